What follows belongs to an exercise in optimizing a design on an open flow for small area; a production flow would make more cautious choices. Where RTL was checked, it was by simulation tests only, not by an equivalence proof against the original. Order is by start time. A run may have started before the one above it ended, and the first run may already hold edits. The series may have gaps, and a smaller design here may also do less where the tests do not look. For runs 3 to 7, only the layout was checked, not whether the RTL still works. Power is estimated from default activity; no workload was simulated.

**flow/config.mk**
```make
export PLATFORM = sky130hd
export DESIGN_NAME = sobel_processor
export DESIGN_NICKNAME = sobel_processor
export VERILOG_FILES = /design/flow/design.v
export SDC_FILE = /design/flow/constraint.sdc
export NUM_CORES = 4
export LEC_CHECK = 0
export CAP_MARGIN = 20
export CORE_MARGIN = 2
export CORE_UTILIZATION = 40
export PLACE_DENSITY = 0.6
export SLEW_MARGIN = 20
```
**flow/constraint.sdc**
```tcl
create_clock -name core_clock -period 13.0 [get_ports {clk}]
set_input_delay 2.6000 -clock core_clock [delete_from_list [all_inputs] [get_ports {clk}]]
set_output_delay 2.6000 -clock core_clock [all_outputs]
set_load 0.01 [all_outputs]
```
**flow/design.v**
```verilog
module bram #(
    parameter ADDR_WIDTH = 10,
    parameter DATA_WIDTH = 8
)(
    output reg  [DATA_WIDTH-1:0] dout,
    input  wire                   clk,
    input  wire                   cea,
    input  wire                   reseta,
    input  wire [ADDR_WIDTH-1:0]  ada,
    input  wire [DATA_WIDTH-1:0]  din,
    input  wire                   ceb,
    input  wire                   resetb,
    input  wire                   oce,
    input  wire [ADDR_WIDTH-1:0]  adb
);
    localparam integer DEPTH = 1 << ADDR_WIDTH;
    (* ram_style = "block", syn_ramstyle = "block_ram" *)
    reg [DATA_WIDTH-1:0] mem [0:DEPTH-1];
    reg [DATA_WIDTH-1:0] dout_reg;
    always @(posedge clk) begin
        if (!reseta && cea) begin
            mem[ada] <= din;
        end
    end
    always @(posedge clk) begin
        if (resetb) begin
            dout_reg <= {DATA_WIDTH{1'b0}};
            dout     <= {DATA_WIDTH{1'b0}};
        end else begin
            if (ceb) begin
                dout_reg <= mem[adb];
            end
            if (oce) begin
                dout <= dout_reg;
            end
        end
    end
endmodule
module line_buffer #(
    parameter IMG_WIDTH   = 640,
    parameter PIXEL_WIDTH = 8,
    parameter ADDR_WIDTH  = 10
)(
    input  wire                     clk,
    input  wire                     rst_n,
    input  wire                     pixel_valid,
    input  wire [PIXEL_WIDTH-1:0]   pixel_in,
    output wire                     window_valid,
    output wire [PIXEL_WIDTH*9-1:0] window_out
);
    reg [ADDR_WIDTH-1:0] col_addr;
    reg [ADDR_WIDTH-1:0] row_count;
    reg pixel_valid_d1, pixel_valid_d2;
    reg [ADDR_WIDTH-1:0] col_addr_d1, col_addr_d2;
    reg [ADDR_WIDTH-1:0] row_count_d1, row_count_d2;
    reg [PIXEL_WIDTH-1:0] pixel_in_d1, pixel_in_d2;
    wire [PIXEL_WIDTH-1:0] line0_q, line1_q, line2_q;
    reg [PIXEL_WIDTH-1:0] top_row  [0:2];   
    reg [PIXEL_WIDTH-1:0] mid_row  [0:2];   
    reg [PIXEL_WIDTH-1:0] bot_row  [0:2];   
    reg prefill_active;
    reg [ADDR_WIDTH+1:0] fill_count;
    localparam FLUSH_THRESHOLD = (IMG_WIDTH * 2) + 1;
    localparam [PIXEL_WIDTH-1:0] ZERO_PIXEL = {PIXEL_WIDTH{1'b0}};
    reg window_valid_reg;
    integer i;
    always @(posedge clk or negedge rst_n) begin
        if (!rst_n) begin
            col_addr <= {ADDR_WIDTH{1'b0}};
        end else if (pixel_valid) begin
            col_addr <= (col_addr == IMG_WIDTH - 1) ? {ADDR_WIDTH{1'b0}} : col_addr + 1'b1;
        end
    end
    always @(posedge clk or negedge rst_n) begin
        if (!rst_n) begin
            row_count <= {ADDR_WIDTH{1'b0}};
        end else if (pixel_valid && (col_addr == IMG_WIDTH - 1)) begin
            if (row_count != {ADDR_WIDTH{1'b1}}) begin
                row_count <= row_count + 1'b1;
            end
        end
    end
    always @(posedge clk or negedge rst_n) begin
        if (!rst_n) begin
            prefill_active <= 1'b1;
            fill_count <= {(ADDR_WIDTH+2){1'b0}};
        end else if (prefill_active && pixel_valid) begin
            if (fill_count >= FLUSH_THRESHOLD - 1) begin
                prefill_active <= 1'b0;
            end else begin
                fill_count <= fill_count + 1'b1;
            end
        end
    end
    always @(posedge clk or negedge rst_n) begin
        if (!rst_n) begin
            pixel_valid_d1 <= 1'b0;
            col_addr_d1    <= {ADDR_WIDTH{1'b0}};
            row_count_d1   <= {ADDR_WIDTH{1'b0}};
            pixel_in_d1    <= {PIXEL_WIDTH{1'b0}};
        end else begin
            pixel_valid_d1 <= pixel_valid;
            if (pixel_valid) begin
                col_addr_d1  <= col_addr;
                row_count_d1 <= row_count;
                pixel_in_d1  <= pixel_in;
            end
        end
    end
    always @(posedge clk or negedge rst_n) begin
        if (!rst_n) begin
            pixel_valid_d2 <= 1'b0;
            col_addr_d2    <= {ADDR_WIDTH{1'b0}};
            row_count_d2   <= {ADDR_WIDTH{1'b0}};
            pixel_in_d2    <= {PIXEL_WIDTH{1'b0}};
        end else begin
            pixel_valid_d2 <= pixel_valid_d1;
            if (pixel_valid_d1) begin
                col_addr_d2  <= col_addr_d1;
                row_count_d2 <= row_count_d1;
                pixel_in_d2  <= pixel_in_d1;
            end
        end
    end
    always @(posedge clk or negedge rst_n) begin
        if (!rst_n) begin
            for (i = 0; i < 3; i = i + 1) begin
                top_row[i] <= ZERO_PIXEL;
                mid_row[i] <= ZERO_PIXEL;
                bot_row[i] <= ZERO_PIXEL;
            end
        end else if (pixel_valid_d2) begin
            if (prefill_active) begin
                for (i = 0; i < 3; i = i + 1) begin
                    top_row[i] <= ZERO_PIXEL;
                    mid_row[i] <= ZERO_PIXEL;
                    bot_row[i] <= ZERO_PIXEL;
                end
            end else begin
                top_row[0] <= top_row[1];
                top_row[1] <= top_row[2];
                top_row[2] <= line2_q;       
                mid_row[0] <= mid_row[1];
                mid_row[1] <= mid_row[2];
                mid_row[2] <= line1_q;       
                bot_row[0] <= bot_row[1];
                bot_row[1] <= bot_row[2];
                bot_row[2] <= pixel_in_d2;   
            end
        end
    end
    always @(posedge clk or negedge rst_n) begin
        if (!rst_n) begin
            window_valid_reg <= 1'b0;
        end else begin
            window_valid_reg <= pixel_valid_d2 && 
                                (row_count_d2 >= 3) && 
                                (col_addr_d2 >= 2) && 
                                !prefill_active;
        end
    end
    assign window_valid = window_valid_reg;
    assign window_out[7:0]   = top_row[0];
    assign window_out[15:8]  = top_row[1];
    assign window_out[23:16] = top_row[2];
    assign window_out[31:24] = mid_row[0];
    assign window_out[39:32] = mid_row[1];
    assign window_out[47:40] = mid_row[2];
    assign window_out[55:48] = bot_row[0];
    assign window_out[63:56] = bot_row[1];
    assign window_out[71:64] = bot_row[2];
    bram #(.ADDR_WIDTH(ADDR_WIDTH), .DATA_WIDTH(PIXEL_WIDTH)) line0 (
        .dout   (line0_q),
        .clk    (clk),
        .cea    (pixel_valid),       
        .reseta (~rst_n),
        .ceb    (1'b1),              
        .resetb (~rst_n),
        .oce    (1'b1),              
        .ada    (col_addr),          
        .din    (pixel_in),          
        .adb    (col_addr)           
    );
    wire [PIXEL_WIDTH-1:0] line1_din = (prefill_active && (row_count_d1 == 0)) 
                                       ? ZERO_PIXEL : line0_q;
    bram #(.ADDR_WIDTH(ADDR_WIDTH), .DATA_WIDTH(PIXEL_WIDTH)) line1 (
        .dout   (line1_q),
        .clk    (clk),
        .cea    (pixel_valid_d1),
        .reseta (~rst_n),
        .ceb    (1'b1),
        .resetb (~rst_n),
        .oce    (1'b1),
        .ada    (col_addr_d1),
        .din    (line1_din),
        .adb    (col_addr_d1)
    );
    wire [PIXEL_WIDTH-1:0] line2_din = (prefill_active && (row_count_d2 <= 1)) 
                                       ? ZERO_PIXEL : line1_q;
    bram #(.ADDR_WIDTH(ADDR_WIDTH), .DATA_WIDTH(PIXEL_WIDTH)) line2 (
        .dout   (line2_q),
        .clk    (clk),
        .cea    (pixel_valid_d2),
        .reseta (~rst_n),
        .ceb    (1'b1),
        .resetb (~rst_n),
        .oce    (1'b1),
        .ada    (col_addr_d2),
        .din    (line2_din),
        .adb    (col_addr_d2)
    );
endmodule
module rgb_to_gray (
    input  wire        clk,
    input  wire        rst_n,
    input  wire        pixel_valid,
    input  wire [15:0] rgb565_in,      
    output reg         gray_valid,
    output reg  [7:0]  gray_out
);
    wire [7:0] red   = {rgb565_in[15:11], rgb565_in[15:13]};   
    wire [7:0] green = {rgb565_in[10:5], rgb565_in[10:9]};    
    wire [7:0] blue  = {rgb565_in[4:0], rgb565_in[4:2]};      
    wire [9:0] simple_avg = red + green + blue;
    wire [7:0] gray_simple = simple_avg[9:2];   
    wire [15:0] red_weighted   = red * 77;     
    wire [15:0] green_weighted = green * 151;  
    wire [15:0] blue_weighted  = blue * 28;    
    wire [17:0] weighted_sum   = red_weighted + green_weighted + blue_weighted;
    wire [7:0]  gray_weighted  = weighted_sum[15:8];   
    parameter USE_WEIGHTED = 1;   
    wire [7:0] gray_result = USE_WEIGHTED ? gray_weighted : gray_simple;
    always @(posedge clk or negedge rst_n) begin
        if (!rst_n) begin
            gray_valid <= 1'b0;
            gray_out <= 8'd0;
        end else begin
            gray_valid <= pixel_valid;
            gray_out <= gray_result;
        end
    end
endmodule
module gaussian_blur #(
    parameter PIXEL_WIDTH = 8
)(
    input  wire clk,
    input  wire rst_n,
    input  wire window_valid,
    input  wire [PIXEL_WIDTH*9-1:0] window_flat,
    output reg blur_valid,
    output reg [PIXEL_WIDTH*9-1:0] window_blurred
);
    wire [PIXEL_WIDTH-1:0] p00 = window_flat[PIXEL_WIDTH*0 +: PIXEL_WIDTH];
    wire [PIXEL_WIDTH-1:0] p01 = window_flat[PIXEL_WIDTH*1 +: PIXEL_WIDTH];
    wire [PIXEL_WIDTH-1:0] p02 = window_flat[PIXEL_WIDTH*2 +: PIXEL_WIDTH];
    wire [PIXEL_WIDTH-1:0] p10 = window_flat[PIXEL_WIDTH*3 +: PIXEL_WIDTH];
    wire [PIXEL_WIDTH-1:0] p11 = window_flat[PIXEL_WIDTH*4 +: PIXEL_WIDTH];
    wire [PIXEL_WIDTH-1:0] p12 = window_flat[PIXEL_WIDTH*5 +: PIXEL_WIDTH];
    wire [PIXEL_WIDTH-1:0] p20 = window_flat[PIXEL_WIDTH*6 +: PIXEL_WIDTH];
    wire [PIXEL_WIDTH-1:0] p21 = window_flat[PIXEL_WIDTH*7 +: PIXEL_WIDTH];
    wire [PIXEL_WIDTH-1:0] p22 = window_flat[PIXEL_WIDTH*8 +: PIXEL_WIDTH];
    wire [PIXEL_WIDTH+3:0] sum = 
        p00 + (p01 << 1) + p02 +
        (p10 << 1) + (p11 << 2) + (p12 << 1) +
        p20 + (p21 << 1) + p22;
    wire [PIXEL_WIDTH-1:0] center_blurred = sum[PIXEL_WIDTH+3:4];  
    wire [PIXEL_WIDTH-1:0] b00 = p00;
    wire [PIXEL_WIDTH-1:0] b01 = p01;
    wire [PIXEL_WIDTH-1:0] b02 = p02;
    wire [PIXEL_WIDTH-1:0] b10 = p10;
    wire [PIXEL_WIDTH-1:0] b11 = center_blurred;  
    wire [PIXEL_WIDTH-1:0] b12 = p12;
    wire [PIXEL_WIDTH-1:0] b20 = p20;
    wire [PIXEL_WIDTH-1:0] b21 = p21;
    wire [PIXEL_WIDTH-1:0] b22 = p22;
    always @(posedge clk or negedge rst_n) begin
        if (!rst_n) begin
            blur_valid <= 1'b0;
            window_blurred <= {(PIXEL_WIDTH*9){1'b0}};
        end else begin
            blur_valid <= window_valid;
            if (window_valid) begin
                window_blurred <= {b22, b21, b20, b12, b11, b10, b02, b01, b00};
            end
        end
    end
endmodule
module bilateral_filter #(
    parameter PIXEL_WIDTH = 8,
    parameter SIGMA_SPATIAL = 2,     
    parameter SIGMA_RANGE = 20       
)(
    input  wire clk,
    input  wire rst_n,
    input  wire window_valid,
    input  wire [PIXEL_WIDTH*9-1:0] window_flat,
    output reg filter_valid,
    output reg [PIXEL_WIDTH*9-1:0] window_filtered
);
    wire [PIXEL_WIDTH-1:0] p00 = window_flat[PIXEL_WIDTH*0 +: PIXEL_WIDTH];
    wire [PIXEL_WIDTH-1:0] p01 = window_flat[PIXEL_WIDTH*1 +: PIXEL_WIDTH];
    wire [PIXEL_WIDTH-1:0] p02 = window_flat[PIXEL_WIDTH*2 +: PIXEL_WIDTH];
    wire [PIXEL_WIDTH-1:0] p10 = window_flat[PIXEL_WIDTH*3 +: PIXEL_WIDTH];
    wire [PIXEL_WIDTH-1:0] p11 = window_flat[PIXEL_WIDTH*4 +: PIXEL_WIDTH];  
    wire [PIXEL_WIDTH-1:0] p12 = window_flat[PIXEL_WIDTH*5 +: PIXEL_WIDTH];
    wire [PIXEL_WIDTH-1:0] p20 = window_flat[PIXEL_WIDTH*6 +: PIXEL_WIDTH];
    wire [PIXEL_WIDTH-1:0] p21 = window_flat[PIXEL_WIDTH*7 +: PIXEL_WIDTH];
    wire [PIXEL_WIDTH-1:0] p22 = window_flat[PIXEL_WIDTH*8 +: PIXEL_WIDTH];
    wire signed [PIXEL_WIDTH:0] diff00 = p11 - p00;
    wire signed [PIXEL_WIDTH:0] diff01 = p11 - p01;
    wire signed [PIXEL_WIDTH:0] diff02 = p11 - p02;
    wire signed [PIXEL_WIDTH:0] diff10 = p11 - p10;
    wire signed [PIXEL_WIDTH:0] diff12 = p11 - p12;
    wire signed [PIXEL_WIDTH:0] diff20 = p11 - p20;
    wire signed [PIXEL_WIDTH:0] diff21 = p11 - p21;
    wire signed [PIXEL_WIDTH:0] diff22 = p11 - p22;
    wire [PIXEL_WIDTH-1:0] abs_diff00 = (diff00[PIXEL_WIDTH]) ? -diff00 : diff00;
    wire [PIXEL_WIDTH-1:0] abs_diff01 = (diff01[PIXEL_WIDTH]) ? -diff01 : diff01;
    wire [PIXEL_WIDTH-1:0] abs_diff02 = (diff02[PIXEL_WIDTH]) ? -diff02 : diff02;
    wire [PIXEL_WIDTH-1:0] abs_diff10 = (diff10[PIXEL_WIDTH]) ? -diff10 : diff10;
    wire [PIXEL_WIDTH-1:0] abs_diff12 = (diff12[PIXEL_WIDTH]) ? -diff12 : diff12;
    wire [PIXEL_WIDTH-1:0] abs_diff20 = (diff20[PIXEL_WIDTH]) ? -diff20 : diff20;
    wire [PIXEL_WIDTH-1:0] abs_diff21 = (diff21[PIXEL_WIDTH]) ? -diff21 : diff21;
    wire [PIXEL_WIDTH-1:0] abs_diff22 = (diff22[PIXEL_WIDTH]) ? -diff22 : diff22;
    wire [2:0] w00 = (abs_diff00 < SIGMA_RANGE) ? 3'd1 : 3'd0;
    wire [2:0] w01 = (abs_diff01 < SIGMA_RANGE) ? 3'd2 : 3'd0;
    wire [2:0] w02 = (abs_diff02 < SIGMA_RANGE) ? 3'd1 : 3'd0;
    wire [2:0] w10 = (abs_diff10 < SIGMA_RANGE) ? 3'd2 : 3'd0;
    wire [2:0] w11 = 3'd4;  
    wire [2:0] w12 = (abs_diff12 < SIGMA_RANGE) ? 3'd2 : 3'd0;
    wire [2:0] w20 = (abs_diff20 < SIGMA_RANGE) ? 3'd1 : 3'd0;
    wire [2:0] w21 = (abs_diff21 < SIGMA_RANGE) ? 3'd2 : 3'd0;
    wire [2:0] w22 = (abs_diff22 < SIGMA_RANGE) ? 3'd1 : 3'd0;
    wire [PIXEL_WIDTH+7:0] weighted_sum = 
        (p00 * w00) + (p01 * w01) + (p02 * w02) +
        (p10 * w10) + (p11 * w11) + (p12 * w12) +
        (p20 * w20) + (p21 * w21) + (p22 * w22);
    wire [4:0] weight_sum = w00 + w01 + w02 + w10 + w11 + w12 + w20 + w21 + w22;
    wire [PIXEL_WIDTH-1:0] center_filtered = 
        (weight_sum > 0) ? (weighted_sum / weight_sum) : p11;
    wire [PIXEL_WIDTH-1:0] f00 = p00;
    wire [PIXEL_WIDTH-1:0] f01 = p01;
    wire [PIXEL_WIDTH-1:0] f02 = p02;
    wire [PIXEL_WIDTH-1:0] f10 = p10;
    wire [PIXEL_WIDTH-1:0] f11 = center_filtered;
    wire [PIXEL_WIDTH-1:0] f12 = p12;
    wire [PIXEL_WIDTH-1:0] f20 = p20;
    wire [PIXEL_WIDTH-1:0] f21 = p21;
    wire [PIXEL_WIDTH-1:0] f22 = p22;
    always @(posedge clk or negedge rst_n) begin
        if (!rst_n) begin
            filter_valid <= 1'b0;
            window_filtered <= {(PIXEL_WIDTH*9){1'b0}};
        end else begin
            filter_valid <= window_valid;
            if (window_valid) begin
                window_filtered <= {f22, f21, f20, f12, f11, f10, f02, f01, f00};
            end
        end
    end
endmodule
module sobel_kernel #(
    parameter PIXEL_WIDTH = 8,
    parameter SOBEL_WIDTH = 11
)(
    input  wire clk,
    input  wire rst_n,
    input  wire window_valid,
    input  wire [PIXEL_WIDTH*9-1:0] window_flat,
    output reg sobel_valid,
    output reg signed [SOBEL_WIDTH-1:0] gx_out,
    output reg signed [SOBEL_WIDTH-1:0] gy_out
);
    wire [PIXEL_WIDTH-1:0] p0 = window_flat[7:0];
    wire [PIXEL_WIDTH-1:0] p1 = window_flat[15:8];
    wire [PIXEL_WIDTH-1:0] p2 = window_flat[23:16];
    wire [PIXEL_WIDTH-1:0] p3 = window_flat[31:24];
    wire [PIXEL_WIDTH-1:0] p4 = window_flat[39:32];
    wire [PIXEL_WIDTH-1:0] p5 = window_flat[47:40];
    wire [PIXEL_WIDTH-1:0] p6 = window_flat[55:48];
    wire [PIXEL_WIDTH-1:0] p7 = window_flat[63:56];
    wire [PIXEL_WIDTH-1:0] p8 = window_flat[71:64];
    wire signed [PIXEL_WIDTH:0] ps0 = {1'b0, p0};
    wire signed [PIXEL_WIDTH:0] ps1 = {1'b0, p1};
    wire signed [PIXEL_WIDTH:0] ps2 = {1'b0, p2};
    wire signed [PIXEL_WIDTH:0] ps3 = {1'b0, p3};
    wire signed [PIXEL_WIDTH:0] ps4 = {1'b0, p4};
    wire signed [PIXEL_WIDTH:0] ps5 = {1'b0, p5};
    wire signed [PIXEL_WIDTH:0] ps6 = {1'b0, p6};
    wire signed [PIXEL_WIDTH:0] ps7 = {1'b0, p7};
    wire signed [PIXEL_WIDTH:0] ps8 = {1'b0, p8};
    wire signed [SOBEL_WIDTH-1:0] gx_result =
        -ps0 + ps2 - (ps3 <<< 1) + (ps5 <<< 1) - ps6 + ps8;
    wire signed [SOBEL_WIDTH-1:0] gy_result =
        -ps0 - (ps1 <<< 1) - ps2 + ps6 + (ps7 <<< 1) + ps8;
    wire [SOBEL_WIDTH-1:0] gx_abs_dbg = gx_result[SOBEL_WIDTH-1] ? (~gx_result + 1'b1) : gx_result;
    wire [SOBEL_WIDTH-1:0] gy_abs_dbg = gy_result[SOBEL_WIDTH-1] ? (~gy_result + 1'b1) : gy_result;
    wire [SOBEL_WIDTH:0] mag_sum_dbg = {1'b0, gx_abs_dbg} + {1'b0, gy_abs_dbg};
    wire mag_overflow_dbg = |mag_sum_dbg[SOBEL_WIDTH:PIXEL_WIDTH];
    wire [PIXEL_WIDTH-1:0] mag_sat_dbg = mag_overflow_dbg ? {PIXEL_WIDTH{1'b1}} : mag_sum_dbg[PIXEL_WIDTH-1:0];
    always @(posedge clk or negedge rst_n) begin
        if (!rst_n) begin
            sobel_valid <= 1'b0;
            gx_out <= 0;
            gy_out <= 0;
        end else begin
            sobel_valid <= window_valid;
            gx_out <= gx_result;
            gy_out <= gy_result;
        end
    end
endmodule
module edge_mag #(
    parameter SOBEL_WIDTH = 11,
    parameter OUTPUT_WIDTH = 8
)(
    input  wire clk,
    input  wire rst_n,
    input  wire sobel_valid,
    input  wire signed [SOBEL_WIDTH-1:0] gx_in,
    input  wire signed [SOBEL_WIDTH-1:0] gy_in,
    output reg edge_valid,
    output reg [OUTPUT_WIDTH-1:0] edge_magnitude
);
    wire [SOBEL_WIDTH-1:0] gx_abs = gx_in[SOBEL_WIDTH-1] ? (~gx_in + 1'b1) : gx_in;
    wire [SOBEL_WIDTH-1:0] gy_abs = gy_in[SOBEL_WIDTH-1] ? (~gy_in + 1'b1) : gy_in;
    wire [SOBEL_WIDTH:0] magnitude_sum = {1'b0, gx_abs} + {1'b0, gy_abs};
    wire [SOBEL_WIDTH:0] magnitude_scaled = magnitude_sum >> 1;
    wire [OUTPUT_WIDTH-1:0] magnitude_pre = magnitude_scaled[OUTPUT_WIDTH-1:0];
    wire [OUTPUT_WIDTH-1:0] max_value = {OUTPUT_WIDTH{1'b1}};
    wire [OUTPUT_WIDTH-1:0] magnitude_sat = (magnitude_scaled > max_value) ? max_value : magnitude_pre;
    always @(posedge clk or negedge rst_n) begin
        if (!rst_n) begin
            edge_valid <= 1'b0;
            edge_magnitude <= {OUTPUT_WIDTH{1'b0}};
        end else begin
            edge_valid <= sobel_valid;
            if (sobel_valid) begin
                edge_magnitude <= magnitude_sat;
            end else begin
                edge_magnitude <= {OUTPUT_WIDTH{1'b0}};
            end
        end
    end
endmodule
module image_binarization #(
    parameter PIXEL_WIDTH       = 8,
    parameter DEFAULT_THRESHOLD = 8'd100,
    parameter HIGH_THRESHOLD    = 8'd150,    
    parameter LOW_THRESHOLD     = 8'd50,     
    parameter ADAPTIVE_MODE     = 0          
)(
    input  wire                     clk,
    input  wire                     rst_n,
    input  wire [PIXEL_WIDTH-1:0]   edge_magnitude,
    input  wire                     edge_valid,
    input  wire [PIXEL_WIDTH-1:0]   threshold,           
    input  wire [1:0]               threshold_mode,      
    output reg                      binary_pixel,
    output reg                      binary_valid,
    output reg                      strong_edge,         
    output reg                      weak_edge            
);
    wire fixed_threshold_result;
    assign fixed_threshold_result = (edge_magnitude > threshold);
    wire is_strong_edge;
    wire is_weak_edge;
    wire is_suppressed;
    assign is_strong_edge = (edge_magnitude >= HIGH_THRESHOLD);
    assign is_weak_edge   = (edge_magnitude >= LOW_THRESHOLD) && 
                            (edge_magnitude < HIGH_THRESHOLD);
    assign is_suppressed  = (edge_magnitude < LOW_THRESHOLD);
    reg [PIXEL_WIDTH+7:0] magnitude_sum;     
    reg [7:0]             pixel_count;
    reg [PIXEL_WIDTH-1:0] local_mean;
    wire [PIXEL_WIDTH-1:0] adaptive_threshold;
    always @(posedge clk or negedge rst_n) begin
        if (!rst_n) begin
            magnitude_sum <= 0;
            pixel_count <= 0;
            local_mean <= 8'd100;    
        end else if (edge_valid) begin
            if (pixel_count == 8'd255) begin
                magnitude_sum <= edge_magnitude;
                pixel_count <= 1;
                local_mean <= magnitude_sum[PIXEL_WIDTH+7:8];   
            end else begin
                magnitude_sum <= magnitude_sum + edge_magnitude;
                pixel_count <= pixel_count + 1;
            end
        end
    end
    assign adaptive_threshold = local_mean + 8'd20;
    wire adaptive_result = (edge_magnitude > adaptive_threshold);
    reg binary_result;
    always @(*) begin
        case (threshold_mode)
            2'b00:   binary_result = fixed_threshold_result;       
            2'b01:   binary_result = adaptive_result;              
            2'b10:   binary_result = is_strong_edge | is_weak_edge;  
            default: binary_result = fixed_threshold_result;
        endcase
    end
    always @(posedge clk or negedge rst_n) begin
        if (!rst_n) begin
            binary_pixel <= 1'b0;
            binary_valid <= 1'b0;
            strong_edge  <= 1'b0;
            weak_edge    <= 1'b0;
        end else begin
            binary_valid <= edge_valid;
            if (edge_valid) begin
                binary_pixel <= binary_result;
                strong_edge  <= is_strong_edge;
                weak_edge    <= is_weak_edge;
            end
        end
    end
endmodule
module noise_rejection_filter (
    input  wire clk,
    input  wire rst_n,
    input  wire pixel_valid,
    input  wire pixel_in,
    output reg pixel_out,
    output reg pixel_out_valid
);
    reg [2:0] row_current;
    reg prev_out;
    reg prev_prev_out;
    wire has_horizontal;
    wire has_vertical;
    wire keep_pixel;
    assign has_horizontal = row_current[0] | row_current[2];   
    assign has_vertical = prev_out | prev_prev_out;             
    assign keep_pixel = row_current[1] && (has_horizontal || has_vertical);
    always @(posedge clk or negedge rst_n) begin
        if (!rst_n) begin
            row_current <= 3'b0;
            prev_out <= 1'b0;
            prev_prev_out <= 1'b0;
            pixel_out <= 1'b0;
            pixel_out_valid <= 1'b0;
        end else if (pixel_valid) begin
            row_current <= {row_current[1:0], pixel_in};
            prev_prev_out <= prev_out;
            prev_out <= keep_pixel;
            pixel_out <= keep_pixel;
            pixel_out_valid <= pixel_valid;
        end
    end
endmodule
module sobel_processor #(
    parameter IMG_WIDTH = 64,
    parameter IMG_HEIGHT = 480,
    parameter PIXEL_WIDTH = 8,
    parameter USE_BILATERAL = 1               
)(
    input  wire clk,
    input  wire rst_n,
    input  wire href,
    input  wire vsync,
    input  wire [15:0] pixel_in,
    input  wire sobel_enable,
    input  wire [7:0] edge_threshold,         
    input  wire [1:0] threshold_mode,         
    output wire pixel_valid,
    output wire [15:0] pixel_out,
    output wire binary_pixel,                 
    output wire binary_valid,                 
    output wire strong_edge,                  
    output wire weak_edge                     
);
    wire [PIXEL_WIDTH-1:0] gray_pixel;
    wire gray_valid;
    wire [PIXEL_WIDTH*9-1:0] window_flat;
    wire window_valid;
    wire [PIXEL_WIDTH*9-1:0] window_blurred;
    wire blur_valid;
    wire signed [10:0] gx, gy;
    wire sobel_valid;
    wire [PIXEL_WIDTH-1:0] edge_magnitude;
    wire edge_valid;
    rgb_to_gray #(.USE_WEIGHTED(1)) u_rgb2gray (
        .clk(clk), .rst_n(rst_n), .pixel_valid(href),
        .rgb565_in(pixel_in), .gray_out(gray_pixel), .gray_valid(gray_valid)
    );
    localparam LB_ADDR_WIDTH = $clog2(IMG_WIDTH);
    line_buffer #(.IMG_WIDTH(IMG_WIDTH), .ADDR_WIDTH(LB_ADDR_WIDTH)) u_linebuf (
        .clk(clk), .rst_n(rst_n), .pixel_valid(gray_valid),
        .pixel_in(gray_pixel), .window_valid(window_valid), .window_out(window_flat)
    );
    gaussian_blur #(.PIXEL_WIDTH(PIXEL_WIDTH)) u_gaussian (
        .clk(clk), .rst_n(rst_n), .window_valid(window_valid),
        .window_flat(window_flat), .blur_valid(blur_valid), .window_blurred(window_blurred)
    );
    wire [PIXEL_WIDTH*9-1:0] window_bilateral;
    wire bilateral_valid;
    bilateral_filter #(
        .PIXEL_WIDTH(PIXEL_WIDTH),
        .SIGMA_RANGE(28)   
    ) u_bilateral (
        .clk(clk), .rst_n(rst_n), .window_valid(window_valid),
        .window_flat(window_flat), .filter_valid(bilateral_valid), .window_filtered(window_bilateral)
    );
    wire [PIXEL_WIDTH*9-1:0] window_filtered = USE_BILATERAL ? window_bilateral : window_blurred;
    wire filter_valid = USE_BILATERAL ? bilateral_valid : blur_valid;
    sobel_kernel u_sobel (
        .clk(clk), .rst_n(rst_n), .window_valid(filter_valid),
        .window_flat(window_filtered), .sobel_valid(sobel_valid), .gx_out(gx), .gy_out(gy)
    );
    edge_mag u_magnitude (
        .clk(clk), .rst_n(rst_n), .sobel_valid(sobel_valid),
        .gx_in(gx), .gy_in(gy), .edge_valid(edge_valid), .edge_magnitude(edge_magnitude)
    );
    reg signed [10:0] gx_prev, gy_prev;
    reg edge_valid_d;
    reg [PIXEL_WIDTH-1:0] edge_magnitude_d;
    reg [PIXEL_WIDTH-1:0] magnitude_prev;
    always @(posedge clk or negedge rst_n) begin
        if (!rst_n)
            edge_valid_d <= 1'b0;
        else
            edge_valid_d <= edge_valid;
    end
    always @(posedge clk) begin
        if (edge_valid) begin
            gx_prev <= gx;
            gy_prev <= gy;
            edge_magnitude_d <= edge_magnitude;
            magnitude_prev <= edge_magnitude;
        end
    end
    wire signed [21:0] dot_product = (gx * gx_prev) + (gy * gy_prev);
    wire signed [21:0] mag_product = (gx * gx) + (gy * gy) + 1;
    wire gradient_consistent = (dot_product > (mag_product >>> 1));  
    wire [PIXEL_WIDTH-1:0] mag_diff = (edge_magnitude_d > magnitude_prev) ? 
                                      (edge_magnitude_d - magnitude_prev) : 
                                      (magnitude_prev - edge_magnitude_d);
    wire magnitude_stable = (mag_diff < 8'd40);  
    wire magnitude_strong = (edge_magnitude_d > 8'd65);  
    wire edge_is_valid = gradient_consistent && magnitude_stable && magnitude_strong && edge_valid_d;
    wire [PIXEL_WIDTH-1:0] filtered_magnitude = edge_is_valid ? edge_magnitude_d : 8'd0;
    wire filtered_valid = edge_valid_d;
    wire binary_pixel_raw;
    wire binary_valid_raw;
    image_binarization #(
        .PIXEL_WIDTH(8),
        .DEFAULT_THRESHOLD(8'd100),
        .HIGH_THRESHOLD(8'd95),          
        .LOW_THRESHOLD(8'd55)            
    ) u_binarization (
        .clk            (clk),
        .rst_n          (rst_n),
        .edge_magnitude (filtered_magnitude),   
        .edge_valid     (filtered_valid),       
        .threshold      (edge_threshold),
        .threshold_mode (threshold_mode),
        .binary_pixel   (binary_pixel_raw),     
        .binary_valid   (binary_valid_raw),
        .strong_edge    (strong_edge),
        .weak_edge      (weak_edge)
    );
    noise_rejection_filter u_noise_filter (
        .clk              (clk),
        .rst_n            (rst_n),
        .pixel_valid      (binary_valid_raw),
        .pixel_in         (binary_pixel_raw),
        .pixel_out        (binary_pixel),
        .pixel_out_valid  (binary_valid)
    );
    wire [15:0] sobel_rgb565 = {edge_magnitude[7:3], edge_magnitude[7:2], edge_magnitude[7:3]};
    assign pixel_valid = sobel_enable ? edge_valid : href;
    assign pixel_out = sobel_enable ? sobel_rgb565 : pixel_in;
endmodule
```
**flow/run.sh**
```bash
#!/bin/bash
# synth_recipe.tcl (not shown) runs the flow's synth.tcl, then flattens the netlist and writes it again
# the make line also repeats each setting of config.mk as NAME=value (left out here)
make -C /OpenROAD-flow-scripts/flow DESIGN_CONFIG=/design/flow/config.mk WORK_HOME=/design/flow/orfs CLKGATE_MAP_FILE= SYNTH_SCRIPT=/design/flow/synth_recipe.tcl finish
```
==> results.yml, run 1 <==
status:
  status: "complete, no violations"
final_layout:
  n_fill_cell: 21000
  fin_cells: 10300
  reg_top3: "u_linebuf.line0.mem: 512 flops, u_linebuf.line1.mem: 512 flops, u_linebuf.line2.mem: 512 flops"
  post-route-cell-area_sq_um: 105000
  drive_gt1_share_pct: 7.70
  layout.nets: 7982
  area_growth_pct: 10.9
sta:
  finalClockSkew_ns: 0.0403
  setup-tns-final_ns: 0
  worstMarginPinSlew_ns: 1.16
  setup_violations: 0
  period_share_pct: 93.2
  fmax_mhz: 82.5
  hold_viol: 0
  drv_slew: 0
  fin_crit_ns: 12.12
  relSlewSlack_pct: 21.7
  grt_setup_unrepaired: "false"
pwr:
  p_leak_nw: 39.9
  power_density_nw_per_um2: 158
  irDropWorstVdd_mv: 0.235
routing:
  vias: 56000
  wl_per_cell_um: 22.3
  drc_errors: 0
  dr.pass1.iters: 7
  viasPerCell: 5.45
  drtIter0Drc: 5239
  antenna_left: 0
  wl_um: 229000
clocking:
  post_cts_buffers: 0
  cts_sinks: 1899
  clk_latency_ns: 0.84
  cts_resized: 0
  cts_hold_buf: 0
  clk_pin_slew_worst_paths_ns: 0.06
  cts_tree: "done"
  cts-htree-levels: 4
  clock_path_buffers: 3
  cts_root_buffer: "clkbuf_16"
  cts_made_buffers: 183
place:
  dp_hpwl_um: 145000
  place.gp.congestion: 0.839
  placed_area_sq_um: 99000
  portBuffers: 50
  post-place-cells: 9942
setup_path:
  crit_path_max_incr_delay_ns: 0.79
  criticalPathCategory: "register to register"
  cp_num_buf_inv: 3
  crit_arrival_ns: 12.82
  path_common_cell: "fa_1"
  cpMaxStageDelayCell: "dfrtp_1"
  critPathLaunchType: "register"
  critPathMaxFanout: 13
  endpoint_kind: "register"
  critPathRequiredTime_ns: 13.70
  crit_family: "adder cells"
synth:
  synth_warnings: 13
  syn_area_sq_um: 94900
  avgSynthCellArea_sq_um: 13.6
  seq_area_frac_synth_pct: 58.1
  synth_nets: 7989
  ys_types: 79
  synth_edf_count: 1566
  ys.flop_type: "edfxtp_1"
  syn_inst: 6984
  ys_top_cells_by_area: "edfxtp_1 50%, fa_1 13%, dfrtp_1 7.4%"
  synthArstFlopShare_pct: 15.0
  yosys.area.top_type: "edfxtp_1"
  ys_ff_latch: 1899
  synth_top_area_share_pct: 49.6
floorplanning:
  rows: 178
  die_area_sq_um: 241000
  ios: 52
  core-area_sq_um: 236000
  start_util_pct: 40.3
  dieHeight_um: 491
  die_w_um: 491
global_route:
  grt_overflow: 0
  grtUsageTotal_pct: 19.0
  antenna_found_initial: 3
  grt_max_degree: 98
  grt_pass1_vias: 57900
  grt_first_pass_wirelength_um: 352000
hold_path:
  hold_path.class: "register to register"
run:
  drv_cap: 0
area by class of cell:
type	count	area [sq um]	area share, %
diodes	2	5.00	0.00476
clock buffers	221	4860	4.62
clock inverters	119	1350	1.28
inverters	943	3540	3.36
multi-input cells	3797	35100	33.3
flip-flops and latches	1899	55200	52.4
well taps	3150	3940	3.75
repair buffers	153	1290	1.23
cells in the final DEF (no fill, tap or decap), drive strengths merged, types with 12 or more instances in the layout:
cell           netlist  final
edfxtp            1566   1566
inv                939    948
fa                 618    618
a22oi              497    497
nand2              362    362
ha                 356    356
nor2               329    329
dfrtp              281    281
clkbuf             276    221
o21ai              180    180
and2               159    159
a31oi              150    150
a22o               138    138
a221oi             137    137
xnor2              131    131
a21oi              109    109
buf                 68    104
clkinv               4     88
mux2                79     79
nand3b              72     72
clkdlybuf4s50        0     49
dfxtp               48     48
nand4               47     47
nor2b               37     37
xor2                37     37
a41oi               34     34
o21a                34     34
nor4                34     34
nor3                33     33
nand3               32     32
bufinv               0     21
a21o                21     21
and3                20     20
or3                 18     18
nand2b              15     15
o21bai              13     13
or2                 13     13
o31ai               12     12
logic make-up after synthesis:
logic type	synth area share, %
flops	58.1
buf+inv	5.12
fa+ha+maj	17.7
mux	0.958
simple gates	6.21
other cells	0.00395
compound gates	10.3
xor+xnor	1.55
synth_stat cells (15+ instances only):
master,count
and2_1,159
xnor2_1,131
nand3_1,32
nor2_1,328
nor2b_1,37
nor4_1,34
edfxtp_1,1566
nand2_1,362
nand3b_1,72
ha_1,356
a22o_1,138
nand4_1,46
dfrtp_1,281
buf_1,65
and3_1,19
a31oi_1,149
or3_1,17
dfxtp_1,48
clkbuf_1,276
o21a_1,33
xor2_1,37
o21ai_0,177
a221oi_1,137
fa_1,618
a21oi_1,109
a22oi_1,497
a21o_1,20
mux2_2,79
a41oi_1,34
nand2b_1,15
nor3_1,32
inv_1,939
worst reg2reg max path, delay by kind of cell, from the launching register on:
| family | cells | cell delay [ns] |
|---|---|---|
| compound gates | 8 | 2.05 |
| xor+xnor | 2 | 0.49 |
| simple gates | 11 | 3.24 |
| buf+inv | 3 | 0.54 |
| flops | 1 | 0.79 |
| fa+ha+maj | 10 | 4.95 |
routing by layer:
layer / vias to the layer above / track usage, % / part of all wire (%)
met5: - / 0 / 0.0057
met4: 2 / 5.80 / 2.9
met3: 356 / 3.02 / 6.8
met2: 1934 / 30.5 / 47
met1: 28800 / 26.5 / 43
li1: 24900 / - / -
power breakdown:
part,leakage [nW],internal (mW),switching [mW]
registers,18.4,7.20,0.368
clock network,3.04,3.11,2.37
logic,18.4,1.20,2.41
worst paths after layout:
kind / to / cells after the start / slack (ns) / from
worst max-delay path: u_binarization.magnitude_sum[9] / 34 / 0.88 / u_sobel.gy_out[9]
worst min-delay path: u_sobel.sobel_valid / 0 / 0.35 / u_bilateral.filter_valid
worst max register to register: u_binarization.magnitude_sum[9] / 34 / 0.88 / u_sobel.gy_out[9]
worst min register to register: u_sobel.sobel_valid / 0 / 0.35 / u_bilateral.filter_valid
max in group asynchronous: u_bilateral.window_filtered[7] / 3 / 9.09 / rst_n
min in group asynchronous: u_rgb2gray.gray_out[0] / 1 / 1.72 / rst_n
stage by stage:
step	util, %	setup slack (ns)	hold WS [ns]	power [mW]
global route	44.6	0.165	0.369	17.4
global placement	42.0	0.873	0.333	11.2
CTS	44.6	0.827	0.348	16.7
floorplan	-	2.60	0.331	9.84
finish	44.6	0.880	0.346	16.7
detailed placement	42.0	0.843	0.335	11.3
==> run 2, diff against run 1 <==
==> flow/design.v (replaced) <==
module sobel_processor #(
    parameter IMG_WIDTH = 64,
    parameter IMG_HEIGHT = 480,
    parameter PIXEL_WIDTH = 8,
    parameter USE_BILATERAL = 1
)(
    input  wire clk,
    input  wire rst_n,
    input  wire href,
    input  wire vsync,
    input  wire [15:0] pixel_in,
    input  wire sobel_enable,
    input  wire [7:0] edge_threshold,
    input  wire [1:0] threshold_mode,
    output wire pixel_valid,
    output wire [15:0] pixel_out,
    output wire binary_pixel,
    output wire binary_valid,
    output wire strong_edge,
    output wire weak_edge
);
    wire [7:0] red   = {pixel_in[15:11], pixel_in[15:13]};
    wire [7:0] green = {pixel_in[10:5],  pixel_in[10:9]};
    wire [7:0] blue  = {pixel_in[4:0],   pixel_in[4:2]};
    wire [17:0] wsum = red * 77 + green * 151 + blue * 28;
    wire [7:0] gray  = wsum[15:8];
    localparam N = 199;
    reg [8*N-1:0] dl;
    always @(posedge clk) begin
        if (href)
            dl <= {dl[8*N-9:0], gray};
    end
    wire [7:0] d [0:N-1];
    genvar gj;
    generate
        for (gj = 0; gj < N; gj = gj + 1) begin : g_taps
            assign d[gj] = dl[8*gj+7 -: 8];
        end
    endgenerate
    reg [5:0] cl;
    reg [2:0] rc;
    reg       a1;
    always @(posedge clk or negedge rst_n) begin
        if (!rst_n) begin
            cl <= 6'd63;
            rc <= 3'd7;
            a1 <= 1'b0;
        end else begin
            a1 <= href;
            if (href) begin
                cl <= cl + 1'b1;
                if (cl == 6'd63 && rc != 3'd3)
                    rc <= rc + 1'b1;
            end
        end
    end
    wire va = a1 && (rc == 3'd3) && (cl >= 6'd2);
    wire c2 = (cl == 6'd2);
    wire c3 = (cl == 6'd3);
    wire c4 = (cl == 6'd4);
    wire c5 = (cl == 6'd5);
    wire lo = (cl < 6'd4);
    wire [7:0] p8 = d[0];
    wire [7:0] p7 = d[1];
    wire [7:0] p6 = d[2];
    wire [7:0] p5 = d[130];
    wire [7:0] p3 = c2 ? d[68]  : c3 ? d[131] : d[132];
    wire [7:0] p2 = c2 ? d[132] : c3 ? d[195] : d[196];
    wire [7:0] p1 = lo ? d[133] : c4 ? d[196] : d[197];
    wire [7:0] p0 = c2 ? d[133] : lo ? d[134] : c4 ? d[134] : c5 ? d[197] : d[198];
    wire signed [10:0] e0 = {3'b0, p0};
    wire signed [10:0] e1 = {2'b0, p1, 1'b0};
    wire signed [10:0] e2 = {3'b0, p2};
    wire signed [10:0] e3 = {2'b0, p3, 1'b0};
    wire signed [10:0] e5 = {2'b0, p5, 1'b0};
    wire signed [10:0] e6 = {3'b0, p6};
    wire signed [10:0] e7 = {2'b0, p7, 1'b0};
    wire signed [10:0] e8 = {3'b0, p8};
    wire signed [10:0] gxc = e2 + e5 + e8 - e0 - e3 - e6;
    wire signed [10:0] gyc = e6 + e7 + e8 - e0 - e1 - e2;
    reg signed [10:0] gxa, gya;
    always @(posedge clk) begin
        gxa <= gxc;
        gya <= gyc;
    end
    wire [10:0] gx_abs = gxa[10] ? -gxa : gxa;
    wire [10:0] gy_abs = gya[10] ? -gya : gya;
    wire [11:0] msum   = {1'b0, gx_abs} + {1'b0, gy_abs};
    wire [7:0]  mag    = (msum[11:1] > 11'd255) ? 8'd255 : msum[8:1];
    wire signed [12:0] gxa2 = {gxa[10], gxa, 1'b0};
    wire signed [12:0] gya2 = {gya[10], gya, 1'b0};
    wire signed [12:0] ux = gxa2 - gxc;
    wire signed [12:0] uy = gya2 - gyc;
    wire signed [24:0] cdot = gxc * ux + gyc * uy;
    wire cons = (cdot >= 25'sd2);
    reg vb, v3, v4, v5, v6, ev, evd;
    always @(posedge clk or negedge rst_n) begin
        if (!rst_n) begin
            vb <= 1'b0; v3 <= 1'b0; v4 <= 1'b0; v5 <= 1'b0; v6 <= 1'b0;
            ev <= 1'b0; evd <= 1'b0;
        end else begin
            vb <= va; v3 <= vb; v4 <= v3; v5 <= v4; v6 <= v5;
            ev <= v6; evd <= ev;
        end
    end
    reg [7:0] m3, m4, m5, m6, emd;
    reg f4, f5, f6, f7, f8;
    always @(posedge clk) begin
        m3 <= mag;
        m4 <= m3; m5 <= m4; m6 <= m5;
        f4 <= cons && (m3 > 8'd65);
        f5 <= f4; f6 <= f5; f7 <= f6; f8 <= f7;
    end
    reg [7:0] em;
    always @(posedge clk or negedge rst_n) begin
        if (!rst_n)
            em <= 8'd0;
        else
            em <= v6 ? m6 : 8'd0;
    end
    always @(posedge clk)
        emd <= em;
    wire [7:0] fm = f8 ? emd : 8'd0;
    reg [15:0] msum_acc;
    reg [7:0]  pcount;
    reg [7:0]  local_mean;
    always @(posedge clk or negedge rst_n) begin
        if (!rst_n) begin
            msum_acc   <= 16'd0;
            pcount     <= 8'd0;
            local_mean <= 8'd100;
        end else if (evd) begin
            if (pcount == 8'd255) begin
                msum_acc   <= fm;
                pcount     <= 8'd1;
                local_mean <= msum_acc[15:8];
            end else begin
                msum_acc <= msum_acc + fm;
                pcount   <= pcount + 1'b1;
            end
        end
    end
    wire [7:0] adaptive_threshold = local_mean + 8'd20;
    wire is_strong = (fm >= 8'd95);
    wire is_weak   = (fm >= 8'd55) && (fm < 8'd95);
    reg  bres;
    always @(*) begin
        case (threshold_mode)
            2'b01:   bres = (fm > adaptive_threshold);
            2'b10:   bres = (fm >= 8'd55);
            default: bres = (fm > edge_threshold);
        endcase
    end
    reg bp_raw, bv_raw, se_r, we_r;
    always @(posedge clk or negedge rst_n) begin
        if (!rst_n) begin
            bp_raw <= 1'b0; bv_raw <= 1'b0; se_r <= 1'b0; we_r <= 1'b0;
        end else begin
            bv_raw <= evd;
            if (evd) begin
                bp_raw <= bres;
                se_r   <= is_strong;
                we_r   <= is_weak;
            end
        end
    end
    assign strong_edge = se_r;
    assign weak_edge   = we_r;
    reg [2:0] row_cur;
    reg prev_prev_out, nr_out, nr_valid;
    wire keep = row_cur[1] && (row_cur[0] | row_cur[2] | nr_out | prev_prev_out);
    always @(posedge clk or negedge rst_n) begin
        if (!rst_n) begin
            row_cur <= 3'b0; prev_prev_out <= 1'b0; nr_out <= 1'b0; nr_valid <= 1'b0;
        end else if (bv_raw) begin
            row_cur       <= {row_cur[1:0], bp_raw};
            prev_prev_out <= nr_out;
            nr_out        <= keep;
            nr_valid      <= 1'b1;
        end
    end
    assign binary_pixel = nr_out;
    assign binary_valid = nr_valid;
    assign pixel_valid = sobel_enable ? ev : href;
    assign pixel_out   = sobel_enable ? {em[7:3], em[7:2], em[7:3]} : pixel_in;
endmodule
==> run 2 against run 1 <==
Compared with the run above:
- still clean on timing, DRC and antenna
- cell count decreased by 31%
- global-route usage decreased by 5.9 points
- utilization rose by 1.5 points
- fmax is 2.3% lower
- non-clock buffer count is 105 higher
- synthesized cell count decreased by 40%
- sequential cell count decreased by 173
- setup slack got worse by 0.29 ns
- cell area decreased by 22%
- wire length down 49%
- die area fell by 24%
- critical path type unchanged
- largest cell class unchanged
==> results.yml, run 2 <==
routing:
  drtIter0Drc: 2186
  vias: 32900
  drc_errors: 0
  viasPerCell: 4.66
  dr.pass1.iters: 5
  wl_um: 117000
  wl_per_cell_um: 16.6
  antenna_left: 0
clocking:
  clk_pin_slew_worst_paths_ns: 0.07
  clock_path_buffers: 3
  cts_tree: "done"
  cts_made_buffers: 162
  cts-htree-levels: 4
  cts_root_buffer: "clkbuf_16"
  clk_latency_ns: 0.76
  cts_sinks: 1726
floorplanning:
  die_w_um: 428
  rows: 155
  start_util_pct: 40.3
  dieHeight_um: 428
  die_area_sq_um: 183000
  ios: 52
  core-area_sq_um: 178000
global_route:
  antenna_found_initial: 1
  grt_overflow: 0
  grt_first_pass_wirelength_um: 190000
  grtUsageTotal_pct: 13.1
  grt_max_degree: 184
  grt_pass1_vias: 34000
sta:
  fmax_mhz: 80.6
  finalClockSkew_ns: 0.0456
  relSlewSlack_pct: 32.0
  worstMarginPinSlew_ns: 1.02
  drv_slew: 0
  fin_crit_ns: 12.41
  setup_violations: 0
  period_share_pct: 95.4
  hold_viol: 0
final_layout:
  final_common_cell: "edfxtp_1"
  reg_top3: "dl: 1592 flops, msum_acc: 16 flops"
  layout_common_cells: "1592 x edfxtp_1, 599 x inv_1, 438 x fa_1"
  layout.nets: 5308
  post-route-cell-area_sq_um: 82400
  n_fill_cell: 15200
  area_growth_pct: 14.6
  seq_area_sq_um: 50800
  regMostFlops: "dl"
  drive_gt1_share_pct: 11.5
  multi_input_area_sq_um: 18900
  fin_cells: 7069
  utilization_pct: 46.2
  largest_reg_flops: 1592
setup_path:
  criticalPathCategory: "register to register"
  r2r_slack_ns: 0.59
  cpMaxStageDelayCell: "fa_1"
  critPathRequiredTime_ns: 13.61
  critPathMaxFanout: 14
  critPathLaunchType: "register"
  path_common_cell: "fa_1"
  crit_arrival_ns: 13.01
  endpoint_kind: "register"
  crit_path_max_incr_delay_ns: 0.59
synth:
  synth_nets: 4947
  synth_warnings: 1
  yosys.cell_count.top_type: "edfxtp_1"
  yosys.area.top_type: "edfxtp_1"
  seq_area_frac_synth_pct: 70.7
  ys_top_cells_by_area: "edfxtp_1 66%, fa_1 12%, ha_1 4.5%"
  synthArstFlopShare_pct: 3.88
  ys_types: 83
  syn_inst: 4217
  synth_edf_count: 1592
  ys_top_cells_by_count: "1592 x edfxtp_1, 601 x inv_1, 442 x fa_1, 257 x ha_1, 248 x nand2_1"
  synth_top_area_share_pct: 66.5
  avgSynthCellArea_sq_um: 17.0
  ys.flop_type: "edfxtp_1"
  syn_area_sq_um: 71900
  ys_ff_latch: 1726
run:
  drv_cap: 0
status:
  status: "complete, no violations"
place:
  post-place-cells: 6755
  dp_hpwl_um: 78200
  placed_area_sq_um: 76600
  place.gp.congestion: 0.845
  portBuffers: 50
hold_path:
  hold_path.class: "register to register"
run 2: cell count changes after synthesis, moves of 114 or more:
| cell | change |
|---|---|
| a22o_1 | -136 |
| a221oi_1 | -137 |
| a31oi_1 | -144 |
| inv_1 | -338 |
| fa_1 | -176 |
| nor2_1 | -175 |
| a22oi_1 | -496 |
| nand2_1 | -114 |
| dfrtp_1 | -226 |
| clkbuf_1 | -222 |
run 2: worst max-delay path, delay by kind of cell (launching register included):
kind            cells  cell delay, ns
compound gates      9            2.04
flops               1            0.41
buf+inv            11            1.19
xor+xnor            1            0.17
fa+ha+maj          14            6.56
simple gates       10            1.86
run 2: layout make-up:
| type | count | share of cell area, % |
|---|---|---|
| timing repair buffer | 258 | 2.61 |
| inverter | 611 | 2.78 |
| antenna | 2 | 0.00607 |
| multi-input combinational | 1819 | 22.9 |
| clock inverter | 87 | 1.11 |
| sequential | 1726 | 61.7 |
| clock buffer | 211 | 5.30 |
| tap | 2355 | 3.58 |
run 2: repair_timing:
item / 4_1_cts / 5_1_grt
hold buffers: 0 / 0
endpoints found under the hold margin: 0 / 0
buffers inserted: 0 / 13
pin swaps: 0 / 24
endpoints found under the setup margin: 1 / 1
gates resized for setup: 3 / 75
run 2: stage by stage:
step / setup TNS (ns) / setup WS, ns / hold slack [ns]
final: 0 / 0.593 / 0.325
after global routing: -0.00713 / -0.00713 / 0.334
after CTS: 0 / 0.00642 / 0.327
after detailed placement: -0.0451 / -0.0451 / 0.312
after global placement: -0.319 / -0.319 / 0.311
after floorplan: 0 / 0.0130 / 0.310
run 2: per-layer routing:
| metal | share of wire (%) | routed length [um] | global-route usage (%) |
|---|---|---|---|
| met1 | 49 | 57800 | 19.9 |
| met2 | 44 | 52000 | 19.4 |
| met3 | 3.7 | 4340 | 2.05 |
| met4 | 2.5 | 2960 | 4.03 |
| met5 | 0 | 0 | 0 |
run 2: final timing paths:
check / startpoint / endpoint / cells after the start
max in group asynchronous: rst_n / msum_acc[7] / 2
worst max-delay path: cl[5] / f4 / 45
worst min-delay path: m5[2] / m6[2] / 0
min in group asynchronous: rst_n / bp_raw / 2
worst min register to register: m5[2] / m6[2] / 0
worst max register to register: cl[5] / f4 / 45
run 2: cells by family (layout without fill, tap and decap cells):
family	after synthesis	after routing	synth area share, %
flops	1726	1726	70.7
fa+ha+maj	700	700	16.8
buf+inv	672	1167	3.54
simple gates	657	657	4.26
compound gates	311	311	2.74
xor+xnor	104	104	1.28
mux	47	47	0.667
other cells	0	2	0
Power of run 2 is left out: the tool's default activity adds up to more than one toggle a clock period on the data nets, which glitch-free logic cannot reach.
==> run 3, diff against run 2 <==
--- a/flow/design.v
+++ b/flow/design.v
@@ -91,8 +91,43 @@
     wire signed [12:0] gya2 = {gya[10], gya, 1'b0};
     wire signed [12:0] ux = gxa2 - gxc;
     wire signed [12:0] uy = gya2 - gyc;
-    wire signed [24:0] cdot = gxc * ux + gyc * uy;
-    wire cons = (cdot >= 25'sd2);
+    wire [11:0] bxe = {gxc[10], gxc};
+    wire [11:0] bye = {gyc[10], gyc};
+    wire [13:0] mxe = {ux[12], ux};
+    wire [13:0] mye = {uy[12], uy};
+    reg  [24:0] cacc;
+    reg  [2:0]  bg;
+    reg  [13:0] bpp;
+    reg         bneg;
+    integer bi;
+    always @(*) begin
+        cacc = 25'd0 - 25'd2;
+        for (bi = 0; bi < 6; bi = bi + 1) begin
+            bg = {bxe[2*bi+1], bxe[2*bi], (bi == 0) ? 1'b0 : bxe[2*bi-1]};
+            case (bg)
+                3'b001, 3'b010: bpp = mxe;
+                3'b011:         bpp = {mxe[12:0], 1'b0};
+                3'b100:         bpp = ~{mxe[12:0], 1'b0};
+                3'b101, 3'b110: bpp = ~mxe;
+                default:        bpp = 14'd0;
+            endcase
+            bneg = bg[2] & ~(bg[1] & bg[0]);
+            cacc = cacc + ({11'd0, ~bpp[13], bpp[12:0]} << (2*bi)) - (25'd1 << (13+2*bi))
+                        + ({24'd0, bneg} << (2*bi));
+            bg = {bye[2*bi+1], bye[2*bi], (bi == 0) ? 1'b0 : bye[2*bi-1]};
+            case (bg)
+                3'b001, 3'b010: bpp = mye;
+                3'b011:         bpp = {mye[12:0], 1'b0};
+                3'b100:         bpp = ~{mye[12:0], 1'b0};
+                3'b101, 3'b110: bpp = ~mye;
+                default:        bpp = 14'd0;
+            endcase
+            bneg = bg[2] & ~(bg[1] & bg[0]);
+            cacc = cacc + ({11'd0, ~bpp[13], bpp[12:0]} << (2*bi)) - (25'd1 << (13+2*bi))
+                        + ({24'd0, bneg} << (2*bi));
+        end
+    end
+    wire cons = ~cacc[24];
     reg vb, v3, v4, v5, v6, ev, evd;
     always @(posedge clk or negedge rst_n) begin
         if (!rst_n) begin
--- a/flow/config.mk
+++ b/flow/config.mk
@@ -8,5 +8,6 @@
 export CAP_MARGIN = 20
 export CORE_MARGIN = 2
 export CORE_UTILIZATION = 40
+export CTS_BUF_LIST = sky130_fd_sc_hd__clkbuf_4
 export PLACE_DENSITY = 0.6
 export SLEW_MARGIN = 20
==> run 3 against run 2 <==
Compared with the run above:
- utilization is 0.66 points lower
- synthesized cell count is 6.1% lower
- clock skew is 0.036 ns higher
- die area is 4.0% lower
- worst hold slack worse by 0.0091 ns
- register-to-register slack better by 0.19 ns
- area after synthesis is 4.1% lower
- sequential share of layout area is 3.4 points higher
- largest cell class unchanged
==> results.yml, run 3 <==
setup_path:
  critPathRequiredTime_ns: 14.11
  cpMaxStageDelayCell: "fa_1"
  critPathLaunchType: "register"
  endpoint_kind: "register"
  crit_path_max_incr_delay_ns: 0.52
  criticalPathCategory: "register to register"
  path_common_cell: "fa_1"
  crit_arrival_ns: 13.33
  critPathMaxFanout: 19
synth:
  synth-adder-area-share_pct: 12.3
  yosys.area.top_type: "edfxtp_1"
  synth_edf_count: 1592
  ys_ff_latch: 1726
  ys_types: 78
  synthArstFlopShare_pct: 3.88
  synth_top_area_share_pct: 69.3
  ys_top_cells_by_area: "edfxtp_1 69%, fa_1 7.5%, ha_1 4.6%"
  seq_area_frac_synth_pct: 73.7
  avgSynthCellArea_sq_um: 17.4
  synth_warnings: 1
  syn_inst: 3959
  ys_top_cells_by_count: "1592 x edfxtp_1, 374 x inv_1, 258 x fa_1, 251 x ha_1, 177 x xnor2_1"
  yosys.cell_count.top_type: "edfxtp_1"
  yosys.area_share.simple_pct: 3.25
  syn_area_sq_um: 69000
  synth_top_family_by_area: "adder cells"
  synth_nets: 4499
  muxShareOfSynthArea_pct: 1.18
  ys.flop_type: "edfxtp_1"
  synth_compound_area_share_pct: 4.23
  synthXorXnorAreaFrac_pct: 2.71
floorplanning:
  ios: 52
  die_area_sq_um: 176000
  dieHeight_um: 419
  start_util_pct: 40.2
  rows: 152
  die_w_um: 419
  core-area_sq_um: 172000
final_layout:
  largest_reg_flops: 1592
  layout.nets: 4983
  area_growth_pct: 13.2
  regMostFlops: "dl"
  layout_common_cells: "1592 x edfxtp_1, 616 x clkbuf_4, 374 x inv_1"
  drive_gt1_share_pct: 17.4
  n_fill_cell: 15100
  reg_top3: "dl: 1592 flops, msum_acc: 16 flops"
  final_common_cell: "edfxtp_1"
clocking:
  post_cts_buffers: 0
  cts_made_buffers: 422
  cts_sinks: 1726
  cts_tree: "done"
  cts-htree-levels: 5
  cts_resized: 0
  clk_pin_slew_worst_paths_ns: 0.08
  clock_path_buffers: 4
  cts_root_buffer: "clkbuf_4"
  clk_latency_ns: 1.25
  cts_hold_buf: 0
routing:
  drtIter0Drc: 2447
  vias: 32900
  antenna_left: 0
  wl_um: 119000
  viasPerCell: 4.65
  drc_errors: 0
  dr.pass1.iters: 6
  wl_per_cell_um: 16.9
sta:
  grt_setup_unrepaired: "false"
  fmax_mhz: 81.8
  fin_crit_ns: 12.22
  setup_violations: 0
  drv_slew: 0
  worstMarginPinSlew_ns: 1.11
  finalClockSkew_ns: 0.0811
  setup-tns-final_ns: 0
  period_share_pct: 94.0
  relSlewSlack_pct: 25.9
  hold_viol: 0
place:
  dp_hpwl_um: 75700
  place.gp.congestion: 0.871
  portBuffers: 50
global_route:
  grt_max_degree: 210
  grt_first_pass_wirelength_um: 187000
  antenna_found_initial: 7
  grt_overflow: 0
  grtUsageTotal_pct: 13.8
  grt_pass1_vias: 33300
hold_path:
  hold_path.class: "register to register"
status:
  status: "complete, no violations"
run:
  drv_cap: 0
## run 3: metrics by stage
| step | cells | hold slack, ns | instance area (sq um) | utilization [%] | setup slack, ns |
|---|---|---|---|---|---|
| 6_report | 7063 | 0.316 | 78100 | 45.5 | 0.780 |
| 2_1_floorplan | 3959 | 0.310 | 69000 | - | 1.10 |
| 5_1_grt | 7061 | 0.321 | 78100 | 45.5 | 0.0168 |
| 3_3_place_gp | 6328 | 0.310 | 72800 | 42.5 | 0.283 |
| 3_5_place_dp | 6328 | 0.312 | 72800 | 42.5 | 0.347 |
| 4_1_cts | 7051 | 0.309 | 78000 | 45.5 | 0.230 |
## run 3: layout make-up
cell class	instances	area, sq um	area share (%)
sequential	1726	50800	65.1
multi-input combinational	1754	16300	20.9
clock buffer	615	4620	5.91
tap	2310	2890	3.70
inverter	381	1430	1.83
timing repair buffer	158	1390	1.78
clock inverter	108	554	0.710
antenna	11	27.5	0.0353
## run 3: critical path, delay by kind of cell (launching register included)
kind / cells / cell delay, ns
adder cells (fa/ha/maj): 15 / 6.25
AND/OR/NAND/NOR: 9 / 1.49
XOR/XNOR: 5 / 0.93
buffers and inverters: 8 / 1.39
flip-flops: 1 / 0.40
AO/OA/AOI/OAI: 8 / 1.66
## run 3: path summary, 6_finish.rpt
kind	from	endpoint	slack, ns	depth (start not counted)
worst max-delay path	cl[5]	f4	0.78	45
worst min-delay path	m3[4]	m4[4]	0.32	0
worst max register to register	cl[5]	f4	0.78	45
worst min register to register	m3[4]	m4[4]	0.32	0
max in group asynchronous	rst_n	msum_acc[13]	10.84	2
min in group asynchronous	rst_n	we_r	1.56	2
## run 3: per-layer routing
layer	GRT usage (%)	vias up	part of all wire [%]
met5	0	-	0.013
met3	3.75	207	5.1
li1	-	15600	-
met4	5.76	2	3.0
met2	19.5	758	44
met1	19.9	16300	48
## run 3: cells by family (layout without fill, tap and decap cells)
group | after synthesis | in the layout
flops | 1726 | 1726
fa+ha+maj | 523 | 523
simple gates | 500 | 500
buf+inv | 479 | 1262
compound gates | 446 | 446
xor+xnor | 206 | 206
mux | 79 | 79
other cells | 0 | 11
Power of run 3 is left out for the same reason.
==> run 4, diff against run 3 <==
--- a/flow/config.mk
+++ b/flow/config.mk
@@ -7,7 +7,8 @@
 export LEC_CHECK = 0
 export CAP_MARGIN = 20
 export CORE_MARGIN = 2
-export CORE_UTILIZATION = 40
-export CTS_BUF_LIST = sky130_fd_sc_hd__clkbuf_4
-export PLACE_DENSITY = 0.6
+export CORE_UTILIZATION = 60
+export CTS_BUF_LIST = sky130_fd_sc_hd__clkbuf_8
+export CTS_CLUSTER_SIZE = 30
+export PLACE_DENSITY = 0.75
 export SLEW_MARGIN = 20
==> run 4 against run 3 <==
Compared with the run above:
- non-clock buffer count up 1
- fmax down 1.8%
- critical path type unchanged
- synthesized cell count unchanged
- largest cell class unchanged
- utilization up 22 points
==> results.yml, run 4 <==
floorplanning:
  rows: 124
  dieHeight_um: 343
  core-area_sq_um: 114000
  die_area_sq_um: 118000
  die_w_um: 343
  ios: 52
  start_util_pct: 60.4
final_layout:
  final_common_cell: "edfxtp_1"
  layout.nets: 4837
  regMostFlops: "dl"
  n_fill_cell: 7324
  area_growth_pct: 11.2
  drive_gt1_share_pct: 11.5
  multi_input_area_sq_um: 16300
  utilization_pct: 67.2
  reg_top3: "dl: 1592 flops, msum_acc: 16 flops"
  seq_area_sq_um: 50800
  largest_reg_flops: 1592
  layout_common_cells: "1592 x edfxtp_1, 450 x inv_1, 281 x clkbuf_8"
sta:
  hold_viol: 0
  setup_violations: 0
  whs_ns: 0.284
  finalClockSkew_ns: 0.0948
  drv_slew: 0
  fmax_mhz: 80.4
  period_share_pct: 95.7
  worstMarginPinSlew_ns: 1.10
  setup-tns-final_ns: 0
  relSlewSlack_pct: 26.9
  fin_crit_ns: 12.44
  grt_setup_unrepaired: "false"
  fin_ws_ns: 0.555
setup_path:
  endpoint_kind: "register"
  timing.rr.end: "f4"
  crit_path_max_incr_delay_ns: 0.64
  r2r-start: "cl[2]"
  reg2reg_depth: 46
  cpMaxStageDelayCell: "dfstp_2"
  path_common_cell: "fa_1"
  critPathRequiredTime_ns: 13.76
  critPathMaxFanout: 11
  critPathLaunchType: "register"
  r2r_slack_ns: 0.56
  criticalPathCategory: "register to register"
  crit_arrival_ns: 13.20
clocking:
  cts_sinks: 1726
  cts_hold_buf: 0
  cts-htree-levels: 5
  cts_root_buffer: "clkbuf_8"
  clock_path_buffers: 4
  clk_latency_ns: 0.91
  cts_made_buffers: 275
  cts_tree: "done"
  clk_pin_slew_worst_paths_ns: 0.06
hold_path:
  whs_endpoint: "v4"
  hold_path_startpoint: "v3"
  hold_path.class: "register to register"
  hold_depth: 0
synth:
  synth_warnings: 1
  avgSynthCellArea_sq_um: 17.4
  synth_edf_count: 1592
  ys.flop_type: "edfxtp_1"
  yosys.area.top_type: "edfxtp_1"
  ys_ff_latch: 1726
  ys_top_cells_by_area: "edfxtp_1 69%, fa_1 7.5%, ha_1 4.6%"
  ys_types: 78
  synth_top_area_share_pct: 69.3
  synth_nets: 4499
  synthArstFlopShare_pct: 3.88
  ys_top_cells_by_count: "1592 x edfxtp_1, 374 x inv_1, 258 x fa_1, 251 x ha_1, 177 x xnor2_1"
  seq_area_frac_synth_pct: 73.7
  yosys.cell_count.top_type: "edfxtp_1"
  syn_area_sq_um: 69000
  syn_inst: 3959
routing:
  dr.pass1.iters: 6
  wl_um: 121000
  drc_errors: 0
  vias: 32200
  drtIter0Drc: 2597
  viasPerCell: 5.38
  wl_per_cell_um: 20.3
  antenna_left: 0
global_route:
  antenna_found_initial: 7
  grtUsageTotal_pct: 21.2
  grt_max_degree: 215
  grt_overflow: 0
  grt_pass1_vias: 32600
  grt_first_pass_wirelength_um: 188000
run:
  drv_cap: 0
place:
  portBuffers: 50
  dp_slack_ns: 0.340
  place.gp.congestion: 0.948
  dp_hpwl_um: 77800
status:
  status: "complete, no violations"
-- run 4: area by class of cell --
type	instances	area share, %
diodes	2	0.00653
clock buffers	281	5.04
clock inverters	171	1.22
inverters	381	1.86
multi-input cells	1754	21.3
flip-flops and latches	1726	66.3
well taps	1512	2.47
repair buffers	159	1.80
-- run 4: critical path: cells and delay by family (launching register included) --
family / cells / cell delay, ns
AND/OR/NAND/NOR: 9 / 1.44
XOR/XNOR: 5 / 1.04
multiplexers: 1 / 0.24
AO/OA/AOI/OAI: 6 / 1.04
adder cells (fa/ha/maj): 15 / 6.36
buffers and inverters: 10 / 1.49
flip-flops: 1 / 0.64
-- run 4: routing by layer --
| layer | track usage, % | wire length (um) | up-vias |
|---|---|---|---|
| met4 | 6.72 | 2740 | 0 |
| li1 | - | - | 15000 |
| met2 | 32.7 | 57400 | 803 |
| met1 | 31.5 | 55700 | 16200 |
| met3 | 3.51 | 5430 | 193 |
| met5 | 0 | 0 | - |
-- run 4: kinds of logic after synthesis --
kind of cell / after synthesis / share of synthesized area, %
flops: 1726 / 73.7
fa+ha+maj: 523 / 12.3
simple gates: 500 / 3.25
buf+inv: 479 / 2.65
compound gates: 446 / 4.23
xor+xnor: 206 / 2.71
mux: 79 / 1.18
-- run 4: timing repair --
action	CTS	global route
endpoints found under the setup margin	0	1
buffers inserted	0	1
gates resized for setup	0	8
-- run 4: metrics by stage --
stage	std cells	instance area, sq um
2_1_floorplan	3959	69000
3_3_place_gp	5530	71800
6_report	5986	76700
5_1_grt	5985	76700
3_5_place_dp	5530	71800
4_1_cts	5982	76600
-- run 4: how the worst max path moves through the flow --
stage	startpoint	end	slack, ns	cells after the start
final	cl[2]	f4	0.56	46
after global routing	cl[2]	f4	0.003	46
after CTS	cl[5]	f4	0.23	46
after detailed placement	cl[5]	f4	0.34	46
after global placement	cl[5]	f4	0.42	43
after floorplan	cl[2]	f4	1.10	47
Power of run 4 is left out for the same reason.
==> run 5, diff against run 4 <==
--- a/flow/design.v
+++ b/flow/design.v
@@ -19,24 +19,18 @@
     output wire strong_edge,
     output wire weak_edge
 );
-    wire [7:0] red   = {pixel_in[15:11], pixel_in[15:13]};
-    wire [7:0] green = {pixel_in[10:5],  pixel_in[10:9]};
-    wire [7:0] blue  = {pixel_in[4:0],   pixel_in[4:2]};
-    wire [17:0] wsum = red * 77 + green * 151 + blue * 28;
+    wire [17:0] red   = {pixel_in[15:11], pixel_in[15:13]};
+    wire [17:0] green = {pixel_in[10:5],  pixel_in[10:9]};
+    wire [17:0] blue  = {pixel_in[4:0],   pixel_in[4:2]};
+    wire [17:0] wsum  = (red << 6) + (red << 3) + (red << 2) + red
+                      + (green << 7) + (green << 4) + (green << 3) - green
+                      + (blue << 5) - (blue << 2);
     wire [7:0] gray  = wsum[15:8];
-    localparam N = 199;
-    reg [8*N-1:0] dl;
-    always @(posedge clk) begin
-        if (href)
-            dl <= {dl[8*N-9:0], gray};
-    end
-    wire [7:0] d [0:N-1];
-    genvar gj;
-    generate
-        for (gj = 0; gj < N; gj = gj + 1) begin : g_taps
-            assign d[gj] = dl[8*gj+7 -: 8];
-        end
-    endgenerate
+    localparam NB = 129;
+    localparam NC = 61;
+    reg [23:0]     la;
+    reg [8*NB-1:0] lb;
+    reg [8*NC-1:0] lc;
     reg [5:0] cl;
     reg [2:0] rc;
     reg       a1;
@@ -54,54 +48,76 @@
             end
         end
     end
+    wire en_b = (cl != 6'd1);
+    wire en_c = (cl == 6'd63) || (cl == 6'd0) || (cl > 6'd4);
+    always @(posedge clk) begin
+        if (href) begin
+            la <= {la[15:0], gray};
+            if (en_b) begin
+                lb <= {lb[8*NB-9:0], la[23:16]};
+                if (en_c)
+                    lc <= {lc[8*NC-9:0], lb[8*NB-1 -: 8]};
+            end
+        end
+    end
+    wire [7:0] a_ [0:2];
+    wire [7:0] b_ [0:NB-1];
+    wire [7:0] c_ [0:NC-1];
+    genvar gj;
+    generate
+        for (gj = 0; gj < 3; gj = gj + 1) begin : g_ta
+            assign a_[gj] = la[8*gj+7 -: 8];
+        end
+        for (gj = 0; gj < NB; gj = gj + 1) begin : g_tb
+            assign b_[gj] = lb[8*gj+7 -: 8];
+        end
+        for (gj = 0; gj < NC; gj = gj + 1) begin : g_tc
+            assign c_[gj] = lc[8*gj+7 -: 8];
+        end
+    endgenerate
     wire va = a1 && (rc == 3'd3) && (cl >= 6'd2);
     wire c2 = (cl == 6'd2);
     wire c3 = (cl == 6'd3);
     wire c4 = (cl == 6'd4);
     wire c5 = (cl == 6'd5);
-    wire lo = (cl < 6'd4);
-    wire [7:0] p8 = d[0];
-    wire [7:0] p7 = d[1];
-    wire [7:0] p6 = d[2];
-    wire [7:0] p5 = d[130];
-    wire [7:0] p3 = c2 ? d[68]  : c3 ? d[131] : d[132];
-    wire [7:0] p2 = c2 ? d[132] : c3 ? d[195] : d[196];
-    wire [7:0] p1 = lo ? d[133] : c4 ? d[196] : d[197];
-    wire [7:0] p0 = c2 ? d[133] : lo ? d[134] : c4 ? d[134] : c5 ? d[197] : d[198];
-    wire signed [10:0] e0 = {3'b0, p0};
-    wire signed [10:0] e1 = {2'b0, p1, 1'b0};
-    wire signed [10:0] e2 = {3'b0, p2};
-    wire signed [10:0] e3 = {2'b0, p3, 1'b0};
-    wire signed [10:0] e5 = {2'b0, p5, 1'b0};
-    wire signed [10:0] e6 = {3'b0, p6};
-    wire signed [10:0] e7 = {2'b0, p7, 1'b0};
-    wire signed [10:0] e8 = {3'b0, p8};
-    wire signed [10:0] gxc = e2 + e5 + e8 - e0 - e3 - e6;
-    wire signed [10:0] gyc = e6 + e7 + e8 - e0 - e1 - e2;
-    reg signed [10:0] gxa, gya;
+    wire [7:0] p8 = a_[0];
+    wire [7:0] p7 = a_[1];
+    wire [7:0] p6 = a_[2];
+    wire [7:0] p5 = b_[125];
+    wire [7:0] p3 = c2 ? b_[63]  : c3 ? b_[126] : b_[127];
+    wire [7:0] p2 = c2 ? b_[126] : (c3 | c4) ? c_[59] : c_[58];
+    wire [7:0] p1 = (c2 | c3) ? b_[127] : c_[59];
+    wire [7:0] p0 = c2 ? b_[127] : (c3 | c4) ? b_[128] : c5 ? c_[59] : c_[60];
+    wire signed [9:0] x0 = {1'b0, p5} - {1'b0, p3};
+    wire signed [9:0] x1 = {1'b0, p7} - {1'b0, p1};
+    wire signed [9:0] x2 = {1'b0, p8} - {1'b0, p0};
+    wire signed [9:0] x3 = {1'b0, p2} - {1'b0, p6};
+    wire signed [10:0] sc = x2 + x0 + x1;
+    wire signed [10:0] tc = x3 + x0 - x1;
+    reg signed [10:0] sa, ta;
     always @(posedge clk) begin
-        gxa <= gxc;
-        gya <= gyc;
-    end
-    wire [10:0] gx_abs = gxa[10] ? -gxa : gxa;
-    wire [10:0] gy_abs = gya[10] ? -gya : gya;
-    wire [11:0] msum   = {1'b0, gx_abs} + {1'b0, gy_abs};
-    wire [7:0]  mag    = (msum[11:1] > 11'd255) ? 8'd255 : msum[8:1];
-    wire signed [12:0] gxa2 = {gxa[10], gxa, 1'b0};
-    wire signed [12:0] gya2 = {gya[10], gya, 1'b0};
-    wire signed [12:0] ux = gxa2 - gxc;
-    wire signed [12:0] uy = gya2 - gyc;
-    wire [11:0] bxe = {gxc[10], gxc};
-    wire [11:0] bye = {gyc[10], gyc};
+        sa <= sc;
+        ta <= tc;
+    end
+    wire [9:0] s_abs = sa[10] ? -sa : sa;
+    wire [9:0] t_abs = ta[10] ? -ta : ta;
+    wire [9:0] mx    = (s_abs > t_abs) ? s_abs : t_abs;
+    wire [7:0] mag   = (mx[9:8] != 2'b00) ? 8'd255 : mx[7:0];
+    wire signed [12:0] sa2 = {sa[10], sa, 1'b0};
+    wire signed [12:0] ta2 = {ta[10], ta, 1'b0};
+    wire signed [12:0] ux = sa2 - sc;
+    wire signed [12:0] uy = ta2 - tc;
+    wire [11:0] bxe = {sc[10], sc};
+    wire [11:0] bye = {tc[10], tc};
     wire [13:0] mxe = {ux[12], ux};
     wire [13:0] mye = {uy[12], uy};
-    reg  [24:0] cacc;
+    reg  [22:0] cacc;
     reg  [2:0]  bg;
     reg  [13:0] bpp;
     reg         bneg;
     integer bi;
     always @(*) begin
-        cacc = 25'd0 - 25'd2;
+        cacc = 23'd0 - 23'd1;
         for (bi = 0; bi < 6; bi = bi + 1) begin
             bg = {bxe[2*bi+1], bxe[2*bi], (bi == 0) ? 1'b0 : bxe[2*bi-1]};
             case (bg)
@@ -112,8 +128,8 @@
                 default:        bpp = 14'd0;
             endcase
             bneg = bg[2] & ~(bg[1] & bg[0]);
-            cacc = cacc + ({11'd0, ~bpp[13], bpp[12:0]} << (2*bi)) - (25'd1 << (13+2*bi))
-                        + ({24'd0, bneg} << (2*bi));
+            cacc = cacc + ({9'd0, ~bpp[13], bpp[12:0]} << (2*bi)) - (23'd1 << (13+2*bi))
+                        + ({22'd0, bneg} << (2*bi));
             bg = {bye[2*bi+1], bye[2*bi], (bi == 0) ? 1'b0 : bye[2*bi-1]};
             case (bg)
                 3'b001, 3'b010: bpp = mye;
@@ -123,11 +139,11 @@
                 default:        bpp = 14'd0;
             endcase
             bneg = bg[2] & ~(bg[1] & bg[0]);
-            cacc = cacc + ({11'd0, ~bpp[13], bpp[12:0]} << (2*bi)) - (25'd1 << (13+2*bi))
-                        + ({24'd0, bneg} << (2*bi));
-        end
-    end
-    wire cons = ~cacc[24];
+            cacc = cacc + ({9'd0, ~bpp[13], bpp[12:0]} << (2*bi)) - (23'd1 << (13+2*bi))
+                        + ({22'd0, bneg} << (2*bi));
+        end
+    end
+    wire cons = ~cacc[22];
     reg vb, v3, v4, v5, v6, ev, evd;
     always @(posedge clk or negedge rst_n) begin
         if (!rst_n) begin
--- a/flow/config.mk
+++ b/flow/config.mk
@@ -8,7 +8,8 @@
 export CAP_MARGIN = 20
 export CORE_MARGIN = 2
 export CORE_UTILIZATION = 60
-export CTS_BUF_LIST = sky130_fd_sc_hd__clkbuf_8
+export CTS_BUF_LIST = sky130_fd_sc_hd__clkbuf_16
+export CTS_CLUSTER_DIAMETER = 100
 export CTS_CLUSTER_SIZE = 30
 export PLACE_DENSITY = 0.75
 export SLEW_MARGIN = 20
==> run 5 against run 4 <==
Compared with the run above:
- count of clock-buffer cells in the layout decreased by 212
- cell area decreased by 5.4%
- first-iteration DRC count increased by 3.3%
- clock skew decreased by 0.046 ns
- cell count decreased by 6.4%
- synthesized cell count decreased by 2.1%
- non-clock buffer count increased by 88
- sequential cell count decreased by 48
==> results.yml, run 5 <==
status:
  status: "complete, no violations"
clocking:
  cts_hold_buf: 0
  cts_tree: "done"
  cts-htree-levels: 3
  clock_path_buffers: 3
  cts_root_buffer: "clkbuf_16"
  cts_sinks: 1678
  clk_latency_ns: 0.69
  clk_pin_slew_worst_paths_ns: 0.12
  cts_made_buffers: 67
sta:
  fmax_mhz: 80.3
  fin_ws_ns: 0.551
  period_share_pct: 95.8
  relSlewSlack_pct: 28.8
  worstMarginPinSlew_ns: 1.06
  fin_crit_ns: 12.45
  finalClockSkew_ns: 0.0491
  drv_slew: 0
  grt_setup_unrepaired: "false"
  hold_viol: 0
  setup_violations: 0
final_layout:
  regMostFlops: "lb"
  layout.nets: 4575
  area_growth_pct: 8.73
  layout_common_cells: "1544 x edfxtp_1, 320 x inv_1, 246 x ha_1"
  final_common_cell: "edfxtp_1"
  largest_reg_flops: 1032
  drive_gt1_share_pct: 9.46
  reg_top3: "lb: 1032 flops, lc: 488 flops, la: 24 flops"
setup_path:
  endpoint_kind: "register"
  criticalPathCategory: "register to register"
  critPathRequiredTime_ns: 13.57
  crit_path_max_incr_delay_ns: 0.61
  critPathMaxFanout: 5
  cpMaxStageDelayCell: "dfstp_2"
  cp_num_buf_inv: 9
  path_common_cell: "fa_1"
  crit_family: "adder cells"
  critPathLaunchType: "register"
  crit_arrival_ns: 13.02
synth:
  synth_edf_count: 1544
  yosys.cell_count.top_type: "edfxtp_1"
  ys_top_cells_by_area: "edfxtp_1 70%, fa_1 5.9%, ha_1 4.7%"
  ys_types: 83
  syn_area_sq_um: 66700
  ys.flop_type: "edfxtp_1"
  yosys.area_share.simple_pct: 3.85
  synth_compound_area_share_pct: 4.76
  synth_top_area_share_pct: 69.5
  synth_nets: 4356
  seq_area_frac_synth_pct: 74.1
  synthArstFlopShare_pct: 3.99
  synth-adder-area-share_pct: 10.7
  ys_ff_latch: 1678
  synth_warnings: 1
  synth_top_family_by_area: "adder cells"
  synthXorXnorAreaFrac_pct: 3.05
  ys_top_cells_by_count: "1544 x edfxtp_1, 314 x inv_1, 251 x ha_1, 197 x fa_1, 173 x xnor2_1"
  avgSynthCellArea_sq_um: 17.2
  yosys.area.top_type: "edfxtp_1"
  syn_inst: 3877
  muxShareOfSynthArea_pct: 1.16
global_route:
  grt_first_pass_wirelength_um: 179000
  grt_max_degree: 222
  antenna_found_initial: 2
  grt_pass1_vias: 30800
  grt_overflow: 0
  grtUsageTotal_pct: 20.9
floorplanning:
  die_w_um: 337
  ios: 52
  dieHeight_um: 337
  core-area_sq_um: 111000
  start_util_pct: 60.3
  die_area_sq_um: 114000
  rows: 122
routing:
  dr.pass1.iters: 7
  drc_errors: 0
  antenna_left: 0
  wl_per_cell_um: 20.8
  drtIter0Drc: 2682
  wl_um: 116000
  vias: 31000
  viasPerCell: 5.54
hold_path:
  hold_path.class: "register to register"
run:
  drv_cap: 0
place:
  portBuffers: 50
  dp_slack_ns: -0.0560
  place.gp.congestion: 0.904
  dp_hpwl_um: 75300
==> run 5: cell types whose count changed in the layout (fill, tap and decap cells not counted), sizes merged, moves of 11 or more <==
cell	before	now
clkinv	78	7
fa	258	197
buf	110	198
nand3	33	45
inv	461	330
a21o	29	40
edfxtp	1592	1544
clkbuf	282	69
o22ai	12	23
xor2	23	38
==> run 5: what timing repair did <==
item | in CTS | in global routing
resized for setup | 4 | 54
pin swaps | 0 | 16
endpoints found under the setup margin | 1 | 1
setup buffers | 0 | 9
==> run 5: area by class of cell <==
type,instances,area [sq um]
antenna,1,2.50
clock buffer,69,1730
clock inverter,16,166
fill,7526,38000
inverter,321,1200
multi-input combinational,1781,16000
sequential,1678,49400
tap,1488,1860
timing repair buffer,247,2150
==> run 5: worst paths after layout <==
path | start | end | slack, ns | cells after the start
worst min register to register | m5[4] | m6[4] | 0.29 | 0
max in group asynchronous | rst_n | prev_prev_out | 10.33 | 2
worst min-delay path | m5[4] | m6[4] | 0.29 | 0
min in group asynchronous | rst_n | se_r | 2.11 | 2
worst max register to register | cl[0] | f4 | 0.55 | 50
worst max-delay path | cl[0] | f4 | 0.55 | 50
==> run 5: cell families (layout without fill, tap and decap cells) <==
family,count (synthesis),in the layout
DFF,1678,1678
and+or+nand+nor,548,548
AOI/OAI and AO/OA,488,488
adders and majority gates,452,452
buffers and inverters,418,653
xor gates and xnor gates,218,218
muxes,75,75
other,0,1
==> run 5: through the flow <==
stage	utilization, %	instances	setup TNS, ns	hold slack [ns]	area, sq um
6_report	65.6	5601	0	0.295	72500
5_1_grt	65.6	5600	0	0.302	72500
2_1_floorplan	-	3877	-	0.310	66700
3_3_place_gp	63.4	5501	0	0.311	70100
4_1_cts	65.2	5586	0	0.292	72000
3_5_place_dp	63.4	5501	-0.0560	0.312	70100
==> run 5: metal layers <==
metal | vias to the layer above | share of wire (%) | track usage, %
met4 | 0 | 3.0 | 6.73
met1 | 15700 | 45 | 31.0
met2 | 667 | 47 | 32.8
met3 | 162 | 4.3 | 2.72
met5 | - | 0 | 0
li1 | 14500 | - | -
Power of run 5 is left out for the same reason.
==> run 6, diff against run 5 <==
--- a/flow/config.mk
+++ b/flow/config.mk
@@ -8,8 +8,8 @@
 export CAP_MARGIN = 20
 export CORE_MARGIN = 2
 export CORE_UTILIZATION = 60
-export CTS_BUF_LIST = sky130_fd_sc_hd__clkbuf_16
-export CTS_CLUSTER_DIAMETER = 100
-export CTS_CLUSTER_SIZE = 30
+export CTS_BUF_LIST = sky130_fd_sc_hd__clkbuf_8 sky130_fd_sc_hd__clkbuf_16
+export CTS_CLUSTER_DIAMETER = 90
+export CTS_CLUSTER_SIZE = 18
 export PLACE_DENSITY = 0.75
 export SLEW_MARGIN = 20
==> run 6 against run 5 <==
Compared with the run above:
- still clean
- clock skew is 0.026 ns higher
- area after synthesis stayed put
- critical path depth stayed put
- via count is 1.2% higher
- worst hold slack better by 0.025 ns
- cell count is 0.75% higher
- critical path type unchanged
- cell area is 1.2% higher
==> results.yml, run 6 <==
global_route:
  antenna_found_initial: 2
  grtUsageTotal_pct: 21.8
  grt_overflow: 0
  grt_max_degree: 222
  grt_first_pass_wirelength_um: 186000
  grt_pass1_vias: 31700
routing:
  dr.pass1.iters: 6
  wl_um: 121000
  drc_errors: 0
  antenna_left: 0
  vias: 31400
  viasPerCell: 5.57
  wl_per_cell_um: 21.5
  drtIter0Drc: 2746
final_layout:
  largest_reg_flops: 1032
  area_growth_pct: 10.1
  post-route-cell-area_sq_um: 73400
  fin_cells: 5643
  regMostFlops: "lb"
  drive_gt1_share_pct: 10.2
  reg_top3: "lb: 1032 flops, lc: 488 flops, la: 24 flops"
  final_common_cell: "edfxtp_1"
  layout_common_cells: "1544 x edfxtp_1, 328 x inv_1, 245 x ha_1"
  layout.nets: 4608
  n_fill_cell: 7392
sta:
  relSlewSlack_pct: 26.2
  fmax_mhz: 80.1
  hold_viol: 0
  worstMarginPinSlew_ns: 1.11
  setup_violations: 0
  drv_slew: 0
  period_share_pct: 96.0
  fin_crit_ns: 12.49
  finalClockSkew_ns: 0.0749
synth:
  synth_top_area_share_pct: 69.5
  seq_area_frac_synth_pct: 74.1
  yosys.area.top_type: "edfxtp_1"
  syn_area_sq_um: 66700
  synthArstFlopShare_pct: 3.99
  ys_types: 83
  yosys.cell_count.top_type: "edfxtp_1"
  synth_edf_count: 1544
  syn_inst: 3877
  synth_nets: 4356
  ys_top_cells_by_count: "1544 x edfxtp_1, 314 x inv_1, 251 x ha_1, 197 x fa_1, 173 x xnor2_1"
  ys_ff_latch: 1678
  avgSynthCellArea_sq_um: 17.2
  synth_warnings: 1
  ys_top_cells_by_area: "edfxtp_1 70%, fa_1 5.9%, ha_1 4.7%"
  ys.flop_type: "edfxtp_1"
floorplanning:
  rows: 122
  core-area_sq_um: 111000
  dieHeight_um: 337
  ios: 52
  die_w_um: 337
  start_util_pct: 60.3
  die_area_sq_um: 114000
place:
  post-place-cells: 5501
  portBuffers: 50
  placed_area_sq_um: 70100
  place.gp.congestion: 0.904
  dp_hpwl_um: 75300
setup_path:
  r2r_slack_ns: 0.51
  critPathMaxFanout: 5
  timing.rr.end: "f4"
  cpMaxStageDelayCell: "dfstp_2"
  crit_path_max_incr_delay_ns: 0.60
  criticalPathCategory: "register to register"
  critPathLaunchType: "register"
  r2r-start: "cl[0]"
  crit_arrival_ns: 13.03
  path_common_cell: "fa_1"
  cp-endpoint: "f4"
  reg2reg_depth: 50
  setup.worst_path.start: "cl[0]"
  critPathRequiredTime_ns: 13.54
  endpoint_kind: "register"
clocking:
  clock_path_buffers: 3
  cts_root_buffer: "clkbuf_16"
  clk_pin_slew_worst_paths_ns: 0.08
  cts_sinks: 1678
  cts_tree: "done"
  cts_hold_buf: 0
  cts-htree-levels: 3
  clk_latency_ns: 0.73
  cts_made_buffers: 104
run:
  drv_cap: 0
hold_path:
  hold_path.class: "register to register"
status:
  status: "complete, no violations"
-- run 6: repair_timing --
action | 4_1_cts | 5_1_grt
resized for setup | 5 | 50
pin swaps | 0 | 19
setup buffers | 0 | 7
setup endpoints to repair | 1 | 1
-- run 6: logic make-up (layout without fill, tap and decap cells) --
| kind of cell | Yosys count | after routing | share of synthesized area, % |
|---|---|---|---|
| flip-flops | 1678 | 1678 | 74.1 |
| AND/OR/NAND/NOR | 548 | 548 | 3.85 |
| AO/OA/AOI/OAI | 488 | 488 | 4.76 |
| adder cells (fa/ha/maj) | 452 | 452 | 10.7 |
| buffers and inverters | 418 | 694 | 2.42 |
| XOR/XNOR | 218 | 218 | 3.05 |
| multiplexers | 75 | 75 | 1.16 |
| other | 0 | 2 | 0 |
-- run 6: metrics by stage --
step	hold WS [ns]	util [%]	setup WS (ns)	setup TNS, ns
after CTS	0.301	66.1	0.0110	0
after floorplan	0.310	-	-44.26	-
final	0.320	66.4	0.515	0
after global placement	0.311	63.4	0.172	0
after detailed placement	0.312	63.4	-0.0560	-0.0560
after global routing	0.312	66.4	-0.0547	-0.0547
-- run 6: how the worst min path moves through the flow --
stage          slack, ns     to   from  depth (start not counted)
4_1_cts             0.30  m4[3]  m3[3]                          0
3_3_place_gp        0.31  m5[6]  m4[6]                          0
3_5_place_dp        0.31     f6     f5                          0
2_1_floorplan       0.31     f5     f4                          0
5_1_grt             0.31  m4[3]  m3[3]                          0
6_report            0.32  m4[3]  m3[3]                          0
-- run 6: critical path: cells and delay by family, from the launching register on --
| family | cells | cell delay (ns) |
|---|---|---|
| flip-flops | 1 | 0.60 |
| AND/OR/NAND/NOR | 8 | 1.62 |
| buffers and inverters | 9 | 0.89 |
| XOR/XNOR | 5 | 0.91 |
| multiplexers | 3 | 0.73 |
| AO/OA/AOI/OAI | 12 | 2.36 |
| adder cells (fa/ha/maj) | 13 | 5.15 |
-- run 6: area by class of cell --
class                      instances  area (sq um)  share of cell area [%]
sequential                      1678         49400                    67.3
tap                             1488          1860                    2.54
multi-input combinational       1781         16000                    21.8
inverter                         321          1200                    1.64
clock inverter                    25           239                   0.326
antenna                            2          5.00                 0.00682
clock buffer                     105          2620                    3.56
timing repair buffer             243          2100                    2.86
-- run 6: routing by layer --
layer / share of wire [%] / global-route usage [%] / up-vias / wire length (um)
met5: 0 / 0 / - / 0
met4: 3.5 / 7.52 / 0 / 4260
met3: 4.3 / 2.84 / 211 / 5180
met2: 48 / 34.9 / 740 / 58100
met1: 44 / 31.4 / 15800 / 53700
li1: - / - / 14600 / -
Power of run 6 is left out for the same reason.
==> run 7, diff against run 6 <==
--- a/flow/config.mk
+++ b/flow/config.mk
@@ -8,8 +8,9 @@
 export CAP_MARGIN = 20
 export CORE_MARGIN = 2
 export CORE_UTILIZATION = 60
-export CTS_BUF_LIST = sky130_fd_sc_hd__clkbuf_8 sky130_fd_sc_hd__clkbuf_16
-export CTS_CLUSTER_DIAMETER = 90
-export CTS_CLUSTER_SIZE = 18
+export CTS_BUF_LIST = sky130_fd_sc_hd__clkbuf_16
+export CTS_CLUSTER_DIAMETER = 100
+export CTS_CLUSTER_SIZE = 30
+export GPL_TIMING_DRIVEN = 0
 export PLACE_DENSITY = 0.75
 export SLEW_MARGIN = 20
==> run 7 against run 6 <==
Compared with the run above:
- setup slack got worse by 0.16 ns
- utilization rose by 0.81 points
- sequential share of layout area decreased by 0.81 points
- area after synthesis is the same
- cell area rose by 1.2%
- critical path type unchanged
- die area is the same
- global-route usage increased by 1.1 points
- fmax down 1.3%
- clock skew is 0.023 ns lower
- register-to-register slack worse by 0.16 ns
- via count increased by 1.0%
==> results.yml, run 7 <==
hold_path:
  hold_path.class: "register to register"
synth:
  ys_top_cells_by_area: "edfxtp_1 70%, fa_1 5.9%, ha_1 4.7%"
  ys_types: 83
  synth_edf_count: 1544
  synth_warnings: 1
  avgSynthCellArea_sq_um: 17.2
  synth_nets: 4356
  synth_top_area_share_pct: 69.5
  seq_area_frac_synth_pct: 74.1
  syn_inst: 3877
  yosys.cell_count.top_type: "edfxtp_1"
  yosys.area.top_type: "edfxtp_1"
  ys_ff_latch: 1678
  synthArstFlopShare_pct: 3.99
  ys_top_cells_by_count: "1544 x edfxtp_1, 314 x inv_1, 251 x ha_1, 197 x fa_1, 173 x xnor2_1"
  syn_area_sq_um: 66700
  ys.flop_type: "edfxtp_1"
routing:
  drc_errors: 0
  vias: 31700
  wl_per_cell_um: 22.7
  wl_um: 128000
  drtIter0Drc: 2933
  dr.pass1.iters: 5
  antenna_left: 0
  viasPerCell: 5.64
sta:
  period_share_pct: 97.3
  setup_violations: 0
  finalClockSkew_ns: 0.0516
  drv_slew: 0
  whs_ns: 0.306
  worstMarginPinSlew_ns: 1.08
  hold_viol: 0
  fmax_mhz: 79.1
  fin_ws_ns: 0.351
  fin_crit_ns: 12.65
  relSlewSlack_pct: 27.6
clocking:
  cts_made_buffers: 68
  cts_hold_buf: 0
  clk_pin_slew_worst_paths_ns: 0.11
  clock_path_buffers: 3
  clk_latency_ns: 0.69
  cts-htree-levels: 3
  cts_sinks: 1678
  cts_root_buffer: "clkbuf_16"
  cts_tree: "done"
setup_path:
  crit_arrival_ns: 13.23
  cpMaxStageDelayCell: "fa_1"
  cp-endpoint: "f4"
  crit_path_max_incr_delay_ns: 0.56
  r2r-start: "cl[5]"
  setup.worst_path.start: "cl[5]"
  critPathRequiredTime_ns: 13.58
  critPathLaunchType: "register"
  reg2reg_depth: 55
  endpoint_kind: "register"
  timing.rr.end: "f4"
  criticalPathCategory: "register to register"
  critPathMaxFanout: 10
  r2r_slack_ns: 0.35
status:
  status: "complete, no violations"
floorplanning:
  start_util_pct: 60.3
  dieHeight_um: 337
  rows: 122
  ios: 52
  die_w_um: 337
  core-area_sq_um: 111000
  die_area_sq_um: 114000
run:
  drv_cap: 0
global_route:
  grt_max_degree: 36
  grt_overflow: 0
  grt_pass1_vias: 31700
  grt_first_pass_wirelength_um: 194000
  antenna_found_initial: 5
  grtUsageTotal_pct: 22.9
final_layout:
  largest_reg_flops: 1032
  layout_common_cells: "1544 x edfxtp_1, 328 x inv_1, 239 x ha_1"
  regMostFlops: "lb"
  reg_top3: "lb: 1032 flops, lc: 488 flops, la: 24 flops"
  fin_cells: 5630
  layout.nets: 4595
  area_growth_pct: 11.4
  drive_gt1_share_pct: 10.0
  n_fill_cell: 7293
  diodes: 0
  final_common_cell: "edfxtp_1"
place:
  post-place-cells: 5491
  dp_hpwl_um: 85600
  dp_slack_ns: -3.09
  portBuffers: 50
  place.gp.congestion: 0.939
run 7: cell counts after synthesis:
Identical to the previous run, type by type.
run 7: cells by family after synthesis:
logic type      Yosys count  synth area share (%)
flops                  1678                  74.1
simple gates            548                  3.85
compound gates          488                  4.76
fa+ha+maj               452                  10.7
buf+inv                 418                  2.42
xor+xnor                218                  3.05
mux                      75                  1.16
run 7: per-layer routing:
layer | vias up | global-route usage, % | part of all wire (%)
li1 | 14600 | - | -
met1 | 16200 | 33.3 | 45
met2 | 761 | 36.9 | 48
met3 | 159 | 2.82 | 4.2
met4 | 2 | 6.72 | 3.1
met5 | - | 0 | 0.010
run 7: worst min path at each step:
stage / from / end / slack (ns) / cells after the start
2_1_floorplan: f4 / f5 / 0.31 / 0
3_3_place_gp: m5[2] / m6[2] / 0.31 / 0
3_5_place_dp: f7 / f8 / 0.31 / 0
4_1_cts: m4[2] / m5[2] / 0.30 / 0
5_1_grt: m3[0] / m4[0] / 0.32 / 0
6_report: m3[0] / m4[0] / 0.31 / 0
run 7: repair_timing:
action                                  CTS  global route
pin swaps                                18            44
resized for setup                        88            94
buffers inserted                         20            28
endpoints found under the setup margin    1             1
run 7: stage by stage:
| step | util (%) | setup TNS, ns | instance area, sq um |
|---|---|---|---|
| 6_report | 67.2 | 0 | 74300 |
| 5_1_grt | 67.2 | -0.0997 | 74300 |
| 4_1_cts | 66.7 | 0 | 73700 |
| 3_5_place_dp | 64.4 | -3.09 | 71100 |
| 3_3_place_gp | 62.5 | - | 69100 |
| 2_1_floorplan | - | - | 66700 |
run 7: area by class of cell:
class	count	area, sq um	share of cell area (%)
plain buffers	92	495	0.667
clock buffers	70	1750	2.36
clock inverters	26	224	0.301
inverters	321	1210	1.62
multi-input cells	1781	16500	22.2
flip-flops and latches	1678	49400	66.5
well taps	1488	1860	2.51
repair buffers	174	2890	3.89
run 7: worst max-delay path: cells and delay by family (launching register included):
family	cells	cell delay (ns)
muxes	1	0.25
xor gates and xnor gates	5	0.81
DFF	1	0.42
and+or+nand+nor	16	3.20
adders and majority gates	14	5.04
buffers and inverters	11	1.18
AOI/OAI and AO/OA	8	1.61
Power of run 7 is left out for the same reason.
==> run 8, diff against run 7 <==
--- a/flow/design.v
+++ b/flow/design.v
@@ -94,21 +94,23 @@
     wire signed [9:0] x3 = {1'b0, p2} - {1'b0, p6};
     wire signed [10:0] sc = x2 + x0 + x1;
     wire signed [10:0] tc = x3 + x0 - x1;
-    reg signed [10:0] sa, ta;
+    reg signed [10:0] sa, ta, sb, tb;
     always @(posedge clk) begin
         sa <= sc;
         ta <= tc;
+        sb <= sa;
+        tb <= ta;
     end
     wire [9:0] s_abs = sa[10] ? -sa : sa;
     wire [9:0] t_abs = ta[10] ? -ta : ta;
     wire [9:0] mx    = (s_abs > t_abs) ? s_abs : t_abs;
     wire [7:0] mag   = (mx[9:8] != 2'b00) ? 8'd255 : mx[7:0];
-    wire signed [12:0] sa2 = {sa[10], sa, 1'b0};
-    wire signed [12:0] ta2 = {ta[10], ta, 1'b0};
-    wire signed [12:0] ux = sa2 - sc;
-    wire signed [12:0] uy = ta2 - tc;
-    wire [11:0] bxe = {sc[10], sc};
-    wire [11:0] bye = {tc[10], tc};
+    wire signed [12:0] sb2 = {sb[10], sb, 1'b0};
+    wire signed [12:0] tb2 = {tb[10], tb, 1'b0};
+    wire signed [12:0] ux = sb2 - sa;
+    wire signed [12:0] uy = tb2 - ta;
+    wire [11:0] bxe = {sa[10], sa};
+    wire [11:0] bye = {ta[10], ta};
     wire [13:0] mxe = {ux[12], ux};
     wire [13:0] mye = {uy[12], uy};
     reg  [22:0] cacc;
@@ -155,12 +157,12 @@
         end
     end
     reg [7:0] m3, m4, m5, m6, emd;
-    reg f4, f5, f6, f7, f8;
+    reg f5, f6, f7, f8;
     always @(posedge clk) begin
         m3 <= mag;
         m4 <= m3; m5 <= m4; m6 <= m5;
-        f4 <= cons && (m3 > 8'd65);
-        f5 <= f4; f6 <= f5; f7 <= f6; f8 <= f7;
+        f5 <= cons && (m4 > 8'd65);
+        f6 <= f5; f7 <= f6; f8 <= f7;
     end
     reg [7:0] em;
     always @(posedge clk or negedge rst_n) begin
--- a/flow/config.mk
+++ b/flow/config.mk
@@ -7,10 +7,9 @@
 export LEC_CHECK = 0
 export CAP_MARGIN = 20
 export CORE_MARGIN = 2
-export CORE_UTILIZATION = 60
+export CORE_UTILIZATION = 70
 export CTS_BUF_LIST = sky130_fd_sc_hd__clkbuf_16
 export CTS_CLUSTER_DIAMETER = 100
 export CTS_CLUSTER_SIZE = 30
-export GPL_TIMING_DRIVEN = 0
-export PLACE_DENSITY = 0.75
+export PLACE_DENSITY = 0.85
 export SLEW_MARGIN = 20
==> run 8 against run 7 <==
Compared with the run above:
- synthesized cell count shrank 1.1%
- global-route usage grew 3.2 points
- utilization grew 7.5 points
- sequential share of layout area grew 3.9 points
- count of clock-buffer cells in the layout shrank 2
- worst hold slack gained 0.027 ns
- setup slack gained 3.1 ns
- clock skew shrank 0.0089 ns
- area after synthesis is essentially flat
- sequential cell count grew 21
- first-iteration DRC count grew 22%
- critical endpoint is now f5
==> results.yml, run 8 <==
hold_path:
  hold_path_startpoint: "m5[4]"
  hold_depth: 0
  hold_path.class: "register to register"
  whs_endpoint: "m6[4]"
synth:
  avgSynthCellArea_sq_um: 17.4
  syn_inst: 3836
  ys_ff_latch: 1699
  synth_warnings: 1
  synth_top_area_share_pct: 69.5
  syn_area_sq_um: 66700
  synth_nets: 4315
  yosys.cell_count.top_type: "edfxtp_1"
  ys.flop_type: "edfxtp_1"
  synthArstFlopShare_pct: 3.94
  yosys.area.top_type: "edfxtp_1"
  seq_area_frac_synth_pct: 74.7
  ys_types: 72
  ys_top_cells_by_count: "1544 x edfxtp_1, 325 x inv_1, 243 x ha_1, 205 x fa_1, 179 x nor2_1"
  synth_edf_count: 1544
  ys_top_cells_by_area: "edfxtp_1 70%, fa_1 6.2%, ha_1 4.6%"
setup_path:
  crit_arrival_ns: 10.06
  reg2reg_depth: 24
  timing.rr.end: "f5"
  critPathRequiredTime_ns: 13.55
  r2r_slack_ns: 3.50
  critPathLaunchType: "register"
  r2r-start: "sa[5]"
  endpoint_kind: "register"
  critPathMaxFanout: 16
  criticalPathCategory: "register to register"
sta:
  relSlewSlack_pct: 19.4
  whs_ns: 0.333
  hold_viol: 0
  grt_setup_unrepaired: "false"
  finalClockSkew_ns: 0.0427
  fin_crit_ns: 9.50
  setup_violations: 0
  fmax_mhz: 105
  worstMarginPinSlew_ns: 1.21
  setup-tns-final_ns: 0
  drv_slew: 0
  period_share_pct: 73.1
clocking:
  cts-htree-levels: 3
  post_cts_buffers: 0
  clk_latency_ns: 0.67
  cts_sinks: 1699
  cts_hold_buf: 0
  cts_made_buffers: 67
  cts_tree: "done"
  cts_root_buffer: "clkbuf_16"
  cts_resized: 0
  clock_path_buffers: 3
  clk_pin_slew_worst_paths_ns: 0.11
final_layout:
  final_common_cell: "edfxtp_1"
  area_growth_pct: 6.12
  reg_top3: "lb: 1032 flops, lc: 488 flops, la: 24 flops"
  largest_reg_flops: 1032
  fin_cells: 5182
  regMostFlops: "lb"
  drive_gt1_share_pct: 4.88
  layout_common_cells: "1544 x edfxtp_1, 337 x inv_1, 243 x ha_1"
  layout.nets: 4376
routing:
  vias: 31300
  dr.pass1.iters: 8
  wl_um: 126000
  wl_per_cell_um: 24.3
  viasPerCell: 6.04
  drtIter0Drc: 3566
  drc_errors: 0
  antenna_left: 0
place:
  post-place-cells: 5089
  dp_hpwl_um: 77500
  portBuffers: 50
  place.gp.congestion: 0.939
floorplanning:
  die_w_um: 313
  start_util_pct: 70.4
  rows: 113
  die_area_sq_um: 97800
  core-area_sq_um: 94700
  ios: 52
  dieHeight_um: 313
global_route:
  grt_first_pass_wirelength_um: 190000
  globalRouteMet1Util_pct: 37.3
  grt_util_met2_pct: 43.0
  busiest_layer: "met2"
  antenna_found_initial: 4
  grt_overflow: 0
  met3_usage_pct: 3.73
  grt_pass1_vias: 31500
  grt_max_degree: 225
  grtUsageTotal_pct: 26.1
run:
  drv_cap: 0
status:
  status: "complete, no violations"
run 8: kinds of logic (layout without fill, tap and decap cells):
| logic type | count (synthesis) | in the layout | share of synthesized area, % |
|---|---|---|---|
| multiplexers | 61 | 61 | 0.944 |
| buffers and inverters | 435 | 515 | 2.48 |
| AND/OR/NAND/NOR | 480 | 480 | 3.25 |
| AO/OA/AOI/OAI | 487 | 487 | 4.85 |
| flip-flops | 1699 | 1699 | 74.7 |
| other | 0 | 1 | 0 |
| XOR/XNOR | 226 | 226 | 3.07 |
| adder cells (fa/ha/maj) | 448 | 448 | 10.7 |
run 8: worst max-delay path by stage:
stage	start	depth (start not counted)	slack, ns	to
2_1_floorplan	href	3	-44.26	lc[0]
3_3_place_gp	sa[5]	24	3.77	f5
3_5_place_dp	ta[3]	27	3.73	f5
4_1_cts	ta[3]	27	3.73	f5
5_1_grt	ta[3]	27	3.09	f5
6_report	sa[5]	24	3.50	f5
run 8: per-layer routing:
metal  up-vias  routed length (um)
met2      1247               62400
met3       258                7890
met5         -                  13
li1      14000                   -
met1     15800               51800
met4         2                4110
run 8: stage by stage:
step                setup WS (ns)  util, %  cell area [sq um]
floorplan                  -44.26        -              66700
global placement             3.77     72.6              68800
detailed placement           3.73     72.6              68800
CTS                          3.73     74.6              70700
global route                 3.09     74.7              70800
finish                       3.50     74.7              70800
run 8: area by class of cell:
class                           instances  area, sq um
Timing Repair Buffer                   96          950
Antenna cell                            1         2.50
Multi-Input combinational cell       1702        15300
Sequential cell                      1699        49800
Clock buffer                           68         1700
Clock inverter                         20          158
Inverter                              331         1240
Fill cell                            5300        23900
Tap cell                             1265         1580
run 8: critical path, stage by stage, from the launching register on:
cell	delay (ns)
dfxtp_1	0.85
inv_1	0.58
ha_1	0.50
o21ai_0	0.18
nand2b_1	0.08
a31o_2	0.27
xor2_2	0.92
xnor2_1	0.20
nor2_1	0.07
a211oi_1	0.43
fa_1	0.53
fa_1	0.49
inv_1	0.05
fa_1	0.50
fa_1	0.52
fa_1	0.50
ha_1	0.35
ha_1	0.30
o21ai_0	0.08
a21oi_1	0.42
o2111ai_1	0.24
a21oi_1	0.37
xnor3_1	0.46
xnor2_1	0.40
nor2_1	0.07
Power of run 8 is left out for the same reason.
==> run 9, diff against run 8 <==
--- a/flow/config.mk
+++ b/flow/config.mk
@@ -7,9 +7,9 @@
 export LEC_CHECK = 0
 export CAP_MARGIN = 20
 export CORE_MARGIN = 2
-export CORE_UTILIZATION = 70
+export CORE_UTILIZATION = 60
 export CTS_BUF_LIST = sky130_fd_sc_hd__clkbuf_16
 export CTS_CLUSTER_DIAMETER = 100
 export CTS_CLUSTER_SIZE = 30
-export PLACE_DENSITY = 0.85
+export PLACE_DENSITY = 0.75
 export SLEW_MARGIN = 20
==> run 9 against run 8 <==
Compared with the run above:
- critical path depth grew 3
- still clean
- count of clock-buffer cells in the layout unchanged
- wire length fell by 15%
- cell area up 0.44%
- die area up 16%
- critical endpoint unchanged
==> results.yml, run 9 <==
synth:
  yosys.cell_count.top_type: "edfxtp_1"
  seq_area_frac_synth_pct: 74.7
  synth_edf_count: 1544
  yosys.area.top_type: "edfxtp_1"
  synth_top_area_share_pct: 69.5
  syn_inst: 3836
  ys_types: 72
  ys.flop_type: "edfxtp_1"
  syn_area_sq_um: 66700
  ys_top_cells_by_count: "1544 x edfxtp_1, 325 x inv_1, 243 x ha_1, 205 x fa_1, 179 x nor2_1"
  synth_warnings: 1
  synth_nets: 4315
  ys_ff_latch: 1699
  ys_top_cells_by_area: "edfxtp_1 70%, fa_1 6.2%, ha_1 4.6%"
  avgSynthCellArea_sq_um: 17.4
  synthArstFlopShare_pct: 3.94
final_layout:
  final_common_cell: "edfxtp_1"
  multi_input_area_sq_um: 15400
  utilization_pct: 64.3
  area_growth_pct: 6.59
  regMostFlops: "lb"
  reg_top3: "lb: 1032 flops, lc: 488 flops, la: 24 flops"
  diodes: 0
  largest_reg_flops: 1032
  seq_area_sq_um: 49800
  drive_gt1_share_pct: 4.89
  layout.nets: 4373
  layout_common_cells: "1544 x edfxtp_1, 330 x inv_1, 243 x ha_1"
  n_fill_cell: 7581
floorplanning:
  core-area_sq_um: 111000
  die_area_sq_um: 114000
  dieHeight_um: 337
  die_w_um: 337
  rows: 122
  start_util_pct: 60.4
  ios: 52
place:
  portBuffers: 50
  place.gp.congestion: 0.930
  dp_hpwl_um: 67400
routing:
  drtIter0Drc: 2374
  viasPerCell: 5.50
  antenna_left: 0
  dr.pass1.iters: 5
  wl_um: 107000
  vias: 29700
  drc_errors: 0
  wl_per_cell_um: 19.8
global_route:
  antenna_found_initial: 2
  grtUsageTotal_pct: 19.1
  grt_first_pass_wirelength_um: 166000
  grt_pass1_vias: 29500
  grt_max_degree: 219
  grt_overflow: 0
clocking:
  cts_hold_buf: 0
  cts_tree: "done"
  cts_root_buffer: "clkbuf_16"
  clk_pin_slew_worst_paths_ns: 0.11
  cts_made_buffers: 67
  cts-htree-levels: 3
  post_cts_buffers: 0
  clk_latency_ns: 0.67
  clock_path_buffers: 3
  cts_sinks: 1699
  cts_resized: 0
sta:
  fmax_mhz: 108
  hold_viol: 0
  relSlewSlack_pct: 26.5
  drv_slew: 0
  finalClockSkew_ns: 0.0230
  period_share_pct: 71.2
  fin_crit_ns: 9.25
  setup_violations: 0
  setup-tns-final_ns: 0
  worstMarginPinSlew_ns: 1.10
  grt_setup_unrepaired: "false"
setup_path:
  critPathMaxFanout: 17
  crit_arrival_ns: 9.81
  critPathRequiredTime_ns: 13.56
  critPathLaunchType: "register"
  criticalPathCategory: "register to register"
  endpoint_kind: "register"
hold_path:
  hold_path.class: "register to register"
run:
  drv_cap: 0
status:
  status: "complete, no violations"
run 9: cell counts after synthesis:
Identical to the previous run, type by type.
run 9: critical path, stage by stage, from the launching register on:
cell,delay [ns]
dfxtp_1,0.86
inv_2,0.32
ha_1,0.43
o21a_1,0.15
o31a_1,0.21
o21a_1,0.13
nor2_1,0.05
xnor2_2,0.83
xnor2_1,0.12
a221oi_1,0.38
fa_1,0.47
inv_1,0.08
fa_1,0.44
fa_1,0.56
inv_1,0.06
fa_1,0.53
inv_1,0.05
fa_1,0.47
ha_1,0.31
ha_1,0.30
nand3_1,0.07
or3_1,0.35
a21oi_1,0.44
o2111ai_1,0.21
a21oi_1,0.46
xnor3_1,0.50
xnor2_1,0.28
nor2_1,0.06
run 9: path summary, 6_finish.rpt:
check | start | end | slack, ns | cells past startpoint
setup / recovery | sa[3] | f5 | 3.75 | 27
hold / removal | m3[1] | m4[1] | 0.33 | 0
setup reg to reg | sa[3] | f5 | 3.75 | 27
hold reg to reg | m3[1] | m4[1] | 0.33 | 0
max in group asynchronous | rst_n | local_mean[1] | 10.29 | 2
min in group asynchronous | rst_n | nr_valid | 2.13 | 2
run 9: metrics by stage:
step	hold WS [ns]	setup WS, ns	instance area (sq um)	instances
after CTS	0.334	3.79	71000	5392
after global placement	0.310	3.88	69100	5308
after detailed placement	0.312	3.84	69100	5309
after global routing	0.341	3.34	71100	5396
final	0.332	3.75	71100	5396
after floorplan	0.310	-44.26	66700	3836
run 9: metal layers:
| layer | global-route usage (%) | vias to the layer above | part of all wire, % |
|---|---|---|---|
| li1 | - | 14000 | - |
| met1 | 29.0 | 14900 | 47 |
| met2 | 29.4 | 616 | 46 |
| met3 | 2.91 | 137 | 4.7 |
| met4 | 5.31 | 2 | 2.3 |
| met5 | 0 | - | 0.010 |
run 9: area by class of cell:
class	instances	share of cell area [%]
clock inverters	15	0.245
inverters	331	1.75
flip-flops and latches	1699	70.1
repair buffers	93	1.31
well taps	1488	2.62
multi-input cells	1702	21.6
clock buffers	68	2.39
run 9: cells by family (layout without fill, tap and decap cells):
group | Yosys count | count (layout) | synth area share [%]
AO/OA/AOI/OAI | 487 | 487 | 4.85
XOR/XNOR | 226 | 226 | 3.07
adder cells (fa/ha/maj) | 448 | 448 | 10.7
buffers and inverters | 435 | 507 | 2.48
flip-flops | 1699 | 1699 | 74.7
multiplexers | 61 | 61 | 0.944
AND/OR/NAND/NOR | 480 | 480 | 3.25
Power of run 9 is left out for the same reason.
==> run 10, diff against run 9 <==
--- a/flow/design.v
+++ b/flow/design.v
@@ -107,19 +107,21 @@
     wire [7:0] mag   = (mx[9:8] != 2'b00) ? 8'd255 : mx[7:0];
     wire signed [12:0] sb2 = {sb[10], sb, 1'b0};
     wire signed [12:0] tb2 = {tb[10], tb, 1'b0};
-    wire signed [12:0] ux = sb2 - sa;
-    wire signed [12:0] uy = tb2 - ta;
+    wire signed [12:0] ux = sa - sb2;
+    wire signed [12:0] uy = ta - tb2;
     wire [11:0] bxe = {sa[10], sa};
     wire [11:0] bye = {ta[10], ta};
     wire [13:0] mxe = {ux[12], ux};
     wire [13:0] mye = {uy[12], uy};
-    reg  [22:0] cacc;
+    reg  [13:0] rx [0:5];
+    reg  [13:0] ry [0:5];
+    reg  [11:0] nvx, nvy;
     reg  [2:0]  bg;
     reg  [13:0] bpp;
-    reg         bneg;
     integer bi;
     always @(*) begin
-        cacc = 23'd0 - 23'd1;
+        nvx = 12'd0;
+        nvy = 12'd0;
         for (bi = 0; bi < 6; bi = bi + 1) begin
             bg = {bxe[2*bi+1], bxe[2*bi], (bi == 0) ? 1'b0 : bxe[2*bi-1]};
             case (bg)
@@ -129,9 +131,8 @@
                 3'b101, 3'b110: bpp = ~mxe;
                 default:        bpp = 14'd0;
             endcase
-            bneg = bg[2] & ~(bg[1] & bg[0]);
-            cacc = cacc + ({9'd0, ~bpp[13], bpp[12:0]} << (2*bi)) - (23'd1 << (13+2*bi))
-                        + ({22'd0, bneg} << (2*bi));
+            nvx[2*bi] = bg[2] & ~(bg[1] & bg[0]);
+            rx[bi] = {~bpp[13], bpp[12:0]};
             bg = {bye[2*bi+1], bye[2*bi], (bi == 0) ? 1'b0 : bye[2*bi-1]};
             case (bg)
                 3'b001, 3'b010: bpp = mye;
@@ -140,12 +141,19 @@
                 3'b101, 3'b110: bpp = ~mye;
                 default:        bpp = 14'd0;
             endcase
-            bneg = bg[2] & ~(bg[1] & bg[0]);
-            cacc = cacc + ({9'd0, ~bpp[13], bpp[12:0]} << (2*bi)) - (23'd1 << (13+2*bi))
-                        + ({22'd0, bneg} << (2*bi));
-        end
-    end
-    wire cons = ~cacc[22];
+            nvy[2*bi] = bg[2] & ~(bg[1] & bg[0]);
+            ry[bi] = {~bpp[13], bpp[12:0]};
+        end
+    end
+    localparam [22:0] SEXT = 23'b10101011 << 14;
+    wire [22:0] qs = SEXT + {11'd0, nvx} + {11'd0, nvy}
+                   + {9'd0, rx[0]}        + {9'd0, ry[0]}
+                   + {7'd0, rx[1], 2'd0}  + {7'd0, ry[1], 2'd0}
+                   + {5'd0, rx[2], 4'd0}  + {5'd0, ry[2], 4'd0}
+                   + {3'd0, rx[3], 6'd0}  + {3'd0, ry[3], 6'd0}
+                   + {1'd0, rx[4], 8'd0}  + {1'd0, ry[4], 8'd0}
+                   + {rx[5][12:0], 10'd0} + {ry[5][12:0], 10'd0};
+    wire cons = qs[22];
     reg vb, v3, v4, v5, v6, ev, evd;
     always @(posedge clk or negedge rst_n) begin
         if (!rst_n) begin
==> run 10 against run 9 <==
Compared with the run above:
- still clean
- via count hardly changed
- cell count increased by 0.44%
- wire length decreased by 1.4%
- clock skew is 0.018 ns higher
- non-clock buffer count is 1 lower
- sequential share of layout area is 0.25 points lower
- worst hold slack better by 0.0026 ns
- critical path type unchanged
- largest cell class unchanged
- highest routed layer is now met4
==> results.yml, run 10 <==
final_layout:
  area_growth_pct: 6.62
  drive_gt1_share_pct: 5.29
  fin_cells: 5420
  diodes: 0
  layout_common_cells: "1544 x edfxtp_1, 341 x inv_1, 234 x ha_1"
  reg_top3: "lb: 1032 flops, lc: 488 flops, la: 24 flops"
  n_fill_cell: 7510
  layout.nets: 4384
  regMostFlops: "lb"
  final_common_cell: "edfxtp_1"
  largest_reg_flops: 1032
sta:
  fin_crit_ns: 9.17
  setup_violations: 0
  period_share_pct: 70.5
  drv_slew: 0
  hold_viol: 0
  finalClockSkew_ns: 0.0412
  worstMarginPinSlew_ns: 1.13
  relSlewSlack_pct: 24.4
  grt_setup_unrepaired: "false"
  whs_ns: 0.335
  setup-tns-final_ns: 0
  fmax_mhz: 109
synth:
  syn_area_sq_um: 66900
  yosys.area.top_type: "edfxtp_1"
  seq_area_frac_synth_pct: 74.4
  synth_top_area_share_pct: 69.3
  yosys.cell_count.top_type: "edfxtp_1"
  ys_ff_latch: 1699
  synth_nets: 4323
  synthArstFlopShare_pct: 3.94
  ys.flop_type: "edfxtp_1"
  ys_types: 89
  synth_edf_count: 1544
  ys_top_cells_by_area: "edfxtp_1 69%, fa_1 6.1%, ha_1 4.4%"
  syn_inst: 3853
  avgSynthCellArea_sq_um: 17.4
  synth_warnings: 3
  ys_top_cells_by_count: "1544 x edfxtp_1, 337 x inv_1, 234 x ha_1, 205 x fa_1, 171 x nand2_1"
global_route:
  grt_overflow: 0
  grt_max_degree: 231
  grt_first_pass_wirelength_um: 165000
  grtUsageTotal_pct: 18.9
  antenna_found_initial: 0
  grt_pass1_vias: 28900
setup_path:
  critPathLaunchType: "register"
  critPathMaxFanout: 12
  critPathRequiredTime_ns: 13.62
  criticalPathCategory: "register to register"
  crit_arrival_ns: 9.78
  endpoint_kind: "register"
place:
  post-place-cells: 5329
  place.gp.congestion: 0.916
  portBuffers: 50
  dp_hpwl_um: 66600
status:
  status: "complete, no violations"
clocking:
  cts_resized: 0
  cts_tree: "done"
  cts_root_buffer: "clkbuf_16"
  clk_pin_slew_worst_paths_ns: 0.11
  post_cts_buffers: 0
  clock_path_buffers: 3
  clk_latency_ns: 0.70
  cts-htree-levels: 3
  cts_sinks: 1699
  cts_hold_buf: 0
  cts_made_buffers: 70
floorplanning:
  dieHeight_um: 338
  rows: 122
  start_util_pct: 60.5
  die_area_sq_um: 114000
  die_w_um: 338
  ios: 52
  core-area_sq_um: 111000
routing:
  viasPerCell: 5.48
  wl_per_cell_um: 19.4
  drc_errors: 0
  wl_um: 105000
  antenna_left: 0
  vias: 29700
  drtIter0Drc: 2628
  dr.pass1.iters: 6
hold_path:
  hold_path.class: "register to register"
run:
  drv_cap: 0
-- run 10: layout make-up --
cell class | count | area [sq um] | share of cell area (%)
clock buffer | 70 | 1750 | 2.45
clock inverter | 20 | 344 | 0.482
inverter | 339 | 1270 | 1.78
multi-input combinational | 1712 | 15400 | 21.6
sequential | 1699 | 49800 | 69.8
tap | 1488 | 1860 | 2.61
timing repair buffer | 92 | 885 | 1.24
-- run 10: per-layer routing --
| metal | wire length, um | vias to the layer above | track usage, % |
|---|---|---|---|
| met2 | 47100 | 529 | 28.2 |
| met5 | 0 | - | 0 |
| met1 | 50900 | 15000 | 29.7 |
| li1 | - | 14000 | - |
| met4 | 2950 | 0 | 5.45 |
| met3 | 4290 | 149 | 2.43 |
-- run 10: cell families after synthesis --
family          after synthesis  synth area share, %
compound gates              482                 4.86
xor+xnor                    214                 2.88
fa+ha+maj                   439                 10.5
buf+inv                     442                 2.60
flops                      1699                 74.4
mux                          84                 1.29
simple gates                493                 3.43
-- run 10: stage by stage --
| stage | setup WS (ns) | area (sq um) | util [%] |
|---|---|---|---|
| 2_1_floorplan | -44.26 | 66900 | - |
| 3_3_place_gp | 3.98 | 69200 | 62.6 |
| 3_5_place_dp | 3.94 | 69200 | 62.6 |
| 4_1_cts | 3.85 | 71300 | 64.4 |
| 5_1_grt | 3.50 | 71400 | 64.5 |
| 6_report | 3.83 | 71400 | 64.5 |
-- run 10: final timing paths --
path                             from         to  slack (ns)  depth (start not counted)
worst max-delay path            sa[1]         f5        3.83                         27
worst max register to register  sa[1]         f5        3.83                         27
worst min register to register  m4[0]      m5[0]        0.33                          0
max in group asynchronous       rst_n  pcount[7]       10.31                          2
min in group asynchronous       rst_n       we_r        2.09                          2
worst min-delay path            m4[0]      m5[0]        0.33                          0
-- run 10: critical path, cell delays in order (launching register included) --
cell,delay (ns)
dfxtp_1,0.57
inv_1,0.39
ha_1,0.26
inv_1,0.06
fa_1,0.44
a21o_1,0.22
a21oi_2,0.20
o21bai_1,0.15
a2111oi_4,0.42
nor2_1,0.13
xnor2_2,0.78
mux2i_1,0.27
a21oi_1,0.11
fa_1,0.57
fa_1,0.53
fa_1,0.52
fa_1,0.53
fa_1,0.50
ha_1,0.31
ha_1,0.31
nand4_1,0.09
nor4_1,0.06
a211oi_1,0.42
o22ai_1,0.22
a211o_1,0.32
xnor2_1,0.15
xnor2_1,0.32
mux2i_1,0.21
Power of run 10 is left out for the same reason.
==> run 11, diff against run 10 <==
==> flow/flow/run.sh (new file) <==
#!/bin/bash
set -e
export BUFFER_PORTS_ARGS="-buffer_cell sky130_fd_sc_hd__buf_1"
bash standard.sh > standard.log 2>&1
==> flow/standard.sh (new file) <==
#!/bin/bash
# synth_recipe.tcl (not shown) runs the flow's synth.tcl, then flattens the netlist and writes it again
# the make line also repeats each setting of config.mk as NAME=value (left out here)
make -C /OpenROAD-flow-scripts/flow DESIGN_CONFIG=/design/flow/config.mk WORK_HOME=/design/flow/orfs CLKGATE_MAP_FILE= SYNTH_SCRIPT=/design/flow/synth_recipe.tcl "${@:-finish}"
removed: flow/run.sh
==> run 11 against run 10 <==
Compared with the run above:
- still clean on timing, DRC and antenna
- non-clock buffer count increased by 3
- area after synthesis unchanged
- die area unchanged
- sequential share of layout area increased by 0.38 points
- critical path type unchanged
- largest cell class unchanged
==> results.yml, run 11 <==
status:
  status: "complete, no violations"
setup_path:
  endpoint_kind: "register"
  r2r_slack_ns: 4.06
  path_common_cell: "fa_1"
  critPathRequiredTime_ns: 13.60
  critPathMaxFanout: 12
  critPathLaunchType: "register"
  crit_family: "adder cells"
  r2r-start: "sa[1]"
  criticalPathCategory: "register to register"
  cpMaxStageDelayCell: "xnor2_2"
  timing.rr.end: "f5"
  reg2reg_depth: 29
  crit_arrival_ns: 9.55
  crit_path_max_incr_delay_ns: 0.72
  cp_num_buf_inv: 5
routing:
  drc_errors: 0
  dr.pass1.iters: 5
  wl_per_cell_um: 19.6
  drtIter0Drc: 2702
  viasPerCell: 5.51
  wl_um: 106000
  vias: 29900
  antenna_left: 0
sta:
  relSlewSlack_pct: 29.3
  finalClockSkew_ns: 0.0402
  fin_crit_ns: 8.94
  period_share_pct: 68.8
  fmax_mhz: 112
  worstMarginPinSlew_ns: 1.05
  drv_slew: 0
  grt_setup_unrepaired: "false"
  setup_violations: 0
  setup-tns-final_ns: 0
  hold_viol: 0
final_layout:
  reg_top3: "lb: 1032 flops, lc: 488 flops, la: 24 flops"
  regMostFlops: "lb"
  layout_common_cells: "1544 x edfxtp_1, 348 x inv_1, 234 x ha_1"
  multi_input_area_sq_um: 15400
  drive_gt1_share_pct: 5.28
  layout.nets: 4385
  area_growth_pct: 6.04
  n_fill_cell: 7549
  seq_area_sq_um: 49800
  largest_reg_flops: 1032
  final_common_cell: "edfxtp_1"
synth:
  yosys.area.top_type: "edfxtp_1"
  synth_edf_count: 1544
  syn_area_sq_um: 66900
  ys.flop_type: "edfxtp_1"
  ys_top_cells_by_count: "1544 x edfxtp_1, 337 x inv_1, 234 x ha_1, 205 x fa_1, 171 x nand2_1"
  syn_inst: 3853
  seq_area_frac_synth_pct: 74.4
  synthArstFlopShare_pct: 3.94
  ys_types: 89
  synth_top_area_share_pct: 69.3
  synth_nets: 4323
  yosys.cell_count.top_type: "edfxtp_1"
  ys_ff_latch: 1699
  synth_warnings: 3
  avgSynthCellArea_sq_um: 17.4
  ys_top_cells_by_area: "edfxtp_1 69%, fa_1 6.1%, ha_1 4.4%"
clocking:
  post_cts_buffers: 0
  cts_hold_buf: 0
  clock_path_buffers: 3
  cts-htree-levels: 3
  clk_pin_slew_worst_paths_ns: 0.10
  cts_made_buffers: 68
  cts_resized: 0
  clk_latency_ns: 0.68
  cts_root_buffer: "clkbuf_16"
  cts_sinks: 1699
  cts_tree: "done"
global_route:
  grtUsageTotal_pct: 19.1
  busiest_layer: "met1"
  met3_usage_pct: 2.47
  grt_pass1_vias: 29100
  grt_first_pass_wirelength_um: 167000
  grt_max_degree: 209
  grt_overflow: 0
  grt_util_met2_pct: 29.1
  antenna_found_initial: 3
  globalRouteMet1Util_pct: 29.5
floorplanning:
  ios: 52
  dieHeight_um: 338
  die_area_sq_um: 114000
  core-area_sq_um: 111000
  start_util_pct: 60.5
  die_w_um: 338
  rows: 122
place:
  place.gp.congestion: 0.912
  dp_hpwl_um: 66600
  portBuffers: 50
hold_path:
  hold_path.class: "register to register"
  hold_depth: 0
  hold_path_startpoint: "m5[2]"
  whs_endpoint: "m6[2]"
run:
  drv_cap: 0
run 11: cell counts after synthesis:
No cell type changed its count.
run 11: worst max-delay path by stage:
stage	from	to	slack [ns]	cells past startpoint
after floorplan	href	lc[0]	-44.26	3
after global placement	sa[1]	f5	4.21	29
after detailed placement	sa[1]	f5	4.15	29
after CTS	sa[1]	f5	4.06	29
after global routing	sa[1]	f5	3.74	29
final	sa[1]	f5	4.06	29
run 11: cells by family (layout without fill, tap and decap cells):
group	after synthesis	after routing	synth area share (%)
AOI/OAI and AO/OA	482	482	4.86
xor gates and xnor gates	214	214	2.88
adders and majority gates	439	439	10.5
buffers and inverters	442	526	2.60
DFF	1699	1699	74.4
muxes	84	84	1.29
other	0	2	0
and+or+nand+nor	493	493	3.43
run 11: per-layer routing:
metal | share of wire [%] | routed length (um) | up-vias
li1 | - | - | 14000
met1 | 47 | 50200 | 15100
met2 | 46 | 49100 | 634
met3 | 4.5 | 4770 | 138
met4 | 2.3 | 2400 | 0
met5 | 0 | 0 | -
run 11: cell type report:
type,instances,area share [%]
Clock inverter,22,0.372
Antenna cell,2,0.00705
Timing Repair Buffer,95,0.807
Multi-Input combinational cell,1712,21.7
Inverter,339,1.79
Tap cell,1488,2.62
Sequential cell,1699,70.2
Clock buffer,70,2.47
run 11: stage by stage:
stage	hold WS [ns]	cell area, sq um	setup WS (ns)	cells	util [%]
after CTS	0.328	71000	4.06	5425	64.1
after global placement	0.314	68900	4.21	5333	62.3
after detailed placement	0.312	68900	4.15	5333	62.3
final	0.327	71000	4.06	5427	64.1
after floorplan	0.310	66900	-44.26	3853	-
after global routing	0.334	71000	3.74	5425	64.1
run 11: worst register-to-register path: cells and delay by family (launching register included):
family,cells,cell delay (ns)
AND/OR/NAND/NOR,3,0.93
buffers and inverters,5,0.63
adder cells (fa/ha/maj),9,3.78
flip-flops,1,0.31
AO/OA/AOI/OAI,7,1.76
XOR/XNOR,4,1.24
multiplexers,1,0.21
Power of run 11 is left out for the same reason.
==> run 12, diff against run 11 <==
--- a/flow/design.v
+++ b/flow/design.v
@@ -101,8 +101,8 @@
         sb <= sa;
         tb <= ta;
     end
-    wire [9:0] s_abs = sa[10] ? -sa : sa;
-    wire [9:0] t_abs = ta[10] ? -ta : ta;
+    wire [9:0] s_abs = sb[10] ? -sb : sb;
+    wire [9:0] t_abs = tb[10] ? -tb : tb;
     wire [9:0] mx    = (s_abs > t_abs) ? s_abs : t_abs;
     wire [7:0] mag   = (mx[9:8] != 2'b00) ? 8'd255 : mx[7:0];
     wire signed [12:0] sb2 = {sb[10], sb, 1'b0};
@@ -164,11 +164,11 @@
             ev <= v6; evd <= ev;
         end
     end
-    reg [7:0] m3, m4, m5, m6, emd;
+    reg [7:0] m4, m5, m6, emd;
     reg f5, f6, f7, f8;
     always @(posedge clk) begin
-        m3 <= mag;
-        m4 <= m3; m5 <= m4; m6 <= m5;
+        m4 <= mag;
+        m5 <= m4; m6 <= m5;
         f5 <= cons && (m4 > 8'd65);
         f6 <= f5; f7 <= f6; f8 <= f7;
     end
==> run 12 against run 11 <==
Compared with the run above:
- synthesized cell count shrank 0.83%
- clock skew increased by 0.00068 ns
- register-to-register slack lost 0.31 ns
- count of clock-buffer cells in the layout is 1 higher
- area after synthesis fell by 1.0%
- cell area fell by 0.80%
- via count down 0.66%
- critical path type unchanged
- utilization up 0.37 points
- first-iteration DRC count grew 6.6%
- non-clock buffer count is 9 lower
==> results.yml, run 12 <==
routing:
  wl_per_cell_um: 20.2
  dr.pass1.iters: 5
  viasPerCell: 5.53
  drtIter0Drc: 2880
  wl_um: 108000
  drc_errors: 0
  vias: 29700
  antenna_left: 0
place:
  portBuffers: 50
  place.gp.congestion: 0.892
  dp_hpwl_um: 66900
  dp_slack_ns: 3.83
synth:
  syn_area_sq_um: 66300
  synth_warnings: 3
  synth_top_area_share_pct: 70.0
  avgSynthCellArea_sq_um: 17.3
  syn_inst: 3821
  seq_area_frac_synth_pct: 74.9
  ys.flop_type: "edfxtp_1"
  yosys.cell_count.top_type: "edfxtp_1"
  ys_top_cells_by_area: "edfxtp_1 70%, fa_1 6.2%, ha_1 4.4%"
  synth_edf_count: 1544
  ys_types: 63
  ys_ff_latch: 1691
  ys_top_cells_by_count: "1544 x edfxtp_1, 325 x inv_1, 232 x ha_1, 205 x fa_1, 173 x nand2_1"
  synth_nets: 4289
  synthArstFlopShare_pct: 3.96
  yosys.area.top_type: "edfxtp_1"
sta:
  grt_setup_unrepaired: "false"
  drv_slew: 0
  setup-tns-final_ns: 0
  setup_violations: 0
  fin_crit_ns: 9.25
  period_share_pct: 71.2
  finalClockSkew_ns: 0.0409
  hold_viol: 0
  fmax_mhz: 108
  worstMarginPinSlew_ns: 1.17
  fin_ws_ns: 3.75
  relSlewSlack_pct: 22.0
  whs_ns: 0.335
final_layout:
  n_fill_cell: 7321
  final_common_cell: "edfxtp_1"
  regMostFlops: "lb"
  layout.nets: 4338
  drive_gt1_share_pct: 4.87
  diodes: 0
  seq_area_sq_um: 49700
  area_growth_pct: 6.26
  largest_reg_flops: 1032
  reg_top3: "lb: 1032 flops, lc: 488 flops, la: 24 flops"
  multi_input_area_sq_um: 15100
  layout_common_cells: "1544 x edfxtp_1, 342 x inv_1, 232 x ha_1"
clocking:
  cts_hold_buf: 0
  clk_latency_ns: 0.67
  cts-htree-levels: 3
  cts_resized: 0
  cts_made_buffers: 69
  post_cts_buffers: 0
  clk_pin_slew_worst_paths_ns: 0.11
  clock_path_buffers: 3
  cts_tree: "done"
  cts_root_buffer: "clkbuf_16"
  cts_sinks: 1691
global_route:
  grt_max_degree: 219
  grt_first_pass_wirelength_um: 168000
  antenna_found_initial: 3
  grt_pass1_vias: 29100
  grtUsageTotal_pct: 19.7
  grt_overflow: 0
floorplanning:
  dieHeight_um: 336
  ios: 52
  die_area_sq_um: 113000
  core-area_sq_um: 109000
  rows: 121
  start_util_pct: 60.7
  die_w_um: 336
setup_path:
  critPathMaxFanout: 16
  endpoint_kind: "register"
  critPathRequiredTime_ns: 13.60
  crit_path_max_incr_delay_ns: 0.83
  cpMaxStageDelayCell: "xor2_2"
  critPathLaunchType: "register"
  criticalPathCategory: "register to register"
  path_common_cell: "fa_1"
  crit_arrival_ns: 9.85
status:
  status: "complete, no violations"
hold_path:
  hold_path.class: "register to register"
run:
  drv_cap: 0
-- run 12: changes by cell type in the layout (fill, tap and decap cells not counted), moves of 12 or more --
cell and delta:
a221o_1 +12, nor2_1 +18, mux2i_1 -23, a21oi_1 +19, a21o_1 -15, buf_4 -13, xor2_1 +13, xnor2_1 -12
mux2_2 +12
-- run 12: cell type report --
cell class | instances | share of cell area (%)
Multi-Input combinational cell | 1695 | 21.4
Clock buffer | 71 | 2.52
Inverter | 327 | 1.74
Sequential cell | 1691 | 70.5
Clock inverter | 30 | 0.414
Timing Repair Buffer | 86 | 0.777
Tap cell | 1476 | 2.62
-- run 12: metal layers --
| metal | share of wire, % | track usage, % | routed length (um) | vias up |
|---|---|---|---|---|
| met4 | 2.6 | 5.51 | 2790 | 0 |
| met2 | 46 | 30.4 | 50300 | 667 |
| met3 | 4.6 | 2.92 | 4950 | 131 |
| met1 | 46 | 29.6 | 50400 | 15000 |
| met5 | 0 | 0 | 0 | - |
| li1 | - | - | - | 13900 |
-- run 12: cell families (layout without fill, tap and decap cells) --
kind of cell	Yosys count	after routing	synth area share, %
xor gates and xnor gates	216	216	2.87
buffers and inverters	435	514	2.49
and+or+nand+nor	497	497	3.37
adders and majority gates	437	437	10.6
AOI/OAI and AO/OA	472	472	4.59
DFF	1691	1691	74.9
muxes	73	73	1.16
-- run 12: worst paths after layout --
kind / startpoint / endpoint / slack [ns] / cells after the start
worst min register to register: m5[7] / m6[7] / 0.34 / 0
max in group asynchronous: rst_n / vb / 10.26 / 2
worst max-delay path: ta[1] / f5 / 3.75 / 26
worst max register to register: ta[1] / f5 / 3.75 / 26
min in group asynchronous: rst_n / local_mean[3] / 2.12 / 2
worst min-delay path: m5[7] / m6[7] / 0.34 / 0
-- run 12: critical path: cells and delay by family, from the launching register on --
kind	cells	cell delay (ns)
multiplexers	2	0.48
AND/OR/NAND/NOR	4	0.50
buffers and inverters	2	0.28
XOR/XNOR	2	1.29
AO/OA/AOI/OAI	7	2.33
flip-flops	1	0.44
adder cells (fa/ha/maj)	9	3.82
-- run 12: through the flow --
| step | area (sq um) | instances | util [%] |
|---|---|---|---|
| after global placement | 68300 | 5273 | 62.6 |
| after CTS | 70300 | 5374 | 64.4 |
| after detailed placement | 68300 | 5273 | 62.6 |
| after floorplan | 66300 | 3821 | - |
| after global routing | 70400 | 5376 | 64.5 |
| final | 70400 | 5376 | 64.5 |
Power of run 12 is left out for the same reason.
==> run 13, diff against run 12 <==
--- a/flow/design.v
+++ b/flow/design.v
@@ -19,18 +19,193 @@
     output wire strong_edge,
     output wire weak_edge
 );
-    wire [17:0] red   = {pixel_in[15:11], pixel_in[15:13]};
-    wire [17:0] green = {pixel_in[10:5],  pixel_in[10:9]};
-    wire [17:0] blue  = {pixel_in[4:0],   pixel_in[4:2]};
-    wire [17:0] wsum  = (red << 6) + (red << 3) + (red << 2) + red
-                      + (green << 7) + (green << 4) + (green << 3) - green
-                      + (blue << 5) - (blue << 2);
-    wire [7:0] gray  = wsum[15:8];
+    wire gr_1 = pixel_in[14] ^ pixel_in[12];
+    wire gr_2 = pixel_in[14] & pixel_in[12];
+    wire gr_3 = pixel_in[15] ^ pixel_in[13];
+    wire gr_4 = pixel_in[15] & pixel_in[13];
+    wire gr_5 = pixel_in[11] ^ pixel_in[14];
+    wire gr_6 = pixel_in[11] & pixel_in[14];
+    wire gr_7 = pixel_in[14] ^ pixel_in[15];
+    wire gr_8 = pixel_in[14] & pixel_in[15];
+    wire gr_9 = pixel_in[15] ^ pixel_in[11] ^ pixel_in[13];
+    wire gr_10 = (pixel_in[15] & pixel_in[11]) | (pixel_in[15] & pixel_in[13]) | (pixel_in[11] & pixel_in[13]);
+    wire gr_11 = pixel_in[10] ^ pixel_in[5];
+    wire gr_12 = pixel_in[10] & pixel_in[5];
+    wire gr_13 = pixel_in[13] ^ pixel_in[11] ^ pixel_in[12];
+    wire gr_14 = (pixel_in[13] & pixel_in[11]) | (pixel_in[13] & pixel_in[12]) | (pixel_in[11] & pixel_in[12]);
+    wire gr_15 = pixel_in[14] ^ pixel_in[5] ^ pixel_in[6];
+    wire gr_16 = (pixel_in[14] & pixel_in[5]) | (pixel_in[14] & pixel_in[6]) | (pixel_in[5] & pixel_in[6]);
+    wire gr_17 = ~pixel_in[9] ^ pixel_in[3];
+    wire gr_18 = ~pixel_in[9] & pixel_in[3];
+    wire gr_19 = pixel_in[13] ^ pixel_in[15] ^ pixel_in[9];
+    wire gr_20 = (pixel_in[13] & pixel_in[15]) | (pixel_in[13] & pixel_in[9]) | (pixel_in[15] & pixel_in[9]);
+    wire gr_21 = pixel_in[6] ^ pixel_in[7] ^ ~pixel_in[10];
+    wire gr_22 = (pixel_in[6] & pixel_in[7]) | (pixel_in[6] & ~pixel_in[10]) | (pixel_in[7] & ~pixel_in[10]);
+    wire gr_23 = pixel_in[4] ^ ~pixel_in[2] ^ gr_1;
+    wire gr_24 = (pixel_in[4] & ~pixel_in[2]) | (pixel_in[4] & gr_1) | (~pixel_in[2] & gr_1);
+    wire gr_25 = pixel_in[14] ^ pixel_in[10] ^ pixel_in[7];
+    wire gr_26 = (pixel_in[14] & pixel_in[10]) | (pixel_in[14] & pixel_in[7]) | (pixel_in[10] & pixel_in[7]);
+    wire gr_27 = pixel_in[8] ^ pixel_in[0] ^ ~pixel_in[3];
+    wire gr_28 = (pixel_in[8] & pixel_in[0]) | (pixel_in[8] & ~pixel_in[3]) | (pixel_in[0] & ~pixel_in[3]);
+    wire gr_29 = 1'b1 ^ gr_3 ^ gr_2;
+    wire gr_30 = (1'b1 & gr_3) | (1'b1 & gr_2) | (gr_3 & gr_2);
+    wire gr_31 = pixel_in[15] ^ pixel_in[5] ^ pixel_in[8];
+    wire gr_32 = (pixel_in[15] & pixel_in[5]) | (pixel_in[15] & pixel_in[8]) | (pixel_in[5] & pixel_in[8]);
+    wire gr_33 = pixel_in[9] ^ pixel_in[1] ^ ~pixel_in[4];
+    wire gr_34 = (pixel_in[9] & pixel_in[1]) | (pixel_in[9] & ~pixel_in[4]) | (pixel_in[1] & ~pixel_in[4]);
+    wire gr_35 = 1'b1 ^ gr_5 ^ gr_4;
+    wire gr_36 = (1'b1 & gr_5) | (1'b1 & gr_4) | (gr_5 & gr_4);
+    wire gr_37 = pixel_in[12] ^ pixel_in[15] ^ pixel_in[6];
+    wire gr_38 = (pixel_in[12] & pixel_in[15]) | (pixel_in[12] & pixel_in[6]) | (pixel_in[15] & pixel_in[6]);
+    wire gr_39 = pixel_in[9] ^ pixel_in[10] ^ pixel_in[2];
+    wire gr_40 = (pixel_in[9] & pixel_in[10]) | (pixel_in[9] & pixel_in[2]) | (pixel_in[10] & pixel_in[2]);
+    wire gr_41 = pixel_in[13] ^ pixel_in[7];
+    wire gr_42 = pixel_in[13] & pixel_in[7];
+    wire gr_43 = pixel_in[13] ^ pixel_in[15];
+    wire gr_44 = pixel_in[13] & pixel_in[15];
+    wire gr_45 = pixel_in[13] ^ pixel_in[14] ^ pixel_in[11];
+    wire gr_46 = (pixel_in[13] & pixel_in[14]) | (pixel_in[13] & pixel_in[11]) | (pixel_in[14] & pixel_in[11]);
+    wire gr_47 = pixel_in[9] ^ ~pixel_in[6];
+    wire gr_48 = pixel_in[9] & ~pixel_in[6];
+    wire gr_49 = pixel_in[12] ^ pixel_in[9] ^ pixel_in[10];
+    wire gr_50 = (pixel_in[12] & pixel_in[9]) | (pixel_in[12] & pixel_in[10]) | (pixel_in[9] & pixel_in[10]);
+    wire gr_51 = ~pixel_in[7] ^ ~pixel_in[4] ^ gr_7;
+    wire gr_52 = (~pixel_in[7] & ~pixel_in[4]) | (~pixel_in[7] & gr_7) | (~pixel_in[4] & gr_7);
+    wire gr_53 = ~pixel_in[8] ^ pixel_in[2] ^ ~pixel_in[0];
+    wire gr_54 = (~pixel_in[8] & pixel_in[2]) | (~pixel_in[8] & ~pixel_in[0]) | (pixel_in[2] & ~pixel_in[0]);
+    wire gr_55 = gr_9 ^ gr_11 ^ gr_8;
+    wire gr_56 = (gr_9 & gr_11) | (gr_9 & gr_8) | (gr_11 & gr_8);
+    wire gr_57 = ~pixel_in[1] ^ gr_13 ^ gr_15;
+    wire gr_58 = (~pixel_in[1] & gr_13) | (~pixel_in[1] & gr_15) | (gr_13 & gr_15);
+    wire gr_59 = gr_17 ^ gr_10 ^ gr_12;
+    wire gr_60 = (gr_17 & gr_10) | (gr_17 & gr_12) | (gr_10 & gr_12);
+    wire gr_61 = gr_19 ^ gr_21 ^ gr_23;
+    wire gr_62 = (gr_19 & gr_21) | (gr_19 & gr_23) | (gr_21 & gr_23);
+    wire gr_63 = gr_14 ^ gr_16 ^ gr_18;
+    wire gr_64 = (gr_14 & gr_16) | (gr_14 & gr_18) | (gr_16 & gr_18);
+    wire gr_65 = gr_25 ^ gr_27 ^ gr_29;
+    wire gr_66 = (gr_25 & gr_27) | (gr_25 & gr_29) | (gr_27 & gr_29);
+    wire gr_67 = gr_20 ^ gr_22 ^ gr_24;
+    wire gr_68 = (gr_20 & gr_22) | (gr_20 & gr_24) | (gr_22 & gr_24);
+    wire gr_69 = gr_31 ^ gr_33 ^ gr_35;
+    wire gr_70 = (gr_31 & gr_33) | (gr_31 & gr_35) | (gr_33 & gr_35);
+    wire gr_71 = gr_26 ^ gr_28 ^ gr_30;
+    wire gr_72 = (gr_26 & gr_28) | (gr_26 & gr_30) | (gr_28 & gr_30);
+    wire gr_73 = gr_6 ^ gr_37 ^ gr_39;
+    wire gr_74 = (gr_6 & gr_37) | (gr_6 & gr_39) | (gr_37 & gr_39);
+    wire gr_75 = gr_32 ^ gr_34 ^ gr_36;
+    wire gr_76 = (gr_32 & gr_34) | (gr_32 & gr_36) | (gr_34 & gr_36);
+    wire gr_77 = pixel_in[10] ^ pixel_in[3] ^ 1'b1;
+    wire gr_78 = (pixel_in[10] & pixel_in[3]) | (pixel_in[10] & 1'b1) | (pixel_in[3] & 1'b1);
+    wire gr_79 = gr_41 ^ gr_38 ^ gr_40;
+    wire gr_80 = (gr_41 & gr_38) | (gr_41 & gr_40) | (gr_38 & gr_40);
+    wire gr_81 = pixel_in[14] ^ pixel_in[8] ^ pixel_in[4];
+    wire gr_82 = (pixel_in[14] & pixel_in[8]) | (pixel_in[14] & pixel_in[4]) | (pixel_in[8] & pixel_in[4]);
+    wire gr_83 = 1'b1 ^ gr_42;
+    wire gr_84 = 1'b1 & gr_42;
+    wire gr_85 = pixel_in[15] ^ pixel_in[9];
+    wire gr_86 = pixel_in[15] & pixel_in[9];
+    wire gr_87 = ~pixel_in[5] ^ ~pixel_in[2];
+    wire gr_88 = ~pixel_in[5] & ~pixel_in[2];
+    wire gr_89 = ~pixel_in[3] ^ gr_45 ^ gr_47;
+    wire gr_90 = (~pixel_in[3] & gr_45) | (~pixel_in[3] & gr_47) | (gr_45 & gr_47);
+    wire gr_91 = gr_49 ^ gr_51 ^ gr_46;
+    wire gr_92 = (gr_49 & gr_51) | (gr_49 & gr_46) | (gr_51 & gr_46);
+    wire gr_93 = gr_53 ^ gr_55 ^ gr_50;
+    wire gr_94 = (gr_53 & gr_55) | (gr_53 & gr_50) | (gr_55 & gr_50);
+    wire gr_95 = gr_57 ^ gr_59 ^ gr_54;
+    wire gr_96 = (gr_57 & gr_59) | (gr_57 & gr_54) | (gr_59 & gr_54);
+    wire gr_97 = gr_61 ^ gr_63 ^ gr_58;
+    wire gr_98 = (gr_61 & gr_63) | (gr_61 & gr_58) | (gr_63 & gr_58);
+    wire gr_99 = gr_65 ^ gr_67 ^ gr_62;
+    wire gr_100 = (gr_65 & gr_67) | (gr_65 & gr_62) | (gr_67 & gr_62);
+    wire gr_101 = gr_69 ^ gr_71 ^ gr_66;
+    wire gr_102 = (gr_69 & gr_71) | (gr_69 & gr_66) | (gr_71 & gr_66);
+    wire gr_103 = gr_73 ^ gr_75 ^ gr_70;
+    wire gr_104 = (gr_73 & gr_75) | (gr_73 & gr_70) | (gr_75 & gr_70);
+    wire gr_105 = gr_77 ^ gr_79 ^ gr_74;
+    wire gr_106 = (gr_77 & gr_79) | (gr_77 & gr_74) | (gr_79 & gr_74);
+    wire gr_107 = gr_81 ^ gr_83 ^ gr_78;
+    wire gr_108 = (gr_81 & gr_83) | (gr_81 & gr_78) | (gr_83 & gr_78);
+    wire gr_109 = 1'b1 ^ gr_85 ^ gr_82;
+    wire gr_110 = (1'b1 & gr_85) | (1'b1 & gr_82) | (gr_85 & gr_82);
+    wire gr_111 = pixel_in[10] ^ 1'b1;
+    wire gr_112 = pixel_in[10] & 1'b1;
+    wire gr_113 = pixel_in[13] ^ ~pixel_in[9];
+    wire gr_114 = pixel_in[13] & ~pixel_in[9];
+    wire gr_115 = pixel_in[14] ^ ~pixel_in[10];
+    wire gr_116 = pixel_in[14] & ~pixel_in[10];
+    wire gr_117 = 1'b1 ^ gr_43 ^ gr_87;
+    wire gr_118 = (1'b1 & gr_43) | (1'b1 & gr_87) | (gr_43 & gr_87);
+    wire gr_119 = gr_44 ^ gr_89 ^ gr_88;
+    wire gr_120 = (gr_44 & gr_89) | (gr_44 & gr_88) | (gr_89 & gr_88);
+    wire gr_121 = gr_48 ^ gr_91 ^ gr_90;
+    wire gr_122 = (gr_48 & gr_91) | (gr_48 & gr_90) | (gr_91 & gr_90);
+    wire gr_123 = gr_52 ^ gr_93 ^ gr_92;
+    wire gr_124 = (gr_52 & gr_93) | (gr_52 & gr_92) | (gr_93 & gr_92);
+    wire gr_125 = gr_56 ^ gr_95 ^ gr_94;
+    wire gr_126 = (gr_56 & gr_95) | (gr_56 & gr_94) | (gr_95 & gr_94);
+    wire gr_127 = gr_60 ^ gr_97 ^ gr_96;
+    wire gr_128 = (gr_60 & gr_97) | (gr_60 & gr_96) | (gr_97 & gr_96);
+    wire gr_129 = gr_64 ^ gr_99 ^ gr_98;
+    wire gr_130 = (gr_64 & gr_99) | (gr_64 & gr_98) | (gr_99 & gr_98);
+    wire gr_131 = gr_68 ^ gr_101 ^ gr_100;
+    wire gr_132 = (gr_68 & gr_101) | (gr_68 & gr_100) | (gr_101 & gr_100);
+    wire gr_133 = gr_72 ^ gr_103 ^ gr_102;
+    wire gr_134 = (gr_72 & gr_103) | (gr_72 & gr_102) | (gr_103 & gr_102);
+    wire gr_135 = gr_76 ^ gr_105 ^ gr_104;
+    wire gr_136 = (gr_76 & gr_105) | (gr_76 & gr_104) | (gr_105 & gr_104);
+    wire gr_137 = gr_80 ^ gr_107 ^ gr_106;
+    wire gr_138 = (gr_80 & gr_107) | (gr_80 & gr_106) | (gr_107 & gr_106);
+    wire gr_139 = gr_84 ^ gr_109 ^ gr_108;
+    wire gr_140 = (gr_84 & gr_109) | (gr_84 & gr_108) | (gr_109 & gr_108);
+    wire gr_141 = gr_86 ^ gr_111 ^ gr_110;
+    wire gr_142 = (gr_86 & gr_111) | (gr_86 & gr_110) | (gr_111 & gr_110);
+    wire gr_143 = 1'b1 ^ gr_112;
+    wire gr_144 = 1'b1 & gr_112;
+    wire gr_145 = 1'b1 ^ gr_113;
+    wire gr_146 = 1'b1 & gr_113;
+    wire gr_147 = gr_115 ^ gr_114 ^ gr_146;
+    wire gr_148 = (gr_115 & gr_114) | (gr_115 & gr_146) | (gr_114 & gr_146);
+    wire gr_149 = gr_117 ^ gr_116 ^ gr_148;
+    wire gr_150 = (gr_117 & gr_116) | (gr_117 & gr_148) | (gr_116 & gr_148);
+    wire gr_151 = gr_119 ^ gr_118 ^ gr_150;
+    wire gr_152 = (gr_119 & gr_118) | (gr_119 & gr_150) | (gr_118 & gr_150);
+    wire gr_153 = gr_121 ^ gr_120 ^ gr_152;
+    wire gr_154 = (gr_121 & gr_120) | (gr_121 & gr_152) | (gr_120 & gr_152);
+    wire gr_155 = gr_123 ^ gr_122 ^ gr_154;
+    wire gr_156 = (gr_123 & gr_122) | (gr_123 & gr_154) | (gr_122 & gr_154);
+    wire gr_157 = gr_125 ^ gr_124 ^ gr_156;
+    wire gr_158 = (gr_125 & gr_124) | (gr_125 & gr_156) | (gr_124 & gr_156);
+    wire gr_159 = gr_127 ^ gr_126 ^ gr_158;
+    wire gr_160 = (gr_127 & gr_126) | (gr_127 & gr_158) | (gr_126 & gr_158);
+    wire gr_161 = gr_129 ^ gr_128 ^ gr_160;
+    wire gr_162 = (gr_129 & gr_128) | (gr_129 & gr_160) | (gr_128 & gr_160);
+    wire gr_163 = gr_131 ^ gr_130 ^ gr_162;
+    wire gr_164 = (gr_131 & gr_130) | (gr_131 & gr_162) | (gr_130 & gr_162);
+    wire gr_165 = gr_133 ^ gr_132 ^ gr_164;
+    wire gr_166 = (gr_133 & gr_132) | (gr_133 & gr_164) | (gr_132 & gr_164);
+    wire gr_167 = gr_135 ^ gr_134 ^ gr_166;
+    wire gr_168 = (gr_135 & gr_134) | (gr_135 & gr_166) | (gr_134 & gr_166);
+    wire gr_169 = gr_137 ^ gr_136 ^ gr_168;
+    wire gr_170 = (gr_137 & gr_136) | (gr_137 & gr_168) | (gr_136 & gr_168);
+    wire gr_171 = gr_139 ^ gr_138 ^ gr_170;
+    wire gr_172 = (gr_139 & gr_138) | (gr_139 & gr_170) | (gr_138 & gr_170);
+    wire gr_173 = gr_141 ^ gr_140 ^ gr_172;
+    wire gr_174 = (gr_141 & gr_140) | (gr_141 & gr_172) | (gr_140 & gr_172);
+    wire gr_175 = gr_143 ^ gr_142 ^ gr_174;
+    wire gr_176 = (gr_143 & gr_142) | (gr_143 & gr_174) | (gr_142 & gr_174);
+    wire [7:0] gray = {gr_175, gr_173, gr_171, gr_169, gr_167, gr_165, gr_163, gr_161};
     localparam NB = 129;
     localparam NC = 61;
     reg [23:0]     la;
     reg [8*NB-1:0] lb;
     reg [8*NC-1:0] lc;
+    wire [5:0] cl_inc;
+    wire [2:0] rc_inc;
+    wire [1:0] inc_co;
+    rca #(6) u_clinc (.a(cl), .b(6'd0), .ci(1'b1), .s(cl_inc), .co(inc_co[0]));
+    rca #(3) u_rcinc (.a(rc), .b(3'd0), .ci(1'b1), .s(rc_inc), .co(inc_co[1]));
     reg [5:0] cl;
     reg [2:0] rc;
     reg       a1;
@@ -42,14 +217,14 @@
         end else begin
             a1 <= href;
             if (href) begin
-                cl <= cl + 1'b1;
+                cl <= cl_inc;
                 if (cl == 6'd63 && rc != 3'd3)
-                    rc <= rc + 1'b1;
+                    rc <= rc_inc;
             end
         end
     end
     wire en_b = (cl != 6'd1);
-    wire en_c = (cl == 6'd63) || (cl == 6'd0) || (cl > 6'd4);
+    wire en_c = (cl == 6'd63) || (cl == 6'd0) || (|cl[5:3]) || (cl[2] & (cl[1] | cl[0]));
     always @(posedge clk) begin
         if (href) begin
             la <= {la[15:0], gray};
@@ -75,7 +250,7 @@
             assign c_[gj] = lc[8*gj+7 -: 8];
         end
     endgenerate
-    wire va = a1 && (rc == 3'd3) && (cl >= 6'd2);
+    wire va = a1 && (rc == 3'd3) && (|cl[5:1]);
     wire c2 = (cl == 6'd2);
     wire c3 = (cl == 6'd3);
     wire c4 = (cl == 6'd4);
@@ -88,12 +263,24 @@
     wire [7:0] p2 = c2 ? b_[126] : (c3 | c4) ? c_[59] : c_[58];
     wire [7:0] p1 = (c2 | c3) ? b_[127] : c_[59];
     wire [7:0] p0 = c2 ? b_[127] : (c3 | c4) ? b_[128] : c5 ? c_[59] : c_[60];
-    wire signed [9:0] x0 = {1'b0, p5} - {1'b0, p3};
-    wire signed [9:0] x1 = {1'b0, p7} - {1'b0, p1};
-    wire signed [9:0] x2 = {1'b0, p8} - {1'b0, p0};
-    wire signed [9:0] x3 = {1'b0, p2} - {1'b0, p6};
-    wire signed [10:0] sc = x2 + x0 + x1;
-    wire signed [10:0] tc = x3 + x0 - x1;
+    wire [8:0] x0, x1, x2, x3;
+    wire [3:0] xco;
+    rca #(9) u_x0 (.a({1'b0, p5}), .b(~{1'b0, p3}), .ci(1'b1), .s(x0), .co(xco[0]));
+    rca #(9) u_x1 (.a({1'b0, p7}), .b(~{1'b0, p1}), .ci(1'b1), .s(x1), .co(xco[1]));
+    rca #(9) u_x2 (.a({1'b0, p8}), .b(~{1'b0, p0}), .ci(1'b1), .s(x2), .co(xco[2]));
+    rca #(9) u_x3 (.a({1'b0, p2}), .b(~{1'b0, p6}), .ci(1'b1), .s(x3), .co(xco[3]));
+    wire [10:0] e0 = {{2{x0[8]}}, x0};
+    wire [10:0] e1 = {{2{x1[8]}}, x1};
+    wire [10:0] e2 = {{2{x2[8]}}, x2};
+    wire [10:0] e3 = {{2{x3[8]}}, x3};
+    wire [10:0] scs, scc, tcs, tcc, sc_u, tc_u;
+    wire [1:0] sco;
+    csa #(11) u_scsa (.x(e2), .y(e0), .z(e1), .s(scs), .c(scc));
+    rca #(11) u_sc (.a(scs), .b(scc), .ci(1'b0), .s(sc_u), .co(sco[0]));
+    csa #(11) u_tcsa (.x(e3), .y(e0), .z(~e1), .s(tcs), .c(tcc));
+    rca #(11) u_tc (.a(tcs), .b(tcc), .ci(1'b1), .s(tc_u), .co(sco[1]));
+    wire signed [10:0] sc = sc_u;
+    wire signed [10:0] tc = tc_u;
     reg signed [10:0] sa, ta, sb, tb;
     always @(posedge clk) begin
         sa <= sc;
@@ -101,14 +288,20 @@
         sb <= sa;
         tb <= ta;
     end
-    wire [9:0] s_abs = sb[10] ? -sb : sb;
-    wire [9:0] t_abs = tb[10] ? -tb : tb;
-    wire [9:0] mx    = (s_abs > t_abs) ? s_abs : t_abs;
+    wire [9:0] s_abs, t_abs;
+    wire [1:0] absco;
+    rca #(10) u_sabs (.a(sb[9:0] ^ {10{sb[10]}}), .b(10'd0), .ci(sb[10]), .s(s_abs), .co(absco[0]));
+    rca #(10) u_tabs (.a(tb[9:0] ^ {10{tb[10]}}), .b(10'd0), .ci(tb[10]), .s(t_abs), .co(absco[1]));
+    wire t_ge_s;
+    rcc #(10) u_cmp (.a(t_abs), .b(~s_abs), .ci(1'b1), .co(t_ge_s));
+    wire [9:0] mx    = t_ge_s ? t_abs : s_abs;
     wire [7:0] mag   = (mx[9:8] != 2'b00) ? 8'd255 : mx[7:0];
-    wire signed [12:0] sb2 = {sb[10], sb, 1'b0};
-    wire signed [12:0] tb2 = {tb[10], tb, 1'b0};
-    wire signed [12:0] ux = sa - sb2;
-    wire signed [12:0] uy = ta - tb2;
+    wire [12:0] sb2 = {sb[10], sb, 1'b0};
+    wire [12:0] tb2 = {tb[10], tb, 1'b0};
+    wire [12:0] ux, uy;
+    wire [1:0] uco;
+    rca #(13) u_ux (.a({{2{sa[10]}}, sa}), .b(~sb2), .ci(1'b1), .s(ux), .co(uco[0]));
+    rca #(13) u_uy (.a({{2{ta[10]}}, ta}), .b(~tb2), .ci(1'b1), .s(uy), .co(uco[1]));
     wire [11:0] bxe = {sa[10], sa};
     wire [11:0] bye = {ta[10], ta};
     wire [13:0] mxe = {ux[12], ux};
@@ -145,15 +338,371 @@
             ry[bi] = {~bpp[13], bpp[12:0]};
         end
     end
-    localparam [22:0] SEXT = 23'b10101011 << 14;
-    wire [22:0] qs = SEXT + {11'd0, nvx} + {11'd0, nvy}
-                   + {9'd0, rx[0]}        + {9'd0, ry[0]}
-                   + {7'd0, rx[1], 2'd0}  + {7'd0, ry[1], 2'd0}
-                   + {5'd0, rx[2], 4'd0}  + {5'd0, ry[2], 4'd0}
-                   + {3'd0, rx[3], 6'd0}  + {3'd0, ry[3], 6'd0}
-                   + {1'd0, rx[4], 8'd0}  + {1'd0, ry[4], 8'd0}
-                   + {rx[5][12:0], 10'd0} + {ry[5][12:0], 10'd0};
-    wire cons = qs[22];
+    wire [13:0] rx0 = rx[0];
+    wire [13:0] rx1 = rx[1];
+    wire [13:0] rx2 = rx[2];
+    wire [13:0] rx3 = rx[3];
+    wire [13:0] rx4 = rx[4];
+    wire [13:0] rx5 = rx[5];
+    wire [13:0] ry0 = ry[0];
+    wire [13:0] ry1 = ry[1];
+    wire [13:0] ry2 = ry[2];
+    wire [13:0] ry3 = ry[3];
+    wire [13:0] ry4 = ry[4];
+    wire [13:0] ry5 = ry[5];
+    wire cq_1 = rx0[10] ^ rx1[8];
+    wire cq_2 = rx0[10] & rx1[8];
+    wire cq_3 = rx0[6] ^ rx1[4];
+    wire cq_4 = rx0[6] & rx1[4];
+    wire cq_5 = rx0[8] ^ rx1[6] ^ rx2[4];
+    wire cq_6 = (rx0[8] & rx1[6]) | (rx0[8] & rx2[4]) | (rx1[6] & rx2[4]);
+    wire cq_7 = rx3[2] ^ rx4[0];
+    wire cq_8 = rx3[2] & rx4[0];
+    wire cq_9 = rx0[9] ^ rx1[7] ^ rx2[5];
+    wire cq_10 = (rx0[9] & rx1[7]) | (rx0[9] & rx2[5]) | (rx1[7] & rx2[5]);
+    wire cq_11 = rx3[3] ^ rx4[1];
+    wire cq_12 = rx3[3] & rx4[1];
+    wire cq_13 = rx2[6] ^ rx3[4] ^ rx4[2];
+    wire cq_14 = (rx2[6] & rx3[4]) | (rx2[6] & rx4[2]) | (rx3[4] & rx4[2]);
+    wire cq_15 = rx5[0] ^ nvx[10] ^ ry0[10];
+    wire cq_16 = (rx5[0] & nvx[10]) | (rx5[0] & ry0[10]) | (nvx[10] & ry0[10]);
+    wire cq_17 = ry1[8] ^ ry2[6] ^ ry3[4];
+    wire cq_18 = (ry1[8] & ry2[6]) | (ry1[8] & ry3[4]) | (ry2[6] & ry3[4]);
+    wire cq_19 = rx0[11] ^ rx1[9] ^ rx2[7];
+    wire cq_20 = (rx0[11] & rx1[9]) | (rx0[11] & rx2[7]) | (rx1[9] & rx2[7]);
+    wire cq_21 = rx3[5] ^ rx4[3] ^ rx5[1];
+    wire cq_22 = (rx3[5] & rx4[3]) | (rx3[5] & rx5[1]) | (rx4[3] & rx5[1]);
+    wire cq_23 = ry0[11] ^ ry1[9] ^ ry2[7];
+    wire cq_24 = (ry0[11] & ry1[9]) | (ry0[11] & ry2[7]) | (ry1[9] & ry2[7]);
+    wire cq_25 = ry3[5] ^ ry4[3];
+    wire cq_26 = ry3[5] & ry4[3];
+    wire cq_27 = rx0[12] ^ rx1[10] ^ rx2[8];
+    wire cq_28 = (rx0[12] & rx1[10]) | (rx0[12] & rx2[8]) | (rx1[10] & rx2[8]);
+    wire cq_29 = rx3[6] ^ rx4[4] ^ rx5[2];
+    wire cq_30 = (rx3[6] & rx4[4]) | (rx3[6] & rx5[2]) | (rx4[4] & rx5[2]);
+    wire cq_31 = ry0[12] ^ ry1[10] ^ ry2[8];
+    wire cq_32 = (ry0[12] & ry1[10]) | (ry0[12] & ry2[8]) | (ry1[10] & ry2[8]);
+    wire cq_33 = ry3[6] ^ ry4[4];
+    wire cq_34 = ry3[6] & ry4[4];
+    wire cq_35 = rx0[13] ^ rx1[11] ^ rx2[9];
+    wire cq_36 = (rx0[13] & rx1[11]) | (rx0[13] & rx2[9]) | (rx1[11] & rx2[9]);
+    wire cq_37 = rx3[7] ^ rx4[5] ^ rx5[3];
+    wire cq_38 = (rx3[7] & rx4[5]) | (rx3[7] & rx5[3]) | (rx4[5] & rx5[3]);
+    wire cq_39 = ry0[13] ^ ry1[11] ^ ry2[9];
+    wire cq_40 = (ry0[13] & ry1[11]) | (ry0[13] & ry2[9]) | (ry1[11] & ry2[9]);
+    wire cq_41 = ry3[7] ^ ry4[5];
+    wire cq_42 = ry3[7] & ry4[5];
+    wire cq_43 = rx1[12] ^ rx2[10] ^ rx3[8];
+    wire cq_44 = (rx1[12] & rx2[10]) | (rx1[12] & rx3[8]) | (rx2[10] & rx3[8]);
+    wire cq_45 = rx4[6] ^ rx5[4] ^ ry1[12];
+    wire cq_46 = (rx4[6] & rx5[4]) | (rx4[6] & ry1[12]) | (rx5[4] & ry1[12]);
+    wire cq_47 = ry2[10] ^ ry3[8] ^ ry4[6];
+    wire cq_48 = (ry2[10] & ry3[8]) | (ry2[10] & ry4[6]) | (ry3[8] & ry4[6]);
+    wire cq_49 = rx1[13] ^ rx2[11] ^ rx3[9];
+    wire cq_50 = (rx1[13] & rx2[11]) | (rx1[13] & rx3[9]) | (rx2[11] & rx3[9]);
+    wire cq_51 = rx4[7] ^ rx5[5] ^ ry1[13];
+    wire cq_52 = (rx4[7] & rx5[5]) | (rx4[7] & ry1[13]) | (rx5[5] & ry1[13]);
+    wire cq_53 = ry2[11] ^ ry3[9];
+    wire cq_54 = ry2[11] & ry3[9];
+    wire cq_55 = rx2[12] ^ rx3[10] ^ rx4[8];
+    wire cq_56 = (rx2[12] & rx3[10]) | (rx2[12] & rx4[8]) | (rx3[10] & rx4[8]);
+    wire cq_57 = rx2[13] ^ rx3[11];
+    wire cq_58 = rx2[13] & rx3[11];
+    wire cq_59 = rx0[4] ^ rx1[2] ^ rx2[0];
+    wire cq_60 = (rx0[4] & rx1[2]) | (rx0[4] & rx2[0]) | (rx1[2] & rx2[0]);
+    wire cq_61 = rx0[5] ^ rx1[3];
+    wire cq_62 = rx0[5] & rx1[3];
+    wire cq_63 = rx2[2] ^ rx3[0] ^ nvx[6];
+    wire cq_64 = (rx2[2] & rx3[0]) | (rx2[2] & nvx[6]) | (rx3[0] & nvx[6]);
+    wire cq_65 = ry0[6] ^ ry1[4] ^ ry2[2];
+    wire cq_66 = (ry0[6] & ry1[4]) | (ry0[6] & ry2[2]) | (ry1[4] & ry2[2]);
+    wire cq_67 = rx0[7] ^ rx1[5] ^ rx2[3];
+    wire cq_68 = (rx0[7] & rx1[5]) | (rx0[7] & rx2[3]) | (rx1[5] & rx2[3]);
+    wire cq_69 = rx3[1] ^ ry0[7] ^ ry1[5];
+    wire cq_70 = (rx3[1] & ry0[7]) | (rx3[1] & ry1[5]) | (ry0[7] & ry1[5]);
+    wire cq_71 = ry2[3] ^ ry3[1];
+    wire cq_72 = ry2[3] & ry3[1];
+    wire cq_73 = nvx[8] ^ ry0[8] ^ ry1[6];
+    wire cq_74 = (nvx[8] & ry0[8]) | (nvx[8] & ry1[6]) | (ry0[8] & ry1[6]);
+    wire cq_75 = ry2[4] ^ ry3[2] ^ ry4[0];
+    wire cq_76 = (ry2[4] & ry3[2]) | (ry2[4] & ry4[0]) | (ry3[2] & ry4[0]);
+    wire cq_77 = nvy[8] ^ cq_5 ^ cq_7;
+    wire cq_78 = (nvy[8] & cq_5) | (nvy[8] & cq_7) | (cq_5 & cq_7);
+    wire cq_79 = ry0[9] ^ ry1[7] ^ ry2[5];
+    wire cq_80 = (ry0[9] & ry1[7]) | (ry0[9] & ry2[5]) | (ry1[7] & ry2[5]);
+    wire cq_81 = ry3[3] ^ ry4[1] ^ cq_9;
+    wire cq_82 = (ry3[3] & ry4[1]) | (ry3[3] & cq_9) | (ry4[1] & cq_9);
+    wire cq_83 = cq_11 ^ cq_6 ^ cq_8;
+    wire cq_84 = (cq_11 & cq_6) | (cq_11 & cq_8) | (cq_6 & cq_8);
+    wire cq_85 = ry4[2] ^ ry5[0] ^ nvy[10];
+    wire cq_86 = (ry4[2] & ry5[0]) | (ry4[2] & nvy[10]) | (ry5[0] & nvy[10]);
+    wire cq_87 = cq_1 ^ cq_13 ^ cq_15;
+    wire cq_88 = (cq_1 & cq_13) | (cq_1 & cq_15) | (cq_13 & cq_15);
+    wire cq_89 = cq_17 ^ cq_10 ^ cq_12;
+    wire cq_90 = (cq_17 & cq_10) | (cq_17 & cq_12) | (cq_10 & cq_12);
+    wire cq_91 = ry5[1] ^ cq_2 ^ cq_19;
+    wire cq_92 = (ry5[1] & cq_2) | (ry5[1] & cq_19) | (cq_2 & cq_19);
+    wire cq_93 = cq_21 ^ cq_23 ^ cq_25;
+    wire cq_94 = (cq_21 & cq_23) | (cq_21 & cq_25) | (cq_23 & cq_25);
+    wire cq_95 = cq_14 ^ cq_16 ^ cq_18;
+    wire cq_96 = (cq_14 & cq_16) | (cq_14 & cq_18) | (cq_16 & cq_18);
+    wire cq_97 = ry5[2] ^ cq_27 ^ cq_29;
+    wire cq_98 = (ry5[2] & cq_27) | (ry5[2] & cq_29) | (cq_27 & cq_29);
+    wire cq_99 = cq_31 ^ cq_33 ^ cq_20;
+    wire cq_100 = (cq_31 & cq_33) | (cq_31 & cq_20) | (cq_33 & cq_20);
+    wire cq_101 = cq_22 ^ cq_24 ^ cq_26;
+    wire cq_102 = (cq_22 & cq_24) | (cq_22 & cq_26) | (cq_24 & cq_26);
+    wire cq_103 = ry5[3] ^ cq_35 ^ cq_37;
+    wire cq_104 = (ry5[3] & cq_35) | (ry5[3] & cq_37) | (cq_35 & cq_37);
+    wire cq_105 = cq_39 ^ cq_41 ^ cq_28;
+    wire cq_106 = (cq_39 & cq_41) | (cq_39 & cq_28) | (cq_41 & cq_28);
+    wire cq_107 = cq_30 ^ cq_32 ^ cq_34;
+    wire cq_108 = (cq_30 & cq_32) | (cq_30 & cq_34) | (cq_32 & cq_34);
+    wire cq_109 = ry5[4] ^ 1'b1 ^ cq_43;
+    wire cq_110 = (ry5[4] & 1'b1) | (ry5[4] & cq_43) | (1'b1 & cq_43);
+    wire cq_111 = cq_45 ^ cq_47 ^ cq_36;
+    wire cq_112 = (cq_45 & cq_47) | (cq_45 & cq_36) | (cq_47 & cq_36);
+    wire cq_113 = cq_38 ^ cq_40 ^ cq_42;
+    wire cq_114 = (cq_38 & cq_40) | (cq_38 & cq_42) | (cq_40 & cq_42);
+    wire cq_115 = ry4[7] ^ ry5[5] ^ 1'b1;
+    wire cq_116 = (ry4[7] & ry5[5]) | (ry4[7] & 1'b1) | (ry5[5] & 1'b1);
+    wire cq_117 = cq_49 ^ cq_51 ^ cq_53;
+    wire cq_118 = (cq_49 & cq_51) | (cq_49 & cq_53) | (cq_51 & cq_53);
+    wire cq_119 = cq_44 ^ cq_46 ^ cq_48;
+    wire cq_120 = (cq_44 & cq_46) | (cq_44 & cq_48) | (cq_46 & cq_48);
+    wire cq_121 = rx5[6] ^ ry2[12] ^ ry3[10];
+    wire cq_122 = (rx5[6] & ry2[12]) | (rx5[6] & ry3[10]) | (ry2[12] & ry3[10]);
+    wire cq_123 = ry4[8] ^ ry5[6] ^ cq_55;
+    wire cq_124 = (ry4[8] & ry5[6]) | (ry4[8] & cq_55) | (ry5[6] & cq_55);
+    wire cq_125 = cq_50 ^ cq_52 ^ cq_54;
+    wire cq_126 = (cq_50 & cq_52) | (cq_50 & cq_54) | (cq_52 & cq_54);
+    wire cq_127 = rx4[9] ^ rx5[7] ^ ry2[13];
+    wire cq_128 = (rx4[9] & rx5[7]) | (rx4[9] & ry2[13]) | (rx5[7] & ry2[13]);
+    wire cq_129 = ry3[11] ^ ry4[9] ^ ry5[7];
+    wire cq_130 = (ry3[11] & ry4[9]) | (ry3[11] & ry5[7]) | (ry4[9] & ry5[7]);
+    wire cq_131 = 1'b1 ^ cq_57 ^ cq_56;
+    wire cq_132 = (1'b1 & cq_57) | (1'b1 & cq_56) | (cq_57 & cq_56);
+    wire cq_133 = rx3[12] ^ rx4[10] ^ rx5[8];
+    wire cq_134 = (rx3[12] & rx4[10]) | (rx3[12] & rx5[8]) | (rx4[10] & rx5[8]);
+    wire cq_135 = ry3[12] ^ ry4[10] ^ ry5[8];
+    wire cq_136 = (ry3[12] & ry4[10]) | (ry3[12] & ry5[8]) | (ry4[10] & ry5[8]);
+    wire cq_137 = rx3[13] ^ rx4[11] ^ rx5[9];
+    wire cq_138 = (rx3[13] & rx4[11]) | (rx3[13] & rx5[9]) | (rx4[11] & rx5[9]);
+    wire cq_139 = ry3[13] ^ ry4[11];
+    wire cq_140 = ry3[13] & ry4[11];
+    wire cq_141 = rx0[2] ^ rx1[0] ^ nvx[2];
+    wire cq_142 = (rx0[2] & rx1[0]) | (rx0[2] & nvx[2]) | (rx1[0] & nvx[2]);
+    wire cq_143 = rx0[3] ^ rx1[1];
+    wire cq_144 = rx0[3] & rx1[1];
+    wire cq_145 = nvx[4] ^ ry0[4] ^ ry1[2];
+    wire cq_146 = (nvx[4] & ry0[4]) | (nvx[4] & ry1[2]) | (ry0[4] & ry1[2]);
+    wire cq_147 = ry2[0] ^ nvy[4];
+    wire cq_148 = ry2[0] & nvy[4];
+    wire cq_149 = rx2[1] ^ ry0[5] ^ ry1[3];
+    wire cq_150 = (rx2[1] & ry0[5]) | (rx2[1] & ry1[3]) | (ry0[5] & ry1[3]);
+    wire cq_151 = ry2[1] ^ cq_61 ^ cq_60;
+    wire cq_152 = (ry2[1] & cq_61) | (ry2[1] & cq_60) | (cq_61 & cq_60);
+    wire cq_153 = ry3[0] ^ nvy[6] ^ cq_3;
+    wire cq_154 = (ry3[0] & nvy[6]) | (ry3[0] & cq_3) | (nvy[6] & cq_3);
+    wire cq_155 = cq_63 ^ cq_65 ^ cq_62;
+    wire cq_156 = (cq_63 & cq_65) | (cq_63 & cq_62) | (cq_65 & cq_62);
+    wire cq_157 = cq_4 ^ cq_67 ^ cq_69;
+    wire cq_158 = (cq_4 & cq_67) | (cq_4 & cq_69) | (cq_67 & cq_69);
+    wire cq_159 = cq_71 ^ cq_64 ^ cq_66;
+    wire cq_160 = (cq_71 & cq_64) | (cq_71 & cq_66) | (cq_64 & cq_66);
+    wire cq_161 = cq_73 ^ cq_75 ^ cq_77;
+    wire cq_162 = (cq_73 & cq_75) | (cq_73 & cq_77) | (cq_75 & cq_77);
+    wire cq_163 = cq_68 ^ cq_70 ^ cq_72;
+    wire cq_164 = (cq_68 & cq_70) | (cq_68 & cq_72) | (cq_70 & cq_72);
+    wire cq_165 = cq_79 ^ cq_81 ^ cq_83;
+    wire cq_166 = (cq_79 & cq_81) | (cq_79 & cq_83) | (cq_81 & cq_83);
+    wire cq_167 = cq_74 ^ cq_76 ^ cq_78;
+    wire cq_168 = (cq_74 & cq_76) | (cq_74 & cq_78) | (cq_76 & cq_78);
+    wire cq_169 = cq_85 ^ cq_87 ^ cq_89;
+    wire cq_170 = (cq_85 & cq_87) | (cq_85 & cq_89) | (cq_87 & cq_89);
+    wire cq_171 = cq_80 ^ cq_82 ^ cq_84;
+    wire cq_172 = (cq_80 & cq_82) | (cq_80 & cq_84) | (cq_82 & cq_84);
+    wire cq_173 = cq_91 ^ cq_93 ^ cq_95;
+    wire cq_174 = (cq_91 & cq_93) | (cq_91 & cq_95) | (cq_93 & cq_95);
+    wire cq_175 = cq_86 ^ cq_88 ^ cq_90;
+    wire cq_176 = (cq_86 & cq_88) | (cq_86 & cq_90) | (cq_88 & cq_90);
+    wire cq_177 = cq_97 ^ cq_99 ^ cq_101;
+    wire cq_178 = (cq_97 & cq_99) | (cq_97 & cq_101) | (cq_99 & cq_101);
+    wire cq_179 = cq_92 ^ cq_94 ^ cq_96;
+    wire cq_180 = (cq_92 & cq_94) | (cq_92 & cq_96) | (cq_94 & cq_96);
+    wire cq_181 = cq_103 ^ cq_105 ^ cq_107;
+    wire cq_182 = (cq_103 & cq_105) | (cq_103 & cq_107) | (cq_105 & cq_107);
+    wire cq_183 = cq_98 ^ cq_100 ^ cq_102;
+    wire cq_184 = (cq_98 & cq_100) | (cq_98 & cq_102) | (cq_100 & cq_102);
+    wire cq_185 = cq_109 ^ cq_111 ^ cq_113;
+    wire cq_186 = (cq_109 & cq_111) | (cq_109 & cq_113) | (cq_111 & cq_113);
+    wire cq_187 = cq_104 ^ cq_106 ^ cq_108;
+    wire cq_188 = (cq_104 & cq_106) | (cq_104 & cq_108) | (cq_106 & cq_108);
+    wire cq_189 = cq_115 ^ cq_117 ^ cq_119;
+    wire cq_190 = (cq_115 & cq_117) | (cq_115 & cq_119) | (cq_117 & cq_119);
+    wire cq_191 = cq_110 ^ cq_112 ^ cq_114;
+    wire cq_192 = (cq_110 & cq_112) | (cq_110 & cq_114) | (cq_112 & cq_114);
+    wire cq_193 = cq_121 ^ cq_123 ^ cq_125;
+    wire cq_194 = (cq_121 & cq_123) | (cq_121 & cq_125) | (cq_123 & cq_125);
+    wire cq_195 = cq_116 ^ cq_118 ^ cq_120;
+    wire cq_196 = (cq_116 & cq_118) | (cq_116 & cq_120) | (cq_118 & cq_120);
+    wire cq_197 = cq_127 ^ cq_129 ^ cq_131;
+    wire cq_198 = (cq_127 & cq_129) | (cq_127 & cq_131) | (cq_129 & cq_131);
+    wire cq_199 = cq_122 ^ cq_124 ^ cq_126;
+    wire cq_200 = (cq_122 & cq_124) | (cq_122 & cq_126) | (cq_124 & cq_126);
+    wire cq_201 = cq_58 ^ cq_133 ^ cq_135;
+    wire cq_202 = (cq_58 & cq_133) | (cq_58 & cq_135) | (cq_133 & cq_135);
+    wire cq_203 = cq_128 ^ cq_130 ^ cq_132;
+    wire cq_204 = (cq_128 & cq_130) | (cq_128 & cq_132) | (cq_130 & cq_132);
+    wire cq_205 = ry5[9] ^ 1'b1 ^ cq_137;
+    wire cq_206 = (ry5[9] & 1'b1) | (ry5[9] & cq_137) | (1'b1 & cq_137);
+    wire cq_207 = cq_139 ^ cq_134 ^ cq_136;
+    wire cq_208 = (cq_139 & cq_134) | (cq_139 & cq_136) | (cq_134 & cq_136);
+    wire cq_209 = rx4[12] ^ rx5[10] ^ ry4[12];
+    wire cq_210 = (rx4[12] & rx5[10]) | (rx4[12] & ry4[12]) | (rx5[10] & ry4[12]);
+    wire cq_211 = ry5[10] ^ cq_138 ^ cq_140;
+    wire cq_212 = (ry5[10] & cq_138) | (ry5[10] & cq_140) | (cq_138 & cq_140);
+    wire cq_213 = rx4[13] ^ rx5[11] ^ ry4[13];
+    wire cq_214 = (rx4[13] & rx5[11]) | (rx4[13] & ry4[13]) | (rx5[11] & ry4[13]);
+    wire cq_215 = ry5[11] ^ 1'b1;
+    wire cq_216 = ry5[11] & 1'b1;
+    wire cq_217 = rx0[0] ^ nvx[0];
+    wire cq_218 = rx0[0] & nvx[0];
+    wire cq_219 = ry0[2] ^ ry1[0];
+    wire cq_220 = ry0[2] & ry1[0];
+    wire cq_221 = ry0[3] ^ ry1[1] ^ cq_143;
+    wire cq_222 = (ry0[3] & ry1[1]) | (ry0[3] & cq_143) | (ry1[1] & cq_143);
+    wire cq_223 = cq_59 ^ cq_145 ^ cq_147;
+    wire cq_224 = (cq_59 & cq_145) | (cq_59 & cq_147) | (cq_145 & cq_147);
+    wire cq_225 = cq_149 ^ cq_151 ^ cq_146;
+    wire cq_226 = (cq_149 & cq_151) | (cq_149 & cq_146) | (cq_151 & cq_146);
+    wire cq_227 = cq_153 ^ cq_155 ^ cq_150;
+    wire cq_228 = (cq_153 & cq_155) | (cq_153 & cq_150) | (cq_155 & cq_150);
+    wire cq_229 = cq_157 ^ cq_159 ^ cq_154;
+    wire cq_230 = (cq_157 & cq_159) | (cq_157 & cq_154) | (cq_159 & cq_154);
+    wire cq_231 = cq_161 ^ cq_163 ^ cq_158;
+    wire cq_232 = (cq_161 & cq_163) | (cq_161 & cq_158) | (cq_163 & cq_158);
+    wire cq_233 = cq_165 ^ cq_167 ^ cq_162;
+    wire cq_234 = (cq_165 & cq_167) | (cq_165 & cq_162) | (cq_167 & cq_162);
+    wire cq_235 = cq_169 ^ cq_171 ^ cq_166;
+    wire cq_236 = (cq_169 & cq_171) | (cq_169 & cq_166) | (cq_171 & cq_166);
+    wire cq_237 = cq_173 ^ cq_175 ^ cq_170;
+    wire cq_238 = (cq_173 & cq_175) | (cq_173 & cq_170) | (cq_175 & cq_170);
+    wire cq_239 = cq_177 ^ cq_179 ^ cq_174;
+    wire cq_240 = (cq_177 & cq_179) | (cq_177 & cq_174) | (cq_179 & cq_174);
+    wire cq_241 = cq_181 ^ cq_183 ^ cq_178;
+    wire cq_242 = (cq_181 & cq_183) | (cq_181 & cq_178) | (cq_183 & cq_178);
+    wire cq_243 = cq_185 ^ cq_187 ^ cq_182;
+    wire cq_244 = (cq_185 & cq_187) | (cq_185 & cq_182) | (cq_187 & cq_182);
+    wire cq_245 = cq_189 ^ cq_191 ^ cq_186;
+    wire cq_246 = (cq_189 & cq_191) | (cq_189 & cq_186) | (cq_191 & cq_186);
+    wire cq_247 = cq_193 ^ cq_195 ^ cq_190;
+    wire cq_248 = (cq_193 & cq_195) | (cq_193 & cq_190) | (cq_195 & cq_190);
+    wire cq_249 = cq_197 ^ cq_199 ^ cq_194;
+    wire cq_250 = (cq_197 & cq_199) | (cq_197 & cq_194) | (cq_199 & cq_194);
+    wire cq_251 = cq_201 ^ cq_203 ^ cq_198;
+    wire cq_252 = (cq_201 & cq_203) | (cq_201 & cq_198) | (cq_203 & cq_198);
+    wire cq_253 = cq_205 ^ cq_207 ^ cq_202;
+    wire cq_254 = (cq_205 & cq_207) | (cq_205 & cq_202) | (cq_207 & cq_202);
+    wire cq_255 = cq_209 ^ cq_211 ^ cq_206;
+    wire cq_256 = (cq_209 & cq_211) | (cq_209 & cq_206) | (cq_211 & cq_206);
+    wire cq_257 = cq_213 ^ cq_215 ^ cq_210;
+    wire cq_258 = (cq_213 & cq_215) | (cq_213 & cq_210) | (cq_215 & cq_210);
+    wire cq_259 = rx5[12] ^ ry5[12] ^ cq_214;
+    wire cq_260 = (rx5[12] & ry5[12]) | (rx5[12] & cq_214) | (ry5[12] & cq_214);
+    wire cq_261 = ry0[0] ^ nvy[0];
+    wire cq_262 = ry0[0] & nvy[0];
+    wire cq_263 = rx0[1] ^ ry0[1] ^ cq_218;
+    wire cq_264 = (rx0[1] & ry0[1]) | (rx0[1] & cq_218) | (ry0[1] & cq_218);
+    wire cq_265 = nvy[2] ^ cq_141 ^ cq_219;
+    wire cq_266 = (nvy[2] & cq_141) | (nvy[2] & cq_219) | (cq_141 & cq_219);
+    wire cq_267 = cq_142 ^ cq_221 ^ cq_220;
+    wire cq_268 = (cq_142 & cq_221) | (cq_142 & cq_220) | (cq_221 & cq_220);
+    wire cq_269 = cq_144 ^ cq_223 ^ cq_222;
+    wire cq_270 = (cq_144 & cq_223) | (cq_144 & cq_222) | (cq_223 & cq_222);
+    wire cq_271 = cq_148 ^ cq_225 ^ cq_224;
+    wire cq_272 = (cq_148 & cq_225) | (cq_148 & cq_224) | (cq_225 & cq_224);
+    wire cq_273 = cq_152 ^ cq_227 ^ cq_226;
+    wire cq_274 = (cq_152 & cq_227) | (cq_152 & cq_226) | (cq_227 & cq_226);
+    wire cq_275 = cq_156 ^ cq_229 ^ cq_228;
+    wire cq_276 = (cq_156 & cq_229) | (cq_156 & cq_228) | (cq_229 & cq_228);
+    wire cq_277 = cq_160 ^ cq_231 ^ cq_230;
+    wire cq_278 = (cq_160 & cq_231) | (cq_160 & cq_230) | (cq_231 & cq_230);
+    wire cq_279 = cq_164 ^ cq_233 ^ cq_232;
+    wire cq_280 = (cq_164 & cq_233) | (cq_164 & cq_232) | (cq_233 & cq_232);
+    wire cq_281 = cq_168 ^ cq_235 ^ cq_234;
+    wire cq_282 = (cq_168 & cq_235) | (cq_168 & cq_234) | (cq_235 & cq_234);
+    wire cq_283 = cq_172 ^ cq_237 ^ cq_236;
+    wire cq_284 = (cq_172 & cq_237) | (cq_172 & cq_236) | (cq_237 & cq_236);
+    wire cq_285 = cq_176 ^ cq_239 ^ cq_238;
+    wire cq_286 = (cq_176 & cq_239) | (cq_176 & cq_238) | (cq_239 & cq_238);
+    wire cq_287 = cq_180 ^ cq_241 ^ cq_240;
+    wire cq_288 = (cq_180 & cq_241) | (cq_180 & cq_240) | (cq_241 & cq_240);
+    wire cq_289 = cq_184 ^ cq_243 ^ cq_242;
+    wire cq_290 = (cq_184 & cq_243) | (cq_184 & cq_242) | (cq_243 & cq_242);
+    wire cq_291 = cq_188 ^ cq_245 ^ cq_244;
+    wire cq_292 = (cq_188 & cq_245) | (cq_188 & cq_244) | (cq_245 & cq_244);
+    wire cq_293 = cq_192 ^ cq_247 ^ cq_246;
+    wire cq_294 = (cq_192 & cq_247) | (cq_192 & cq_246) | (cq_247 & cq_246);
+    wire cq_295 = cq_196 ^ cq_249 ^ cq_248;
+    wire cq_296 = (cq_196 & cq_249) | (cq_196 & cq_248) | (cq_249 & cq_248);
+    wire cq_297 = cq_200 ^ cq_251 ^ cq_250;
+    wire cq_298 = (cq_200 & cq_251) | (cq_200 & cq_250) | (cq_251 & cq_250);
+    wire cq_299 = cq_204 ^ cq_253 ^ cq_252;
+    wire cq_300 = (cq_204 & cq_253) | (cq_204 & cq_252) | (cq_253 & cq_252);
+    wire cq_301 = cq_208 ^ cq_255 ^ cq_254;
+    wire cq_302 = (cq_208 & cq_255) | (cq_208 & cq_254) | (cq_255 & cq_254);
+    wire cq_303 = cq_212 ^ cq_257 ^ cq_256;
+    wire cq_304 = (cq_212 & cq_257) | (cq_212 & cq_256) | (cq_257 & cq_256);
+    wire cq_305 = cq_216 ^ cq_259 ^ cq_258;
+    wire cq_306 = (cq_216 & cq_259) | (cq_216 & cq_258) | (cq_259 & cq_258);
+    wire cq_307 = cq_217 ^ cq_261;
+    wire cq_308 = cq_217 & cq_261;
+    wire cq_309 = cq_263 ^ cq_262 ^ cq_308;
+    wire cq_310 = (cq_263 & cq_262) | (cq_263 & cq_308) | (cq_262 & cq_308);
+    wire cq_311 = cq_265 ^ cq_264 ^ cq_310;
+    wire cq_312 = (cq_265 & cq_264) | (cq_265 & cq_310) | (cq_264 & cq_310);
+    wire cq_313 = cq_267 ^ cq_266 ^ cq_312;
+    wire cq_314 = (cq_267 & cq_266) | (cq_267 & cq_312) | (cq_266 & cq_312);
+    wire cq_315 = cq_269 ^ cq_268 ^ cq_314;
+    wire cq_316 = (cq_269 & cq_268) | (cq_269 & cq_314) | (cq_268 & cq_314);
+    wire cq_317 = cq_271 ^ cq_270 ^ cq_316;
+    wire cq_318 = (cq_271 & cq_270) | (cq_271 & cq_316) | (cq_270 & cq_316);
+    wire cq_319 = cq_273 ^ cq_272 ^ cq_318;
+    wire cq_320 = (cq_273 & cq_272) | (cq_273 & cq_318) | (cq_272 & cq_318);
+    wire cq_321 = cq_275 ^ cq_274 ^ cq_320;
+    wire cq_322 = (cq_275 & cq_274) | (cq_275 & cq_320) | (cq_274 & cq_320);
+    wire cq_323 = cq_277 ^ cq_276 ^ cq_322;
+    wire cq_324 = (cq_277 & cq_276) | (cq_277 & cq_322) | (cq_276 & cq_322);
+    wire cq_325 = cq_279 ^ cq_278 ^ cq_324;
+    wire cq_326 = (cq_279 & cq_278) | (cq_279 & cq_324) | (cq_278 & cq_324);
+    wire cq_327 = cq_281 ^ cq_280 ^ cq_326;
+    wire cq_328 = (cq_281 & cq_280) | (cq_281 & cq_326) | (cq_280 & cq_326);
+    wire cq_329 = cq_283 ^ cq_282 ^ cq_328;
+    wire cq_330 = (cq_283 & cq_282) | (cq_283 & cq_328) | (cq_282 & cq_328);
+    wire cq_331 = cq_285 ^ cq_284 ^ cq_330;
+    wire cq_332 = (cq_285 & cq_284) | (cq_285 & cq_330) | (cq_284 & cq_330);
+    wire cq_333 = cq_287 ^ cq_286 ^ cq_332;
+    wire cq_334 = (cq_287 & cq_286) | (cq_287 & cq_332) | (cq_286 & cq_332);
+    wire cq_335 = cq_289 ^ cq_288 ^ cq_334;
+    wire cq_336 = (cq_289 & cq_288) | (cq_289 & cq_334) | (cq_288 & cq_334);
+    wire cq_337 = cq_291 ^ cq_290 ^ cq_336;
+    wire cq_338 = (cq_291 & cq_290) | (cq_291 & cq_336) | (cq_290 & cq_336);
+    wire cq_339 = cq_293 ^ cq_292 ^ cq_338;
+    wire cq_340 = (cq_293 & cq_292) | (cq_293 & cq_338) | (cq_292 & cq_338);
+    wire cq_341 = cq_295 ^ cq_294 ^ cq_340;
+    wire cq_342 = (cq_295 & cq_294) | (cq_295 & cq_340) | (cq_294 & cq_340);
+    wire cq_343 = cq_297 ^ cq_296 ^ cq_342;
+    wire cq_344 = (cq_297 & cq_296) | (cq_297 & cq_342) | (cq_296 & cq_342);
+    wire cq_345 = cq_299 ^ cq_298 ^ cq_344;
+    wire cq_346 = (cq_299 & cq_298) | (cq_299 & cq_344) | (cq_298 & cq_344);
+    wire cq_347 = cq_301 ^ cq_300 ^ cq_346;
+    wire cq_348 = (cq_301 & cq_300) | (cq_301 & cq_346) | (cq_300 & cq_346);
+    wire cq_349 = cq_303 ^ cq_302 ^ cq_348;
+    wire cq_350 = (cq_303 & cq_302) | (cq_303 & cq_348) | (cq_302 & cq_348);
+    wire cq_351 = cq_305 ^ cq_304 ^ cq_350;
+    wire cq_352 = (cq_305 & cq_304) | (cq_305 & cq_350) | (cq_304 & cq_350);
+    wire cons = cq_351;
     reg vb, v3, v4, v5, v6, ev, evd;
     always @(posedge clk or negedge rst_n) begin
         if (!rst_n) begin
@@ -169,7 +718,7 @@
     always @(posedge clk) begin
         m4 <= mag;
         m5 <= m4; m6 <= m5;
-        f5 <= cons && (m4 > 8'd65);
+        f5 <= cons && (m4[7] | (m4[6] & (|m4[5:1])));   
         f6 <= f5; f7 <= f6; f8 <= f7;
     end
     reg [7:0] em;
@@ -183,6 +732,9 @@
         emd <= em;
     wire [7:0] fm = f8 ? emd : 8'd0;
     reg [15:0] msum_acc;
+    wire [15:0] acc_next;
+    wire [7:0]  pc_inc;
+    wire [1:0]  bco;
     reg [7:0]  pcount;
     reg [7:0]  local_mean;
     always @(posedge clk or negedge rst_n) begin
@@ -191,25 +743,34 @@
             pcount     <= 8'd0;
             local_mean <= 8'd100;
         end else if (evd) begin
-            if (pcount == 8'd255) begin
+            if (&pcount) begin
                 msum_acc   <= fm;
                 pcount     <= 8'd1;
                 local_mean <= msum_acc[15:8];
             end else begin
-                msum_acc <= msum_acc + fm;
-                pcount   <= pcount + 1'b1;
+                msum_acc <= acc_next;
+                pcount   <= pc_inc;
             end
         end
     end
-    wire [7:0] adaptive_threshold = local_mean + 8'd20;
-    wire is_strong = (fm >= 8'd95);
-    wire is_weak   = (fm >= 8'd55) && (fm < 8'd95);
+    rca #(16) u_acc (.a(msum_acc), .b({8'd0, fm}), .ci(1'b0), .s(acc_next), .co(bco[0]));
+    rca #(8) u_pcinc (.a(pcount), .b(8'd0), .ci(1'b1), .s(pc_inc), .co(bco[1]));
+    wire [7:0] adaptive_threshold;
+    wire       at_co;
+    rca #(8) u_at (.a(local_mean), .b(8'd20), .ci(1'b0), .s(adaptive_threshold), .co(at_co));
+    wire at_ge, th_ge;
+    rcc #(8) u_cat (.a(adaptive_threshold), .b(~fm), .ci(1'b1), .co(at_ge));
+    rcc #(8) u_cth (.a(edge_threshold), .b(~fm), .ci(1'b1), .co(th_ge));
+    wire ge95 = fm[7] | (fm[6] & (fm[5] | (&fm[4:0])));
+    wire ge55 = fm[7] | fm[6] | (fm[5] & fm[4] & (fm[3] | (&fm[2:0])));
+    wire is_strong = ge95;
+    wire is_weak   = ge55 & ~ge95;
     reg  bres;
     always @(*) begin
         case (threshold_mode)
-            2'b01:   bres = (fm > adaptive_threshold);
-            2'b10:   bres = (fm >= 8'd55);
-            default: bres = (fm > edge_threshold);
+            2'b01:   bres = ~at_ge;
+            2'b10:   bres = ge55;
+            default: bres = ~th_ge;
         endcase
     end
     reg bp_raw, bv_raw, se_r, we_r;
@@ -245,3 +806,33 @@
     assign pixel_valid = sobel_enable ? ev : href;
     assign pixel_out   = sobel_enable ? {em[7:3], em[7:2], em[7:3]} : pixel_in;
 endmodule
+module rca #(parameter W = 8) (input [W-1:0] a, input [W-1:0] b, input ci,
+                               output [W-1:0] s, output co);
+    wire [W:0] c;
+    assign c[0] = ci;
+    genvar i;
+    generate
+        for (i = 0; i < W; i = i + 1) begin : g_bit
+            assign s[i]   = a[i] ^ b[i] ^ c[i];
+            assign c[i+1] = (a[i] & b[i]) | (a[i] & c[i]) | (b[i] & c[i]);
+        end
+    endgenerate
+    assign co = c[W];
+endmodule
+module rcc #(parameter W = 8) (input [W-1:0] a, input [W-1:0] b, input ci, output co);
+    wire [W:0] c;
+    assign c[0] = ci;
+    genvar i;
+    generate
+        for (i = 0; i < W; i = i + 1) begin : g_bit
+            assign c[i+1] = (a[i] & b[i]) | (a[i] & c[i]) | (b[i] & c[i]);
+        end
+    endgenerate
+    assign co = c[W];
+endmodule
+module csa #(parameter W = 8) (input [W-1:0] x, input [W-1:0] y, input [W-1:0] z,
+                               output [W-1:0] s, output [W-1:0] c);
+    wire [W-1:0] m = (x & y) | (x & z) | (y & z);
+    assign s = x ^ y ^ z;
+    assign c = {m[W-2:0], 1'b0};
+endmodule
==> run 13 against run 12 <==
Compared with the run above:
- still clean
- setup slack got worse by 0.86 ns
- cell area decreased by 3.4%
- critical path depth increased by 9
- non-clock buffer count decreased by 7
- via count decreased by 8.4%
- first-iteration DRC count decreased by 5.0%
- wire length decreased by 4.5%
- sequential share of layout area increased by 2.5 points
- register-to-register slack got worse by 0.86 ns
- synthesized cell count decreased by 8.1%
- fmax decreased by 8.5%
==> results.yml, run 13 <==
setup_path:
  critPathMaxFanout: 18
  path_common_cell: "fa_1"
  cpMaxStageDelayCell: "dfxtp_1"
  criticalPathCategory: "register to register"
  critPathRequiredTime_ns: 13.62
  critPathLaunchType: "register"
  crit_path_max_incr_delay_ns: 0.77
  r2r_slack_ns: 2.88
  crit_arrival_ns: 10.73
  endpoint_kind: "register"
hold_path:
  hold_path.class: "register to register"
synth:
  synth_top_area_share_pct: 72.0
  yosys.area.top_type: "edfxtp_1"
  ys.flop_type: "edfxtp_1"
  synthArstFlopShare_pct: 3.96
  ys_top_cells_by_area: "edfxtp_1 72%, fa_1 8.6%, dfxtp_1 2.5%"
  ys_types: 70
  seq_area_frac_synth_pct: 77.1
  ys_top_cells_by_count: "1544 x edfxtp_1, 361 x inv_1, 276 x fa_1, 130 x nand2_1, 111 x o21ai_0"
  ys_ff_latch: 1691
  syn_area_sq_um: 64400
  avgSynthCellArea_sq_um: 18.3
  synth_warnings: 5
  syn_inst: 3511
  yosys.cell_count.top_type: "edfxtp_1"
  synth_nets: 3909
  synth_edf_count: 1544
final_layout:
  reg_top3: "lb: 1032 flops, lc: 488 flops, la: 24 flops"
  final_common_cell: "edfxtp_1"
  layout.nets: 3931
  utilization_pct: 63.7
  n_fill_cell: 7132
  regMostFlops: "lb"
  layout_common_cells: "1544 x edfxtp_1, 374 x inv_1, 276 x fa_1"
  largest_reg_flops: 1032
  area_growth_pct: 5.61
  drive_gt1_share_pct: 4.47
global_route:
  grt_max_degree: 204
  grt_first_pass_wirelength_um: 159000
  grt_overflow: 0
  grt_pass1_vias: 26500
  antenna_found_initial: 10
  grtUsageTotal_pct: 19.1
clocking:
  cts_resized: 0
  clock_path_buffers: 3
  cts-htree-levels: 3
  cts_tree: "done"
  post_cts_buffers: 0
  clk_latency_ns: 0.67
  cts_made_buffers: 66
  cts_hold_buf: 0
  cts_sinks: 1691
  clk_pin_slew_worst_paths_ns: 0.12
  cts_root_buffer: "clkbuf_16"
routing:
  dr.pass1.iters: 6
  wl_per_cell_um: 20.9
  wl_um: 104000
  viasPerCell: 5.49
  antenna_left: 0
  vias: 27200
  drc_errors: 0
  drtIter0Drc: 2736
sta:
  fin_crit_ns: 10.12
  period_share_pct: 77.8
  setup-tns-final_ns: 0
  drv_slew: 0
  finalClockSkew_ns: 0.0393
  fin_ws_ns: 2.88
  worstMarginPinSlew_ns: 1.10
  fmax_mhz: 98.9
  hold_viol: 0
  grt_setup_unrepaired: "false"
  relSlewSlack_pct: 26.1
  setup_violations: 0
place:
  place.gp.congestion: 0.916
  dp_hpwl_um: 65400
  portBuffers: 50
  dp_slack_ns: 2.95
floorplanning:
  core-area_sq_um: 107000
  rows: 120
  die_area_sq_um: 110000
  start_util_pct: 60.3
  ios: 52
  die_w_um: 332
  dieHeight_um: 332
run:
  drv_cap: 0
status:
  status: "complete, no violations"
-- run 13: changes by cell type after synthesis, sizes merged, moves of 43 or more --
cell / change
a21oi: -72
fa: +71
ha: -141
nand2: -43
nor2: -58
xnor2: -45
-- run 13: layout make-up --
class                      count  area (sq um)  area share, %
sequential                  1691         49700           73.0
multi-input combinational   1331         12900           19.0
tap                         1403          1760           2.58
clock buffer                  69          1730           2.54
inverter                     364          1370           2.01
timing repair buffer          79           462          0.679
clock inverter                20           135          0.199
antenna                        1          2.50        0.00368
-- run 13: critical path, delay by kind of cell, from the launching register on --
family,cells,cell delay (ns)
buffers and inverters,8,0.82
DFF,1,0.77
and+or+nand+nor,6,0.84
xor gates and xnor gates,1,0.26
AOI/OAI and AO/OA,3,0.62
adders and majority gates,17,6.76
-- run 13: path summary, 6_finish.rpt --
check / start / to / cells after the start
min reg2reg: f7 / f8 / 0
min in group asynchronous: rst_n / evd / 2
max reg2reg: ta[1] / f5 / 35
max: ta[1] / f5 / 35
max in group asynchronous: rst_n / v3 / 2
min: f7 / f8 / 0
-- run 13: through the flow --
stage	hold WS [ns]	area, sq um	std cells
2_1_floorplan	0.310	64400	3511
3_3_place_gp	0.311	66100	4868
3_5_place_dp	0.312	66100	4868
4_1_cts	0.335	68000	4957
5_1_grt	0.343	68000	4957
6_report	0.335	68000	4958
-- run 13: cell families after synthesis --
kind of cell             after synthesis  share of synthesized area (%)
XOR/XNOR                             146                           1.99
AO/OA/AOI/OAI                        367                           3.72
flip-flops                          1691                           77.1
buffers and inverters                489                           2.88
adder cells (fa/ha/maj)              379                           10.5
AND/OR/NAND/NOR                      367                           2.60
multiplexers                          72                           1.17
-- run 13: metal layers --
layer | GRT usage (%) | vias up | routed length [um]
met5 | 0 | - | 0
met4 | 4.37 | 0 | 2090
met3 | 3.16 | 113 | 5160
met2 | 28.4 | 585 | 46900
met1 | 30.1 | 13900 | 49400
li1 | - | 12600 | -
Power of run 13 is left out for the same reason.
==> run 14, diff against run 13 <==
==> flow/run.sh (new file) <==
#!/bin/bash
# synth_recipe.tcl (not shown) runs the flow's synth.tcl, then flattens the netlist and writes it again
# the make line also repeats each setting of config.mk as NAME=value (left out here)
make -C /OpenROAD-flow-scripts/flow DESIGN_CONFIG=/design/flow/config.mk WORK_HOME=/design/flow/orfs CLKGATE_MAP_FILE= SYNTH_SCRIPT=/design/flow/synth_recipe.tcl finish
removed: flow/flow/run.sh
removed: flow/standard.sh
==> run 14 against run 13 <==
Compared with the run above:
- utilization up 0.32 points
- still clean
- fmax down 2.9%
- synthesized cell count unchanged
- critical endpoint unchanged
- global-route usage down 0.31 points
- sequential share of layout area down 0.36 points
==> results.yml, run 14 <==
status:
  status: "complete, no violations"
synth:
  synth_top_area_share_pct: 72.0
  ys_ff_latch: 1691
  ys_types: 70
  avgSynthCellArea_sq_um: 18.3
  syn_area_sq_um: 64400
  seq_area_frac_synth_pct: 77.1
  synth_nets: 3909
  yosys.area.top_type: "edfxtp_1"
  ys_top_cells_by_count: "1544 x edfxtp_1, 361 x inv_1, 276 x fa_1, 130 x nand2_1, 111 x o21ai_0"
  yosys.cell_count.top_type: "edfxtp_1"
  syn_inst: 3511
  synth_edf_count: 1544
  synth_warnings: 5
  ys.flop_type: "edfxtp_1"
  synthArstFlopShare_pct: 3.96
  ys_top_cells_by_area: "edfxtp_1 72%, fa_1 8.6%, dfxtp_1 2.5%"
clocking:
  cts-htree-levels: 3
  clock_path_buffers: 3
  clk_latency_ns: 0.68
  cts_root_buffer: "clkbuf_16"
  cts_sinks: 1691
  cts_tree: "done"
  cts_hold_buf: 0
  clk_pin_slew_worst_paths_ns: 0.12
  cts_resized: 0
  post_cts_buffers: 0
  cts_made_buffers: 67
floorplanning:
  core-area_sq_um: 107000
  start_util_pct: 60.3
  rows: 120
  dieHeight_um: 332
  die_w_um: 332
  die_area_sq_um: 110000
  ios: 52
setup_path:
  r2r_slack_ns: 2.58
  critPathRequiredTime_ns: 13.62
  criticalPathCategory: "register to register"
  critPathLaunchType: "register"
  critPathMaxFanout: 18
  endpoint_kind: "register"
  path_common_cell: "fa_1"
  crit_path_max_incr_delay_ns: 0.85
  crit_arrival_ns: 11.04
  cpMaxStageDelayCell: "dfxtp_1"
final_layout:
  n_fill_cell: 7149
  area_growth_pct: 6.14
  largest_reg_flops: 1032
  utilization_pct: 64.0
  diodes: 0
  multi_input_area_sq_um: 12900
  final_common_cell: "edfxtp_1"
  regMostFlops: "lb"
  reg_top3: "lb: 1032 flops, lc: 488 flops, la: 24 flops"
  drive_gt1_share_pct: 4.43
  layout_common_cells: "1544 x edfxtp_1, 368 x inv_1, 276 x fa_1"
  layout.nets: 3930
  seq_area_sq_um: 49700
  post-route-cell-area_sq_um: 68400
global_route:
  grtUsageTotal_pct: 18.8
  grt_pass1_vias: 26400
  grt_overflow: 0
  grt_max_degree: 213
  grt_first_pass_wirelength_um: 157000
  antenna_found_initial: 1
routing:
  vias: 27300
  drtIter0Drc: 2688
  dr.pass1.iters: 6
  wl_um: 102000
  antenna_left: 0
  drc_errors: 0
  viasPerCell: 5.51
  wl_per_cell_um: 20.6
sta:
  worstMarginPinSlew_ns: 1.10
  hold_viol: 0
  fmax_mhz: 96.0
  relSlewSlack_pct: 27.0
  finalClockSkew_ns: 0.0370
  period_share_pct: 80.1
  grt_setup_unrepaired: "false"
  drv_slew: 0
  setup-tns-final_ns: 0
  fin_crit_ns: 10.42
  setup_violations: 0
place:
  place.gp.congestion: 0.909
  portBuffers: 50
  dp_hpwl_um: 64200
  placed_area_sq_um: 66400
hold_path:
  hold_path.class: "register to register"
run:
  drv_cap: 0
[run 14: cell counts after synthesis]
Identical to the previous run, type by type.
[run 14: routing by layer]
layer | global-route usage [%] | vias up | wire, um
met1 | 30.3 | 14000 | 49200
met3 | 2.77 | 119 | 4870
met2 | 27.5 | 554 | 45900
li1 | - | 12600 | -
met4 | 4.27 | 0 | 1930
met5 | 0 | - | 0
[run 14: logic make-up (layout without fill, tap and decap cells)]
group,after synthesis,count (layout),synth area share (%)
DFF,1691,1691,77.1
buffers and inverters,489,525,2.88
adders and majority gates,379,379,10.5
AOI/OAI and AO/OA,367,367,3.72
and+or+nand+nor,367,367,2.60
xor gates and xnor gates,146,146,1.99
muxes,72,72,1.17
[run 14: cell type report]
cell class,count,share of cell area (%)
Inverter,364,2.00
Tap cell,1403,2.57
Timing Repair Buffer,77,1.14
Clock inverter,14,0.198
Sequential cell,1691,72.7
Clock buffer,70,2.56
Multi-Input combinational cell,1331,18.9
[run 14: final timing paths]
kind	to	startpoint	cells past startpoint
worst min-delay path	f7	f6	0
worst max-delay path	f5	sa[1]	35
worst min register to register	f7	f6	0
min in group asynchronous	ev	rst_n	2
worst max register to register	f5	sa[1]	35
max in group asynchronous	prev_prev_out	rst_n	2
[run 14: worst max-delay path: cells and delay by family, from the launching register on]
family | cells | cell delay [ns]
xor+xnor | 1 | 0.25
simple gates | 6 | 0.91
buf+inv | 9 | 0.95
compound gates | 2 | 0.61
flops | 1 | 0.85
fa+ha+maj | 17 | 6.80
[run 14: stage by stage]
stage	worst slack [ns]	std cells	hold slack (ns)
2_1_floorplan	-44.29	3511	0.310
3_3_place_gp	2.71	4865	0.311
3_5_place_dp	2.61	4865	0.313
4_1_cts	2.59	4949	0.322
5_1_grt	2.23	4950	0.321
6_report	2.58	4950	0.322
Power of run 14 is left out for the same reason.
==> run 15, diff against run 14 <==
==> flow/flow/run.sh (new file) <==
#!/bin/bash
set -e
export BUFFER_PORTS_ARGS="-buffer_cell sky130_fd_sc_hd__buf_1"
bash standard.sh > standard.log 2>&1
==> flow/standard.sh (new file) <==
#!/bin/bash
# synth_recipe.tcl (not shown) runs the flow's synth.tcl, then flattens the netlist and writes it again
# the make line also repeats each setting of config.mk as NAME=value (left out here)
make -C /OpenROAD-flow-scripts/flow DESIGN_CONFIG=/design/flow/config.mk WORK_HOME=/design/flow/orfs CLKGATE_MAP_FILE= SYNTH_SCRIPT=/design/flow/synth_recipe.tcl "${@:-finish}"
--- a/flow/config.mk
+++ b/flow/config.mk
@@ -5,6 +5,7 @@
 export SDC_FILE = /design/flow/constraint.sdc
 export NUM_CORES = 4
 export LEC_CHECK = 0
+export ABC_AREA = 1
 export CAP_MARGIN = 20
 export CORE_MARGIN = 2
 export CORE_UTILIZATION = 60
removed: flow/run.sh
==> run 15 against run 14 <==
Compared with the run above:
- still clean on timing, DRC and antenna
- non-clock buffer count rose by 1
- die area fell by 1.2%
- count of clock-buffer cells in the layout fell by 2
- utilization barely moved
- setup slack improved by 1.2 ns
- global-route usage rose by 0.82 points
==> results.yml, run 15 <==
synth:
  ys_types: 54
  synthArstFlopShare_pct: 3.96
  yosys.cell_count.top_type: "edfxtp_1"
  synth_nets: 3969
  avgSynthCellArea_sq_um: 17.8
  synth_edf_count: 1544
  ys_ff_latch: 1691
  synth_warnings: 5
  yosys.area.top_type: "edfxtp_1"
  seq_area_frac_synth_pct: 78.1
  syn_inst: 3571
  syn_area_sq_um: 63600
  ys_top_cells_by_area: "edfxtp_1 73%, fa_1 8.7%, inv_1 2.7%"
  ys_top_cells_by_count: "1544 x edfxtp_1, 458 x inv_1, 276 x fa_1, 260 x nand2_1, 151 x o21ai_0"
  synth_top_area_share_pct: 72.9
  ys.flop_type: "edfxtp_1"
clocking:
  cts_sinks: 1691
  cts_resized: 0
  clk_pin_slew_worst_paths_ns: 0.12
  post_cts_buffers: 0
  cts_hold_buf: 0
  cts-htree-levels: 3
  cts_root_buffer: "clkbuf_16"
  cts_made_buffers: 68
  clk_latency_ns: 0.69
  clock_path_buffers: 3
  cts_tree: "done"
run:
  drv_cap: 0
routing:
  dr.pass1.iters: 6
  antenna_left: 0
  viasPerCell: 5.52
  drtIter0Drc: 2565
  wl_per_cell_um: 20.7
  wl_um: 104000
  drc_errors: 0
  vias: 27800
setup_path:
  critPathRequiredTime_ns: 13.52
  critPathLaunchType: "register"
  endpoint_kind: "register"
  criticalPathCategory: "register to register"
  cpMaxStageDelayCell: "fa_1"
  path_common_cell: "fa_1"
  crit_path_max_incr_delay_ns: 0.71
  critPathMaxFanout: 21
  crit_arrival_ns: 9.73
final_layout:
  final_common_cell: "edfxtp_1"
  largest_reg_flops: 1032
  diodes: 0
  reg_top3: "lb: 1032 flops, lc: 488 flops, la: 24 flops"
  layout_common_cells: "1544 x edfxtp_1, 467 x inv_1, 276 x fa_1"
  layout.nets: 4013
  drive_gt1_share_pct: 4.24
  utilization_pct: 64.1
  n_fill_cell: 7077
  regMostFlops: "lb"
  fin_cells: 5027
  area_growth_pct: 6.02
place:
  post-place-cells: 4935
  portBuffers: 50
  dp_hpwl_um: 63600
  place.gp.congestion: 0.889
  dp_slack_ns: 3.83
sta:
  finalClockSkew_ns: 0.0450
  setup-tns-final_ns: 0
  grt_setup_unrepaired: "false"
  setup_violations: 0
  drv_slew: 0
  worstMarginPinSlew_ns: 1.08
  fin_crit_ns: 9.21
  fmax_mhz: 109
  period_share_pct: 70.9
  hold_viol: 0
  fin_ws_ns: 3.79
  relSlewSlack_pct: 28.1
global_route:
  antenna_found_initial: 3
  grt_max_degree: 201
  grt_overflow: 0
  grt_pass1_vias: 27100
  grtUsageTotal_pct: 19.6
  grt_first_pass_wirelength_um: 160000
floorplanning:
  ios: 52
  die_w_um: 330
  rows: 119
  start_util_pct: 60.4
  die_area_sq_um: 109000
  core-area_sq_um: 105000
  dieHeight_um: 330
hold_path:
  hold_path.class: "register to register"
status:
  status: "complete, no violations"
-- run 15: stage by stage --
step | hold WS (ns) | cell area (sq um)
6_report | 0.337 | 67400
3_5_place_dp | 0.312 | 65400
2_1_floorplan | 0.310 | 63700
4_1_cts | 0.338 | 67400
5_1_grt | 0.346 | 67400
3_3_place_gp | 0.311 | 65400
-- run 15: metal layers --
metal	wire length (um)	up-vias	GRT usage (%)
met4	2560	0	5.12
met2	49000	672	30.9
met1	48200	14200	29.7
met5	0	-	0
li1	-	12800	-
met3	4230	134	2.22
-- run 15: path summary, 6_finish.rpt --
kind                       startpoint           to  slack [ns]  cells past startpoint
max                             sa[1]           f5        3.79                     42
min                             m5[6]        m6[6]        0.34                      0
max reg2reg                     sa[1]           f5        3.79                     42
min reg2reg                     m5[6]        m6[6]        0.34                      0
max in group asynchronous       rst_n           v5       10.33                      2
min in group asynchronous       rst_n  msum_acc[0]        2.12                      2
-- run 15: kinds of logic (layout without fill, tap and decap cells) --
family | Yosys count | after routing | share of synthesized area, %
xor gates and xnor gates | 35 | 35 | 0.494
buffers and inverters | 582 | 647 | 3.50
DFF | 1691 | 1691 | 78.1
muxes | 1 | 1 | 0.0177
and+or+nand+nor | 442 | 442 | 2.79
AOI/OAI and AO/OA | 453 | 453 | 4.65
adders and majority gates | 367 | 367 | 10.5
-- run 15: critical path: cells and delay by family (launching register included) --
kind                       cells  cell delay (ns)
adders and majority gates     16             6.34
AOI/OAI and AO/OA              4             0.52
buffers and inverters         10             0.79
DFF                            1             0.63
and+or+nand+nor               12             0.76
-- run 15: cell type report --
type	count	area, sq um	area share [%]
sequential	1691	49700	73.6
multi-input combinational	1298	11800	17.5
inverter	478	1810	2.68
tap	1391	1740	2.58
clock buffer	68	1700	2.52
timing repair buffer	78	470	0.698
clock inverter	23	284	0.421
Power of run 15 is left out for the same reason.
==> run 16, diff against run 15 <==
--- a/flow/config.mk
+++ b/flow/config.mk
@@ -6,11 +6,11 @@
 export NUM_CORES = 4
 export LEC_CHECK = 0
 export ABC_AREA = 1
-export CAP_MARGIN = 20
+export CAP_MARGIN = 0
 export CORE_MARGIN = 2
 export CORE_UTILIZATION = 60
 export CTS_BUF_LIST = sky130_fd_sc_hd__clkbuf_16
 export CTS_CLUSTER_DIAMETER = 100
 export CTS_CLUSTER_SIZE = 30
 export PLACE_DENSITY = 0.75
-export SLEW_MARGIN = 20
+export SLEW_MARGIN = 0
==> run 16 against run 15 <==
Compared with the run above:
- still clean
- utilization hardly changed
- worst hold slack hardly changed
- first-iteration DRC count is 1.8% higher
- cell area hardly changed
- area after synthesis stayed put
- clock skew is 0.0015 ns lower
- count of clock-buffer cells in the layout stayed put
- die area stayed put
- global-route usage stayed put
- sequential share of layout area hardly changed
- largest cell class unchanged
==> results.yml, run 16 <==
setup_path:
  reg2reg_depth: 42
  critPathLaunchType: "register"
  cpMaxStageDelayCell: "fa_1"
  crit_arrival_ns: 9.73
  endpoint_kind: "register"
  r2r_slack_ns: 3.79
  critPathMaxFanout: 21
  critPathRequiredTime_ns: 13.52
  timing.rr.end: "f5"
  path_common_cell: "fa_1"
  r2r-start: "sa[1]"
  criticalPathCategory: "register to register"
  crit_path_max_incr_delay_ns: 0.71
floorplanning:
  die_w_um: 330
  start_util_pct: 60.4
  rows: 119
  core-area_sq_um: 105000
  ios: 52
  die_area_sq_um: 109000
  dieHeight_um: 330
clocking:
  cts_hold_buf: 0
  clk_latency_ns: 0.69
  clk_pin_slew_worst_paths_ns: 0.12
  post_cts_buffers: 0
  cts_resized: 0
  cts_tree: "done"
  cts_made_buffers: 68
  cts-htree-levels: 3
  clock_path_buffers: 3
  cts_root_buffer: "clkbuf_16"
  cts_sinks: 1691
routing:
  antenna_left: 0
  drtIter0Drc: 2611
  wl_per_cell_um: 20.7
  dr.pass1.iters: 6
  viasPerCell: 5.52
  drc_errors: 0
  wl_um: 104000
  vias: 27800
final_layout:
  layout_common_cells: "1544 x edfxtp_1, 467 x inv_1, 276 x fa_1"
  fin_cells: 5026
  area_growth_pct: 5.97
  regMostFlops: "lb"
  utilization_pct: 64.0
  n_fill_cell: 7081
  reg_top3: "lb: 1032 flops, lc: 488 flops, la: 24 flops"
  largest_reg_flops: 1032
  layout.nets: 4012
  diodes: 0
  post-route-cell-area_sq_um: 67400
  final_common_cell: "edfxtp_1"
  drive_gt1_share_pct: 4.15
synth:
  ys_types: 54
  yosys.cell_count.top_type: "edfxtp_1"
  synth_edf_count: 1544
  yosys.area.top_type: "edfxtp_1"
  ys.flop_type: "edfxtp_1"
  syn_area_sq_um: 63600
  ys_top_cells_by_area: "edfxtp_1 73%, fa_1 8.7%, inv_1 2.7%"
  synth_warnings: 5
  synthArstFlopShare_pct: 3.96
  synth_top_area_share_pct: 72.9
  avgSynthCellArea_sq_um: 17.8
  ys_top_cells_by_count: "1544 x edfxtp_1, 458 x inv_1, 276 x fa_1, 260 x nand2_1, 151 x o21ai_0"
  seq_area_frac_synth_pct: 78.1
  synth_nets: 3969
  ys_ff_latch: 1691
  syn_inst: 3571
global_route:
  grt_overflow: 0
  grt_first_pass_wirelength_um: 160000
  grt_pass1_vias: 27100
  antenna_found_initial: 3
  grtUsageTotal_pct: 19.6
  grt_max_degree: 201
place:
  placed_area_sq_um: 65400
  portBuffers: 50
  dp_hpwl_um: 63600
  post-place-cells: 4935
  place.gp.congestion: 0.889
sta:
  fmax_mhz: 109
  fin_crit_ns: 9.21
  finalClockSkew_ns: 0.0435
  hold_viol: 0
  worstMarginPinSlew_ns: 1.29
  setup_violations: 0
  period_share_pct: 70.9
  drv_slew: 0
  relSlewSlack_pct: 13.3
  grt_setup_unrepaired: "false"
hold_path:
  hold_depth: 0
  hold_path.class: "register to register"
  whs_endpoint: "m6[0]"
  hold_path_startpoint: "m5[0]"
run:
  drv_cap: 0
status:
  status: "complete, no violations"
run 16: cell counts after synthesis:
No cell type changed its count.
run 16: critical path, delay by kind of cell (launching register included):
kind | cells | cell delay (ns)
compound gates | 4 | 0.52
simple gates | 12 | 0.76
buf+inv | 10 | 0.79
fa+ha+maj | 16 | 6.33
flops | 1 | 0.63
run 16: cell type report:
cell class | count | area, sq um | area share, %
well taps | 1391 | 1740 | 2.58
clock buffers | 68 | 1700 | 2.52
clock inverters | 23 | 284 | 0.421
inverters | 478 | 1810 | 2.68
multi-input cells | 1298 | 11800 | 17.5
flip-flops and latches | 1691 | 49700 | 73.7
repair buffers | 77 | 443 | 0.657
run 16: worst max path at each step:
| stage | startpoint | to | depth (start not counted) |
|---|---|---|---|
| final | sa[1] | f5 | 42 |
| after global routing | sa[1] | f5 | 42 |
| after CTS | sa[1] | f5 | 42 |
| after detailed placement | sa[1] | f5 | 42 |
| after global placement | sa[1] | f5 | 42 |
| after floorplan | href | lb[0] | 3 |
run 16: cells by family (layout without fill, tap and decap cells):
family          count (synthesis)  count (layout)  share of synthesized area, %
buf+inv                       582             646                          3.50
flops                        1691            1691                          78.1
mux                             1               1                        0.0177
xor+xnor                       35              35                         0.494
simple gates                  442             442                          2.79
fa+ha+maj                     367             367                          10.5
compound gates                453             453                          4.65
run 16: metrics by stage:
step / setup WS, ns / setup TNS, ns / hold WS (ns)
after floorplan: -5.77 / -5954.57 / 0.310
after global placement: 3.86 / 0 / 0.311
after detailed placement: 3.83 / 0 / 0.312
after CTS: 3.78 / 0 / 0.338
after global routing: 3.07 / 0 / 0.346
final: 3.79 / 0 / 0.337
run 16: per-layer routing:
layer / part of all wire (%) / up-vias / global-route usage [%]
met4: 2.5 / 0 / 5.12
met3: 4.1 / 132 / 2.22
met2: 47 / 664 / 30.9
met1: 46 / 14200 / 29.7
met5: 0 / - / 0
li1: - / 12800 / -
Power of run 16 is left out for the same reason.
==> run 17, diff against run 16 <==
--- a/flow/design.v
+++ b/flow/design.v
@@ -306,38 +306,37 @@
     wire [11:0] bye = {ta[10], ta};
     wire [13:0] mxe = {ux[12], ux};
     wire [13:0] mye = {uy[12], uy};
-    reg  [13:0] rx [0:5];
-    reg  [13:0] ry [0:5];
-    reg  [11:0] nvx, nvy;
-    reg  [2:0]  bg;
-    reg  [13:0] bpp;
-    integer bi;
-    always @(*) begin
-        nvx = 12'd0;
-        nvy = 12'd0;
-        for (bi = 0; bi < 6; bi = bi + 1) begin
-            bg = {bxe[2*bi+1], bxe[2*bi], (bi == 0) ? 1'b0 : bxe[2*bi-1]};
-            case (bg)
-                3'b001, 3'b010: bpp = mxe;
-                3'b011:         bpp = {mxe[12:0], 1'b0};
-                3'b100:         bpp = ~{mxe[12:0], 1'b0};
-                3'b101, 3'b110: bpp = ~mxe;
-                default:        bpp = 14'd0;
-            endcase
-            nvx[2*bi] = bg[2] & ~(bg[1] & bg[0]);
-            rx[bi] = {~bpp[13], bpp[12:0]};
-            bg = {bye[2*bi+1], bye[2*bi], (bi == 0) ? 1'b0 : bye[2*bi-1]};
-            case (bg)
-                3'b001, 3'b010: bpp = mye;
-                3'b011:         bpp = {mye[12:0], 1'b0};
-                3'b100:         bpp = ~{mye[12:0], 1'b0};
-                3'b101, 3'b110: bpp = ~mye;
-                default:        bpp = 14'd0;
-            endcase
-            nvy[2*bi] = bg[2] & ~(bg[1] & bg[0]);
-            ry[bi] = {~bpp[13], bpp[12:0]};
+    wire [5:0] xone, xtwo, xng, yone, ytwo, yng;
+    wire [13:0] rx [0:5];
+    wire [13:0] ry [0:5];
+    wire [11:0] nvx, nvy;
+    genvar bi;
+    generate
+        for (bi = 0; bi < 6; bi = bi + 1) begin : g_booth
+            wire xb0 = (bi == 0) ? 1'b0 : bxe[(bi == 0) ? 0 : 2*bi-1];
+            wire yb0 = (bi == 0) ? 1'b0 : bye[(bi == 0) ? 0 : 2*bi-1];
+            assign xone[bi] = bxe[2*bi] ^ xb0;
+            assign xtwo[bi] = (bxe[2*bi+1] & ~bxe[2*bi] & ~xb0) | (~bxe[2*bi+1] & bxe[2*bi] & xb0);
+            assign xng[bi]  = bxe[2*bi+1] & ~(bxe[2*bi] & xb0);
+            assign yone[bi] = bye[2*bi] ^ yb0;
+            assign ytwo[bi] = (bye[2*bi+1] & ~bye[2*bi] & ~yb0) | (~bye[2*bi+1] & bye[2*bi] & yb0);
+            assign yng[bi]  = bye[2*bi+1] & ~(bye[2*bi] & yb0);
+            wire [13:0] xp = ({14{xone[bi]}} & mxe) | ({14{xtwo[bi]}} & {mxe[12:0], 1'b0});
+            wire [13:0] yp = ({14{yone[bi]}} & mye) | ({14{ytwo[bi]}} & {mye[12:0], 1'b0});
+            wire [13:0] xpp = xp ^ {14{xng[bi]}};
+            wire [13:0] ypp = yp ^ {14{yng[bi]}};
+            assign rx[bi] = {~xpp[13], xpp[12:0]};
+            assign ry[bi] = {~ypp[13], ypp[12:0]};
+            assign nvx[2*bi] = xng[bi];
+            assign nvy[2*bi] = yng[bi];
+            if (bi < 5) begin : g_pad
+                assign nvx[2*bi+1] = 1'b0;
+                assign nvy[2*bi+1] = 1'b0;
+            end
         end
-    end
+    endgenerate
+    assign nvx[11] = 1'b0;
+    assign nvy[11] = 1'b0;
     wire [13:0] rx0 = rx[0];
     wire [13:0] rx1 = rx[1];
     wire [13:0] rx2 = rx[2];
@@ -773,19 +772,21 @@
             default: bres = ~th_ge;
         endcase
     end
-    reg bp_raw, bv_raw, se_r, we_r;
+    reg bv_raw, se_r, we_r;
     always @(posedge clk or negedge rst_n) begin
         if (!rst_n) begin
-            bp_raw <= 1'b0; bv_raw <= 1'b0; se_r <= 1'b0; we_r <= 1'b0;
+            bv_raw <= 1'b0; se_r <= 1'b0; we_r <= 1'b0;
         end else begin
             bv_raw <= evd;
             if (evd) begin
-                bp_raw <= bres;
                 se_r   <= is_strong;
                 we_r   <= is_weak;
             end
         end
     end
+    reg bp_raw;
+    always @(posedge clk)
+        bp_raw <= bres;
     assign strong_edge = se_r;
     assign weak_edge   = we_r;
     reg [2:0] row_cur;
--- a/flow/config.mk
+++ b/flow/config.mk
@@ -6,11 +6,11 @@
 export NUM_CORES = 4
 export LEC_CHECK = 0
 export ABC_AREA = 1
-export CAP_MARGIN = 0
+export CAP_MARGIN = 20
 export CORE_MARGIN = 2
 export CORE_UTILIZATION = 60
 export CTS_BUF_LIST = sky130_fd_sc_hd__clkbuf_16
-export CTS_CLUSTER_DIAMETER = 100
-export CTS_CLUSTER_SIZE = 30
+export CTS_CLUSTER_DIAMETER = 90
+export CTS_CLUSTER_SIZE = 26
 export PLACE_DENSITY = 0.75
-export SLEW_MARGIN = 0
+export SLEW_MARGIN = 20
==> run 17 against run 16 <==
Compared with the run above:
- still clean on timing, DRC and antenna
- sequential share of layout area is 0.18 points lower
- worst hold slack got worse by 0.0051 ns
- sequential cell count stayed put
- via count fell by 3.3%
- fmax decreased by 10%
- global-route usage rose by 0.24 points
- critical path type unchanged
==> results.yml, run 17 <==
floorplanning:
  core-area_sq_um: 105000
  rows: 119
  dieHeight_um: 329
  start_util_pct: 60.3
  die_area_sq_um: 108000
  die_w_um: 329
  ios: 52
setup_path:
  r2r-start: "sa[1]"
  r2r_slack_ns: 2.73
  cp_num_buf_inv: 6
  criticalPathCategory: "register to register"
  crit_path_max_incr_delay_ns: 0.54
  reg2reg_depth: 40
  path_common_cell: "fa_1"
  crit_family: "adder cells"
  crit_arrival_ns: 10.82
  timing.rr.end: "f5"
  critPathLaunchType: "register"
  critPathRequiredTime_ns: 13.56
  cpMaxStageDelayCell: "dfxtp_1"
  endpoint_kind: "register"
  critPathMaxFanout: 13
final_layout:
  drive_gt1_share_pct: 4.21
  reg_top3: "lb: 1032 flops, lc: 488 flops, la: 24 flops"
  layout_common_cells: "1544 x edfxtp_1, 463 x inv_1, 271 x fa_1"
  largest_reg_flops: 1032
  n_fill_cell: 7043
  diodes: 0
  utilization_pct: 64.3
  area_growth_pct: 6.55
  regMostFlops: "lb"
  layout.nets: 3970
  final_common_cell: "edfxtp_1"
synth:
  synth_warnings: 1
  synth_edf_count: 1544
  syn_area_sq_um: 63400
  ys.flop_type: "edfxtp_1"
  avgSynthCellArea_sq_um: 18.2
  ys_ff_latch: 1691
  syn_inst: 3476
  synthArstFlopShare_pct: 3.90
  yosys.cell_count.top_type: "edfxtp_1"
  seq_area_frac_synth_pct: 78.3
  ys_top_cells_by_area: "edfxtp_1 73%, fa_1 8.6%, inv_1 2.7%"
  synth_nets: 3878
  ys_types: 43
  yosys.area.top_type: "edfxtp_1"
  ys_top_cells_by_count: "1544 x edfxtp_1, 455 x inv_1, 271 x fa_1, 235 x nand2_1, 173 x xor2_1"
  synth_top_area_share_pct: 73.1
sta:
  grt_setup_unrepaired: "false"
  hold_viol: 0
  finalClockSkew_ns: 0.0367
  worstMarginPinSlew_ns: 1.19
  drv_slew: 0
  period_share_pct: 79.0
  fin_ws_ns: 2.73
  relSlewSlack_pct: 20.5
  whs_ns: 0.331
  fin_crit_ns: 10.27
  fmax_mhz: 97.4
  setup_violations: 0
clocking:
  cts_tree: "done"
  cts-htree-levels: 3
  cts_made_buffers: 77
  clk_latency_ns: 0.69
  cts_root_buffer: "clkbuf_16"
  post_cts_buffers: 0
  clock_path_buffers: 3
  cts_sinks: 1691
  cts_hold_buf: 0
  clk_pin_slew_worst_paths_ns: 0.10
  cts_resized: 0
global_route:
  grtUsageTotal_pct: 19.8
  grt_overflow: 0
  grt_pass1_vias: 27300
  grt_first_pass_wirelength_um: 162000
  antenna_found_initial: 4
  grt_max_degree: 221
status:
  status: "complete, no violations"
hold_path:
  hold_path.class: "register to register"
  hold_path_startpoint: "f7"
  whs_endpoint: "f8"
  hold_depth: 0
routing:
  drc_errors: 0
  dr.pass1.iters: 5
  vias: 26800
  wl_per_cell_um: 21.4
  viasPerCell: 5.39
  drtIter0Drc: 2475
  antenna_left: 0
  wl_um: 107000
place:
  dp_hpwl_um: 61100
  dp_slack_ns: 2.70
  portBuffers: 50
  place.gp.congestion: 0.904
run:
  drv_cap: 0
run 17: kinds of logic after synthesis:
group	count (synthesis)	share of synthesized area (%)
DFF	1691	78.3
AOI/OAI and AO/OA	315	2.93
muxes	2	0.0355
buffers and inverters	546	3.24
adders and majority gates	371	10.5
xor gates and xnor gates	189	2.61
and+or+nand+nor	362	2.34
run 17: how the worst max path moves through the flow:
stage | start | endpoint | slack [ns] | cells past startpoint
final | sa[1] | f5 | 2.73 | 40
after global routing | sa[1] | f5 | 2.09 | 40
after CTS | sa[1] | f5 | 2.66 | 40
after detailed placement | sa[1] | f5 | 2.70 | 40
after global placement | sa[1] | f5 | 2.76 | 40
after floorplan | href | lb[0] | -5.74 | 3
run 17: final cells by class:
class,count,area [sq um],share of cell area [%]
clock buffers,77,1930,2.85
clock inverters,23,188,0.278
inverters,487,1830,2.71
multi-input cells,1239,11700,17.4
flip-flops and latches,1691,49700,73.5
well taps,1391,1740,2.58
repair buffers,72,490,0.726
run 17: worst reg2reg max path: cells and delay by family, from the launching register on:
family                   cells  cell delay (ns)
AND/OR/NAND/NOR             14             0.90
flip-flops                   1             0.54
buffers and inverters        6             0.75
adder cells (fa/ha/maj)     16             7.29
AO/OA/AOI/OAI                4             0.71
run 17: metal layers:
layer,track usage (%),part of all wire (%),vias up
met1,29.5,45,13700
met5,0,0,-
li1,-,-,12400
met2,32.1,48,627
met4,4.67,2.4,0
met3,2.36,4.3,142
run 17: per-stage QoR:
stage	cell area (sq um)	setup TNS (ns)	std cells
2_1_floorplan	63400	-8439.23	3476
4_1_cts	67500	0	4977
3_5_place_dp	65400	0	4877
3_3_place_gp	65400	0	4877
6_report	67600	0	4980
5_1_grt	67600	0	4980
Power of run 17 is left out for the same reason.

[separate check: timing with driven ports]
Ports are ideal in the flow. The routed layouts listed here were re-timed in OpenROAD.
Step 1 assumes that a clkbuf_16 drives the clock port and a buf_2 every other input.
Step 2 also shifts input and output timing later by t, the mid clock arrival at the registers, as if the neighbouring blocks saw the same clock.
Three values: no drivers, after step 1, after step 2; two values: the first two.
run	t (ns)	setup WS [ns]	hold WS [ns]
run 1	0.908	0.880 / 0.880 / 0.880	0.346 / 0.346 / 0.346
run 2	0.809	0.593 / 0.593 / 0.593	0.325 / 0.325 / 0.325
run 3	1.296	0.780 / 0.780 / 0.780	0.316 / 0.316 / 0.316
run 4	0.950	0.555 / 0.555 / 0.555	0.284 / 0.284 / 0.284
run 5	0.732	0.551 / 0.551 / 0.551	0.295 / 0.295 / 0.295
run 6	0.754	0.515 / 0.515 / 0.515	0.320 / 0.320 / 0.320
run 7	0.738	0.351 / 0.351 / 0.351	0.306 / 0.306 / 0.306
run 8	0.726	3.498 / 3.498 / 3.498	0.333 / 0.333 / 0.333
run 9	0.726	3.746 / 3.746 / 3.746	0.332 / 0.332 / 0.332
run 10	0.748	3.835 / 3.835 / 3.835	0.335 / 0.335 / 0.335
run 11	0.728	4.057 / 4.057 / 4.057	0.327 / 0.327 / 0.327
run 12	0.728	3.748 / 3.748 / 3.748	0.335 / 0.335 / 0.335
run 13	0.713	2.884 / 2.884 / 2.884	0.335 / 0.335 / 0.335
run 14	0.729	2.581 / 2.581 / 2.581	0.322 / 0.322 / 0.322
run 15	0.738	3.789 / 3.789 / 3.789	0.337 / 0.337 / 0.337
run 16	0.738	3.788 / 3.788 / 3.788	0.337 / 0.337 / 0.337
run 17	0.734	2.731 / 2.731 / 2.731	0.331 / 0.331 / 0.331
After both steps every run listed still meets setup and hold.
